This design comes from an exercise in tuning for a short achievable clock period and few clock cycles on the open sky130 flow, not from production work.
At most, simulation tests tie the RTL to the original design; equivalence was not proved.
Runs are listed by start time; runs that overlapped did not see each other's results, and the first one shown may already differ from the original design.
Not every run is shown, and edits may drop behaviour that the tests do not exercise.
For runs 2 to 4, 6, 8, 10 and 11, only the layout was checked, not whether the RTL still works.
Power figures rest on the tool's default switching activity, not on a simulated workload.

===== flow/run.sh =====
#!/bin/bash
# synth_recipe.tcl (not shown) runs the flow's synth.tcl, then flattens the netlist and writes it again
# the make line also repeats each setting of config.mk as NAME=value (left out here)
make -C /OpenROAD-flow-scripts/flow DESIGN_CONFIG=/design/flow/config.mk WORK_HOME=/design/flow/orfs CLKGATE_MAP_FILE= SYNTH_SCRIPT=/design/flow/synth_recipe.tcl finish

===== flow/config.mk =====
export PLATFORM = sky130hd
export DESIGN_NAME = cpu
export DESIGN_NICKNAME = cpu
export VERILOG_FILES = /design/flow/design.v
export SDC_FILE = /design/flow/constraint.sdc
export NUM_CORES = 4
export LEC_CHECK = 0
export CAP_MARGIN = 20
export CORE_MARGIN = 2
export CORE_UTILIZATION = 40
export SLEW_MARGIN = 20

===== flow/constraint.sdc =====
create_clock -name core_clock -period 8.0 [get_ports {clock}]
set_input_delay 1.6000 -clock core_clock [delete_from_list [all_inputs] [get_ports {clock}]]
set_output_delay 1.6000 -clock core_clock [all_outputs]
set_load 0.01 [all_outputs]

===== flow/design.v =====
module regfile(clock,raddr1,rout1,raddr2,rout2,wen,waddr,win);
    input clock;    
    input wen; 
    input [15:0] win;
    input [2:0] raddr1,raddr2;
    input [2:0] waddr;
    output [15:0] rout1,rout2;
    reg [15:0] ram[7:0];
    assign rout1 = ram[raddr1];
    assign rout2 = ram[raddr2];
    always @(posedge clock) 
    begin
        ram[0]<=16'b0;
        if (wen) 
        begin
            if(waddr!=0) ram[waddr]<= win;
        end
    end
endmodule
module fetch_module(clock,reset,brbus,inst,imem_addr,imem_data);
    input clock;
    input reset;
    input [17:0]brbus;
    output [11:0]imem_addr;  
    input [15:0]imem_data;   
    output [15:0]inst;  
    reg [15:0]inst;
    reg [15:0] pc;
    wire brbus_valid;  
    wire brbus_taken;  
    wire [15:0]brbus_offset;
    assign brbus_valid=brbus[17];
    assign brbus_taken=brbus[16];
    assign brbus_offset=brbus[15:0];
    wire [15:0]rom_out;
    assign imem_addr=pc[12:1];
    assign rom_out=imem_data;
    reg rom_en;
    always @(posedge clock) begin
        if(reset==1) begin
            rom_en<=0;
        end
        else begin
            rom_en<=1;
        end
    end
    always @(posedge clock) begin
        if(reset==1) begin
            pc<=0;
        end
        else if(brbus_taken==1) begin
            pc<=pc+brbus_offset;
        end
        else if(brbus_valid==1) begin
            pc<=pc+2;
        end
    end
    always @(posedge clock) begin
        if(reset==1) begin
            inst<=0;
        end
        else begin
            inst<=(rom_en==1)? rom_out:16'h0000;
        end
    end
endmodule  
module decode_module(clock,reset,inst,ex_dest,mem_dest,wb_dest,wbbus,brbus,idbus);
    input clock;
    input reset;
    input [15:0]inst;
    input [2:0] ex_dest,mem_dest,wb_dest;
    input [19:0]wbbus;
    output [55:0]idbus;
    reg [55:0] idbus;
    output [17:0]brbus;
    wire wbbus_valid;
    wire [2:0]wbbus_dest;
    wire [15:0]wbbus_value;
    reg idbus_valid;
    wire [3:0]idbus_op;
    wire [2:0]idbus_dest;
    wire [15:0]idbus_value1;
    wire [15:0]idbus_value2;
    wire [15:0]idbus_stvalue;
    reg brbus_valid;
    reg brbus_taken;
    reg [15:0]brbus_offset;
    assign wbbus_valid=wbbus[19];
    assign wbbus_dest=wbbus[18:16];
    assign wbbus_value=wbbus[15:0];
    reg [15:0] inst_save;
    reg inst_save_valid;
    always @(posedge clock) begin
        if(reset==1) begin
            inst_save<=0;
            inst_save_valid<=1'b0;
        end
        else begin
            if(brbus_valid==1) begin
                inst_save<=0;
                inst_save_valid<=1'b0;
            end
            else if(inst_save_valid==1'b0) begin
                inst_save<=inst;
                inst_save_valid<=1'b1;
            end
        end
    end
    reg [15:0] cur_inst;
    always @(*) begin
        if(inst_save_valid==0) begin
            cur_inst<=inst;
        end
        else begin
            cur_inst<=inst_save;
        end
    end
    reg [2:0]reg_rd_addr2;
    always @(*) begin
        if(cur_inst[15:12]==4'b1011) begin  
            reg_rd_addr2<=cur_inst[11:9];
        end
        else begin
            reg_rd_addr2<=cur_inst[5:3];
        end
    end
    regfile registers(.clock(clock),.raddr1(cur_inst[8:6]),.rout1(idbus_value1),.raddr2(reg_rd_addr2),
                .rout2(idbus_value2),.wen(wbbus_valid),.waddr(wbbus_dest),.win(wbbus_value));
    assign idbus_stvalue={{11{cur_inst[5]}},cur_inst[4:0]};
    assign idbus_op=cur_inst[15:12];
    assign idbus_dest=cur_inst[11:9];
    reg reset_over;
    always @(posedge clock) begin
        if(reset==1) begin
            reset_over<=0;
        end
        else begin
            reset_over<=1;
        end
    end
    always @(*) begin
        if(reset_over==1) begin
            brbus_valid<=1'b1;
        end
        else begin
            brbus_valid<=1'b0;
        end
        if((cur_inst[8:6]!=0)&&((cur_inst[8:6]==ex_dest)||(cur_inst[8:6]==mem_dest)||(cur_inst[8:6]==wb_dest))) begin
            brbus_valid<=1'b0;
        end
        if(cur_inst[15:14]!=4'b11) begin
            if((cur_inst[11:9]!=0)&&((cur_inst[11:9]==ex_dest)||(cur_inst[11:9]==mem_dest)||(cur_inst[11:9]==wb_dest))) begin
                brbus_valid<=1'b0;
            end
            if((cur_inst[15]==1'b0)||(cur_inst[15:12]==4'b1000)) begin
                if((cur_inst[5:3]!=0)&&((cur_inst[5:3]==ex_dest)||(cur_inst[5:3]==mem_dest)||(cur_inst[5:3]==wb_dest))) begin
                    brbus_valid<=1'b0;
                end
            end
        end
    end
    always @(*) begin
        brbus_taken<=1'b0;
        brbus_offset<=16'h0000;
        if(cur_inst[15:14]==2'b11) begin  
            if((cur_inst[8:6]==0)||((cur_inst[8:6]!=ex_dest)&&(cur_inst[8:6]!=mem_dest)&&(cur_inst[8:6]!=wb_dest))) begin
                case(cur_inst[10:9])
                    2'b00: begin  
                        if(idbus_value1==0) begin
                            brbus_taken<=1'b1;
                            brbus_offset<={{11{cur_inst[5]}},cur_inst[4:0]};
                        end
                    end
                    2'b01: begin  
                        if((idbus_value1[15]==0)&&(idbus_value1[14:0]!=0)) begin
                            brbus_taken<=1'b1;
                            brbus_offset<={{11{cur_inst[5]}},cur_inst[4:0]};
                        end
                    end
                    2'b10: begin  
                        if((idbus_value1[15]==1)||(idbus_value1==0)) begin
                            brbus_taken<=1'b1;
                            brbus_offset<={{11{cur_inst[5]}},cur_inst[4:0]};
                        end
                    end
                endcase
            end
        end
    end
    always @(posedge clock) begin
        if(reset==1) begin
            idbus_valid<=0;
        end
        else begin
            idbus_valid<=brbus_valid;
        end
    end
    assign brbus[17]=brbus_valid;
    assign brbus[16]=brbus_taken;
    assign brbus[15:0]=brbus_offset;
    always @(posedge clock) begin
        if(reset==1) begin
            idbus<=0;
        end
        else begin
            idbus[55]<=brbus_valid;
            idbus[54:51]<=idbus_op;
            idbus[50:48]<=idbus_dest;
            idbus[47:32]<=idbus_value1;
            idbus[31:16]<=idbus_value2;
            idbus[15:0]<=idbus_stvalue;
        end
    end
endmodule
module alu_module(clock,reset,idbus,exbus,ex_dest);
    input clock;
    input reset;
    input [55:0]idbus;
    output [39:0]exbus;
    reg [39:0]exbus;
    output [2:0]ex_dest;
    reg [2:0]ex_dest;
    wire idbus_valid;
    wire [3:0]idbus_op;
    wire [2:0]idbus_dest;
    wire [15:0]idbus_value1;
    wire [15:0]idbus_value2;
    wire [15:0]idbus_stvalue;
    reg exbus_valid;
    reg [3:0]exbus_op;
    reg [2:0]exbus_dest;
    reg [15:0]exbus_exresult;
    reg [15:0]exbus_stvalue;
    assign idbus_valid=idbus[55];
    assign idbus_op=idbus[54:51];
    assign idbus_dest=idbus[50:48];
    assign idbus_value1=idbus[47:32];
    assign idbus_value2=idbus[31:16];
    assign idbus_stvalue=idbus[15:0];
    always @(*) begin
        if(idbus_valid==1) begin
            ex_dest<=idbus_dest;
        end
        else begin
            ex_dest<=0;
        end
    end
    always @(*) begin
        exbus_valid<=0;
        exbus_op<=0;
        exbus_dest<=0;
        exbus_exresult<=16'h0000;
        exbus_stvalue<=16'h0000;
        if(idbus_valid==1'b1) begin
            exbus_valid<=1;
            exbus_op<=idbus_op;
            exbus_dest<=idbus_dest;
            case(idbus_op)
                4'b0001: begin  
                    exbus_exresult<=idbus_value1+idbus_value2;
                end
                4'b0010: begin  
                    exbus_exresult<=idbus_value1-idbus_value2;
                end
                4'b0011: begin  
                    exbus_exresult<=idbus_value1&idbus_value2;
                end
                4'b0100: begin  
                    exbus_exresult<=idbus_value1|idbus_value2;
                end
                4'b0101: begin  
                    exbus_exresult<=~idbus_value1;
                end
                4'b0110: begin  
                    exbus_exresult<=idbus_value1<<idbus_value2[3:0];
                end
                4'b0111: begin  
                    exbus_exresult<=(~(16'hffff>>idbus_value2[3:0]))|(idbus_value1>>idbus_value2[3:0]);
                end
                4'b1000: begin  
                    exbus_exresult<=idbus_value1>>idbus_value2[3:0];
                end
                4'b1001: begin  
                    exbus_exresult<=idbus_value1+idbus_stvalue;
                end
                4'b1010: begin  
                    exbus_exresult<=idbus_value1+idbus_stvalue;
                end
                4'b1011: begin  
                    exbus_exresult<=idbus_value1+idbus_stvalue;
                    exbus_stvalue<=idbus_value2;
                end
            endcase
        end
    end
    always @(posedge clock) begin
        if(reset==1) begin
            exbus<=0;
        end
        else begin
            exbus[39]<=exbus_valid;
            exbus[38:35]<=exbus_op;
            exbus[34:32]<=exbus_dest;
            exbus[31:16]<=exbus_exresult;
            exbus[15:0]<=exbus_stvalue;
        end
    end
endmodule 
module mem_module(clock,reset,exbus,membus,mem_dest,dmem_addr,dmem_we,dmem_wdata,dmem_rdata);
    input clock;
    input reset;
    output [11:0]dmem_addr;   
    output dmem_we;           
    output [15:0]dmem_wdata;  
    input [15:0]dmem_rdata;   
    input [39:0]exbus;
    output [39:0]membus;
    reg [39:0] membus;
    output [2:0]mem_dest;
    reg [2:0]mem_dest;
    wire exbus_valid;
    wire [3:0]exbus_op;
    wire [2:0]exbus_dest;
    wire [15:0]exbus_exresult;
    wire [15:0]exbus_stvalue;
    wire membus_valid;
    wire [3:0]membus_op;
    wire [2:0]membus_dest;
    wire [15:0]membus_exresult;
    wire [15:0]membus_memresult;
    assign exbus_valid=exbus[39];
    assign exbus_op=exbus[38:35];
    assign exbus_dest=exbus[34:32];
    assign exbus_exresult=exbus[31:16];
    assign exbus_stvalue=exbus[15:0];
    always @(*) begin
        if(exbus_valid==1) begin
            mem_dest<=exbus_dest;
        end
        else begin
            mem_dest<=0;
        end
end
    reg rd_wr;  
    always @(*) begin
        rd_wr<=0;
        if(exbus_op==4'b1011) begin  
            rd_wr<=1;
        end
    end
    assign membus_valid=exbus_valid;
    assign membus_op=exbus_op;
    assign membus_dest=exbus_dest;
    assign membus_exresult=exbus_exresult;
    assign dmem_addr=exbus_exresult[11:0];
    assign dmem_we=rd_wr;
    assign dmem_wdata=exbus_stvalue;
    assign membus_memresult=dmem_rdata;
    always @(posedge clock) begin
        if(reset==1) begin
            membus<=0;
        end
        else begin
            membus[39]<=membus_valid;
            membus[38:35]<=membus_op;
            membus[34:32]<=membus_dest;
            membus[31:16]<=membus_exresult;
            membus[15:0]<=membus_memresult;
        end
    end
endmodule 
module wb_module(clock,reset,membus,wbbus,wb_dest);
    input clock;
    input reset;
    input [39:0]membus;
    output [19:0]wbbus;
    reg [19:0]wbbus;
    output [2:0]wb_dest;
    reg [2:0]wb_dest;
    wire membus_valid;
    wire [3:0]membus_op;
    wire [2:0]membus_dest;
    wire [15:0]membus_exresult;
    wire [15:0]membus_memresult;
    reg wbbus_valid;
    reg [2:0]wbbus_dest;
    reg [15:0]wbbus_value;
    assign membus_valid=membus[39];
    assign membus_op=membus[38:35];
    assign membus_dest=membus[34:32];
    assign membus_exresult=membus[31:16];
    assign membus_memresult=membus[15:0];
    always @(*) begin
        if(membus_valid==1) begin
            wb_dest<=membus_dest;
        end
        else begin
            wb_dest<=0;
        end
    end
    always @(*) begin
        wbbus_valid<=0;
        wbbus_dest<=0;
        wbbus_value<=0;
        if(membus_valid==1) begin
            if((membus_op[3]==1'b0)||((membus_op[3:2]==2'b10)&&(membus_op[1:0]!=2'b11))) begin
                wbbus_valid<=1;
                wbbus_dest<=membus_dest;
                wbbus_value<=(membus_op[3:1]==3'b101)? membus_memresult:membus_exresult;
            end
        end
    end
    always @(*) begin
        wbbus[19]<=wbbus_valid;
        wbbus[18:16]<=wbbus_dest;
        wbbus[15:0]<=wbbus_value;
    end
endmodule
module cpu(clock,reset,imem_addr,imem_data,dmem_addr,dmem_we,dmem_wdata,dmem_rdata);
    input clock;
    input reset;
    output [11:0]imem_addr;
    input [15:0]imem_data;
    output [11:0]dmem_addr;
    output dmem_we;
    output [15:0]dmem_wdata;
    input [15:0]dmem_rdata;
    wire [17:0]brbus;
    wire [15:0]inst;
    wire [2:0] ex_dest,mem_dest,wb_dest;
    wire [19:0]wbbus;
    wire [55:0]idbus;
    wire [39:0]exbus;
    wire [39:0]membus;
    fetch_module fetch(.clock(clock),.reset(reset),.brbus(brbus),.inst(inst),.imem_addr(imem_addr),.imem_data(imem_data));
    decode_module decode(.clock(clock),.reset(reset),.inst(inst),.ex_dest(ex_dest),.mem_dest(mem_dest),
                        .wb_dest(wb_dest),.wbbus(wbbus),.brbus(brbus),.idbus(idbus));
    alu_module alu(.clock(clock),.reset(reset),.idbus(idbus),.exbus(exbus),.ex_dest(ex_dest));
    mem_module mem(.clock(clock),.reset(reset),.exbus(exbus),.membus(membus),.mem_dest(mem_dest),
                   .dmem_addr(dmem_addr),.dmem_we(dmem_we),.dmem_wdata(dmem_wdata),.dmem_rdata(dmem_rdata));
    wb_module wb(.clock(clock),.reset(reset),.membus(membus),.wbbus(wbbus),.wb_dest(wb_dest));
endmodule

==> flow_metrics.py, run 1 <==
metrics = {
    "timing": {
        "rsz0062_at_grt": "false",
        "setup_violations": 0,
        "timing.hold.ws_ns": 0.451,
        "worstMarginPinSlew_ns": 1.09,
        "fin_skew_ns": 0.0219,
        "min_period_ns": 7.03,
        "hold_viol": 0,
        "fin_ws_ns": 0.973,
        "maxSlewViolCount": 0,
        "fin_tns_setup_ns": 0,
        "fin_crit_sh_pct": 87.8,
        "max_slew_margin_pct": 25.3,
        "fmax_mhz": 142,
    },
    "synth": {
        "synth_edf_count": 112,
        "synthCells": 1587,
        "seq_area_frac_synth_pct": 45.4,
        "ys.flop_type": "dfxtp_1",
        "synth_area_um2": 15700,
        "synth.avg_cell_area_um2": 9.92,
        "synth.distinct_cells": 76,
        "yosys_warnings": 6,
        "async_flop_share_pct": 0,
        "synth_seq_cells": 301,
    },
    "place": {
        "place_ws_ns": 0.979,
        "gp_congestion": 0.936,
        "io_buffers": 74,
        "place_area_um2": 16700,
        "hpwl_um": 32100,
    },
    "routing": {
        "route.vias.total": 12257,
        "wire_per_inst_um": 21.2,
        "first_pass_iters": 5,
        "wirelength_um": 45500,
        "drc_errors": 0,
        "drt_iter0_drc": 993,
        "drt.antenna.violating_nets": 0,
        "vias_per_cell": 5.72,
    },
    "clocking": {
        "insertion_delay_ns": 0.52,
        "cts_tree": "done",
        "cts-root-buf": "clkbuf_16",
        "clockBufferDepth": 3,
        "ctsResizeCount": 0,
        "post_cts_buffers": 0,
        "h-tree-depth": 2,
        "numCtsBuffers": 34,
        "holdBufCountCts": 0,
        "clk_pin_slew_ns": 0.06,
        "clock_sinks": 301,
    },
    "critical_path": {
        "crit_path_end_kind": "flip-flop",
        "cp.required_ns": 8.38,
        "critPathKind": "flip-flop to flip-flop",
        "arrival_ns": 7.40,
        "cp_max_fo": 49,
        "start_kind": "flip-flop",
    },
    "grt": {
        "grt-ovfl-total": 0,
        "grt_pass1_vias": 12190,
        "antenna_found_initial": 0,
        "grt_first_pass_wirelength_um": 70400,
        "grt_max_degree": 87,
        "grt_usage_pct": 22.0,
    },
    "finish": {
        "design_area_um2": 17900,
        "postLayoutCoreUtil_pct": 46.3,
        "seq_area_um2": 7150,
        "area_growth_pct": 13.9,
        "layout_commonest_cell": "nor2_1",
        "fill_cells": 3659,
        "multiInputGateArea_um2": 7950,
        "diodes": 0,
        "layout-drive-gt1-share_pct": 10.4,
        "nets": 1669,
        "final_cell_mix": "nor2_1, dfxtp_1, edfxtp_1",
    },
    "pwr": {
        "p_int_mw": 2.80,
        "combPwrFrac_pct": 12.8,
        "switching_share_pct": 25.8,
        "p_leak_nw": 6.63,
        "p_per_area_nw_per_um2": 211,
        "p_sw_mw": 0.974,
        "seq_power_share_pct": 44.3,
        "ir_drop_mv": 0.108,
        "clockPowerShare_pct": 42.9,
    },
    "run": {
        "drv_cap": 0,
    },
    "die": {
        "num_rows": 72,
        "top_level_ports": 75,
        "initial_core_util_pct": 40.6,
        "die_area_um2": 41000,
        "die_w_um": 202,
        "die_h_um": 202,
        "core_area_um2": 38700,
    },
    "status": {
        "outcome": "no timing/DRC/antenna violations",
    },
    "hold_path": {
        "hp-class": "flip-flop to flip-flop",
    },
}
==> logic make-up (layout without fill, tap and decap cells) <==
logic type                 count (synthesis)  count (layout)  share of synthesized area (%)
and+or+nand+nor                          525             525                           16.1
AOI/OAI and AO/OA                        379             379                           15.5
DFF                                      301             301                           45.4
buffers and inverters                    160             184                           5.16
muxes                                    135             135                           12.2
xor gates and xnor gates                  52              52                           2.89
adders and majority gates                 34              34                           2.80
other                                      1              16                         0.0238
==> final timing paths <==
| path | startpoint | end | slack (ns) | cells after the start |
|---|---|---|---|---|
| setup reg to reg | decode.inst_save[6] | fetch.pc[12] | 0.97 | 20 |
| hold / removal | alu.exbus[29] | mem.membus[29] | 0.45 | 1 |
| hold reg to reg | alu.exbus[29] | mem.membus[29] | 0.45 | 1 |
| setup / recovery | decode.inst_save[6] | fetch.pc[12] | 0.97 | 20 |
==> metal layers <==
metal,GRT usage (%),up-vias,part of all wire (%)
li1,-,5762,-
met1,29.2,5911,43
met2,35.2,466,46
met3,4.19,118,6.6
met4,9.20,0,4.0
met5,0,-,0
==> critical path: stages (launching register included) <==
cell and delay (ns):
dfxtp_1 0.69, mux2_4 0.82, mux4_2 0.58, mux2i_1 0.27, nand4_1 0.21, nor4_2 0.49, mux2i_1 0.26, buf_4 0.23
and2_1 0.64, nor2_1 0.12, ha_1 0.25, fa_1 0.41, a21oi_1 0.21, o21ai_0 0.09, and2_1 0.15, o41ai_1 0.40
o21ai_0 0.20, o41ai_1 0.35, xor2_1 0.24, a211o_1 0.15, o211ai_2 0.08
==> state kept, by name, summed over array words and instances (netlist names) <==
signal                  cells
decode.reset_over           1
decode.inst_save_valid      1
mem.membus                 40
decode.inst_save           16
fetch.inst                 16
decode.idbus               46
decode.registers.ram      128
fetch.pc                   13
alu.exbus                  40
==> synth_stat cells (all sizes together), types with 43 or more instances <==
cell    instances  area [um2]
nor2b          52         325
dfxtp         189        3780
o21ai          96         480
a21oi         107         536
edfxtp        112        3360
mux2i          82         828
and2           46         288
buf            72         482
nor2          196         736
clkbuf         64         240
nand2         106         398
mux4           43         968
==> power groups by stage <==
stage                     registers (mW)  logic [mW]  clock network (mW)
final                               1.67       0.485                1.62
after global routing                1.68       0.531                1.71
after CTS                           1.67       0.479                1.65
after detailed placement            1.70       0.476                   0
after global placement              1.70       0.472                   0
after floorplan                     1.67       0.360                   0
==> final cells by class <==
| cell class | count | share of cell area (%) |
|---|---|---|
| multi-input combinational | 1141 | 44.3 |
| sequential | 301 | 39.9 |
| clock buffer | 46 | 5.46 |
| timing repair buffer | 99 | 5.16 |
| tap | 518 | 3.62 |
| clock inverter | 15 | 1.08 |
| inverter | 24 | 0.502 |
==> metrics by stage <==
step           power, mW  instances
5_1_grt             3.92       2144
3_3_place_gp        2.18       2083
3_5_place_dp        2.18       2083
6_report            3.78       2144
2_1_floorplan       2.03       1602
4_1_cts             3.80       2144
Testbench counts, summed over its fixed seeds: cycles 65,131.
==> run 2, diff against run 1 <==
==> flow/design.v (replaced) <==
module cpu(clock,reset,imem_addr,imem_data,dmem_addr,dmem_we,dmem_wdata,dmem_rdata);
    input clock;
    input reset;
    output [11:0]imem_addr;
    input [15:0]imem_data;
    output [11:0]dmem_addr;
    output dmem_we;
    output [15:0]dmem_wdata;
    input [15:0]dmem_rdata;
    reg [15:0] pc;
    reg [15:0] ir;
    reg        ir_v;
    assign imem_addr = pc[12:1];
    reg [15:0] held;         
    reg        held_v;
    reg        hold;
    reg        e_v;          
    reg [2:0]  e_rd;
    reg        e_ld;         
    reg        e_st;         
    reg [15:0] e_a, e_b, e_sd;
    reg [8:0]  e_sel;        
    reg        m_v;
    reg [2:0]  m_rd;
    reg        m_ld;
    reg        m_st;
    reg [15:0] m_res;
    reg [11:0] m_addr;
    reg [15:0] m_sd;
    reg        w_v;
    reg [2:0]  w_rd;
    reg [15:0] w_val;
    reg [15:0] r1, r2, r3, r4, r5, r6, r7;
    function [15:0] rfread(input [2:0] a, input [15:0] x1, input [15:0] x2, input [15:0] x3,
                           input [15:0] x4, input [15:0] x5, input [15:0] x6, input [15:0] x7);
        case (a)
            3'd1: rfread = x1;
            3'd2: rfread = x2;
            3'd3: rfread = x3;
            3'd4: rfread = x4;
            3'd5: rfread = x5;
            3'd6: rfread = x6;
            3'd7: rfread = x7;
            default: rfread = 16'd0;
        endcase
    endfunction
    assign dmem_addr  = m_addr;
    assign dmem_we    = m_st;
    assign dmem_wdata = m_sd;
    wire [15:0] di = hold ? held : ir;
    wire        dv = hold ? held_v : ir_v;
    wire [3:0]  op  = di[15:12];
    wire [2:0]  rd  = di[11:9];
    wire [2:0]  rs1 = di[8:6];
    wire [2:0]  rs2 = di[5:3];
    wire [15:0] imm = {{10{di[5]}}, di[5:0]};
    wire        is_br  = op[3] & op[2];
    wire        is_st  = (op == 4'b1011);
    wire        is_ld  = (op == 4'b1010);
    wire        use1   = (op != 4'b0000);
    wire        use2   = (op == 4'd1) | (op == 4'd2) | (op == 4'd3) | (op == 4'd4) |
                         (op == 4'd6) | (op == 4'd7) | (op == 4'd8);
    wire        wen    = ~op[3] | (op == 4'd8) | (op == 4'd9) | (op == 4'd10);
    wire [2:0]  rb     = is_st ? rd : rs2;    
    wire [15:0] rf1 = rfread(rs1, r1, r2, r3, r4, r5, r6, r7);
    wire [15:0] rfb = rfread(rb,  r1, r2, r3, r4, r5, r6, r7);
    wire e1 = e_v & (e_rd == rs1) & (rs1 != 3'd0);
    wire m1 = m_v & (m_rd == rs1) & (rs1 != 3'd0);
    wire w1 = w_v & (w_rd == rs1) & (rs1 != 3'd0);
    wire eb = e_v & (e_rd == rb) & (rb != 3'd0);
    wire mb = m_v & (m_rd == rb) & (rb != 3'd0);
    wire wb = w_v & (w_rd == rb) & (rb != 3'd0);
    wire [15:0] mval = m_ld ? dmem_rdata : m_res;
    wire [15:0] v1_noe = m1 ? mval : w1 ? w_val : rf1;
    wire [15:0] vb_noe = mb ? mval : wb ? w_val : rfb;
    wire ld_use = e_v & e_ld & ((use1 & e1) | (use2 & eb));
    wire br_ld  = is_br & ((e1 & e_ld) | (m1 & m_ld));
    wire stall  = dv & (ld_use | br_ld);
    wire [15:0] sum  = e_a + e_b;
    wire [15:0] diff = e_a - e_b;
    wire [15:0] shl  = e_a << e_b[3:0];
    wire [15:0] shr  = e_a >> e_b[3:0];
    wire [15:0] sra1 = ~(16'hffff >> e_b[3:0]) | shr;
    wire [15:0] res =
        ({16{e_sel[0]}} & sum)  | ({16{e_sel[1]}} & diff) |
        ({16{e_sel[2]}} & (e_a & e_b)) | ({16{e_sel[3]}} & (e_a | e_b)) |
        ({16{e_sel[4]}} & ~e_a) | ({16{e_sel[5]}} & shl) |
        ({16{e_sel[6]}} & sra1) | ({16{e_sel[7]}} & shr);
    wire e_zero =
        (e_sel[0] & ((e_a ^ e_b) == {e_a[14:0] | e_b[14:0], 1'b0})) |
        (e_sel[1] & (e_a == e_b)) |
        (e_sel[2] & ((e_a & e_b) == 16'd0)) |
        (e_sel[3] & ((e_a | e_b) == 16'd0)) |
        (e_sel[4] & (e_a == 16'hffff)) |
        (e_sel[5] & (shl == 16'd0)) |
        (e_sel[6] & (sra1 == 16'd0)) |
        (e_sel[7] & (shr == 16'd0)) |
        e_sel[8];
    wire e_sign =
        (e_sel[0] & sum[15]) | (e_sel[1] & diff[15]) |
        (e_sel[2] & e_a[15] & e_b[15]) | (e_sel[3] & (e_a[15] | e_b[15])) |
        (e_sel[4] & ~e_a[15]) | (e_sel[5] & shl[15]) |
        (e_sel[6] & sra1[15]) | (e_sel[7] & shr[15]);
    wire zero1 = e1 ? e_zero : (v1_noe == 16'd0);
    wire sign1 = e1 ? e_sign : v1_noe[15];
    reg  cond;
    always @(*) begin
        case (di[10:9])
            2'b00: cond = zero1;
            2'b01: cond = ~sign1 & ~zero1;
            2'b10: cond = sign1 | zero1;
            default: cond = 1'b0;
        endcase
    end
    wire taken = dv & is_br & cond & ~stall;
    wire [15:0] pc_seq = pc + 16'd2;
    wire [15:0] pc_br  = pc + imm;
    always @(posedge clock) begin
        if (reset) begin
            pc   <= 16'd0;
            ir_v <= 1'b0;
            hold <= 1'b0;
        end else begin
            if (!stall) pc <= taken ? pc_br : pc_seq;
            ir_v <= 1'b1;
            hold <= stall;
        end
        ir     <= imem_data;
        held   <= di;
        held_v <= dv;
    end
    wire [8:0] sel;
    assign sel[0] = (op == 4'd1) | (op == 4'd9) | (op == 4'd10) | (op == 4'd11);
    assign sel[1] = (op == 4'd2);
    assign sel[2] = (op == 4'd3);
    assign sel[3] = (op == 4'd4);
    assign sel[4] = (op == 4'd5);
    assign sel[5] = (op == 4'd6);
    assign sel[6] = (op == 4'd7);
    assign sel[7] = (op == 4'd8);
    assign sel[8] = (op == 4'd0);
    wire use_imm = op[3] & (op[1] | op[0]);    
    always @(posedge clock) begin
        if (reset) begin
            e_v  <= 1'b0;
            e_ld <= 1'b0;
            e_st <= 1'b0;
        end else begin
            e_v  <= dv & ~stall & wen & (rd != 3'd0);
            e_ld <= dv & ~stall & is_ld;
            e_st <= dv & ~stall & is_st;
        end
        e_rd  <= rd;
        e_sel <= sel;
        e_a   <= e1 ? res : v1_noe;
        e_b   <= use_imm ? imm : (eb ? res : vb_noe);
        e_sd  <= eb ? res : vb_noe;
    end
    reg [2:0] e_sdr;
    always @(posedge clock) e_sdr <= rb;
    wire sd_m = m_v & m_ld & (m_rd == e_sdr) & (e_sdr != 3'd0);
    always @(posedge clock) begin
        if (reset) begin
            m_v  <= 1'b0;
            m_ld <= 1'b0;
            m_st <= 1'b0;
        end else begin
            m_v  <= e_v;
            m_ld <= e_ld;
            m_st <= e_st;
        end
        m_rd   <= e_rd;
        m_res  <= res;
        m_addr <= sum[11:0];
        m_sd   <= sd_m ? dmem_rdata : e_sd;
    end
    always @(posedge clock) begin
        if (reset) begin
            w_v <= 1'b0;
        end else begin
            w_v <= m_v;
        end
        w_rd  <= m_rd;
        w_val <= mval;
    end
    always @(posedge clock) begin
        if (w_v & (w_rd == 3'd1)) r1 <= w_val;
        if (w_v & (w_rd == 3'd2)) r2 <= w_val;
        if (w_v & (w_rd == 3'd3)) r3 <= w_val;
        if (w_v & (w_rd == 3'd4)) r4 <= w_val;
        if (w_v & (w_rd == 3'd5)) r5 <= w_val;
        if (w_v & (w_rd == 3'd6)) r6 <= w_val;
        if (w_v & (w_rd == 3'd7)) r7 <= w_val;
    end
endmodule
--- a/flow/config.mk
+++ b/flow/config.mk
@@ -8,4 +8,5 @@
 export CAP_MARGIN = 20
 export CORE_MARGIN = 2
 export CORE_UTILIZATION = 40
+export SETUP_SLACK_MARGIN = 5
 export SLEW_MARGIN = 20
==> run 2 against run 1 <==
Still clean. Sequential power up 14%. Sequential share of layout area fell by 7.8 points. Cell count is 15% higher. Setup slack improved by 2.9 ns. Count of clock-buffer cells in the layout down 1. Core utilization increased by 7.2 points. Non-clock buffer count up 155. Via count rose by 23%. Fmax increased by 72%. Wire length rose by 38%. Synthesized cell count up 8.9%. Critical path type is now primary input to flip-flop. Largest power group unchanged.
==> flow_metrics.py, run 2 <==
metrics = {
    "timing": {
        "fin_crit_sh_pct": 51.0,
        "worstMarginPinSlew_ns": 1.02,
        "rsz0062_at_grt": "true",
        "fin_tns_setup_ns": 0,
        "hold_viol": 0,
        "min_period_ns": 4.08,
        "fin_skew_ns": 0.0244,
        "fmax_mhz": 245,
        "maxSlewViolCount": 0,
        "max_slew_margin_pct": 32.1,
        "fin_ws_ns": 3.92,
        "setup_violations": 0,
    },
    "clocking": {
        "clk_pin_slew_ns": 0.06,
        "clock_sinks": 293,
        "h-tree-depth": 2,
        "cts_tree": "done",
        "insertion_delay_ns": 0.56,
        "clockBufferDepth": 3,
        "cts-root-buf": "clkbuf_16",
        "numCtsBuffers": 34,
    },
    "place": {
        "place_area_um2": 18100,
        "io_buffers": 74,
        "gp_congestion": 0.962,
        "placed_cells": 2238,
        "hpwl_um": 39700,
        "place_ws_ns": 2.84,
    },
    "die": {
        "initial_core_util_pct": 40.7,
        "num_rows": 74,
        "die_w_um": 209,
        "die_h_um": 209,
        "top_level_ports": 75,
        "die_area_um2": 43500,
        "core_area_um2": 41100,
    },
    "hold_path": {
        "min_path_cells": 0,
        "hp-class": "flip-flop to flip-flop",
    },
    "finish": {
        "fill_cells": 3587,
        "area_growth_pct": 31.4,
        "layoutNonFillerInstCount": 2460,
        "design_area_um2": 22000,
        "layout-drive-gt1-share_pct": 27.7,
        "nets": 2003,
        "final_cell_mix": "nand2_1, dfxtp_1, buf_4",
        "diodes": 0,
        "layout_commonest_cell": "nand2_1",
    },
    "synth": {
        "async_flop_share_pct": 0,
        "seq_area_frac_synth_pct": 41.7,
        "synth_area_um2": 16700,
        "yosys_warnings": 1,
        "synth.area.top_cells": "dfxtp_1, edfxtp_1, mux2i_1, ha_1, nand2_1",
        "synthCells": 1729,
        "synth_commonest_cells": "dfxtp_1, nand2_1, edfxtp_1",
        "synth.avg_cell_area_um2": 9.69,
        "yosysTopAreaCell": "dfxtp_1",
        "synth.distinct_cells": 87,
        "ys.flop_type": "dfxtp_1",
        "synth_edf_count": 112,
        "synth_seq_cells": 293,
        "netlist.area_leader.share_pct": 21.6,
    },
    "critical_path": {
        "arrival_ns": 4.55,
        "critPathKind": "primary input to flip-flop",
        "cp.required_ns": 8.46,
        "start_kind": "primary input",
        "cp_max_fo": 5,
        "rrSetupSlack_ns": 3.94,
        "startpoint": "dmem_rdata[6]",
        "crit_path_end": "pc[3]",
        "timing.rr.end": "pc[3]",
        "crit_path_end_kind": "flip-flop",
        "timing.rr.start": "hold",
        "ff2ff_path_depth": 16,
    },
    "grt": {
        "grt-ovfl-total": 0,
        "grt_first_pass_wirelength_um": 91100,
        "grt_max_degree": 47,
        "grt_usage_pct": 27.4,
        "antenna_found_initial": 0,
        "grt_pass1_vias": 14828,
    },
    "pwr": {
        "ir_drop_mv": 0.155,
        "p_per_area_nw_per_um2": 223,
        "total_power_mw": 4.91,
        "p_leak_nw": 8.81,
    },
    "routing": {
        "wire_per_inst_um": 25.5,
        "drt.antenna.violating_nets": 0,
        "route.vias.total": 15113,
        "first_pass_iters": 6,
        "drt_iter0_drc": 1678,
        "drc_errors": 0,
        "wirelength_um": 62700,
        "vias_per_cell": 6.14,
    },
    "run": {
        "drv_cap": 0,
    },
    "status": {
        "outcome": "no timing/DRC/antenna violations",
    },
}
## run 2: cell count changes in the layout (fill, tap and decap cells not counted), moves of 24 or more
cell | before | now
nor2_1 | 195 | 86
buf_4 | 26 | 122
nand2_1 | 106 | 178
inv_1 | 21 | 86
o21ai_0 | 94 | 54
and2_1 | 46 | 7
mux2_2 | 9 | 46
dfxtp_1 | 189 | 154
clkdlybuf4s50_1 | 73 | 39
dlygate4sd2_1 | 0 | 30
nor2b_1 | 52 | 23
buf_12 | 0 | 24
## run 2: kinds of logic after synthesis
logic type | synth area share [%]
simple gates | 12.6
compound gates | 18.7
flops | 41.7
buf+inv | 5.60
mux | 13.5
fa+ha+maj | 5.14
xor+xnor | 2.82
## run 2: stage by stage
stage | hold slack, ns | util [%]
2_1_floorplan | 0.329 | -
3_3_place_gp | 0.427 | 43.9
3_5_place_dp | 0.434 | 43.9
4_1_cts | 0.441 | 51.3
5_1_grt | 0.451 | 53.5
6_report | 0.437 | 53.5
## run 2: layout make-up
cell class              instances  area (um2)  area share, %
multi-input cells            1218        9990           45.4
repair buffers                254        2690           12.2
clock inverters                17         196          0.893
repair inverters                3        30.0          0.136
inverters                      98         429           1.95
flip-flops and latches        293        7060           32.1
well taps                     532         666           3.03
clock buffers                  45         942           4.28
## run 2: worst min-delay path by stage
stage | end | slack [ns] | startpoint
4_1_cts | m_rd[2] | 0.44 | held[11]
3_5_place_dp | m_rd[2] | 0.43 | held[11]
2_1_floorplan | w_rd[1] | 0.33 | m_rd[1]
3_3_place_gp | m_rd[2] | 0.43 | held[11]
6_report | m_rd[2] | 0.44 | held[11]
5_1_grt | m_rd[2] | 0.45 | held[11]
## run 2: routing by layer
| metal | global-route usage, % | part of all wire [%] | vias to the layer above |
|---|---|---|---|
| li1 | - | - | 6739 |
| met1 | 33.7 | 39 | 7353 |
| met2 | 46.7 | 48 | 810 |
| met3 | 4.64 | 7.9 | 211 |
| met4 | 13.3 | 5.0 | 0 |
| met5 | 0 | 0 | - |
## run 2: worst max-delay path: stages
cell,delay [ns]
clkdlybuf4s50_1,0.44
mux2i_1,0.60
nand4_1,0.21
o21ai_0,0.19
nand4_1,0.21
o21ai_2,0.22
nor4_2,0.05
o31a_1,0.38
buf_6,0.17
clkbuf_16,0.17
o31ai_2,0.17
o2bb2ai_1,0.13
## run 2: repair_timing
item,CTS,global route
pin swaps,52,61
setup endpoints to repair,115,72
gates cloned,11,7
gates resized for setup,230,99
hold buffers,0,0
endpoints found under the hold margin,0,0
buffers inserted,102,40
## run 2: where the power goes
| group | total, mW | internal (mW) | switching (mW) |
|---|---|---|---|
| clock | 1.59 | 0.937 | 0.648 |
| combinational | 1.42 | 0.620 | 0.802 |
| sequential | 1.90 | 1.73 | 0.169 |
| total | 4.91 | 3.29 | 1.62 |
==> run 3, diff against run 2 <==
==> flow/design.v (replaced) <==
module cpu(clock,reset,imem_addr,imem_data,dmem_addr,dmem_we,dmem_wdata,dmem_rdata);
    input clock;
    input reset;
    output [11:0]imem_addr;
    input [15:0]imem_data;
    output [11:0]dmem_addr;
    output dmem_we;
    output [15:0]dmem_wdata;
    input [15:0]dmem_rdata;
    reg [15:0] pc;
    reg [15:0] ir;
    reg        ir_v;
    assign imem_addr = pc[12:1];
    reg        e_v;          
    reg [2:0]  e_rd;
    reg        e_ld;         
    reg        e_st;         
    reg [15:0] e_a, e_b;
    reg [11:0] e_addr;
    reg [15:0] e_sd;
    reg [8:0]  e_sel;        
    reg        e_shift;      
    reg [15:0] e_sa;         
    reg [3:0]  e_sh;         
    reg        w_v;
    reg [2:0]  w_rd;
    reg [15:0] w_val;
    reg [15:0] r1, r2, r3, r4, r5, r6, r7;
    reg [7:1]  rz;           
    function [15:0] rfread(input [2:0] a, input [15:0] x1, input [15:0] x2, input [15:0] x3,
                           input [15:0] x4, input [15:0] x5, input [15:0] x6, input [15:0] x7);
        case (a)
            3'd1: rfread = x1;
            3'd2: rfread = x2;
            3'd3: rfread = x3;
            3'd4: rfread = x4;
            3'd5: rfread = x5;
            3'd6: rfread = x6;
            3'd7: rfread = x7;
            default: rfread = 16'd0;
        endcase
    endfunction
    assign dmem_addr  = e_addr;
    assign dmem_we    = e_st;
    assign dmem_wdata = e_sd;
    wire [15:0] di = ir;
    wire        dv = ir_v;
    wire [3:0]  op  = di[15:12];
    wire [2:0]  rd  = di[11:9];
    wire [2:0]  rs1 = di[8:6];
    wire [2:0]  rs2 = di[5:3];
    wire [15:0] imm = {{10{di[5]}}, di[5:0]};
    wire        is_br  = op[3] & op[2];
    wire        is_st  = (op == 4'b1011);
    wire        is_ld  = (op == 4'b1010);
    wire        is_mem = is_st | is_ld;
    wire        wen    = ~op[3] | (op == 4'd8) | (op == 4'd9) | (op == 4'd10);
    wire [15:0] rf1 = rfread(rs1, r1, r2, r3, r4, r5, r6, r7);
    wire [15:0] rf2 = rfread(rs2, r1, r2, r3, r4, r5, r6, r7);
    wire [15:0] rfd = rfread(rd,  r1, r2, r3, r4, r5, r6, r7);
    wire e1 = e_v & (e_rd == rs1) & (rs1 != 3'd0);
    wire w1 = w_v & (w_rd == rs1) & (rs1 != 3'd0);
    wire e2 = e_v & (e_rd == rs2) & (rs2 != 3'd0);
    wire w2 = w_v & (w_rd == rs2) & (rs2 != 3'd0);
    wire ed = e_v & (e_rd == rd)  & (rd  != 3'd0);
    wire wd = w_v & (w_rd == rd)  & (rd  != 3'd0);
    wire [15:0] v1_noe = w1 ? w_val : rf1;
    wire [15:0] v2_noe = w2 ? w_val : rf2;
    wire [15:0] vd_noe = wd ? w_val : rfd;
    wire stall = dv & ((is_mem & e1) | (is_br & e1 & (e_ld | e_shift)));
    wire [15:0] sum  = e_a + e_b;
    wire [15:0] diff = e_a - e_b;
    wire [15:0] shl  = e_sa << e_sh;
    wire [15:0] shr  = e_sa >> e_sh;
    wire [15:0] sra1 = ~(16'hffff >> e_sh) | shr;
    wire [15:0] res =
        ({16{e_sel[0]}} & sum)  | ({16{e_sel[1]}} & diff) |
        ({16{e_sel[2]}} & (e_a & e_b)) | ({16{e_sel[3]}} & (e_a | e_b)) |
        ({16{e_sel[4]}} & ~e_a) | ({16{e_sel[5]}} & shl) |
        ({16{e_sel[6]}} & sra1) | ({16{e_sel[7]}} & shr);
    wire [15:0] eval = e_ld ? dmem_rdata : res;
    wire e_zero =
        (e_sel[0] & ((e_a ^ e_b) == {e_a[14:0] | e_b[14:0], 1'b0})) |
        (e_sel[1] & (e_a == e_b)) |
        (e_sel[2] & ((e_a & e_b) == 16'd0)) |
        (e_sel[3] & ((e_a | e_b) == 16'd0)) |
        (e_sel[4] & (e_a == 16'hffff)) |
        e_sel[8];
    wire e_sign =
        (e_sel[0] & sum[15]) | (e_sel[1] & diff[15]) |
        (e_sel[2] & e_a[15] & e_b[15]) | (e_sel[3] & (e_a[15] | e_b[15])) |
        (e_sel[4] & ~e_a[15]);
    wire rz1   = (rs1 == 3'd0) | rz[rs1];
    wire zero1 = e1 ? e_zero : w1 ? (w_val == 16'd0) : rz1;
    wire sign1 = e1 ? e_sign : v1_noe[15];
    reg  cond;
    always @(*) begin
        case (di[10:9])
            2'b00: cond = zero1;
            2'b01: cond = ~sign1 & ~zero1;
            2'b10: cond = sign1 | zero1;
            default: cond = 1'b0;
        endcase
    end
    wire taken = dv & is_br & cond & ~stall;
    wire [15:0] pc_seq = pc + 16'd2;
    wire [15:0] pc_br  = pc + imm;
    always @(posedge clock) begin
        if (reset) begin
            pc   <= 16'd0;
            ir_v <= 1'b0;
        end else if (!stall) begin
            pc   <= taken ? pc_br : pc_seq;
            ir_v <= 1'b1;
        end
        if (!stall) ir <= imem_data;
    end
    wire [8:0] sel;
    assign sel[0] = (op == 4'd1) | (op == 4'd9);
    assign sel[1] = (op == 4'd2);
    assign sel[2] = (op == 4'd3);
    assign sel[3] = (op == 4'd4);
    assign sel[4] = (op == 4'd5);
    assign sel[5] = (op == 4'd6);
    assign sel[6] = (op == 4'd7);
    assign sel[7] = (op == 4'd8);
    assign sel[8] = (op == 4'd0);
    wire use_imm = (op == 4'd9);
    wire [15:0] addr = v1_noe + imm;
    always @(posedge clock) begin
        if (reset) begin
            e_v  <= 1'b0;
            e_ld <= 1'b0;
            e_st <= 1'b0;
        end else begin
            e_v  <= dv & ~stall & wen & (rd != 3'd0);
            e_ld <= dv & ~stall & is_ld;
            e_st <= dv & ~stall & is_st;
        end
        e_shift <= dv & ~stall & (sel[5] | sel[6] | sel[7]);
        e_sa   <= (sel[5] | sel[6] | sel[7]) ? (e1 ? eval : v1_noe) : 16'd0;
        e_sh   <= (sel[5] | sel[6] | sel[7]) ? (e2 ? eval[3:0] : v2_noe[3:0]) : 4'd0;
        e_rd   <= rd;
        e_sel  <= sel;
        e_a    <= e1 ? eval : v1_noe;
        e_b    <= use_imm ? imm : (e2 ? eval : v2_noe);
        e_sd   <= ed ? eval : vd_noe;
        e_addr <= addr[11:0];
    end
    always @(posedge clock) begin
        if (reset) begin
            w_v <= 1'b0;
        end else begin
            w_v <= e_v;
        end
        w_rd  <= e_rd;
        w_val <= eval;
    end
    always @(posedge clock) begin
        if (w_v) rz[w_rd] <= (w_val == 16'd0);
        if (w_v & (w_rd == 3'd1)) r1 <= w_val;
        if (w_v & (w_rd == 3'd2)) r2 <= w_val;
        if (w_v & (w_rd == 3'd3)) r3 <= w_val;
        if (w_v & (w_rd == 3'd4)) r4 <= w_val;
        if (w_v & (w_rd == 3'd5)) r5 <= w_val;
        if (w_v & (w_rd == 3'd6)) r6 <= w_val;
        if (w_v & (w_rd == 3'd7)) r7 <= w_val;
    end
endmodule
==> run 3 against run 2 <==
Critical path depth grew 8. Register-to-register slack improved by 0.58 ns. Power fell by 16%. Cell count is 1.4% higher. Sequential share of layout area down 0.38 points. Synthesized cell count up 4.6%. Combinational power decreased by 23%. Cell area is 3.3% lower. Count of clock-buffer cells in the layout shrank 6. Core utilization decreased by 2.8 points. Critical endpoint is now e_addr[10]. Largest cell class unchanged.
==> flow_metrics.py, run 3 <==
metrics = {
    "routing": {
        "vias_per_cell": 6.20,
        "drc_errors": 0,
        "wire_per_inst_um": 24.9,
        "drt_iter0_drc": 1992,
        "first_pass_iters": 7,
        "route.vias.total": 15472,
        "wirelength_um": 62200,
        "drt.antenna.violating_nets": 0,
    },
    "pwr": {
        "ir_drop_mv": 0.178,
        "p_leak_nw": 8.17,
        "p_per_area_nw_per_um2": 193,
    },
    "run": {
        "drv_cap": 0,
    },
    "clocking": {
        "cts_tree": "done",
        "clockBufferDepth": 3,
        "h-tree-depth": 1,
        "numCtsBuffers": 29,
        "insertion_delay_ns": 0.57,
        "holdBufCountCts": 0,
        "clock_sinks": 265,
        "clk_pin_slew_ns": 0.07,
        "cts-root-buf": "clkbuf_16",
    },
    "synth": {
        "ys.flop_type": "edfxtp_1",
        "synth.distinct_cells": 78,
        "synth.most_common_cell": "o21ai_0",
        "synth_area_um2": 17000,
        "yosysTopAreaCell": "edfxtp_1",
        "synth.area.top_cells": "edfxtp_1, dfxtp_1, ha_1, o21ai_0, mux4_2",
        "yosys_warnings": 1,
        "synth_seq_cells": 265,
        "synthCells": 1809,
        "synth_commonest_cells": "o21ai_0, nand2_1, edfxtp_1",
        "async_flop_share_pct": 0,
        "netlist.area_leader.share_pct": 23.8,
        "synth_edf_count": 135,
        "synth.avg_cell_area_um2": 9.40,
        "seq_area_frac_synth_pct": 39.1,
    },
    "grt": {
        "grt_max_degree": 57,
        "antenna_found_initial": 4,
        "grt_pass1_vias": 14647,
        "grt-ovfl-total": 0,
        "grt_first_pass_wirelength_um": 92900,
        "grt_usage_pct": 27.5,
    },
    "critical_path": {
        "critPathKind": "flip-flop to flip-flop",
        "arrival_ns": 3.98,
        "cp_max_fo": 8,
        "cp.required_ns": 8.50,
        "crit_path_top_delay_cell": "edfxtp_1",
        "crit_path_end_kind": "flip-flop",
        "start_kind": "flip-flop",
        "max_stage_delay_ns": 0.39,
        "crit_chain": "buf_6 > buf_6 > inv_8 > ha_4 > buf_12 > buf_4 > buf_4 > a22o_1 > o21ai_0 > o21ai_0 > a22o_1 > ha_1 > a21boi_2 > o21ai_2 > a21boi_2 > o21ai_1 > nand2b_1 > a21o_1 > a21oi_2 > xnor2_1",
    },
    "die": {
        "die_area_um2": 44200,
        "initial_core_util_pct": 40.6,
        "die_w_um": 210,
        "core_area_um2": 41900,
        "num_rows": 75,
        "die_h_um": 210,
        "top_level_ports": 75,
    },
    "timing": {
        "setup_violations": 0,
        "fin_tns_setup_ns": 0,
        "fin_crit_sh_pct": 43.5,
        "rsz0062_at_grt": "true",
        "maxSlewViolCount": 0,
        "fin_skew_ns": 0.0139,
        "hold_viol": 0,
        "worstMarginPinSlew_ns": 1.15,
        "min_period_ns": 3.48,
        "max_slew_margin_pct": 23.7,
        "fmax_mhz": 287,
    },
    "finish": {
        "area_growth_pct": 25.0,
        "layout_commonest_cell": "nand2_1",
        "nets": 2058,
        "fill_cells": 3810,
        "layout-drive-gt1-share_pct": 24.1,
        "final_cell_mix": "nand2_1, edfxtp_1, o21ai_0",
        "layoutNonFillerInstCount": 2495,
    },
    "place": {
        "hpwl_um": 42500,
        "io_buffers": 74,
        "placed_cells": 2308,
        "gp_congestion": 0.992,
    },
    "hold_path": {
        "hp-class": "flip-flop to flip-flop",
    },
    "status": {
        "outcome": "no timing/DRC/antenna violations",
    },
}
run 3: cell type report:
type	instances	area [um2]	area share, %
multi-input cells	1312	10400	48.8
flip-flops and latches	265	6750	31.7
clock buffers	39	867	4.08
repair inverters	1	5.00	0.0235
diodes	1	2.50	0.0118
well taps	539	674	3.17
clock inverters	14	116	0.547
inverters	97	410	1.93
repair buffers	227	2060	9.68
run 3: where the power goes:
group | leakage, nW | internal [mW] | total, mW | switching, mW
logic | 5.34 | 0.486 | 1.09 | 0.601
registers | 2.35 | 1.52 | 1.64 | 0.116
clock network | 0.476 | 0.795 | 1.38 | 0.581
run 3: logic make-up (layout without fill, tap and decap cells):
kind of cell	Yosys count	after routing	share of synthesized area, %
XOR/XNOR	64	64	3.30
other	0	1	0
buffers and inverters	232	378	5.58
AO/OA/AOI/OAI	538	538	21.5
multiplexers	129	129	9.89
flip-flops	265	265	39.1
adder cells (fa/ha/maj)	91	91	6.87
AND/OR/NAND/NOR	490	490	13.7
run 3: metrics by stage:
step | hold slack (ns) | worst slack, ns | power, mW | area (um2) | utilization (%)
floorplan | 0.346 | 4.62 | 2.19 | 17300 | -
global placement | 0.441 | 4.03 | 2.50 | 18200 | 43.3
detailed placement | 0.431 | 3.92 | 2.50 | 18200 | 43.4
CTS | 0.432 | 4.59 | 3.99 | 20500 | 48.8
global route | 0.448 | 4.37 | 4.25 | 21300 | 50.7
finish | 0.433 | 4.52 | 4.10 | 21300 | 50.7
run 3: path summary, 6_finish.rpt:
check / cells after the start / from / slack [ns] / end
setup / recovery: 20 / ir[6] / 4.52 / e_addr[10]
hold / removal: 0 / e_rd[0] / 0.43 / w_rd[0]
setup reg to reg: 20 / ir[6] / 4.52 / e_addr[10]
hold reg to reg: 0 / e_rd[0] / 0.43 / w_rd[0]
run 3: what timing repair did:
| item | in CTS | in global routing |
|---|---|---|
| gates resized for setup | 207 | 106 |
| cloned | 2 | 1 |
| endpoints found under the setup margin | 163 | 71 |
| buffers inserted | 82 | 48 |
| pin swaps | 60 | 49 |
run 3: routing by layer:
metal  wire (um)  vias to the layer above  GRT usage [%]
met5          26                        -              0
met4        2990                        4           11.3
met2       28700                      812           44.6
met3        5400                      179           3.67
met1       25100                     7471           37.1
li1            -                     7006              -
run 3: worst max-delay path: cells and delay by family, from the launching register on:
family,cells,cell delay [ns]
AO/OA/AOI/OAI,10,1.64
buffers and inverters,6,0.67
adder cells (fa/ha/maj),2,0.51
flip-flops,1,0.39
XOR/XNOR,1,0.13
AND/OR/NAND/NOR,1,0.08
==> run 4, diff against run 3 <==
==> flow/design.v (replaced) <==
module cpu(clock,reset,imem_addr,imem_data,dmem_addr,dmem_we,dmem_wdata,dmem_rdata);
    input clock;
    input reset;
    output [11:0]imem_addr;
    input [15:0]imem_data;
    output [11:0]dmem_addr;
    output dmem_we;
    output [15:0]dmem_wdata;
    input [15:0]dmem_rdata;
    function [15:0] ksadd(input [15:0] a, input [15:0] b, input ci);
        reg [15:0] g, p, g1, p1, g2, p2, g3, p3, g4;
        integer i;
        begin
            g = a & b;
            p = a ^ b;
            g[0] = g[0] | (p[0] & ci);
            for (i = 0; i < 16; i = i + 1) begin
                g1[i] = (i >= 1) ? (g[i]  | (p[i]  & g[i-1]))  : g[i];
                p1[i] = (i >= 1) ? (p[i]  & p[i-1])            : p[i];
            end
            for (i = 0; i < 16; i = i + 1) begin
                g2[i] = (i >= 2) ? (g1[i] | (p1[i] & g1[i-2])) : g1[i];
                p2[i] = (i >= 2) ? (p1[i] & p1[i-2])           : p1[i];
            end
            for (i = 0; i < 16; i = i + 1) begin
                g3[i] = (i >= 4) ? (g2[i] | (p2[i] & g2[i-4])) : g2[i];
                p3[i] = (i >= 4) ? (p2[i] & p2[i-4])           : p2[i];
            end
            for (i = 0; i < 16; i = i + 1)
                g4[i] = (i >= 8) ? (g3[i] | (p3[i] & g3[i-8])) : g3[i];
            ksadd = (a ^ b) ^ {g4[14:0], ci};
        end
    endfunction
    function [7:0] onehot(input [2:0] a);
        onehot = 8'd1 << a;
    endfunction
    function [15:0] rfsel(input [7:0] s, input [15:0] x1, input [15:0] x2, input [15:0] x3,
                          input [15:0] x4, input [15:0] x5, input [15:0] x6, input [15:0] x7);
        rfsel = ({16{s[1]}} & x1) | ({16{s[2]}} & x2) | ({16{s[3]}} & x3) |
                ({16{s[4]}} & x4) | ({16{s[5]}} & x5) | ({16{s[6]}} & x6) |
                ({16{s[7]}} & x7);
    endfunction
    reg [15:0] pc;
    reg [15:0] ir;
    reg        ir_v;
    reg [7:0]  ir_s1, ir_s2, ir_sd;    
    reg        e_v;          
    reg [7:0]  e_rd;         
    reg        e_ld;
    reg        e_st;
    reg        e_shift;
    reg [15:0] e_a, e_b;
    reg [15:0] e_sa;         
    reg [3:0]  e_sh;         
    reg [11:0] e_addr;
    reg [15:0] e_sd;
    reg [8:0]  e_sel;        
    reg        w_v;
    reg [7:0]  w_rd;         
    reg [15:0] w_val;
    reg [15:0] r1, r2, r3, r4, r5, r6, r7;
    reg [7:1]  rz;           
    assign imem_addr  = pc[12:1];
    assign dmem_addr  = e_addr;
    assign dmem_we    = e_st;
    assign dmem_wdata = e_sd;
    wire [3:0]  op  = ir[15:12];
    wire [15:0] imm = {{10{ir[5]}}, ir[5:0]};
    wire        dv  = ir_v;
    wire        is_br  = op[3] & op[2];
    wire        is_st  = (op == 4'd11);
    wire        is_ld  = (op == 4'd10);
    wire        is_mem = is_st | is_ld;
    wire        wen    = ~op[3] | (op == 4'd8) | (op == 4'd9) | (op == 4'd10);
    wire        rd_nz  = ir[11:9] != 3'd0;
    wire [15:0] rf1 = rfsel(ir_s1, r1, r2, r3, r4, r5, r6, r7);
    wire [15:0] rf2 = rfsel(ir_s2, r1, r2, r3, r4, r5, r6, r7);
    wire [15:0] rfd = rfsel(ir_sd, r1, r2, r3, r4, r5, r6, r7);
    wire        rz1 = ir_s1[0] | (|(ir_s1[7:1] & rz));
    wire e1 = e_v & (|(e_rd & ir_s1));
    wire e2 = e_v & (|(e_rd & ir_s2));
    wire ed = e_v & (|(e_rd & ir_sd));
    wire w1 = w_v & (|(w_rd & ir_s1));
    wire w2 = w_v & (|(w_rd & ir_s2));
    wire wd = w_v & (|(w_rd & ir_sd));
    wire [15:0] v1_noe = w1 ? w_val : rf1;
    wire [15:0] v2_noe = w2 ? w_val : rf2;
    wire [15:0] vd_noe = wd ? w_val : rfd;
    wire stall = dv & e1 & (is_mem | (is_br & (e_ld | e_shift)));
    wire [15:0] sum  = ksadd(e_a, e_b, 1'b0);
    wire [15:0] diff = ksadd(e_a, ~e_b, 1'b1);
    wire [15:0] shl  = e_sa << e_sh;
    wire [15:0] shr  = e_sa >> e_sh;
    wire [15:0] sra1 = ~(16'hffff >> e_sh) | shr;
    wire [15:0] res_fast =
        ({16{e_sel[2]}} & (e_a & e_b)) | ({16{e_sel[3]}} & (e_a | e_b)) |
        ({16{e_sel[4]}} & ~e_a) | ({16{e_sel[5]}} & shl) |
        ({16{e_sel[6]}} & sra1) | ({16{e_sel[7]}} & shr);
    wire [15:0] res = ({16{e_sel[0]}} & sum) | ({16{e_sel[1]}} & diff) | res_fast;
    wire [15:0] eval = e_ld ? dmem_rdata : res;
    wire e_zero =
        (e_sel[0] & ((e_a ^ e_b) == {e_a[14:0] | e_b[14:0], 1'b0})) |
        (e_sel[1] & (e_a == e_b)) |
        (e_sel[2] & ((e_a & e_b) == 16'd0)) |
        (e_sel[3] & ((e_a | e_b) == 16'd0)) |
        (e_sel[4] & (e_a == 16'hffff)) |
        e_sel[8];
    wire e_sign =
        (e_sel[0] & sum[15]) | (e_sel[1] & diff[15]) |
        (e_sel[2] & e_a[15] & e_b[15]) | (e_sel[3] & (e_a[15] | e_b[15])) |
        (e_sel[4] & ~e_a[15]);
    wire zero1 = e1 ? e_zero : w1 ? (w_val == 16'd0) : rz1;
    wire sign1 = e1 ? e_sign : v1_noe[15];
    reg  cond;
    always @(*) begin
        case (ir[10:9])
            2'b00: cond = zero1;
            2'b01: cond = ~sign1 & ~zero1;
            2'b10: cond = sign1 | zero1;
            default: cond = 1'b0;
        endcase
    end
    wire taken = dv & is_br & cond & ~stall;
    wire [15:0] pc_seq = pc + 16'd2;
    wire [15:0] pc_br  = pc + imm;
    always @(posedge clock) begin
        if (reset) begin
            pc   <= 16'd0;
            ir_v <= 1'b0;
        end else if (!stall) begin
            pc   <= taken ? pc_br : pc_seq;
            ir_v <= 1'b1;
        end
        if (!stall) begin
            ir    <= imem_data;
            ir_s1 <= onehot(imem_data[8:6]);
            ir_s2 <= onehot(imem_data[5:3]);
            ir_sd <= onehot(imem_data[11:9]);
        end
    end
    wire [8:0] sel;
    assign sel[0] = (op == 4'd1) | (op == 4'd9);
    assign sel[1] = (op == 4'd2);
    assign sel[2] = (op == 4'd3);
    assign sel[3] = (op == 4'd4);
    assign sel[4] = (op == 4'd5);
    assign sel[5] = (op == 4'd6);
    assign sel[6] = (op == 4'd7);
    assign sel[7] = (op == 4'd8);
    assign sel[8] = (op == 4'd0);
    wire is_shift = sel[5] | sel[6] | sel[7];
    wire use_imm  = (op == 4'd9);
    wire [15:0] addr = ksadd(v1_noe, imm, 1'b0);
    always @(posedge clock) begin
        if (reset) begin
            e_v     <= 1'b0;
            e_ld    <= 1'b0;
            e_st    <= 1'b0;
            e_shift <= 1'b0;
        end else begin
            e_v     <= dv & ~stall & wen & rd_nz;
            e_ld    <= dv & ~stall & is_ld;
            e_st    <= dv & ~stall & is_st;
            e_shift <= dv & ~stall & is_shift;
        end
        e_rd   <= ir_sd & {7'h7f, 1'b0};
        e_sel  <= sel;
        e_a    <= e1 ? eval : v1_noe;
        e_b    <= use_imm ? imm : (e2 ? eval : v2_noe);
        e_sa   <= is_shift ? (e1 ? eval : v1_noe) : 16'd0;
        e_sh   <= is_shift ? (e2 ? eval[3:0] : v2_noe[3:0]) : 4'd0;
        e_sd   <= ed ? eval : vd_noe;
        e_addr <= addr[11:0];
    end
    always @(posedge clock) begin
        if (reset) begin
            w_v <= 1'b0;
        end else begin
            w_v <= e_v;
        end
        w_rd  <= e_rd;
        w_val <= eval;
    end
    wire w_zero = (w_val == 16'd0);
    always @(posedge clock) begin
        if (w_v & w_rd[1]) begin r1 <= w_val; rz[1] <= w_zero; end
        if (w_v & w_rd[2]) begin r2 <= w_val; rz[2] <= w_zero; end
        if (w_v & w_rd[3]) begin r3 <= w_val; rz[3] <= w_zero; end
        if (w_v & w_rd[4]) begin r4 <= w_val; rz[4] <= w_zero; end
        if (w_v & w_rd[5]) begin r5 <= w_val; rz[5] <= w_zero; end
        if (w_v & w_rd[6]) begin r6 <= w_val; rz[6] <= w_zero; end
        if (w_v & w_rd[7]) begin r7 <= w_val; rz[7] <= w_zero; end
    end
endmodule
==> run 4 against run 3 <==
Wire length down 1.7%. Cell count down 5.8%. Synthesized area down 2.4%. Clock skew up 0.0061 ns. Worst hold slack worse by 0.051 ns. Combinational power up 6%.
==> flow_metrics.py, run 4 <==
metrics = {
    "critical_path": {
        "ff2ff_path_depth": 18,
        "timing.rr.end": "e_addr[10]",
        "cpMostUsedCell": "a21oi_2",
        "crit_path_end": "e_addr[10]",
        "cp.required_ns": 8.46,
        "max_stage_delay_ns": 0.41,
        "crit_chain": "buf_12 > a222oi_1 > a31oi_2 > buf_8 > mux2i_2 > inv_2 > ha_4 > fa_2 > a21o_1 > a21oi_2 > o21bai_1 > a21oi_2 > nor2b_1 > o21a_1 > o21ai_2 > nand2b_1 > a21oi_2 > xnor2_2",
        "start_kind": "flip-flop",
        "critPathKind": "flip-flop to flip-flop",
        "cp_max_fo": 4,
        "rrSetupSlack_ns": 4.44,
        "timing.rr.start": "ir_s1[5]",
        "crit_path_top_delay_cell": "edfxtp_1",
        "arrival_ns": 4.02,
        "crit_path_end_kind": "flip-flop",
        "startpoint": "ir_s1[5]",
    },
    "place": {
        "io_buffers": 74,
        "hpwl_um": 40400,
        "gp_congestion": 0.936,
    },
    "pwr": {
        "p_per_area_nw_per_um2": 224,
        "ir_drop_mv": 0.130,
        "p_leak_nw": 7.87,
    },
    "routing": {
        "route.vias.total": 15030,
        "drt_iter0_drc": 2059,
        "wirelength_um": 61100,
        "first_pass_iters": 13,
        "wire_per_inst_um": 26.0,
        "drt.antenna.violating_nets": 0,
        "drc_errors": 0,
        "vias_per_cell": 6.39,
    },
    "run": {
        "drv_cap": 0,
    },
    "timing": {
        "rsz0062_at_grt": "true",
        "max_slew_margin_pct": 23.7,
        "fin_tns_setup_ns": 0,
        "timing.hold.ws_ns": 0.382,
        "worstMarginPinSlew_ns": 1.14,
        "hold_viol": 0,
        "setup_violations": 0,
        "min_period_ns": 3.56,
        "fmax_mhz": 281,
        "fin_crit_sh_pct": 44.5,
        "maxSlewViolCount": 0,
        "fin_skew_ns": 0.0200,
    },
    "die": {
        "top_level_ports": 75,
        "die_w_um": 208,
        "num_rows": 74,
        "die_h_um": 208,
        "die_area_um2": 43100,
        "core_area_um2": 40900,
        "initial_core_util_pct": 40.6,
    },
    "synth": {
        "seq_area_frac_synth_pct": 44.5,
        "yosys_warnings": 1,
        "synth.avg_cell_area_um2": 9.88,
        "synth.distinct_cells": 78,
        "synth_area_um2": 16600,
        "async_flop_share_pct": 0,
        "ys.flop_type": "edfxtp_1",
        "synth_commonest_cells": "edfxtp_1, dfxtp_1, a22oi_1",
        "synth.most_common_cell": "edfxtp_1",
        "synth_seq_cells": 292,
        "yosysTopAreaCell": "edfxtp_1",
        "synth_edf_count": 154,
        "synthCells": 1680,
        "synth.area.top_cells": "edfxtp_1, dfxtp_1, ha_1, a22oi_1, mux2i_1",
        "netlist.area_leader.share_pct": 27.9,
    },
    "grt": {
        "grt_usage_pct": 27.5,
        "antenna_found_initial": 0,
        "grt_first_pass_wirelength_um": 91000,
        "grt-ovfl-total": 0,
        "grt_pass1_vias": 14566,
        "grt_max_degree": 50,
    },
    "clocking": {
        "cts_tree": "done",
        "h-tree-depth": 2,
        "clockBufferDepth": 3,
        "clk_pin_slew_ns": 0.06,
        "holdBufCountCts": 0,
        "clock_sinks": 292,
        "numCtsBuffers": 34,
        "insertion_delay_ns": 0.55,
        "cts-root-buf": "clkbuf_16",
    },
    "finish": {
        "diodes": 0,
        "nets": 1905,
        "layout_commonest_cell": "edfxtp_1",
        "final_cell_mix": "edfxtp_1, a22oi_1, buf_4",
        "area_growth_pct": 26.0,
        "layout-drive-gt1-share_pct": 22.2,
    },
    "hold_path": {
        "hp-class": "flip-flop to flip-flop",
    },
    "status": {
        "outcome": "no timing/DRC/antenna violations",
    },
}
==> run 4: changes by cell type in the layout (fill, tap and decap cells not counted), moves of 32 or more <==
cell / previous run / this run
nand3_1: 35 / 67
a222oi_1: 15 / 54
a22oi_1: 30 / 113
o21ai_0: 120 / 55
nand2_1: 143 / 98
a22o_1: 47 / 3
==> run 4: metrics by stage <==
| stage | instances | worst slack, ns | power (mW) | instance area [um2] | util (%) |
|---|---|---|---|---|---|
| floorplan | 1680 | 4.65 | 2.38 | 16800 | - |
| global placement | 2187 | 3.73 | 2.73 | 17800 | 43.5 |
| detailed placement | 2187 | 3.69 | 2.73 | 17800 | 43.5 |
| CTS | 2327 | 4.38 | 4.58 | 20300 | 49.6 |
| global route | 2351 | 4.24 | 4.86 | 20900 | 51.1 |
| finish | 2351 | 4.44 | 4.69 | 20900 | 51.1 |
==> run 4: kinds of logic after synthesis <==
kind of cell / share of synthesized area, %
AND/OR/NAND/NOR: 12.8
flip-flops: 44.5
multiplexers: 6.75
adder cells (fa/ha/maj): 5.99
XOR/XNOR: 2.59
AO/OA/AOI/OAI: 22.1
buffers and inverters: 5.32
==> run 4: timing repair <==
action / in CTS / in global routing
cloned: 2 / 0
setup buffers: 77 / 24
pin swaps: 60 / 57
gates resized for setup: 187 / 101
endpoints found under the setup margin: 155 / 101
endpoints found under the hold margin: 0 / 0
==> run 4: layout make-up <==
cell class              count  area (um2)
well taps                 532         666
fillers                  3672       20000
flip-flops and latches    292        7460
multi-input cells        1170        9360
clock inverters            11         170
clock buffers              50        1060
repair buffers            202        1830
inverters                  94         368
==> run 4: where the power goes <==
| group | total (mW) | leakage (nW) | internal (mW) | switching, mW |
|---|---|---|---|---|
| combinational | 1.15 | 4.64 | 0.523 | 0.625 |
| clock | 1.69 | 0.591 | 1.05 | 0.638 |
| sequential | 1.86 | 2.64 | 1.71 | 0.150 |
==> run 4: routing by layer <==
metal / vias up / global-route usage (%) / wire (um)
met4: 0 / 13.7 / 3010
met3: 195 / 4.92 / 6090
met2: 949 / 42.7 / 27300
li1: 6657 / - / -
met1: 7229 / 36.8 / 24700
met5: - / 0 / 0
==> run 4: how the worst min path moves through the flow <==
stage                     startpoint      end  slack (ns)  cells after the start
final                        e_rd[7]  w_rd[7]        0.38                      0
after floorplan             ir_sd[1]  e_rd[1]        0.35                      0
after global placement       e_rd[7]  w_rd[7]        0.37                      0
after global routing         e_rd[7]  w_rd[7]        0.39                      0
after CTS                    e_rd[7]  w_rd[7]        0.38                      0
after detailed placement     e_rd[2]  w_rd[2]        0.38                      0
==> run 4: critical path: cells and delay by family, from the launching register on <==
kind | cells | cell delay (ns)
AOI/OAI and AO/OA | 9 | 1.65
and+or+nand+nor | 2 | 0.15
adders and majority gates | 2 | 0.54
xor gates and xnor gates | 1 | 0.14
buffers and inverters | 3 | 0.41
DFF | 1 | 0.41
muxes | 1 | 0.17
==> run 5, diff against run 4 <==
--- a/flow/design.v
+++ b/flow/design.v
@@ -43,7 +43,13 @@
     reg [15:0] pc;
     reg [15:0] ir;
     reg        ir_v;
-    reg [7:0]  ir_s1, ir_s2, ir_sd;    
+    reg [7:0]  d_s1, d_s2, d_sd;     
+    reg [7:0]  d_rd;                 
+    reg        d_br, d_ld, d_st, d_shift, d_imm;
+    reg [8:0]  d_sel;                
+    reg        d_e1, d_e2, d_ed;     
+    reg        d_w1, d_w2, d_wd;     
+    reg        stall;
     reg        e_v;          
     reg [7:0]  e_rd;         
     reg        e_ld;
@@ -54,9 +60,9 @@
     reg [3:0]  e_sh;         
     reg [11:0] e_addr;
     reg [15:0] e_sd;
-    reg [8:0]  e_sel;        
+    reg [8:0]  e_sel;
     reg        w_v;
-    reg [7:0]  w_rd;         
+    reg [7:0]  w_rd;
     reg [15:0] w_val;
     reg [15:0] r1, r2, r3, r4, r5, r6, r7;
     reg [7:1]  rz;           
@@ -64,29 +70,15 @@
     assign dmem_addr  = e_addr;
     assign dmem_we    = e_st;
     assign dmem_wdata = e_sd;
-    wire [3:0]  op  = ir[15:12];
     wire [15:0] imm = {{10{ir[5]}}, ir[5:0]};
-    wire        dv  = ir_v;
-    wire        is_br  = op[3] & op[2];
-    wire        is_st  = (op == 4'd11);
-    wire        is_ld  = (op == 4'd10);
-    wire        is_mem = is_st | is_ld;
-    wire        wen    = ~op[3] | (op == 4'd8) | (op == 4'd9) | (op == 4'd10);
-    wire        rd_nz  = ir[11:9] != 3'd0;
-    wire [15:0] rf1 = rfsel(ir_s1, r1, r2, r3, r4, r5, r6, r7);
-    wire [15:0] rf2 = rfsel(ir_s2, r1, r2, r3, r4, r5, r6, r7);
-    wire [15:0] rfd = rfsel(ir_sd, r1, r2, r3, r4, r5, r6, r7);
-    wire        rz1 = ir_s1[0] | (|(ir_s1[7:1] & rz));
-    wire e1 = e_v & (|(e_rd & ir_s1));
-    wire e2 = e_v & (|(e_rd & ir_s2));
-    wire ed = e_v & (|(e_rd & ir_sd));
-    wire w1 = w_v & (|(w_rd & ir_s1));
-    wire w2 = w_v & (|(w_rd & ir_s2));
-    wire wd = w_v & (|(w_rd & ir_sd));
-    wire [15:0] v1_noe = w1 ? w_val : rf1;
-    wire [15:0] v2_noe = w2 ? w_val : rf2;
-    wire [15:0] vd_noe = wd ? w_val : rfd;
-    wire stall = dv & e1 & (is_mem | (is_br & (e_ld | e_shift)));
+    wire        dgo = ir_v & ~stall;        
+    wire [15:0] rf1 = rfsel(d_s1, r1, r2, r3, r4, r5, r6, r7);
+    wire [15:0] rf2 = rfsel(d_s2, r1, r2, r3, r4, r5, r6, r7);
+    wire [15:0] rfd = rfsel(d_sd, r1, r2, r3, r4, r5, r6, r7);
+    wire        rz1 = d_s1[0] | (|(d_s1[7:1] & rz));
+    wire [15:0] v1_noe = d_w1 ? w_val : rf1;
+    wire [15:0] v2_noe = d_w2 ? w_val : rf2;
+    wire [15:0] vd_noe = d_wd ? w_val : rfd;
     wire [15:0] sum  = ksadd(e_a, e_b, 1'b0);
     wire [15:0] diff = ksadd(e_a, ~e_b, 1'b1);
     wire [15:0] shl  = e_sa << e_sh;
@@ -109,8 +101,8 @@
         (e_sel[0] & sum[15]) | (e_sel[1] & diff[15]) |
         (e_sel[2] & e_a[15] & e_b[15]) | (e_sel[3] & (e_a[15] | e_b[15])) |
         (e_sel[4] & ~e_a[15]);
-    wire zero1 = e1 ? e_zero : w1 ? (w_val == 16'd0) : rz1;
-    wire sign1 = e1 ? e_sign : v1_noe[15];
+    wire zero1 = d_e1 ? e_zero : d_w1 ? (w_val == 16'd0) : rz1;
+    wire sign1 = d_e1 ? e_sign : v1_noe[15];
     reg  cond;
     always @(*) begin
         case (ir[10:9])
@@ -120,36 +112,67 @@
             default: cond = 1'b0;
         endcase
     end
-    wire taken = dv & is_br & cond & ~stall;
+    wire taken = dgo & d_br & cond;
     wire [15:0] pc_seq = pc + 16'd2;
     wire [15:0] pc_br  = pc + imm;
+    wire [3:0] n_op  = imem_data[15:12];
+    wire [7:0] n_s1  = onehot(imem_data[8:6]);
+    wire [7:0] n_s2  = onehot(imem_data[5:3]);
+    wire [7:0] n_sd  = onehot(imem_data[11:9]);
+    wire       n_wen = ~n_op[3] | (n_op == 4'd8) | (n_op == 4'd9) | (n_op == 4'd10);
+    wire       n_mem = (n_op == 4'd10) | (n_op == 4'd11);
+    wire       n_br  = n_op[3] & n_op[2];
+    wire [8:0] n_sel;
+    assign n_sel[0] = (n_op == 4'd1) | (n_op == 4'd9);
+    assign n_sel[1] = (n_op == 4'd2);
+    assign n_sel[2] = (n_op == 4'd3);
+    assign n_sel[3] = (n_op == 4'd4);
+    assign n_sel[4] = (n_op == 4'd5);
+    assign n_sel[5] = (n_op == 4'd6);
+    assign n_sel[6] = (n_op == 4'd7);
+    assign n_sel[7] = (n_op == 4'd8);
+    assign n_sel[8] = (n_op == 4'd0);
+    wire [7:0] d_rdgo = d_rd & {8{ir_v}};
+    wire       n_e1   = |(n_s1 & d_rdgo);
     always @(posedge clock) begin
         if (reset) begin
-            pc   <= 16'd0;
-            ir_v <= 1'b0;
+            pc    <= 16'd0;
+            ir_v  <= 1'b0;
+            stall <= 1'b0;
         end else if (!stall) begin
-            pc   <= taken ? pc_br : pc_seq;
-            ir_v <= 1'b1;
+            pc    <= taken ? pc_br : pc_seq;
+            ir_v  <= 1'b1;
+            stall <= n_e1 & (n_mem | (n_br & (d_ld | d_shift)));
+        end else begin
+            stall <= 1'b0;
         end
         if (!stall) begin
-            ir    <= imem_data;
-            ir_s1 <= onehot(imem_data[8:6]);
-            ir_s2 <= onehot(imem_data[5:3]);
-            ir_sd <= onehot(imem_data[11:9]);
-        end
-    end
-    wire [8:0] sel;
-    assign sel[0] = (op == 4'd1) | (op == 4'd9);
-    assign sel[1] = (op == 4'd2);
-    assign sel[2] = (op == 4'd3);
-    assign sel[3] = (op == 4'd4);
-    assign sel[4] = (op == 4'd5);
-    assign sel[5] = (op == 4'd6);
-    assign sel[6] = (op == 4'd7);
-    assign sel[7] = (op == 4'd8);
-    assign sel[8] = (op == 4'd0);
-    wire is_shift = sel[5] | sel[6] | sel[7];
-    wire use_imm  = (op == 4'd9);
+            ir      <= imem_data;
+            d_s1    <= n_s1;
+            d_s2    <= n_s2;
+            d_sd    <= n_sd;
+            d_rd    <= n_sd & {{7{n_wen}}, 1'b0};
+            d_br    <= n_br;
+            d_ld    <= (n_op == 4'd10);
+            d_st    <= (n_op == 4'd11);
+            d_shift <= n_sel[5] | n_sel[6] | n_sel[7];
+            d_imm   <= (n_op == 4'd9);
+            d_sel   <= n_sel;
+            d_e1    <= n_e1;
+            d_e2    <= |(n_s2 & d_rdgo);
+            d_ed    <= |(n_sd & d_rdgo);
+            d_w1    <= e_v & (|(n_s1 & e_rd));
+            d_w2    <= e_v & (|(n_s2 & e_rd));
+            d_wd    <= e_v & (|(n_sd & e_rd));
+        end else begin
+            d_e1    <= 1'b0;
+            d_e2    <= 1'b0;
+            d_ed    <= 1'b0;
+            d_w1    <= e_v & (|(d_s1 & e_rd));
+            d_w2    <= e_v & (|(d_s2 & e_rd));
+            d_wd    <= e_v & (|(d_sd & e_rd));
+        end
+    end
     wire [15:0] addr = ksadd(v1_noe, imm, 1'b0);
     always @(posedge clock) begin
         if (reset) begin
@@ -158,18 +181,18 @@
             e_st    <= 1'b0;
             e_shift <= 1'b0;
         end else begin
-            e_v     <= dv & ~stall & wen & rd_nz;
-            e_ld    <= dv & ~stall & is_ld;
-            e_st    <= dv & ~stall & is_st;
-            e_shift <= dv & ~stall & is_shift;
-        end
-        e_rd   <= ir_sd & {7'h7f, 1'b0};
-        e_sel  <= sel;
-        e_a    <= e1 ? eval : v1_noe;
-        e_b    <= use_imm ? imm : (e2 ? eval : v2_noe);
-        e_sa   <= is_shift ? (e1 ? eval : v1_noe) : 16'd0;
-        e_sh   <= is_shift ? (e2 ? eval[3:0] : v2_noe[3:0]) : 4'd0;
-        e_sd   <= ed ? eval : vd_noe;
+            e_v     <= dgo & (|d_rd);
+            e_ld    <= dgo & d_ld;
+            e_st    <= dgo & d_st;
+            e_shift <= dgo & d_shift;
+        end
+        e_rd   <= d_rd;
+        e_sel  <= d_sel;
+        e_a    <= d_e1 ? eval : v1_noe;
+        e_b    <= d_imm ? imm : (d_e2 ? eval : v2_noe);
+        e_sa   <= d_shift ? (d_e1 ? eval : v1_noe) : 16'd0;
+        e_sh   <= d_shift ? (d_e2 ? eval[3:0] : v2_noe[3:0]) : 4'd0;
+        e_sd   <= d_ed ? eval : vd_noe;
         e_addr <= addr[11:0];
     end
     always @(posedge clock) begin
==> run 5 against run 4 <==
Still clean on timing, DRC and antenna. Fmax up 7.9%. Register-to-register slack better by 0.26 ns. Global-route usage increased by 0.47 points. Sequential power grew 9%. Synthesized area is 5.6% higher. Synthesized cell count up 3.8%. Worst hold slack worse by 0.043 ns. Cell area increased by 3.2%. Via count increased by 5.0%. Sequential share of layout area increased by 1.6 points. Combinational power rose by about 20%.
==> flow_metrics.py, run 5 <==
metrics = {
    "status": {
        "outcome": "no timing/DRC/antenna violations",
    },
    "pwr": {
        "ir_drop_mv": 0.130,
        "p_leak_nw": 7.97,
        "p_per_area_nw_per_um2": 235,
    },
    "routing": {
        "first_pass_iters": 14,
        "route.vias.total": 15779,
        "wire_per_inst_um": 26.2,
        "drc_errors": 0,
        "drt.antenna.violating_nets": 0,
        "drt_iter0_drc": 2426,
        "vias_per_cell": 6.42,
        "wirelength_um": 64300,
    },
    "clocking": {
        "clock_sinks": 314,
        "clockBufferDepth": 3,
        "holdBufCountCts": 0,
        "h-tree-depth": 2,
        "insertion_delay_ns": 0.57,
        "clk_pin_slew_ns": 0.06,
        "cts-root-buf": "clkbuf_16",
        "cts_tree": "done",
        "numCtsBuffers": 37,
    },
    "die": {
        "core_area_um2": 43200,
        "die_area_um2": 45500,
        "die_w_um": 213,
        "top_level_ports": 75,
        "initial_core_util_pct": 40.6,
        "num_rows": 76,
        "die_h_um": 213,
    },
    "synth": {
        "synth_edf_count": 170,
        "synth.distinct_cells": 85,
        "synth.avg_cell_area_um2": 10.1,
        "synth_area_um2": 17500,
        "yosys_warnings": 1,
        "netlist.area_leader.share_pct": 29.1,
        "synth_commonest_cells": "edfxtp_1, dfxtp_1, a22oi_1",
        "async_flop_share_pct": 0,
        "synth.area.top_cells": "edfxtp_1, dfxtp_1, ha_1, a22oi_1, a21oi_1",
        "synthCells": 1743,
        "synth.most_common_cell": "edfxtp_1",
        "ys.flop_type": "edfxtp_1",
        "yosysTopAreaCell": "edfxtp_1",
        "seq_area_frac_synth_pct": 45.6,
        "synth_seq_cells": 314,
    },
    "critical_path": {
        "cp_max_fo": 6,
        "arrival_ns": 3.70,
        "start_kind": "flip-flop",
        "crit_path_top_delay_cell": "dfxtp_4",
        "cp.required_ns": 8.40,
        "critPathKind": "flip-flop to flip-flop",
        "max_stage_delay_ns": 0.39,
        "crit_path_end_kind": "flip-flop",
        "crit_chain": "inv_4 > ha_4 > o21ba_4 > nor4_4 > or3_4 > a31o_4 > mux2i_2 > a211oi_4 > mux2_4 > a21oi_4 > buf_6 > mux2i_1 > a211oi_1",
    },
    "timing": {
        "fin_crit_sh_pct": 41.2,
        "rsz0062_at_grt": "true",
        "worstMarginPinSlew_ns": 1.14,
        "fin_skew_ns": 0.0253,
        "hold_viol": 0,
        "fmax_mhz": 303,
        "max_slew_margin_pct": 23.8,
        "min_period_ns": 3.30,
        "setup_violations": 0,
        "fin_tns_setup_ns": 0,
        "timing.hold.ws_ns": 0.339,
        "maxSlewViolCount": 0,
    },
    "run": {
        "drv_cap": 0,
    },
    "hold_path": {
        "hp-class": "flip-flop to flip-flop",
    },
    "grt": {
        "antenna_found_initial": 1,
        "grt_usage_pct": 27.9,
        "grt_max_degree": 65,
        "grt_first_pass_wirelength_um": 94500,
        "grt_pass1_vias": 15116,
        "grt-ovfl-total": 0,
    },
    "finish": {
        "nets": 1954,
        "layout_commonest_cell": "edfxtp_1",
        "area_growth_pct": 23.2,
        "layout-drive-gt1-share_pct": 21.9,
        "diodes": 0,
        "final_cell_mix": "edfxtp_1, dfxtp_1, buf_4",
    },
    "place": {
        "hpwl_um": 42300,
        "io_buffers": 74,
        "gp_congestion": 0.962,
    },
}
[run 5: layout make-up]
type                       count  area [um2]
inverter                      91         364
timing repair buffer         195        1690
clock inverter                15         128
multi-input combinational   1204        9560
clock buffer                  53        1070
fill                        3929       21600
tap                          585         732
sequential                   314        8040
[run 5: path summary, 6_finish.rpt]
path                  from        to  slack [ns]  depth (start not counted)
setup / recovery    e_a[1]     pc[2]        4.70                         13
hold / removal    d_sel[2]  e_sel[2]        0.34                          0
setup reg to reg    e_a[1]     pc[2]        4.70                         13
hold reg to reg   d_sel[2]  e_sel[2]        0.34                          0
[run 5: layer usage]
| metal | up-vias | global-route usage, % | part of all wire (%) |
|---|---|---|---|
| li1 | 6876 | - | - |
| met2 | 1048 | 42.0 | 44 |
| met1 | 7646 | 39.0 | 41 |
| met5 | - | 0 | 0.020 |
| met3 | 207 | 6.18 | 11 |
| met4 | 2 | 11.4 | 4.4 |
[run 5: power breakdown]
group	switching, mW	internal, mW	leakage (nW)
combinational	0.759	0.621	4.47
clock	0.692	0.970	0.595
sequential	0.167	1.85	2.90
total	1.62	3.44	7.97
[run 5: worst max-delay path, delay by kind of cell (launching register included)]
family / cells / cell delay (ns)
compound gates: 5 / 1.08
mux: 3 / 0.72
flops: 1 / 0.39
simple gates: 2 / 0.39
fa+ha+maj: 1 / 0.32
buf+inv: 2 / 0.23
[run 5: kinds of logic after synthesis]
family / share of synthesized area (%)
adders and majority gates: 5.67
xor gates and xnor gates: 2.20
muxes: 5.24
DFF: 45.6
buffers and inverters: 5.45
AOI/OAI and AO/OA: 22.3
and+or+nand+nor: 13.5
[run 5: repair_timing]
item | in CTS | in global routing
gates resized for setup | 226 | 67
setup buffers | 60 | 34
setup endpoints to repair | 130 | 56
pin swaps | 53 | 34
gates cloned | 2 | 1
[run 5: per-stage QoR]
step	utilization, %	instances	total power [mW]	cell area (um2)	setup WS (ns)
3_3_place_gp	43.2	2292	3.07	18600	3.99
6_report	50.0	2457	5.06	21600	4.70
2_1_floorplan	-	1743	2.67	17600	4.75
4_1_cts	48.7	2422	4.95	21000	4.78
3_5_place_dp	43.2	2292	3.07	18600	3.86
5_1_grt	50.0	2457	5.24	21600	4.55
Testbench counts for the RTL of run 5, summed over its fixed seeds: cycles 32,938.
==> run 6, diff against run 5 <==
==> flow/design.v (replaced) <==
module cpu(clock,reset,imem_addr,imem_data,dmem_addr,dmem_we,dmem_wdata,dmem_rdata);
    input clock;
    input reset;
    output [11:0]imem_addr;
    input [15:0]imem_data;
    output [11:0]dmem_addr;
    output dmem_we;
    output [15:0]dmem_wdata;
    input [15:0]dmem_rdata;
    function [7:0] onehot(input [2:0] a);
        onehot = 8'd1 << a;
    endfunction
    reg [15:0] pc;
    reg [15:0] ir;
    reg        ir_v;
    reg [7:0]  d_s1, d_s2, d_sd;     
    reg [7:0]  d_rd;                 
    reg        d_br, d_ld, d_st, d_shift, d_imm;
    reg [8:0]  d_sel;                
    reg        d_e1, d_e2, d_ed;     
    reg        d_w1, d_w2, d_wd;     
    reg        stall;
    reg        e_v;          
    reg [7:0]  e_rd;         
    reg        e_ld;
    reg        e_st;
    reg [15:0] e_a, e_b;
    reg [15:0] e_sa;         
    reg [3:0]  e_sh;         
    reg [11:0] e_addr;
    reg [15:0] e_sd;
    reg [8:0]  e_sel;
    reg        e_br;         
    reg        e_cz, e_cg, e_cl, e_pred;
    reg [15:0] e_alt;        
    reg        w_v;
    reg [7:0]  w_rd;
    reg [15:0] w_val;
    reg [15:0] r1, r2, r3, r4, r5, r6, r7;
    reg [7:1]  rz;           
    assign imem_addr  = pc[12:1];
    assign dmem_addr  = e_addr;
    assign dmem_we    = e_st;
    assign dmem_wdata = e_sd;
    wire [15:0] imm = {{10{ir[5]}}, ir[5:0]};
    wire        dgo = ir_v & ~stall;        
    wire [15:0] v1_noe, v2_noe, vd_noe;
    wire [11:0] addr;
    rdu rdu (.s1(d_s1), .s2(d_s2), .sd(d_sd), .w1(d_w1), .w2(d_w2), .wd(d_wd), .w_val(w_val),
             .r1(r1), .r2(r2), .r3(r3), .r4(r4), .r5(r5), .r6(r6), .r7(r7), .imm(imm),
             .v1(v1_noe), .v2(v2_noe), .vd(vd_noe), .addr(addr));
    wire        rz1 = d_s1[0] | (|(d_s1[7:1] & rz));
    wire [15:0] eval;
    wire [15:0] n_ea, n_eb, n_esa, n_esd;
    wire [3:0]  n_esh;
    exu exu (.e_a(e_a), .e_b(e_b), .e_sa(e_sa), .e_sh(e_sh), .e_sel(e_sel), .e_ld(e_ld),
             .rdata(dmem_rdata), .v1(v1_noe), .v2(v2_noe), .vd(vd_noe), .imm(imm),
             .f1(d_e1), .f2(d_e2), .fd(d_ed), .use_imm(d_imm), .shift(d_shift),
             .eval(eval), .n_a(n_ea), .n_b(n_eb), .n_sa(n_esa), .n_sh(n_esh), .n_sd(n_esd));
    wire ez   = (e_a == 16'd0);
    wire es   = e_a[15];
    wire eact = (e_cz & ez) | (e_cg & ~es & ~ez) | (e_cl & (es | ez));
    wire miss = e_br & (eact ^ e_pred);
    wire zero1 = d_w1 ? (w_val == 16'd0) : rz1;
    wire sign1 = v1_noe[15];
    reg  cond;
    always @(*) begin
        case (ir[10:9])
            2'b00: cond = zero1;
            2'b01: cond = ~sign1 & ~zero1;
            2'b10: cond = sign1 | zero1;
            default: cond = 1'b0;
        endcase
    end
    wire pred  = imm[15];                           
    wire go_br = dgo & d_br & (d_e1 ? pred : cond);
    wire [15:0] pc_seq, pc_br;
    ks16 add_seq (.a(pc), .b(16'd2), .ci(1'b0), .s(pc_seq));
    ks16 add_br  (.a(pc), .b(imm),   .ci(1'b0), .s(pc_br));
    wire [3:0] n_op  = imem_data[15:12];
    wire [7:0] n_s1  = onehot(imem_data[8:6]);
    wire [7:0] n_s2  = onehot(imem_data[5:3]);
    wire [7:0] n_sd  = onehot(imem_data[11:9]);
    wire       n_wen = ~n_op[3] | (n_op == 4'd8) | (n_op == 4'd9) | (n_op == 4'd10);
    wire       n_mem = (n_op == 4'd10) | (n_op == 4'd11);
    wire [8:0] n_sel;
    assign n_sel[0] = (n_op == 4'd1) | (n_op == 4'd9);
    assign n_sel[1] = (n_op == 4'd2);
    assign n_sel[2] = (n_op == 4'd3);
    assign n_sel[3] = (n_op == 4'd4);
    assign n_sel[4] = (n_op == 4'd5);
    assign n_sel[5] = (n_op == 4'd6);
    assign n_sel[6] = (n_op == 4'd7);
    assign n_sel[7] = (n_op == 4'd8);
    assign n_sel[8] = (n_op == 4'd0);
    wire [7:0] d_rdgo = d_rd & {8{ir_v}};
    wire       n_e1   = |(n_s1 & d_rdgo);
    always @(posedge clock) begin
        if (reset) begin
            pc    <= 16'd0;
            ir_v  <= 1'b0;
            stall <= 1'b0;
        end else if (miss) begin
            pc    <= e_alt;
            ir_v  <= 1'b0;
            stall <= 1'b0;
        end else if (!stall) begin
            pc    <= go_br ? pc_br : pc_seq;
            ir_v  <= 1'b1;
            stall <= n_e1 & n_mem;
        end else begin
            stall <= 1'b0;
        end
        if (!stall) begin
            ir      <= imem_data;
            d_s1    <= n_s1;
            d_s2    <= n_s2;
            d_sd    <= n_sd;
            d_rd    <= n_sd & {{7{n_wen}}, 1'b0};
            d_br    <= n_op[3] & n_op[2];
            d_ld    <= (n_op == 4'd10);
            d_st    <= (n_op == 4'd11);
            d_shift <= n_sel[5] | n_sel[6] | n_sel[7];
            d_imm   <= (n_op == 4'd9);
            d_sel   <= n_sel;
            d_e1    <= n_e1;
            d_e2    <= |(n_s2 & d_rdgo);
            d_ed    <= |(n_sd & d_rdgo);
            d_w1    <= e_v & (|(n_s1 & e_rd));
            d_w2    <= e_v & (|(n_s2 & e_rd));
            d_wd    <= e_v & (|(n_sd & e_rd));
        end else begin
            d_e1    <= 1'b0;
            d_e2    <= 1'b0;
            d_ed    <= 1'b0;
            d_w1    <= e_v & (|(d_s1 & e_rd));
            d_w2    <= e_v & (|(d_s2 & e_rd));
            d_wd    <= e_v & (|(d_sd & e_rd));
        end
    end
    always @(posedge clock) begin
        if (reset) begin
            e_v  <= 1'b0;
            e_ld <= 1'b0;
            e_st <= 1'b0;
            e_br <= 1'b0;
        end else begin
            e_v  <= dgo & (|d_rd);
            e_ld <= dgo & d_ld;
            e_st <= dgo & d_st;
            e_br <= dgo & d_br & d_e1;
        end
        e_rd   <= d_rd;
        e_sel  <= d_sel;
        e_a    <= n_ea;
        e_b    <= n_eb;
        e_sa   <= n_esa;
        e_sh   <= n_esh;
        e_sd   <= n_esd;
        e_addr <= addr;
        e_cz   <= (ir[10:9] == 2'b00);
        e_cg   <= (ir[10:9] == 2'b01);
        e_cl   <= (ir[10:9] == 2'b10);
        e_pred <= pred;
        e_alt  <= pred ? pc_seq : pc_br;
    end
    always @(posedge clock) begin
        if (reset) begin
            w_v <= 1'b0;
        end else begin
            w_v <= e_v;
        end
        w_rd  <= e_rd;
        w_val <= eval;
    end
    wire w_zero = (w_val == 16'd0);
    always @(posedge clock) begin
        if (w_v & w_rd[1]) begin r1 <= w_val; rz[1] <= w_zero; end
        if (w_v & w_rd[2]) begin r2 <= w_val; rz[2] <= w_zero; end
        if (w_v & w_rd[3]) begin r3 <= w_val; rz[3] <= w_zero; end
        if (w_v & w_rd[4]) begin r4 <= w_val; rz[4] <= w_zero; end
        if (w_v & w_rd[5]) begin r5 <= w_val; rz[5] <= w_zero; end
        if (w_v & w_rd[6]) begin r6 <= w_val; rz[6] <= w_zero; end
        if (w_v & w_rd[7]) begin r7 <= w_val; rz[7] <= w_zero; end
    end
endmodule
module exu(e_a, e_b, e_sa, e_sh, e_sel, e_ld, rdata, v1, v2, vd, imm, f1, f2, fd, use_imm,
           shift, eval, n_a, n_b, n_sa, n_sh, n_sd);
    input [15:0] e_a, e_b, e_sa;
    input [3:0]  e_sh;
    input [8:0]  e_sel;
    input        e_ld;
    input [15:0] rdata, v1, v2, vd, imm;
    input        f1, f2, fd, use_imm, shift;
    output [15:0] eval, n_a, n_b, n_sa, n_sd;
    output [3:0]  n_sh;
    function [15:0] ksadd(input [15:0] a, input [15:0] b, input ci);
        reg [15:0] g, p, g1, p1, g2, p2, g3, p3, g4;
        integer i;
        begin
            g = a & b;
            p = a ^ b;
            g[0] = g[0] | (p[0] & ci);
            for (i = 0; i < 16; i = i + 1) begin
                g1[i] = (i >= 1) ? (g[i]  | (p[i]  & g[i-1]))  : g[i];
                p1[i] = (i >= 1) ? (p[i]  & p[i-1])            : p[i];
            end
            for (i = 0; i < 16; i = i + 1) begin
                g2[i] = (i >= 2) ? (g1[i] | (p1[i] & g1[i-2])) : g1[i];
                p2[i] = (i >= 2) ? (p1[i] & p1[i-2])           : p1[i];
            end
            for (i = 0; i < 16; i = i + 1) begin
                g3[i] = (i >= 4) ? (g2[i] | (p2[i] & g2[i-4])) : g2[i];
                p3[i] = (i >= 4) ? (p2[i] & p2[i-4])           : p2[i];
            end
            for (i = 0; i < 16; i = i + 1)
                g4[i] = (i >= 8) ? (g3[i] | (p3[i] & g3[i-8])) : g3[i];
            ksadd = (a ^ b) ^ {g4[14:0], ci};
        end
    endfunction
    wire [15:0] sum  = ksadd(e_a, e_b, 1'b0);
    wire [15:0] diff = ksadd(e_a, ~e_b, 1'b1);
    wire [15:0] shl  = e_sa << e_sh;
    wire [15:0] shr  = e_sa >> e_sh;
    wire [15:0] sra1 = ~(16'hffff >> e_sh) | shr;
    wire [15:0] res =
        ({16{e_sel[0]}} & sum)  | ({16{e_sel[1]}} & diff) |
        ({16{e_sel[2]}} & (e_a & e_b)) | ({16{e_sel[3]}} & (e_a | e_b)) |
        ({16{e_sel[4]}} & ~e_a) | ({16{e_sel[5]}} & shl) |
        ({16{e_sel[6]}} & sra1) | ({16{e_sel[7]}} & shr);
    assign eval = e_ld ? rdata : res;
    assign n_a  = f1 ? eval : v1;
    assign n_b  = use_imm ? imm : (f2 ? eval : v2);
    assign n_sa = shift ? (f1 ? eval : v1) : 16'd0;
    assign n_sh = shift ? (f2 ? eval[3:0] : v2[3:0]) : 4'd0;
    assign n_sd = fd ? eval : vd;
endmodule
module rdu(s1, s2, sd, w1, w2, wd, w_val, r1, r2, r3, r4, r5, r6, r7, imm, v1, v2, vd, addr);
    input [7:0]  s1, s2, sd;
    input        w1, w2, wd;
    input [15:0] w_val, r1, r2, r3, r4, r5, r6, r7, imm;
    output [15:0] v1, v2, vd;
    output [11:0] addr;
    function [15:0] rfsel(input [7:0] s, input [15:0] x1, input [15:0] x2, input [15:0] x3,
                          input [15:0] x4, input [15:0] x5, input [15:0] x6, input [15:0] x7);
        rfsel = ({16{s[1]}} & x1) | ({16{s[2]}} & x2) | ({16{s[3]}} & x3) |
                ({16{s[4]}} & x4) | ({16{s[5]}} & x5) | ({16{s[6]}} & x6) |
                ({16{s[7]}} & x7);
    endfunction
    function [15:0] ksadd(input [15:0] a, input [15:0] b, input ci);
        reg [15:0] g, p, g1, p1, g2, p2, g3, p3, g4;
        integer i;
        begin
            g = a & b;
            p = a ^ b;
            g[0] = g[0] | (p[0] & ci);
            for (i = 0; i < 16; i = i + 1) begin
                g1[i] = (i >= 1) ? (g[i]  | (p[i]  & g[i-1]))  : g[i];
                p1[i] = (i >= 1) ? (p[i]  & p[i-1])            : p[i];
            end
            for (i = 0; i < 16; i = i + 1) begin
                g2[i] = (i >= 2) ? (g1[i] | (p1[i] & g1[i-2])) : g1[i];
                p2[i] = (i >= 2) ? (p1[i] & p1[i-2])           : p1[i];
            end
            for (i = 0; i < 16; i = i + 1) begin
                g3[i] = (i >= 4) ? (g2[i] | (p2[i] & g2[i-4])) : g2[i];
                p3[i] = (i >= 4) ? (p2[i] & p2[i-4])           : p2[i];
            end
            for (i = 0; i < 16; i = i + 1)
                g4[i] = (i >= 8) ? (g3[i] | (p3[i] & g3[i-8])) : g3[i];
            ksadd = (a ^ b) ^ {g4[14:0], ci};
        end
    endfunction
    assign v1 = w1 ? w_val : rfsel(s1, r1, r2, r3, r4, r5, r6, r7);
    assign v2 = w2 ? w_val : rfsel(s2, r1, r2, r3, r4, r5, r6, r7);
    assign vd = wd ? w_val : rfsel(sd, r1, r2, r3, r4, r5, r6, r7);
    wire [15:0] a = ksadd(v1, imm, 1'b0);
    assign addr = a[11:0];
endmodule
module ks16(a, b, ci, s);
    input [15:0] a, b;
    input ci;
    output [15:0] s;
    function [15:0] ksadd(input [15:0] a, input [15:0] b, input ci);
        reg [15:0] g, p, g1, p1, g2, p2, g3, p3, g4;
        integer i;
        begin
            g = a & b;
            p = a ^ b;
            g[0] = g[0] | (p[0] & ci);
            for (i = 0; i < 16; i = i + 1) begin
                g1[i] = (i >= 1) ? (g[i]  | (p[i]  & g[i-1]))  : g[i];
                p1[i] = (i >= 1) ? (p[i]  & p[i-1])            : p[i];
            end
            for (i = 0; i < 16; i = i + 1) begin
                g2[i] = (i >= 2) ? (g1[i] | (p1[i] & g1[i-2])) : g1[i];
                p2[i] = (i >= 2) ? (p1[i] & p1[i-2])           : p1[i];
            end
            for (i = 0; i < 16; i = i + 1) begin
                g3[i] = (i >= 4) ? (g2[i] | (p2[i] & g2[i-4])) : g2[i];
                p3[i] = (i >= 4) ? (p2[i] & p2[i-4])           : p2[i];
            end
            for (i = 0; i < 16; i = i + 1)
                g4[i] = (i >= 8) ? (g3[i] | (p3[i] & g3[i-8])) : g3[i];
            ksadd = (a ^ b) ^ {g4[14:0], ci};
        end
    endfunction
    assign s = ksadd(a, b, ci);
endmodule
==> flow/flow/run.sh (new file) <==
#!/bin/bash
set -o pipefail
bash standard.sh ADDER_MAP_FILE= SETUP_SLACK_MARGIN=6 finish > standard.log 2>&1
==> flow/standard.sh (new file) <==
#!/bin/bash
# synth_recipe.tcl (not shown) runs the flow's synth.tcl, then flattens the netlist and writes it again
# the make line also repeats each setting of config.mk as NAME=value (left out here)
make -C /OpenROAD-flow-scripts/flow DESIGN_CONFIG=/design/flow/config.mk WORK_HOME=/design/flow/orfs CLKGATE_MAP_FILE= SYNTH_SCRIPT=/design/flow/synth_recipe.tcl "${@:-finish}"
--- a/flow/config.mk
+++ b/flow/config.mk
@@ -10,3 +10,4 @@
 export CORE_UTILIZATION = 40
 export SETUP_SLACK_MARGIN = 5
 export SLEW_MARGIN = 20
+export SYNTH_HIERARCHICAL = 1
removed: flow/run.sh
==> run 6 against run 5 <==
Worst hold slack better by 0.00083 ns. Critical path type unchanged. Wire length is 7.0% higher. Synthesized area is 10% higher. Via count is 8.5% higher. Sequential power is 12% higher. Critical path depth is 3 lower. Sequential share of layout area is 4.3 points lower. Non-clock buffer count is 71 higher. Still clean on timing, DRC and antenna. Core utilization is 3.8 points higher. Combinational power is 56% higher. Critical endpoint is now e_addr[8]. Power is 24% higher. Largest cell class unchanged.
==> flow_metrics.py, run 6 <==
metrics = {
    "status": {
        "outcome": "no timing/DRC/antenna violations",
    },
    "finish": {
        "fill_cells": 4056,
        "diodes": 0,
        "layoutNonFillerInstCount": 2716,
        "multiInputGateArea_um2": 12200,
        "final_cell_mix": "edfxtp_1, buf_4, a22oi_1",
        "seq_area_um2": 8440,
        "layout_commonest_cell": "edfxtp_1",
        "layout-drive-gt1-share_pct": 38.2,
        "nets": 2106,
        "area_growth_pct": 32.9,
    },
    "critical_path": {
        "cp.required_ns": 8.41,
        "cp_max_fo": 5,
        "crit_chain": "buf_4 > a222oi_1 > nand3_1 > o21ai_2 > maj3_2 > o21ai_4 > o31ai_4 > a31oi_4 > maj3_2 > xnor2_1",
        "critPathBufInv": 1,
        "critical_path.top_delay_family": "compound AO/OA/AOI/OAI gates",
        "critPathKind": "flip-flop to flip-flop",
        "crit_path_end_kind": "flip-flop",
        "arrival_ns": 3.25,
        "max_stage_delay_ns": 0.51,
        "cpMostUsedCell": "maj3_2",
        "start_kind": "flip-flop",
        "crit_path_top_delay_cell": "edfxtp_1",
    },
    "timing": {
        "rsz0062_at_grt": "true",
        "min_period_ns": 2.84,
        "fmax_mhz": 352,
        "setup_violations": 0,
        "worstMarginPinSlew_ns": 1.16,
        "fin_skew_ns": 0.0211,
        "maxSlewViolCount": 0,
        "hold_viol": 0,
        "max_slew_margin_pct": 22.8,
        "fin_crit_sh_pct": 35.5,
        "fin_tns_setup_ns": 0,
    },
    "pwr": {
        "combPwrFrac_pct": 34.3,
        "seq_power_share_pct": 36.2,
        "clockPowerShare_pct": 29.6,
        "p_leak_nw": 9.46,
        "p_int_mw": 4.18,
        "ir_drop_mv": 0.239,
        "p_sw_mw": 2.08,
        "p_per_area_nw_per_um2": 244,
        "switching_share_pct": 33.2,
    },
    "die": {
        "die_area_um2": 50000,
        "initial_core_util_pct": 40.5,
        "top_level_ports": 75,
        "die_h_um": 224,
        "die_w_um": 224,
        "num_rows": 80,
        "core_area_um2": 47600,
    },
    "place": {
        "placed_cells": 2478,
        "gp_congestion": 0.951,
        "io_buffers": 74,
        "hpwl_um": 43700,
    },
    "clocking": {
        "insertion_delay_ns": 0.54,
        "holdBufCountCts": 0,
        "clockBufferDepth": 3,
        "cts-root-buf": "clkbuf_16",
        "clock_sinks": 330,
        "h-tree-depth": 2,
        "numCtsBuffers": 37,
        "clk_pin_slew_ns": 0.06,
        "cts_tree": "done",
    },
    "hold_path": {
        "hp-class": "flip-flop to flip-flop",
    },
    "routing": {
        "drt.antenna.violating_nets": 0,
        "drc_errors": 0,
        "vias_per_cell": 6.30,
        "first_pass_iters": 9,
        "route.vias.total": 17113,
        "wirelength_um": 68800,
        "drt_iter0_drc": 2375,
        "wire_per_inst_um": 25.3,
    },
    "grt": {
        "grt_max_degree": 53,
        "antenna_found_initial": 0,
        "grt-ovfl-total": 0,
        "grt_pass1_vias": 16596,
        "grt_first_pass_wirelength_um": 102000,
        "grt_usage_pct": 26.6,
    },
    "synth": {
        "synthCells": 1860,
        "yosys_warnings": 10,
        "synth.avg_cell_area_um2": 10.4,
        "synth_area_um2": 19300,
    },
    "run": {
        "drv_cap": 0,
    },
}
run 6: changes by cell type in the layout (fill, tap and decap cells not counted), moves of 35 or more:
cell,delta
buf_6,+64
inv_1,-35
conb_1,+54
ha_1,-50
nand4_1,-39
dlygate4sd2_1,-39
o21ai_0,-43
run 6: final cells by class:
class / count / share of cell area [%]
Multi-Input combinational cell: 1390 / 47.8
Sequential cell: 330 / 32.9
Clock inverter: 15 / 0.747
Tap cell: 615 / 3.00
Inverter: 47 / 0.747
Clock buffer: 53 / 4.50
Timing Repair Buffer: 266 / 10.3
run 6: worst paths after layout:
check,to,depth (start not counted),slack [ns],from
worst min-delay path,e_sel[4],0,0.34,d_sel[4]
worst max-delay path,e_addr[8],10,5.16,d_s1[6]
worst min register to register,e_sel[4],0,0.34,d_sel[4]
worst max register to register,e_addr[8],10,5.16,d_s1[6]
run 6: power groups by stage:
stage	Sequential, mW	Combinational, mW	Clock [mW]
floorplan	2.18	1.28	0
global placement	2.35	1.50	0
detailed placement	2.35	1.52	0
CTS	2.25	1.91	1.87
global route	2.28	2.29	1.94
finish	2.26	2.15	1.85
run 6: worst reg2reg max path: cells and delay by family (launching register included):
kind                       cells  cell delay (ns)
DFF                            1             0.51
AOI/OAI and AO/OA              5             1.04
xor gates and xnor gates       1             0.13
and+or+nand+nor                1             0.20
adders and majority gates      2             0.64
buffers and inverters          1             0.20
run 6: through the flow:
step	utilization [%]	cell area (um2)	power, mW	setup WS [ns]	hold WS (ns)
6_report	53.8	25600	6.26	5.16	0.339
5_1_grt	53.8	25600	6.51	5.09	0.344
4_1_cts	51.1	24400	6.03	5.23	0.340
3_5_place_dp	44.1	21000	3.87	4.47	0.327
3_3_place_gp	44.0	21000	3.85	4.52	0.325
2_1_floorplan	-	20400	3.46	4.81	0.323
run 6: metal layers:
metal / up-vias / share of wire (%) / global-route usage [%] / routed length, um
li1: 7556 / - / - / -
met1: 8437 / 40 / 36.0 / 27700
met2: 954 / 46 / 41.9 / 31600
met3: 166 / 9.8 / 5.19 / 6760
met4: 0 / 4.0 / 10.5 / 2760
met5: - / 0 / 0 / 0
run 6: what timing repair did:
item,in CTS,in global routing
gates resized for setup,530,165
pin swaps,89,77
gates cloned,5,2
buffers inserted,111,51
setup endpoints to repair,220,175
==> run 7, diff against run 6 <==
--- a/flow/design.v
+++ b/flow/design.v
@@ -11,11 +11,16 @@
         onehot = 8'd1 << a;
     endfunction
     reg [15:0] pc;
-    reg [15:0] ir;
+    reg [15:0] ir;           
     reg        ir_v;
+    reg [15:0] di;           
     reg [7:0]  d_s1, d_s2, d_sd;     
     reg [7:0]  d_rd;                 
     reg        d_br, d_ld, d_st, d_shift, d_imm;
+    reg        d_bz, d_bg, d_bl;     
+    reg        d_bp;                 
+    reg        d_dec;                
+    reg        d_fdec;               
     reg [8:0]  d_sel;                
     reg        d_e1, d_e2, d_ed;     
     reg        d_w1, d_w2, d_wd;     
@@ -31,6 +36,7 @@
     reg [15:0] e_sd;
     reg [8:0]  e_sel;
     reg        e_br;         
+    reg        e_dec;        
     reg        e_cz, e_cg, e_cl, e_pred;
     reg [15:0] e_alt;        
     reg        w_v;
@@ -42,7 +48,7 @@
     assign dmem_addr  = e_addr;
     assign dmem_we    = e_st;
     assign dmem_wdata = e_sd;
-    wire [15:0] imm = {{10{ir[5]}}, ir[5:0]};
+    wire [15:0] imm = {{10{di[5]}}, di[5:0]};
     wire        dgo = ir_v & ~stall;        
     wire [15:0] v1_noe, v2_noe, vd_noe;
     wire [11:0] addr;
@@ -61,26 +67,21 @@
     wire es   = e_a[15];
     wire eact = (e_cz & ez) | (e_cg & ~es & ~ez) | (e_cl & (es | ez));
     wire miss = e_br & (eact ^ e_pred);
-    wire zero1 = d_w1 ? (w_val == 16'd0) : rz1;
-    wire sign1 = v1_noe[15];
-    reg  cond;
-    always @(*) begin
-        case (ir[10:9])
-            2'b00: cond = zero1;
-            2'b01: cond = ~sign1 & ~zero1;
-            2'b10: cond = sign1 | zero1;
-            default: cond = 1'b0;
-        endcase
-    end
+    wire zdec  = (e_a == 16'd1);
+    wire sdec  = (e_a == 16'd0) | (e_a[15] & (e_a[14:0] != 15'd0));
+    wire zero1 = d_fdec ? zdec : d_w1 ? (w_val == 16'd0) : rz1;
+    wire sign1 = d_fdec ? sdec : v1_noe[15];
     wire pred  = imm[15];                           
-    wire go_br = dgo & d_br & (d_e1 ? pred : cond);
+    wire go_br = ir_v & ((d_bz & zero1) | (d_bg & ~sign1 & ~zero1) |
+                         (d_bl & (sign1 | zero1)) | d_bp);
     wire [15:0] pc_seq, pc_br;
     ks16 add_seq (.a(pc), .b(16'd2), .ci(1'b0), .s(pc_seq));
     ks16 add_br  (.a(pc), .b(imm),   .ci(1'b0), .s(pc_br));
-    wire [3:0] n_op  = imem_data[15:12];
-    wire [7:0] n_s1  = onehot(imem_data[8:6]);
-    wire [7:0] n_s2  = onehot(imem_data[5:3]);
-    wire [7:0] n_sd  = onehot(imem_data[11:9]);
+    wire [15:0] nx   = stall ? ir : imem_data;
+    wire [3:0] n_op  = nx[15:12];
+    wire [7:0] n_s1  = onehot(nx[8:6]);
+    wire [7:0] n_s2  = onehot(nx[5:3]);
+    wire [7:0] n_sd  = onehot(nx[11:9]);
     wire       n_wen = ~n_op[3] | (n_op == 4'd8) | (n_op == 4'd9) | (n_op == 4'd10);
     wire       n_mem = (n_op == 4'd10) | (n_op == 4'd11);
     wire [8:0] n_sel;
@@ -95,6 +96,7 @@
     assign n_sel[8] = (n_op == 4'd0);
     wire [7:0] d_rdgo = d_rd & {8{ir_v}};
     wire       n_e1   = |(n_s1 & d_rdgo);
+    wire       n_res  = ~n_e1 | (~stall & d_dec);
     always @(posedge clock) begin
         if (reset) begin
             pc    <= 16'd0;
@@ -111,18 +113,25 @@
         end else begin
             stall <= 1'b0;
         end
+        if (!stall) ir <= imem_data;
+        di      <= nx;
+        d_s1    <= n_s1;
+        d_s2    <= n_s2;
+        d_sd    <= n_sd;
+        d_rd    <= n_sd & {{7{n_wen}}, 1'b0};
+        d_br    <= n_op[3] & n_op[2];
+        d_bz    <= n_op[3] & n_op[2] & n_res & (nx[10:9] == 2'b00);
+        d_bg    <= n_op[3] & n_op[2] & n_res & (nx[10:9] == 2'b01);
+        d_bl    <= n_op[3] & n_op[2] & n_res & (nx[10:9] == 2'b10);
+        d_bp    <= n_op[3] & n_op[2] & ~n_res & nx[5];
+        d_dec   <= (n_op == 4'd9) & (nx[5:0] == 6'h3f);
+        d_fdec  <= ~stall & n_e1 & d_dec;
+        d_ld    <= (n_op == 4'd10);
+        d_st    <= (n_op == 4'd11);
+        d_shift <= n_sel[5] | n_sel[6] | n_sel[7];
+        d_imm   <= (n_op == 4'd9);
+        d_sel   <= n_sel;
         if (!stall) begin
-            ir      <= imem_data;
-            d_s1    <= n_s1;
-            d_s2    <= n_s2;
-            d_sd    <= n_sd;
-            d_rd    <= n_sd & {{7{n_wen}}, 1'b0};
-            d_br    <= n_op[3] & n_op[2];
-            d_ld    <= (n_op == 4'd10);
-            d_st    <= (n_op == 4'd11);
-            d_shift <= n_sel[5] | n_sel[6] | n_sel[7];
-            d_imm   <= (n_op == 4'd9);
-            d_sel   <= n_sel;
             d_e1    <= n_e1;
             d_e2    <= |(n_s2 & d_rdgo);
             d_ed    <= |(n_sd & d_rdgo);
@@ -133,9 +142,9 @@
             d_e1    <= 1'b0;
             d_e2    <= 1'b0;
             d_ed    <= 1'b0;
-            d_w1    <= e_v & (|(d_s1 & e_rd));
-            d_w2    <= e_v & (|(d_s2 & e_rd));
-            d_wd    <= e_v & (|(d_sd & e_rd));
+            d_w1    <= e_v & (|(n_s1 & e_rd));
+            d_w2    <= e_v & (|(n_s2 & e_rd));
+            d_wd    <= e_v & (|(n_sd & e_rd));
         end
     end
     always @(posedge clock) begin
@@ -148,7 +157,7 @@
             e_v  <= dgo & (|d_rd);
             e_ld <= dgo & d_ld;
             e_st <= dgo & d_st;
-            e_br <= dgo & d_br & d_e1;
+            e_br <= dgo & d_br & d_e1 & ~d_fdec;
         end
         e_rd   <= d_rd;
         e_sel  <= d_sel;
@@ -158,9 +167,9 @@
         e_sh   <= n_esh;
         e_sd   <= n_esd;
         e_addr <= addr;
-        e_cz   <= (ir[10:9] == 2'b00);
-        e_cg   <= (ir[10:9] == 2'b01);
-        e_cl   <= (ir[10:9] == 2'b10);
+        e_cz   <= (di[10:9] == 2'b00);
+        e_cg   <= (di[10:9] == 2'b01);
+        e_cl   <= (di[10:9] == 2'b10);
         e_pred <= pred;
         e_alt  <= pred ? pc_seq : pc_br;
     end
@@ -247,35 +256,13 @@
                 ({16{s[4]}} & x4) | ({16{s[5]}} & x5) | ({16{s[6]}} & x6) |
                 ({16{s[7]}} & x7);
     endfunction
-    function [15:0] ksadd(input [15:0] a, input [15:0] b, input ci);
-        reg [15:0] g, p, g1, p1, g2, p2, g3, p3, g4;
-        integer i;
-        begin
-            g = a & b;
-            p = a ^ b;
-            g[0] = g[0] | (p[0] & ci);
-            for (i = 0; i < 16; i = i + 1) begin
-                g1[i] = (i >= 1) ? (g[i]  | (p[i]  & g[i-1]))  : g[i];
-                p1[i] = (i >= 1) ? (p[i]  & p[i-1])            : p[i];
-            end
-            for (i = 0; i < 16; i = i + 1) begin
-                g2[i] = (i >= 2) ? (g1[i] | (p1[i] & g1[i-2])) : g1[i];
-                p2[i] = (i >= 2) ? (p1[i] & p1[i-2])           : p1[i];
-            end
-            for (i = 0; i < 16; i = i + 1) begin
-                g3[i] = (i >= 4) ? (g2[i] | (p2[i] & g2[i-4])) : g2[i];
-                p3[i] = (i >= 4) ? (p2[i] & p2[i-4])           : p2[i];
-            end
-            for (i = 0; i < 16; i = i + 1)
-                g4[i] = (i >= 8) ? (g3[i] | (p3[i] & g3[i-8])) : g3[i];
-            ksadd = (a ^ b) ^ {g4[14:0], ci};
-        end
-    endfunction
     assign v1 = w1 ? w_val : rfsel(s1, r1, r2, r3, r4, r5, r6, r7);
     assign v2 = w2 ? w_val : rfsel(s2, r1, r2, r3, r4, r5, r6, r7);
     assign vd = wd ? w_val : rfsel(sd, r1, r2, r3, r4, r5, r6, r7);
-    wire [15:0] a = ksadd(v1, imm, 1'b0);
-    assign addr = a[11:0];
+    wire [15:0] a_rf, a_w;
+    ks16 add_rf (.a(rfsel(s1, r1, r2, r3, r4, r5, r6, r7)), .b(imm), .ci(1'b0), .s(a_rf));
+    ks16 add_w  (.a(w_val), .b(imm), .ci(1'b0), .s(a_w));
+    assign addr = w1 ? a_w[11:0] : a_rf[11:0];
 endmodule
 module ks16(a, b, ci, s);
     input [15:0] a, b;
==> flow/flow/run.sh (replaced) <==
#!/bin/bash
# The standard layout (standard.sh), with these changes to how it is made:
#  - ORFS's full/half-adder extraction is off, so ABC maps the adders itself;
#  - ABC does not use a few weak cells (flow/my_synth.tcl);
set -o pipefail
export FLOW_SYNTH_TCL=$PWD/synth_recipe.tcl
bash standard.sh ADDER_MAP_FILE= SETUP_SLACK_MARGIN=6 SYNTH_SCRIPT=$PWD/flow/my_synth.tcl finish > standard.log 2>&1
==> flow/flow/my_synth.tcl (new file) <==
# The standard flow's synthesis script (synth_recipe.tcl), with ABC told not to use a few
# weak cells: a222oi_1 (made in one size only) and the _0 drive-strength cells.
# Flip-flops are mapped before ABC runs, so the registers are the same.
proc abc {args} {
  foreach c {sky130_fd_sc_hd__a222oi_1 sky130_fd_sc_hd__*_0} { lappend args -dont_use $c }
  yosys abc {*}$args
}
source $::env(FLOW_SYNTH_TCL)
==> run 7 against run 6 <==
Critical path depth fell by 1. Count of clock-buffer cells in the layout up 2. Clock skew shrank 0.0038 ns. Sequential share of layout area shrank 3.0 points. Fmax grew 6.1%. Sequential cell count is 14 higher. Still clean. Register-to-register slack better by 0.16 ns. Non-clock buffer count increased by 72. Power up 2.7%. Synthesized cell count up 13%. Critical path type unchanged.
==> flow_metrics.py, run 7 <==
metrics = {
    "critical_path": {
        "timing.rr.start": "e_sh[0]",
        "cp.required_ns": 8.44,
        "crit_path_end_kind": "flip-flop",
        "timing.rr.end": "e_sd[8]",
        "cp_max_fo": 8,
        "ff2ff_path_depth": 9,
        "start_kind": "flip-flop",
        "arrival_ns": 3.11,
        "rrSetupSlack_ns": 5.32,
        "critPathKind": "flip-flop to flip-flop",
    },
    "synth": {
        "synth.avg_cell_area_um2": 9.69,
        "synthCells": 2097,
        "synth_area_um2": 20300,
        "yosys_warnings": 10,
    },
    "clocking": {
        "clock_sinks": 344,
        "h-tree-depth": 2,
        "holdBufCountCts": 0,
        "cts_tree": "done",
        "cts-root-buf": "clkbuf_16",
        "insertion_delay_ns": 0.57,
        "clockBufferDepth": 3,
        "numCtsBuffers": 39,
        "clk_pin_slew_ns": 0.06,
    },
    "routing": {
        "first_pass_iters": 8,
        "highest_layer": "met4",
        "wirelength_met1_um": 30900,
        "drc_errors": 0,
        "route.vias.total": 18812,
        "drt_iter0_drc": 1889,
        "wire_per_inst_um": 24.4,
        "wl_met3_um": 6100,
        "vias_per_cell": 6.15,
        "wl_met2_um": 34000,
        "drt.antenna.violating_nets": 0,
        "wirelength_um": 74600,
    },
    "hold_path": {
        "hp-start": "d_sel[1]",
        "hold_path_end": "e_sel[1]",
        "min_path_cells": 0,
        "hp-class": "flip-flop to flip-flop",
    },
    "finish": {
        "diodes": 0,
        "layout_commonest_cell": "buf_4",
        "nets": 2391,
        "layout-drive-gt1-share_pct": 39.8,
        "area_growth_pct": 36.0,
        "fill_cells": 4217,
        "final_cell_mix": "buf_4, dfxtp_1, edfxtp_1",
    },
    "pwr": {
        "ir_drop_mv": 0.169,
        "seq_power_share_pct": 35.9,
        "p_int_mw": 4.22,
        "p_leak_nw": 10.2,
        "clockPowerShare_pct": 28.7,
        "p_per_area_nw_per_um2": 233,
        "p_sw_mw": 2.21,
        "combPwrFrac_pct": 35.4,
        "switching_share_pct": 34.3,
    },
    "grt": {
        "grt-ovfl-total": 0,
        "antenna_found_initial": 1,
        "grt_max_degree": 39,
        "grt_usage_pct": 27.0,
        "grt_pass1_vias": 18060,
        "grt_first_pass_wirelength_um": 110000,
    },
    "timing": {
        "setup_violations": 0,
        "fmax_mhz": 374,
        "max_slew_margin_pct": 21.1,
        "fin_crit_sh_pct": 33.4,
        "rsz0062_at_grt": "true",
        "maxSlewViolCount": 0,
        "fin_tns_setup_ns": 0,
        "min_period_ns": 2.68,
        "hold_viol": 0,
        "fin_skew_ns": 0.0172,
        "worstMarginPinSlew_ns": 1.18,
        "timing.hold.ws_ns": 0.320,
    },
    "die": {
        "num_rows": 82,
        "initial_core_util_pct": 40.5,
        "die_area_um2": 52600,
        "die_h_um": 229,
        "die_w_um": 229,
        "core_area_um2": 50200,
        "top_level_ports": 75,
    },
    "run": {
        "drv_cap": 0,
    },
    "place": {
        "gp_congestion": 0.954,
        "hpwl_um": 45600,
        "io_buffers": 74,
    },
    "status": {
        "outcome": "no timing/DRC/antenna violations",
    },
}
-- run 7: cell count changes in the layout (fill, tap and decap cells not counted), sizes merged, moves of 23 or more --
| cell | previous run | this run |
|---|---|---|
| dfxtp | 161 | 225 |
| a222oi | 48 | 0 |
| a221oi | 21 | 44 |
| a22o | 16 | 42 |
| inv | 47 | 74 |
| a32oi | 0 | 34 |
| nor2 | 107 | 143 |
| a21oi | 72 | 127 |
| nand2 | 101 | 147 |
| buf | 243 | 308 |
| nand3 | 52 | 23 |
| edfxtp | 169 | 119 |
-- run 7: worst max-delay path by stage --
stage	slack, ns	depth (start not counted)	endpoint	startpoint
3_3_place_gp	4.33	9	d_bg	imem_data[6]
6_report	5.32	9	e_sd[8]	e_sh[0]
5_1_grt	5.24	11	e_addr[9]	d_s1[4]
3_5_place_dp	4.29	9	d_bg	imem_data[6]
4_1_cts	5.33	1	imem_addr[8]	pc[9]
2_1_floorplan	4.97	8	d_bg	imem_data[6]
-- run 7: power by group through the flow --
stage	sequential, mW	clock [mW]	combinational [mW]
3_5_place_dp	2.40	0	1.59
3_3_place_gp	2.39	0	1.56
2_1_floorplan	2.22	0	1.35
5_1_grt	2.33	1.94	2.42
6_report	2.31	1.85	2.28
4_1_cts	2.29	1.86	2.04
-- run 7: layout make-up --
| cell class | count | area, um2 | area share [%] |
|---|---|---|---|
| repair inverters | 2 | 12.5 | 0.0453 |
| repair buffers | 338 | 3510 | 12.7 |
| clock inverters | 16 | 184 | 0.666 |
| inverters | 79 | 347 | 1.25 |
| multi-input cells | 1553 | 13300 | 48.3 |
| flip-flops and latches | 344 | 8270 | 29.9 |
| clock buffers | 55 | 1130 | 4.08 |
| well taps | 672 | 841 | 3.04 |
-- run 7: stage by stage --
step                total power [mW]  setup WS (ns)  cells  area, um2  util, %
floorplan                       3.56           4.97   2146      21300        -
global placement                3.95           4.33   2747      22000     43.8
detailed placement              3.99           4.29   2747      22000     43.8
CTS                             6.20           5.33   2993      26300     52.5
global route                    6.69           5.24   3059      27600     55.1
finish                          6.43           5.32   3059      27600     55.1
-- run 7: repair_timing --
| item | in CTS | in global routing |
|---|---|---|
| gates cloned | 13 | 1 |
| pin swaps | 117 | 111 |
| endpoints found under the setup margin | 232 | 186 |
| gates resized for setup | 583 | 185 |
| buffers inserted | 162 | 64 |
-- run 7: layer usage --
layer / vias to the layer above / global-route usage, %
li1: 8371 / -
met1: 9215 / 36.2
met2: 1011 / 42.4
met3: 215 / 4.62
met4: 0 / 12.6
met5: - / 0
-- run 7: worst max-delay path: stages (launching register included) --
cell and delay (ns):
dfxtp_4 0.37, buf_12 0.14, mux4_2 0.54, mux2i_1 0.18, o21ai_1 0.14, a221o_1 0.40, a211oi_2 0.19, o31ai_2 0.13
and2_4 0.19, mux2_4 0.25
Testbench counts for the RTL of run 7, summed over its fixed seeds: cycles 32,923.
==> run 8, diff against run 7 <==
--- a/flow/design.v
+++ b/flow/design.v
@@ -21,6 +21,8 @@
     reg        d_bp;                 
     reg        d_dec;                
     reg        d_fdec;               
+    reg        d_ae;                 
+    reg        d_aw, d_arf;          
     reg [8:0]  d_sel;                
     reg        d_e1, d_e2, d_ed;     
     reg        d_w1, d_w2, d_wd;     
@@ -51,10 +53,12 @@
     wire [15:0] imm = {{10{di[5]}}, di[5:0]};
     wire        dgo = ir_v & ~stall;        
     wire [15:0] v1_noe, v2_noe, vd_noe;
-    wire [11:0] addr;
+    wire [11:0] addr, addr_rf, addr_w, addr_e;
     rdu rdu (.s1(d_s1), .s2(d_s2), .sd(d_sd), .w1(d_w1), .w2(d_w2), .wd(d_wd), .w_val(w_val),
              .r1(r1), .r2(r2), .r3(r3), .r4(r4), .r5(r5), .r6(r6), .r7(r7), .imm(imm),
-             .v1(v1_noe), .v2(v2_noe), .vd(vd_noe), .addr(addr));
+             .v1(v1_noe), .v2(v2_noe), .vd(vd_noe), .addr_rf(addr_rf), .addr_w(addr_w));
+    aeu aeu (.a(e_a), .b(e_b), .sub(e_sel[1]), .imm(di[5:0]), .addr(addr_e));
+    assign addr = ({12{d_arf}} & addr_rf) | ({12{d_aw}} & addr_w) | ({12{d_ae}} & addr_e);
     wire        rz1 = d_s1[0] | (|(d_s1[7:1] & rz));
     wire [15:0] eval;
     wire [15:0] n_ea, n_eb, n_esa, n_esd;
@@ -109,7 +113,7 @@
         end else if (!stall) begin
             pc    <= go_br ? pc_br : pc_seq;
             ir_v  <= 1'b1;
-            stall <= n_e1 & n_mem;
+            stall <= n_e1 & n_mem & ~d_sel[0] & ~d_sel[1];
         end else begin
             stall <= 1'b0;
         end
@@ -126,6 +130,9 @@
         d_bp    <= n_op[3] & n_op[2] & ~n_res & nx[5];
         d_dec   <= (n_op == 4'd9) & (nx[5:0] == 6'h3f);
         d_fdec  <= ~stall & n_e1 & d_dec;
+        d_ae    <= ~stall & n_e1;
+        d_aw    <= ~(~stall & n_e1) & e_v & (|(n_s1 & e_rd));
+        d_arf   <= ~(~stall & n_e1) & ~(e_v & (|(n_s1 & e_rd)));
         d_ld    <= (n_op == 4'd10);
         d_st    <= (n_op == 4'd11);
         d_shift <= n_sel[5] | n_sel[6] | n_sel[7];
@@ -244,12 +251,13 @@
     assign n_sh = shift ? (f2 ? eval[3:0] : v2[3:0]) : 4'd0;
     assign n_sd = fd ? eval : vd;
 endmodule
-module rdu(s1, s2, sd, w1, w2, wd, w_val, r1, r2, r3, r4, r5, r6, r7, imm, v1, v2, vd, addr);
+module rdu(s1, s2, sd, w1, w2, wd, w_val, r1, r2, r3, r4, r5, r6, r7, imm, v1, v2, vd,
+           addr_rf, addr_w);
     input [7:0]  s1, s2, sd;
     input        w1, w2, wd;
     input [15:0] w_val, r1, r2, r3, r4, r5, r6, r7, imm;
     output [15:0] v1, v2, vd;
-    output [11:0] addr;
+    output [11:0] addr_rf, addr_w;
     function [15:0] rfsel(input [7:0] s, input [15:0] x1, input [15:0] x2, input [15:0] x3,
                           input [15:0] x4, input [15:0] x5, input [15:0] x6, input [15:0] x7);
         rfsel = ({16{s[1]}} & x1) | ({16{s[2]}} & x2) | ({16{s[3]}} & x3) |
@@ -262,7 +270,41 @@
     wire [15:0] a_rf, a_w;
     ks16 add_rf (.a(rfsel(s1, r1, r2, r3, r4, r5, r6, r7)), .b(imm), .ci(1'b0), .s(a_rf));
     ks16 add_w  (.a(w_val), .b(imm), .ci(1'b0), .s(a_w));
-    assign addr = w1 ? a_w[11:0] : a_rf[11:0];
+    assign addr_rf = a_rf[11:0];
+    assign addr_w  = a_w[11:0];
+endmodule
+module aeu(a, b, sub, imm, addr);
+    input [15:0] a, b;
+    input        sub;
+    input [5:0]  imm;
+    output [11:0] addr;
+    wire [11:0] x = a[11:0];
+    wire [11:0] y = b[11:0] ^ {12{sub}};
+    wire [11:0] z = {{6{imm[5]}}, imm};
+    wire [11:0] s = x ^ y ^ z;
+    wire [11:0] c = (x & y) | (x & z) | (y & z);
+    wire [11:0] p = {s[11:1] ^ c[10:0], s[0]};
+    reg  [11:0] g0, p0, g1, p1, g2, p2, g3, g4;
+    integer i;
+    always @(*) begin
+        for (i = 0; i < 12; i = i + 1) begin
+            g0[i] = (i == 0) ? (s[0] & sub) : (s[i] & c[i-1]);
+            p0[i] = p[i];
+        end
+        for (i = 0; i < 12; i = i + 1) begin
+            g1[i] = (i >= 1) ? (g0[i] | (p0[i] & g0[i-1])) : g0[i];
+            p1[i] = (i >= 1) ? (p0[i] & p0[i-1]) : p0[i];
+        end
+        for (i = 0; i < 12; i = i + 1) begin
+            g2[i] = (i >= 2) ? (g1[i] | (p1[i] & g1[i-2])) : g1[i];
+            p2[i] = (i >= 2) ? (p1[i] & p1[i-2]) : p1[i];
+        end
+        for (i = 0; i < 12; i = i + 1)
+            g3[i] = (i >= 4) ? (g2[i] | (p2[i] & g2[i-4])) : g2[i];
+        for (i = 0; i < 12; i = i + 1)
+            g4[i] = (i >= 8) ? (g3[i] | ((p2[i] & p2[i-4]) & g3[i-8])) : g3[i];
+    end
+    assign addr = (p ^ {g4[10:0], 1'b0}) ^ {11'd0, sub};
 endmodule
 module ks16(a, b, ci, s);
     input [15:0] a, b;
==> flow/flow/my_synth.tcl (replaced) <==
# The standard flow's synthesis script (synth_recipe.tcl), with ABC told not to use some
# slow or weak cells: a222oi_1 (made in one size only), the _0 drive-strength
# cells, mux4, or4, a221o and a211o. Flip-flops are mapped before ABC runs, so
# the registers are the same.
proc abc {args} {
  foreach c {sky130_fd_sc_hd__a222oi_1 sky130_fd_sc_hd__*_0 sky130_fd_sc_hd__mux4*
             sky130_fd_sc_hd__or4* sky130_fd_sc_hd__a221o* sky130_fd_sc_hd__a211o_*} {
    lappend args -dont_use $c
  }
  yosys abc {*}$args
}
source $::env(FLOW_SYNTH_TCL)
--- a/flow/config.mk
+++ b/flow/config.mk
@@ -7,7 +7,8 @@
 export LEC_CHECK = 0
 export CAP_MARGIN = 20
 export CORE_MARGIN = 2
-export CORE_UTILIZATION = 40
+export CORE_UTILIZATION = 50
+export PLACE_DENSITY = 0.7
 export SETUP_SLACK_MARGIN = 5
 export SLEW_MARGIN = 20
 export SYNTH_HIERARCHICAL = 1
==> run 8 against run 7 <==
Still clean. Setup slack got worse by 0.18 ns. Count of clock-buffer cells in the layout decreased by 2. Clock skew increased by 0.00074 ns. Synthesized area increased by 9.4%.
==> flow_metrics.py, run 8 <==
metrics = {
    "status": {
        "outcome": "no timing/DRC/antenna violations",
    },
    "timing": {
        "worstMarginPinSlew_ns": 1.16,
        "fmax_mhz": 351,
        "hold_viol": 0,
        "fin_skew_ns": 0.0180,
        "setup_violations": 0,
        "min_period_ns": 2.85,
        "timing.hold.ws_ns": 0.326,
        "fin_ws_ns": 5.15,
        "fin_tns_setup_ns": 0,
        "maxSlewViolCount": 0,
        "rsz0062_at_grt": "true",
        "fin_crit_sh_pct": 35.6,
        "max_slew_margin_pct": 23.0,
    },
    "synth": {
        "synthCells": 2417,
        "synth_area_um2": 22200,
        "yosys_warnings": 11,
        "synth.avg_cell_area_um2": 9.20,
    },
    "place": {
        "io_buffers": 74,
        "gp_congestion": 0.984,
        "place_area_um2": 23700,
        "hpwl_um": 50100,
        "place_ws_ns": 4.34,
    },
    "finish": {
        "layout-drive-gt1-share_pct": 41.3,
        "layout_commonest_cell": "buf_4",
        "fill_cells": 3098,
        "area_growth_pct": 38.5,
        "design_area_um2": 30800,
        "diodes": 0,
        "final_cell_mix": "buf_4, nand2_1, dfxtp_1",
        "nets": 2750,
    },
    "clocking": {
        "numCtsBuffers": 38,
        "clockBufferDepth": 3,
        "clock_sinks": 347,
        "clk_pin_slew_ns": 0.06,
        "cts_tree": "done",
        "cts-root-buf": "clkbuf_16",
        "h-tree-depth": 2,
        "insertion_delay_ns": 0.57,
    },
    "grt": {
        "grt_usage_pct": 35.1,
        "grt_pass1_vias": 20980,
        "grt-ovfl-total": 0,
        "grt_max_degree": 39,
        "grt_first_pass_wirelength_um": 126000,
        "antenna_found_initial": 1,
    },
    "critical_path": {
        "cp.required_ns": 8.43,
        "critPathKind": "flip-flop to flip-flop",
        "crit_path_end_kind": "flip-flop",
        "cp_max_fo": 17,
        "arrival_ns": 3.28,
        "start_kind": "flip-flop",
    },
    "pwr": {
        "switching_share_pct": 36.6,
        "p_int_mw": 4.32,
        "ir_drop_mv": 0.224,
        "p_sw_mw": 2.49,
        "p_leak_nw": 11.3,
        "combPwrFrac_pct": 39.9,
        "total_power_mw": 6.81,
        "p_per_area_nw_per_um2": 221,
        "seq_power_share_pct": 34.4,
        "clockPowerShare_pct": 25.7,
    },
    "routing": {
        "route.vias.total": 21956,
        "drt_iter0_drc": 2854,
        "wire_per_inst_um": 26.0,
        "vias_per_cell": 6.58,
        "wirelength_um": 86800,
        "drt.antenna.violating_nets": 0,
        "first_pass_iters": 6,
        "drc_errors": 0,
    },
    "run": {
        "drv_cap": 0,
    },
    "die": {
        "die_w_um": 215,
        "core_area_um2": 44000,
        "initial_core_util_pct": 50.5,
        "die_h_um": 215,
        "num_rows": 77,
        "die_area_um2": 46200,
        "top_level_ports": 75,
    },
    "hold_path": {
        "hp-class": "flip-flop to flip-flop",
    },
}
[run 8: cell type report]
class                      instances  area, um2  area share, %
clock buffer                      53       1100           3.57
multi-input combinational       1842      15800           51.3
timing repair inverter             1       7.51         0.0244
tap                              592        741           2.41
timing repair buffer             407       4270           13.9
clock inverter                    17        136          0.443
inverter                          79        372           1.21
sequential                       347       8360           27.2
[run 8: final timing paths]
check / cells past startpoint / endpoint / slack, ns / from
worst max-delay path: 11 / e_addr[5] / 5.15 / d_s1[1]
worst max register to register: 11 / e_addr[5] / 5.15 / d_s1[1]
worst min register to register: 0 / e_sel[4] / 0.33 / d_sel[4]
worst min-delay path: 0 / e_sel[4] / 0.33 / d_sel[4]
[run 8: per-stage QoR]
step / cells / utilization, %
6_report: 3338 / 69.9
5_1_grt: 3338 / 69.9
4_1_cts: 3279 / 66.6
3_5_place_dp: 2954 / 53.8
3_3_place_gp: 2954 / 53.8
2_1_floorplan: 2467 / -
[run 8: routing by layer]
layer,GRT usage (%),routed length [um]
met5,0,0
met4,17.7,4930
met1,45.9,32700
met3,6.82,9790
met2,55.6,39400
[run 8: worst max-delay path, stage by stage, from the launching register on]
cell,delay [ns]
dfxtp_4,0.45
a22oi_1,0.21
nand4_1,0.13
buf_6,0.16
maj3_2,0.33
maj3_2,0.34
nand2_1,0.09
o21ai_2,0.07
maj3_2,0.32
xnor2_1,0.18
a22oi_2,0.26
nand2_1,0.15
[run 8: power by group through the flow]
stage	Sequential (mW)	Combinational (mW)	Clock (mW)
final	2.34	2.72	1.75
after global routing	2.35	2.86	1.82
after CTS	2.32	2.41	1.74
after detailed placement	2.46	1.83	0
after global placement	2.44	1.80	0
after floorplan	2.23	1.58	0
[run 8: repair_timing]
| item | 4_1_cts | 5_1_grt |
|---|---|---|
| setup endpoints to repair | 233 | 199 |
| resized for setup | 676 | 210 |
| endpoints found under the hold margin | 0 | 0 |
| hold buffers | 0 | 0 |
| pin swaps | 144 | 129 |
| buffers inserted | 238 | 58 |
| cloned | 17 | 1 |
==> run 9, diff against run 8 <==
==> flow/design.v: back to that of run 7 <==
==> run 9 against run 8 <==
Global-route usage is 2.4 points lower. Sequential power barely moved. Count of clock-buffer cells in the layout down 1. Register-to-register slack better by 0.22 ns. Critical path type is now flip-flop to output port. Still clean.
==> flow_metrics.py, run 9 <==
metrics = {
    "status": {
        "outcome": "no timing/DRC/antenna violations",
    },
    "die": {
        "die_w_um": 207,
        "die_area_um2": 43000,
        "num_rows": 74,
        "core_area_um2": 40800,
        "die_h_um": 207,
        "initial_core_util_pct": 50.6,
        "top_level_ports": 75,
    },
    "routing": {
        "wirelength_met1_um": 29600,
        "drt_iter0_drc": 2226,
        "wl_met2_um": 34900,
        "drc_errors": 0,
        "first_pass_iters": 7,
        "highest_layer": "met4",
        "vias_per_cell": 6.48,
        "wl_met3_um": 7580,
        "drt.antenna.violating_nets": 0,
        "wire_per_inst_um": 25.2,
        "route.vias.total": 19546,
        "wirelength_um": 76000,
    },
    "clocking": {
        "insertion_delay_ns": 0.56,
        "clock_sinks": 344,
        "numCtsBuffers": 38,
        "cts_tree": "done",
        "clockBufferDepth": 3,
        "h-tree-depth": 2,
        "clk_pin_slew_ns": 0.06,
        "cts-root-buf": "clkbuf_16",
    },
    "place": {
        "hpwl_um": 44600,
        "placed_cells": 2671,
        "place_ws_ns": 4.40,
        "gp_congestion": 0.930,
        "io_buffers": 74,
    },
    "pwr": {
        "seq_power_share_pct": 35.8,
        "p_per_area_nw_per_um2": 230,
        "clockPowerShare_pct": 28.5,
        "switching_share_pct": 34.5,
        "ir_drop_mv": 0.183,
        "combPwrFrac_pct": 35.7,
        "p_leak_nw": 10.4,
        "p_int_mw": 4.28,
        "p_sw_mw": 2.25,
    },
    "finish": {
        "layout-drive-gt1-share_pct": 41.9,
        "layout_commonest_cell": "buf_4",
        "final_cell_mix": "buf_4, nand2_1, dfxtp_1",
        "diodes": 0,
        "nets": 2489,
        "layoutNonFillerInstCount": 3016,
        "area_growth_pct": 37.5,
    },
    "critical_path": {
        "startpoint": "pc[8]",
        "arrival_ns": 1.05,
        "critPathBufInv": 1,
        "cp_max_fo": 2,
        "critPathKind": "flip-flop to output port",
        "start_kind": "flip-flop",
        "ff2ff_path_depth": 10,
        "crit_path_end_kind": "output port",
        "max_stage_delay_ns": 0.39,
        "timing.rr.start": "d_s1[4]",
        "path_depth": 1,
        "cp.required_ns": 6.40,
        "critical_path.top_delay_family": "flip-flops",
        "crit_chain": "buf_6",
        "crit_path_top_delay_cell": "dfxtp_4",
    },
    "timing": {
        "max_slew_margin_pct": 19.5,
        "maxSlewViolCount": 0,
        "fin_tns_setup_ns": 0,
        "fin_ws_ns": 5.35,
        "hold_viol": 0,
        "setup_violations": 0,
        "min_period_ns": 2.65,
        "worstMarginPinSlew_ns": 1.21,
        "fin_skew_ns": 0.0168,
        "fin_crit_sh_pct": 33.1,
        "fmax_mhz": 378,
        "rsz0062_at_grt": "true",
    },
    "grt": {
        "grt_pass1_vias": 18945,
        "antenna_found_initial": 0,
        "grt_usage_pct": 32.7,
        "grt-ovfl-total": 0,
        "grt_max_degree": 78,
        "grt_first_pass_wirelength_um": 110000,
    },
    "synth": {
        "synth_area_um2": 20700,
        "synth.avg_cell_area_um2": 9.48,
        "synthCells": 2178,
        "yosys_warnings": 10,
    },
    "hold_path": {
        "min_path_cells": 0,
        "hp-class": "flip-flop to flip-flop",
        "hp-start": "d_sel[4]",
    },
    "run": {
        "drv_cap": 0,
    },
}
-- run 9: path summary, 6_finish.rpt --
| check | end | slack, ns |
|---|---|---|
| max | imem_addr[7] | 5.35 |
| min | e_sel[4] | 0.33 |
| max reg2reg | e_addr[5] | 5.37 |
| min reg2reg | e_sel[4] | 0.33 |
-- run 9: area by class of cell --
class / count / area, um2
sequential: 344 / 8280
clock buffer: 52 / 1100
clock inverter: 17 / 243
timing repair inverter: 1 / 7.51
multi-input combinational: 1630 / 14100
timing repair buffer: 369 / 3700
tap: 532 / 666
inverter: 71 / 327
fill: 2835 / 12400
-- run 9: repair_timing --
action	CTS	global route
cloned	7	1
resized for setup	653	162
endpoints found under the setup margin	226	184
setup buffers	213	54
hold buffers	0	0
pin swaps	148	94
-- run 9: per-layer routing --
metal / global-route usage, % / vias up
li1: - / 8553
met1: 43.5 / 9513
met2: 51.5 / 1214
met3: 6.49 / 266
met4: 15.0 / 0
met5: 0 / -
-- run 9: stage by stage --
stage	cell area, um2	total power [mW]	hold WS, ns	util, %
after global placement	22200	4.00	0.315	54.3
final	28400	6.53	0.327	69.5
after CTS	27200	6.28	0.326	66.5
after detailed placement	22200	4.04	0.313	54.3
after floorplan	21900	3.64	0.310	-
after global routing	28400	6.76	0.334	69.5
-- run 9: power by group through the flow --
stage / clock network [mW] / registers, mW / logic (mW)
floorplan: 0 / 2.22 / 1.42
global placement: 0 / 2.42 / 1.58
detailed placement: 0 / 2.43 / 1.62
CTS: 1.86 / 2.32 / 2.10
global route: 1.94 / 2.35 / 2.47
finish: 1.86 / 2.34 / 2.33
Testbench counts for the RTL of run 9, summed over its fixed seeds: cycles 32,923.
==> run 10, diff against run 9 <==
--- a/flow/design.v
+++ b/flow/design.v
@@ -259,11 +259,37 @@
     assign v1 = w1 ? w_val : rfsel(s1, r1, r2, r3, r4, r5, r6, r7);
     assign v2 = w2 ? w_val : rfsel(s2, r1, r2, r3, r4, r5, r6, r7);
     assign vd = wd ? w_val : rfsel(sd, r1, r2, r3, r4, r5, r6, r7);
-    wire [15:0] a_rf, a_w;
-    ks16 add_rf (.a(rfsel(s1, r1, r2, r3, r4, r5, r6, r7)), .b(imm), .ci(1'b0), .s(a_rf));
-    ks16 add_w  (.a(w_val), .b(imm), .ci(1'b0), .s(a_w));
+    wire [11:0] a_rf, a_w;
+    wire [15:0] rf1 = rfsel(s1, r1, r2, r3, r4, r5, r6, r7);
+    ks12 add_rf (.a(rf1[11:0]), .b(imm[11:0]), .s(a_rf));
+    ks12 add_w  (.a(w_val[11:0]), .b(imm[11:0]), .s(a_w));
     assign addr = w1 ? a_w[11:0] : a_rf[11:0];
 endmodule
+module ks12(a, b, s);
+    input [11:0] a, b;
+    output [11:0] s;
+    reg [11:0] g, p, g1, p1, g2, p2, g3, p3, g4;
+    integer i;
+    always @(*) begin
+        g = a & b;
+        p = a ^ b;
+        for (i = 0; i < 12; i = i + 1) begin
+            g1[i] = (i >= 1) ? (g[i]  | (p[i]  & g[i-1]))  : g[i];
+            p1[i] = (i >= 1) ? (p[i]  & p[i-1])            : p[i];
+        end
+        for (i = 0; i < 12; i = i + 1) begin
+            g2[i] = (i >= 2) ? (g1[i] | (p1[i] & g1[i-2])) : g1[i];
+            p2[i] = (i >= 2) ? (p1[i] & p1[i-2])           : p1[i];
+        end
+        for (i = 0; i < 12; i = i + 1) begin
+            g3[i] = (i >= 4) ? (g2[i] | (p2[i] & g2[i-4])) : g2[i];
+            p3[i] = (i >= 4) ? (p2[i] & p2[i-4])           : p2[i];
+        end
+        for (i = 0; i < 12; i = i + 1)
+            g4[i] = (i >= 8) ? (g3[i] | (p3[i] & g3[i-8])) : g3[i];
+    end
+    assign s = (a ^ b) ^ {g4[10:0], 1'b0};
+endmodule
 module ks16(a, b, ci, s);
     input [15:0] a, b;
     input ci;
==> run 10 against run 9 <==
Critical path type unchanged. Core utilization is 1.1 points higher. Highest routed layer unchanged. Fmax is 0.19% higher. Worst hold slack worse by 0.0011 ns.
==> flow_metrics.py, run 10 <==
metrics = {
    "critical_path": {
        "critical_path.top_delay_family": "flip-flops",
        "crit_path_end_kind": "output port",
        "path_depth": 1,
        "max_stage_delay_ns": 0.37,
        "cp_max_fo": 2,
        "crit_path_top_delay_cell": "dfxtp_4",
        "critPathBufInv": 1,
        "crit_chain": "buf_6",
        "arrival_ns": 1.04,
        "critPathKind": "flip-flop to output port",
        "ff2ff_path_depth": 10,
        "cp.required_ns": 6.40,
        "start_kind": "flip-flop",
    },
    "die": {
        "top_level_ports": 75,
        "die_w_um": 207,
        "core_area_um2": 40800,
        "num_rows": 74,
        "initial_core_util_pct": 50.6,
        "die_h_um": 207,
        "die_area_um2": 43000,
    },
    "clocking": {
        "cts-root-buf": "clkbuf_16",
        "h-tree-depth": 2,
        "clock_sinks": 344,
        "insertion_delay_ns": 0.56,
        "cts_tree": "done",
        "clockBufferDepth": 3,
        "clk_pin_slew_ns": 0.06,
        "numCtsBuffers": 37,
    },
    "grt": {
        "grt_pass1_vias": 19464,
        "grt_max_degree": 81,
        "grt_first_pass_wirelength_um": 116000,
        "grt_usage_pct": 34.5,
        "antenna_found_initial": 0,
        "grt-ovfl-total": 0,
    },
    "hold_path": {
        "hp-class": "flip-flop to flip-flop",
        "min_path_cells": 0,
    },
    "synth": {
        "synthCells": 2187,
        "yosys_warnings": 11,
        "synth.avg_cell_area_um2": 9.45,
        "synth_area_um2": 20700,
    },
    "place": {
        "hpwl_um": 45400,
        "gp_congestion": 0.953,
        "place_ws_ns": 4.44,
        "place_area_um2": 22100,
        "io_buffers": 74,
    },
    "timing": {
        "rsz0062_at_grt": "true",
        "max_slew_margin_pct": 18.2,
        "hold_viol": 0,
        "worstMarginPinSlew_ns": 1.22,
        "fmax_mhz": 379,
        "fin_ws_ns": 5.36,
        "fin_skew_ns": 0.0207,
        "setup_violations": 0,
        "maxSlewViolCount": 0,
        "fin_tns_setup_ns": 0,
        "min_period_ns": 2.64,
        "fin_crit_sh_pct": 33.0,
    },
    "routing": {
        "first_pass_iters": 6,
        "drt_iter0_drc": 2511,
        "drt.antenna.violating_nets": 0,
        "route.vias.total": 20591,
        "wire_per_inst_um": 26.8,
        "wirelength_um": 81700,
        "drc_errors": 0,
        "vias_per_cell": 6.76,
    },
    "finish": {
        "postLayoutCoreUtil_pct": 70.7,
        "layout_commonest_cell": "buf_4",
        "area_growth_pct": 39.6,
        "nets": 2519,
        "final_cell_mix": "buf_4, nand2_1, a22oi_1",
        "layout-drive-gt1-share_pct": 43.7,
        "diodes": 0,
        "design_area_um2": 28800,
    },
    "run": {
        "drv_cap": 0,
    },
    "pwr": {
        "p_per_area_nw_per_um2": 227,
        "p_leak_nw": 10.6,
        "ir_drop_mv": 0.220,
    },
    "status": {
        "outcome": "no timing/DRC/antenna violations",
    },
}
[run 10: through the flow]
step	hold slack [ns]	power (mW)	std cells
global route	0.325	6.77	3044
finish	0.325	6.55	3044
detailed placement	0.312	4.05	2676
global placement	0.312	4.00	2676
CTS	0.324	6.21	2977
floorplan	0.310	3.62	2234
[run 10: cell type report]
class | count | area, um2
clock buffer | 55 | 1110
clock inverter | 11 | 92.6
fill | 2677 | 12000
inverter | 65 | 314
multi-input combinational | 1642 | 14300
sequential | 344 | 8300
tap | 532 | 666
timing repair buffer | 393 | 4010
timing repair inverter | 2 | 13.8
[run 10: per-layer routing]
metal,share of wire [%],vias up,GRT usage [%]
met3,11,376,7.62
met5,0,-,0
li1,-,8702,-
met1,38,9992,45.4
met2,46,1521,54.5
met4,5.6,0,15.4
[run 10: path summary, 6_finish.rpt]
check,endpoint,slack (ns),startpoint
setup / recovery,imem_addr[8],5.36,pc[9]
hold / removal,e_sel[0],0.33,d_sel[0]
setup reg to reg,e_addr[11],5.36,d_s1[4]
hold reg to reg,e_sel[0],0.33,d_sel[0]
[run 10: timing repair]
item	in CTS	in global routing
cloned	11	1
resized for setup	685	226
setup buffers	224	66
pin swaps	134	120
hold buffers	0	0
setup endpoints to repair	231	186
[run 10: power breakdown]
group          leakage [nW]  total, mW  internal (mW)  switching [mW]
clock                 0.597       1.75          0.998           0.748
sequential             2.97       2.35           2.04           0.310
combinational          7.03       2.46           1.18            1.28
total                  10.6       6.55           4.22            2.34
==> run 11, diff against run 10 <==
--- a/flow/design.v
+++ b/flow/design.v
@@ -21,6 +21,8 @@
     reg        d_bp;                 
     reg        d_dec;                
     reg        d_fdec;               
+    reg        d_ae;                 
+    reg        d_aw, d_arf;          
     reg [8:0]  d_sel;                
     reg        d_e1, d_e2, d_ed;     
     reg        d_w1, d_w2, d_wd;     
@@ -51,10 +53,12 @@
     wire [15:0] imm = {{10{di[5]}}, di[5:0]};
     wire        dgo = ir_v & ~stall;        
     wire [15:0] v1_noe, v2_noe, vd_noe;
-    wire [11:0] addr;
+    wire [11:0] addr, addr_e;
     rdu rdu (.s1(d_s1), .s2(d_s2), .sd(d_sd), .w1(d_w1), .w2(d_w2), .wd(d_wd), .w_val(w_val),
              .r1(r1), .r2(r2), .r3(r3), .r4(r4), .r5(r5), .r6(r6), .r7(r7), .imm(imm),
-             .v1(v1_noe), .v2(v2_noe), .vd(vd_noe), .addr(addr));
+             .v1(v1_noe), .v2(v2_noe), .vd(vd_noe), .addr_e(addr_e), .sel_rf(d_arf),
+             .sel_w(d_aw), .addr(addr));
+    aeu aeu (.a(e_a), .b(e_b), .sub(e_sel[1]), .imm(di[5:0]), .addr(addr_e));
     wire        rz1 = d_s1[0] | (|(d_s1[7:1] & rz));
     wire [15:0] eval;
     wire [15:0] n_ea, n_eb, n_esa, n_esd;
@@ -109,7 +113,7 @@
         end else if (!stall) begin
             pc    <= go_br ? pc_br : pc_seq;
             ir_v  <= 1'b1;
-            stall <= n_e1 & n_mem;
+            stall <= n_e1 & n_mem & ~d_sel[0] & ~d_sel[1];
         end else begin
             stall <= 1'b0;
         end
@@ -126,6 +130,9 @@
         d_bp    <= n_op[3] & n_op[2] & ~n_res & nx[5];
         d_dec   <= (n_op == 4'd9) & (nx[5:0] == 6'h3f);
         d_fdec  <= ~stall & n_e1 & d_dec;
+        d_ae    <= ~stall & n_e1;
+        d_aw    <= ~(~stall & n_e1) & e_v & (|(n_s1 & e_rd));
+        d_arf   <= ~(~stall & n_e1) & ~(e_v & (|(n_s1 & e_rd)));
         d_ld    <= (n_op == 4'd10);
         d_st    <= (n_op == 4'd11);
         d_shift <= n_sel[5] | n_sel[6] | n_sel[7];
@@ -244,11 +251,14 @@
     assign n_sh = shift ? (f2 ? eval[3:0] : v2[3:0]) : 4'd0;
     assign n_sd = fd ? eval : vd;
 endmodule
-module rdu(s1, s2, sd, w1, w2, wd, w_val, r1, r2, r3, r4, r5, r6, r7, imm, v1, v2, vd, addr);
+module rdu(s1, s2, sd, w1, w2, wd, w_val, r1, r2, r3, r4, r5, r6, r7, imm, v1, v2, vd,
+           addr_e, sel_rf, sel_w, addr);
     input [7:0]  s1, s2, sd;
     input        w1, w2, wd;
     input [15:0] w_val, r1, r2, r3, r4, r5, r6, r7, imm;
     output [15:0] v1, v2, vd;
+    input [11:0] addr_e;         
+    input        sel_rf, sel_w;   
     output [11:0] addr;
     function [15:0] rfsel(input [7:0] s, input [15:0] x1, input [15:0] x2, input [15:0] x3,
                           input [15:0] x4, input [15:0] x5, input [15:0] x6, input [15:0] x7);
@@ -263,7 +273,40 @@
     wire [15:0] rf1 = rfsel(s1, r1, r2, r3, r4, r5, r6, r7);
     ks12 add_rf (.a(rf1[11:0]), .b(imm[11:0]), .s(a_rf));
     ks12 add_w  (.a(w_val[11:0]), .b(imm[11:0]), .s(a_w));
-    assign addr = w1 ? a_w[11:0] : a_rf[11:0];
+    assign addr = sel_rf ? a_rf : (sel_w ? a_w : addr_e);
+endmodule
+module aeu(a, b, sub, imm, addr);
+    input [15:0] a, b;
+    input        sub;
+    input [5:0]  imm;
+    output [11:0] addr;
+    wire [11:0] x = a[11:0];
+    wire [11:0] y = b[11:0] ^ {12{sub}};
+    wire [11:0] z = {{6{imm[5]}}, imm};
+    wire [11:0] s = x ^ y ^ z;
+    wire [11:0] c = (x & y) | (x & z) | (y & z);
+    wire [11:0] p = {s[11:1] ^ c[10:0], s[0]};
+    reg  [11:0] g0, p0, g1, p1, g2, p2, g3, g4;
+    integer i;
+    always @(*) begin
+        for (i = 0; i < 12; i = i + 1) begin
+            g0[i] = (i == 0) ? (s[0] & sub) : (s[i] & c[i-1]);
+            p0[i] = p[i];
+        end
+        for (i = 0; i < 12; i = i + 1) begin
+            g1[i] = (i >= 1) ? (g0[i] | (p0[i] & g0[i-1])) : g0[i];
+            p1[i] = (i >= 1) ? (p0[i] & p0[i-1]) : p0[i];
+        end
+        for (i = 0; i < 12; i = i + 1) begin
+            g2[i] = (i >= 2) ? (g1[i] | (p1[i] & g1[i-2])) : g1[i];
+            p2[i] = (i >= 2) ? (p1[i] & p1[i-2]) : p1[i];
+        end
+        for (i = 0; i < 12; i = i + 1)
+            g3[i] = (i >= 4) ? (g2[i] | (p2[i] & g2[i-4])) : g2[i];
+        for (i = 0; i < 12; i = i + 1)
+            g4[i] = (i >= 8) ? (g3[i] | ((p2[i] & p2[i-4]) & g3[i-8])) : g3[i];
+    end
+    assign addr = (p ^ {g4[10:0], 1'b0}) ^ {11'd0, sub};
 endmodule
 module ks12(a, b, s);
     input [11:0] a, b;
==> run 11 against run 10 <==
Wire length rose by 12%. Cell count is 11% higher. Sequential power is essentially flat. Register-to-register slack worse by 0.09 ns. Die area is 8.0% higher. Critical path depth increased by 8. Sequential cell count is 2 higher. Worst hold slack is essentially flat. Critical path type is now flip-flop to flip-flop. Still clean on timing, DRC and antenna.
==> flow_metrics.py, run 11 <==
metrics = {
    "routing": {
        "wirelength_um": 91400,
        "vias_per_cell": 6.84,
        "route.vias.total": 23196,
        "drt.antenna.violating_nets": 0,
        "drt_iter0_drc": 3307,
        "wire_per_inst_um": 26.9,
        "drc_errors": 0,
        "first_pass_iters": 8,
    },
    "clocking": {
        "clockBufferDepth": 3,
        "cts-root-buf": "clkbuf_16",
        "clk_pin_slew_ns": 0.07,
        "insertion_delay_ns": 0.59,
        "cts_tree": "done",
        "numCtsBuffers": 39,
        "h-tree-depth": 2,
        "clock_sinks": 346,
    },
    "pwr": {
        "p_leak_nw": 11.5,
        "ir_drop_mv": 0.224,
        "p_per_area_nw_per_um2": 225,
    },
    "die": {
        "top_level_ports": 75,
        "num_rows": 77,
        "die_w_um": 215,
        "core_area_um2": 44100,
        "die_area_um2": 46400,
        "initial_core_util_pct": 50.6,
        "die_h_um": 215,
    },
    "grt": {
        "grt_first_pass_wirelength_um": 127000,
        "grt-ovfl-total": 0,
        "grt_usage_pct": 35.3,
        "grt_max_degree": 45,
        "antenna_found_initial": 1,
        "grt_pass1_vias": 21528,
    },
    "timing": {
        "rsz0062_at_grt": "true",
        "fin_tns_setup_ns": 0,
        "fin_ws_ns": 5.27,
        "setup_violations": 0,
        "maxSlewViolCount": 0,
        "fin_skew_ns": 0.0300,
        "worstMarginPinSlew_ns": 1.24,
        "hold_viol": 0,
        "fin_crit_sh_pct": 34.1,
        "fmax_mhz": 367,
        "min_period_ns": 2.73,
        "max_slew_margin_pct": 17.1,
    },
    "finish": {
        "final_cell_mix": "buf_4, nand2_1, a22oi_1",
        "layoutNonFillerInstCount": 3393,
        "nets": 2804,
        "layout-drive-gt1-share_pct": 42.3,
        "area_growth_pct": 40.6,
        "layout_commonest_cell": "buf_4",
        "postLayoutCoreUtil_pct": 71.2,
    },
    "critical_path": {
        "critPathBufInv": 2,
        "start_kind": "flip-flop",
        "crit_path_end_kind": "flip-flop",
        "crit_chain": "nor4_4 > nand4_1 > buf_6 > buf_4 > nor3_1 > a21o_1 > mux2i_4 > o21a_4 > o221ai_1",
        "max_stage_delay_ns": 0.43,
        "cp.required_ns": 8.42,
        "critical_path.top_delay_family": "simple AND/OR/NAND/NOR gates",
        "crit_path_top_delay_cell": "mux2i_4",
        "cp_max_fo": 7,
        "critPathKind": "flip-flop to flip-flop",
        "arrival_ns": 3.15,
    },
    "synth": {
        "synth_area_um2": 22300,
        "synth.avg_cell_area_um2": 9.12,
        "yosys_warnings": 12,
        "synthCells": 2448,
    },
    "place": {
        "gp_congestion": 0.968,
        "place_ws_ns": 3.88,
        "placed_cells": 2970,
        "hpwl_um": 49100,
        "io_buffers": 74,
    },
    "run": {
        "drv_cap": 0,
    },
    "hold_path": {
        "hp-class": "flip-flop to flip-flop",
    },
    "status": {
        "outcome": "no timing/DRC/antenna violations",
    },
}
-- run 11: cell types whose count changed in the layout (fill, tap and decap cells not counted), moves of 10 or more --
cell / delta
o21ai_1: +20
xor2_1: +10
xnor2_1: +34
buf_4: +42
o22ai_1: -11
nor2_1: +17
nand2_1: +46
a21oi_1: +17
o2111ai_2: +13
buf_6: -13
-- run 11: area by class of cell --
cell class	instances	area, um2
Clock inverter	18	184
Multi-Input combinational cell	1872	16200
Sequential cell	346	8360
Timing Repair Buffer	437	4470
Timing Repair inverter	1	7.51
Tap cell	592	741
Antenna cell	1	2.50
Clock buffer	53	1100
Inverter	73	359
Fill cell	2897	12700
-- run 11: worst paths after layout --
path,startpoint,endpoint,slack (ns),cells past startpoint
max,e_a[6],pc[7],5.27,9
min,d_sel[5],e_sel[5],0.33,0
max reg2reg,e_a[6],pc[7],5.27,9
min reg2reg,d_sel[5],e_sel[5],0.33,0
-- run 11: per-layer routing --
| layer | global-route usage, % | part of all wire (%) | vias to the layer above |
|---|---|---|---|
| met4 | 18.6 | 6.7 | 0 |
| met5 | 0 | 0 | - |
| met3 | 8.25 | 12 | 481 |
| met2 | 55.3 | 45 | 1909 |
| met1 | 45.2 | 36 | 11097 |
| li1 | - | - | 9709 |
-- run 11: per-stage QoR --
| step | power [mW] | area (um2) | hold slack [ns] |
|---|---|---|---|
| final | 7.08 | 31400 | 0.326 |
| after global routing | 7.28 | 31400 | 0.337 |
| after CTS | 6.61 | 29500 | 0.323 |
| after detailed placement | 4.29 | 23600 | 0.314 |
| after global placement | 4.23 | 23600 | 0.315 |
| after floorplan | 3.83 | 23300 | 0.310 |
-- run 11: timing repair --
action                                  4_1_cts  5_1_grt
hold buffers                                  0        0
endpoints found under the setup margin      230      194
pin swaps                                   184      115
setup buffers                               249       86
gates cloned                                 15        1
resized for setup                           753      228
-- run 11: power breakdown --
part	total [mW]	switching, mW	leakage, nW	internal (mW)
Sequential	2.34	0.304	3.01	2.03
Combinational	2.91	1.56	7.81	1.35
Clock	1.83	0.787	0.640	1.05
==> run 12, diff against run 11 <==
--- a/flow/design.v
+++ b/flow/design.v
@@ -21,8 +21,6 @@
     reg        d_bp;                 
     reg        d_dec;                
     reg        d_fdec;               
-    reg        d_ae;                 
-    reg        d_aw, d_arf;          
     reg [8:0]  d_sel;                
     reg        d_e1, d_e2, d_ed;     
     reg        d_w1, d_w2, d_wd;     
@@ -53,12 +51,10 @@
     wire [15:0] imm = {{10{di[5]}}, di[5:0]};
     wire        dgo = ir_v & ~stall;        
     wire [15:0] v1_noe, v2_noe, vd_noe;
-    wire [11:0] addr, addr_e;
+    wire [11:0] addr;
     rdu rdu (.s1(d_s1), .s2(d_s2), .sd(d_sd), .w1(d_w1), .w2(d_w2), .wd(d_wd), .w_val(w_val),
              .r1(r1), .r2(r2), .r3(r3), .r4(r4), .r5(r5), .r6(r6), .r7(r7), .imm(imm),
-             .v1(v1_noe), .v2(v2_noe), .vd(vd_noe), .addr_e(addr_e), .sel_rf(d_arf),
-             .sel_w(d_aw), .addr(addr));
-    aeu aeu (.a(e_a), .b(e_b), .sub(e_sel[1]), .imm(di[5:0]), .addr(addr_e));
+             .v1(v1_noe), .v2(v2_noe), .vd(vd_noe), .addr(addr));
     wire        rz1 = d_s1[0] | (|(d_s1[7:1] & rz));
     wire [15:0] eval;
     wire [15:0] n_ea, n_eb, n_esa, n_esd;
@@ -101,10 +97,16 @@
     wire [7:0] d_rdgo = d_rd & {8{ir_v}};
     wire       n_e1   = |(n_s1 & d_rdgo);
     wire       n_res  = ~n_e1 | (~stall & d_dec);
+    wire       pre0   = (pc == 16'd0) & ~stall & ~ir_v & ~e_v & ~w_v;
     always @(posedge clock) begin
         if (reset) begin
-            pc    <= 16'd0;
-            ir_v  <= 1'b0;
+            if (pre0) begin
+                pc   <= 16'd2;
+                ir_v <= 1'b1;
+            end else begin
+                pc   <= 16'd0;
+                ir_v <= 1'b0;
+            end
             stall <= 1'b0;
         end else if (miss) begin
             pc    <= e_alt;
@@ -113,7 +115,7 @@
         end else if (!stall) begin
             pc    <= go_br ? pc_br : pc_seq;
             ir_v  <= 1'b1;
-            stall <= n_e1 & n_mem & ~d_sel[0] & ~d_sel[1];
+            stall <= n_e1 & n_mem;
         end else begin
             stall <= 1'b0;
         end
@@ -130,9 +132,6 @@
         d_bp    <= n_op[3] & n_op[2] & ~n_res & nx[5];
         d_dec   <= (n_op == 4'd9) & (nx[5:0] == 6'h3f);
         d_fdec  <= ~stall & n_e1 & d_dec;
-        d_ae    <= ~stall & n_e1;
-        d_aw    <= ~(~stall & n_e1) & e_v & (|(n_s1 & e_rd));
-        d_arf   <= ~(~stall & n_e1) & ~(e_v & (|(n_s1 & e_rd)));
         d_ld    <= (n_op == 4'd10);
         d_st    <= (n_op == 4'd11);
         d_shift <= n_sel[5] | n_sel[6] | n_sel[7];
@@ -251,14 +250,11 @@
     assign n_sh = shift ? (f2 ? eval[3:0] : v2[3:0]) : 4'd0;
     assign n_sd = fd ? eval : vd;
 endmodule
-module rdu(s1, s2, sd, w1, w2, wd, w_val, r1, r2, r3, r4, r5, r6, r7, imm, v1, v2, vd,
-           addr_e, sel_rf, sel_w, addr);
+module rdu(s1, s2, sd, w1, w2, wd, w_val, r1, r2, r3, r4, r5, r6, r7, imm, v1, v2, vd, addr);
     input [7:0]  s1, s2, sd;
     input        w1, w2, wd;
     input [15:0] w_val, r1, r2, r3, r4, r5, r6, r7, imm;
     output [15:0] v1, v2, vd;
-    input [11:0] addr_e;         
-    input        sel_rf, sel_w;   
     output [11:0] addr;
     function [15:0] rfsel(input [7:0] s, input [15:0] x1, input [15:0] x2, input [15:0] x3,
                           input [15:0] x4, input [15:0] x5, input [15:0] x6, input [15:0] x7);
@@ -273,40 +269,7 @@
     wire [15:0] rf1 = rfsel(s1, r1, r2, r3, r4, r5, r6, r7);
     ks12 add_rf (.a(rf1[11:0]), .b(imm[11:0]), .s(a_rf));
     ks12 add_w  (.a(w_val[11:0]), .b(imm[11:0]), .s(a_w));
-    assign addr = sel_rf ? a_rf : (sel_w ? a_w : addr_e);
-endmodule
-module aeu(a, b, sub, imm, addr);
-    input [15:0] a, b;
-    input        sub;
-    input [5:0]  imm;
-    output [11:0] addr;
-    wire [11:0] x = a[11:0];
-    wire [11:0] y = b[11:0] ^ {12{sub}};
-    wire [11:0] z = {{6{imm[5]}}, imm};
-    wire [11:0] s = x ^ y ^ z;
-    wire [11:0] c = (x & y) | (x & z) | (y & z);
-    wire [11:0] p = {s[11:1] ^ c[10:0], s[0]};
-    reg  [11:0] g0, p0, g1, p1, g2, p2, g3, g4;
-    integer i;
-    always @(*) begin
-        for (i = 0; i < 12; i = i + 1) begin
-            g0[i] = (i == 0) ? (s[0] & sub) : (s[i] & c[i-1]);
-            p0[i] = p[i];
-        end
-        for (i = 0; i < 12; i = i + 1) begin
-            g1[i] = (i >= 1) ? (g0[i] | (p0[i] & g0[i-1])) : g0[i];
-            p1[i] = (i >= 1) ? (p0[i] & p0[i-1]) : p0[i];
-        end
-        for (i = 0; i < 12; i = i + 1) begin
-            g2[i] = (i >= 2) ? (g1[i] | (p1[i] & g1[i-2])) : g1[i];
-            p2[i] = (i >= 2) ? (p1[i] & p1[i-2]) : p1[i];
-        end
-        for (i = 0; i < 12; i = i + 1)
-            g3[i] = (i >= 4) ? (g2[i] | (p2[i] & g2[i-4])) : g2[i];
-        for (i = 0; i < 12; i = i + 1)
-            g4[i] = (i >= 8) ? (g3[i] | ((p2[i] & p2[i-4]) & g3[i-8])) : g3[i];
-    end
-    assign addr = (p ^ {g4[10:0], 1'b0}) ^ {11'd0, sub};
+    assign addr = w1 ? a_w[11:0] : a_rf[11:0];
 endmodule
 module ks12(a, b, s);
     input [11:0] a, b;
==> run 12 against run 11 <==
Register-to-register slack improved by 0.03 ns. Clock skew increased by 0.0040 ns. Setup slack got worse by 0.11 ns. Critical path type is now flip-flop to output port. Largest cell class unchanged. Largest power group unchanged.
==> flow_metrics.py, run 12 <==
metrics = {
    "clocking": {
        "insertion_delay_ns": 0.56,
        "clk_pin_slew_ns": 0.06,
        "holdBufCountCts": 0,
        "numCtsBuffers": 38,
        "clockBufferDepth": 3,
        "cts_tree": "done",
        "h-tree-depth": 2,
        "clock_sinks": 350,
        "cts-root-buf": "clkbuf_16",
    },
    "grt": {
        "grt-ovfl-total": 0,
        "grt_max_degree": 50,
        "grt_pass1_vias": 19963,
        "grt_first_pass_wirelength_um": 117000,
        "grt_usage_pct": 34.1,
        "antenna_found_initial": 0,
    },
    "finish": {
        "nets": 2654,
        "layout_commonest_cell": "buf_4",
        "layoutNonFillerInstCount": 3188,
        "design_area_um2": 30200,
        "layout-drive-gt1-share_pct": 42.5,
        "diodes": 0,
        "area_growth_pct": 40.2,
        "final_cell_mix": "buf_4, nand2_1, dfxtp_1",
    },
    "die": {
        "die_h_um": 211,
        "num_rows": 75,
        "initial_core_util_pct": 50.9,
        "top_level_ports": 75,
        "die_area_um2": 44700,
        "core_area_um2": 42200,
        "die_w_um": 211,
    },
    "critical_path": {
        "cp.required_ns": 6.40,
        "crit_path_end_kind": "output port",
        "critical_path.top_delay_family": "flip-flops",
        "ff2ff_path_depth": 12,
        "max_stage_delay_ns": 0.49,
        "timing.rr.start": "d_s1[7]",
        "critPathKind": "flip-flop to output port",
        "cp_max_fo": 2,
        "timing.rr.end": "e_addr[11]",
        "critPathBufInv": 1,
        "crit_path_top_delay_cell": "edfxtp_1",
        "crit_chain": "buf_2",
        "rrSetupSlack_ns": 5.30,
        "start_kind": "flip-flop",
        "arrival_ns": 1.24,
    },
    "routing": {
        "drt.antenna.violating_nets": 0,
        "wire_per_inst_um": 25.5,
        "wirelength_um": 81400,
        "route.vias.total": 21264,
        "drc_errors": 0,
        "vias_per_cell": 6.67,
        "first_pass_iters": 8,
        "drt_iter0_drc": 2566,
    },
    "run": {
        "drv_cap": 0,
    },
    "timing": {
        "min_period_ns": 2.84,
        "timing.hold.ws_ns": 0.327,
        "maxSlewViolCount": 0,
        "fmax_mhz": 353,
        "max_slew_margin_pct": 22.9,
        "rsz0062_at_grt": "true",
        "fin_skew_ns": 0.0339,
        "fin_crit_sh_pct": 35.4,
        "setup_violations": 0,
        "hold_viol": 0,
        "fin_tns_setup_ns": 0,
        "worstMarginPinSlew_ns": 1.16,
    },
    "hold_path": {
        "hold_path_end": "e_sel[5]",
        "hp-class": "flip-flop to flip-flop",
        "hp-start": "d_sel[5]",
        "min_path_cells": 0,
    },
    "synth": {
        "synth_area_um2": 21500,
        "synthCells": 2285,
        "yosys_warnings": 11,
        "synth.avg_cell_area_um2": 9.41,
    },
    "place": {
        "placed_cells": 2799,
        "io_buffers": 74,
        "place_area_um2": 23200,
        "gp_congestion": 0.969,
        "hpwl_um": 46900,
    },
    "pwr": {
        "total_power_mw": 7.05,
        "ir_drop_mv": 0.199,
        "p_per_area_nw_per_um2": 234,
        "p_leak_nw": 10.9,
    },
    "status": {
        "outcome": "no timing/DRC/antenna violations",
    },
}
[run 12: final cells by class]
class / instances / area (um2)
multi-input cells: 1749 / 15200
fillers: 2776 / 12100
flip-flops and latches: 350 / 8520
repair buffers: 416 / 4120
clock buffers: 62 / 1170
well taps: 539 / 674
inverters: 64 / 335
clock inverters: 7 / 95.1
repair inverters: 1 / 7.51
[run 12: how the worst max path moves through the flow]
stage / startpoint / slack, ns / cells past startpoint / endpoint
finish: pc[10] / 5.16 / 1 / imem_addr[9]
CTS: pc[10] / 5.19 / 1 / imem_addr[9]
global placement: w_val[10] / 4.15 / 7 / pc[15]
detailed placement: w_val[10] / 4.01 / 7 / pc[15]
global route: pc[11] / 5.17 / 1 / imem_addr[10]
floorplan: imem_data[6] / 5.03 / 8 / d_bg
[run 12: report_power, final]
part / switching [mW] / internal, mW
Combinational: 1.50 / 1.36
Sequential: 0.315 / 2.09
Clock: 0.724 / 1.07
[run 12: per-stage QoR]
step,setup WS [ns],util (%)
floorplan,5.03,-
global placement,4.15,54.8
detailed placement,4.01,54.8
CTS,5.19,67.5
global route,5.17,71.4
finish,5.16,71.4
[run 12: what timing repair did]
item,4_1_cts,5_1_grt
setup endpoints to repair,256,219
pin swaps,157,136
gates cloned,16,2
buffers inserted,229,72
gates resized for setup,683,213
[run 12: routing by layer]
layer	part of all wire [%]	GRT usage (%)	up-vias
li1	-	-	9205
met4	5.8	18.0	0
met1	38	44.5	10274
met5	0	0	-
met3	10	6.47	339
met2	46	53.9	1446
Testbench counts for the RTL of run 12, summed over its fixed seeds: cycles 32,739.
==> run 13, diff against run 12 <==
--- a/flow/design.v
+++ b/flow/design.v
@@ -100,13 +100,8 @@
     wire       pre0   = (pc == 16'd0) & ~stall & ~ir_v & ~e_v & ~w_v;
     always @(posedge clock) begin
         if (reset) begin
-            if (pre0) begin
-                pc   <= 16'd2;
-                ir_v <= 1'b1;
-            end else begin
-                pc   <= 16'd0;
-                ir_v <= 1'b0;
-            end
+            pc    <= 16'd0;
+            ir_v  <= pre0;
             stall <= 1'b0;
         end else if (miss) begin
             pc    <= e_alt;
@@ -119,6 +114,7 @@
         end else begin
             stall <= 1'b0;
         end
+        if (reset & pre0) pc[1] <= 1'b1;
         if (!stall) ir <= imem_data;
         di      <= nx;
         d_s1    <= n_s1;
==> run 13 against run 12 <==
Die area barely moved. Worst hold slack improved by 0.0048 ns. Non-clock buffer count fell by 12. Via count is 0.94% higher. Clock power rose by 11%. Cell count is 1.3% higher. Fmax increased by 2.8%. Register-to-register slack got worse by 0.06 ns. Critical endpoint is now e_sd[15]. Highest routed layer unchanged.
==> flow_metrics.py, run 13 <==
metrics = {
    "status": {
        "outcome": "no timing/DRC/antenna violations",
    },
    "clocking": {
        "clock_sinks": 350,
        "holdBufCountCts": 0,
        "h-tree-depth": 2,
        "clockBufferDepth": 3,
        "clk_pin_slew_ns": 0.06,
        "numCtsBuffers": 39,
        "insertion_delay_ns": 0.56,
        "cts_tree": "done",
        "cts-root-buf": "clkbuf_16",
    },
    "timing": {
        "max_slew_margin_pct": 21.1,
        "setup_violations": 0,
        "rsz0062_at_grt": "true",
        "hold_viol": 0,
        "fmax_mhz": 362,
        "fin_crit_sh_pct": 34.5,
        "worstMarginPinSlew_ns": 1.18,
        "timing.hold.ws_ns": 0.332,
        "maxSlewViolCount": 0,
        "fin_skew_ns": 0.0199,
        "fin_tns_setup_ns": 0,
        "min_period_ns": 2.76,
    },
    "critical_path": {
        "ff2ff_path_depth": 11,
        "cp.required_ns": 8.42,
        "cp_max_fo": 6,
        "crit_path_end_kind": "flip-flop",
        "start_kind": "flip-flop",
        "rrSetupSlack_ns": 5.24,
        "critPathKind": "flip-flop to flip-flop",
        "arrival_ns": 3.18,
        "timing.rr.start": "e_sh[1]",
        "timing.rr.end": "e_sd[15]",
    },
    "place": {
        "place_area_um2": 23100,
        "placed_cells": 2848,
        "io_buffers": 74,
        "gp_congestion": 0.949,
        "hpwl_um": 47900,
    },
    "grt": {
        "grt_usage_pct": 35.0,
        "grt_max_degree": 93,
        "top_usage_layer": "met2",
        "grt_pass1_vias": 20398,
        "grt_first_pass_wirelength_um": 120000,
        "met2_usage_pct": 55.1,
        "antenna_found_initial": 0,
        "grt-ovfl-total": 0,
        "grt_use_met3_pct": 6.50,
        "grtUsageMet1_pct": 45.7,
    },
    "die": {
        "top_level_ports": 75,
        "num_rows": 75,
        "die_area_um2": 44700,
        "die_h_um": 211,
        "core_area_um2": 42200,
        "initial_core_util_pct": 50.9,
        "die_w_um": 211,
    },
    "finish": {
        "nets": 2695,
        "layout-drive-gt1-share_pct": 42.4,
        "area_growth_pct": 41.8,
        "layoutNonFillerInstCount": 3231,
        "design_area_um2": 30500,
        "fill_cells": 2769,
        "diodes": 0,
        "layout_commonest_cell": "buf_4",
        "final_cell_mix": "buf_4, nand2_1, a22oi_1",
    },
    "pwr": {
        "p_leak_nw": 11.0,
        "ir_drop_mv": 0.185,
        "p_per_area_nw_per_um2": 238,
    },
    "routing": {
        "drt.antenna.violating_nets": 0,
        "route.vias.total": 21463,
        "first_pass_iters": 6,
        "drt_iter0_drc": 2742,
        "drc_errors": 0,
        "wirelength_um": 83000,
        "wire_per_inst_um": 25.7,
        "vias_per_cell": 6.64,
    },
    "synth": {
        "synthCells": 2341,
        "yosys_warnings": 11,
        "synth_area_um2": 21500,
        "synth.avg_cell_area_um2": 9.19,
    },
    "hold_path": {
        "hp-class": "flip-flop to flip-flop",
        "hold_path_end": "e_sel[6]",
        "hp-start": "d_sel[6]",
        "min_path_cells": 0,
    },
    "run": {
        "drv_cap": 0,
    },
}
==> run 13: cell type report <==
| class | instances | area, um2 | area share, % |
|---|---|---|---|
| multi-input cells | 1773 | 15500 | 50.8 |
| flip-flops and latches | 350 | 8420 | 27.6 |
| repair buffers | 404 | 4020 | 13.2 |
| clock buffers | 56 | 1180 | 3.86 |
| well taps | 539 | 674 | 2.21 |
| inverters | 92 | 450 | 1.48 |
| clock inverters | 16 | 250 | 0.820 |
| repair inverters | 1 | 7.51 | 0.0246 |
==> run 13: layer usage <==
layer | vias to the layer above | wire, um
li1 | 9325 | -
met1 | 10268 | 31300
met2 | 1503 | 37500
met3 | 367 | 9030
met4 | 0 | 5190
met5 | - | 0
==> run 13: metrics by stage <==
| stage | utilization, % | worst slack, ns | power (mW) |
|---|---|---|---|
| after floorplan | - | 5.22 | 3.88 |
| final | 72.2 | 5.24 | 7.27 |
| after detailed placement | 54.6 | 3.87 | 4.36 |
| after global placement | 54.6 | 4.00 | 4.32 |
| after CTS | 68.6 | 5.35 | 6.95 |
| after global routing | 72.2 | 5.12 | 7.53 |
==> run 13: timing repair <==
item,4_1_cts,5_1_grt
cloned,13,1
endpoints found under the setup margin,234,190
pin swaps,163,117
setup buffers,235,62
resized for setup,767,205
==> run 13: how the worst max path moves through the flow <==
stage,startpoint,endpoint,slack [ns]
floorplan,imem_data[6],stall,5.22
global placement,e_a[11],pc[8],4.00
detailed placement,e_a[11],pc[11],3.87
CTS,pc[11],imem_addr[10],5.35
global route,di[5],pc[15],5.12
finish,e_sh[1],e_sd[15],5.24
==> run 13: critical path, cell delays in order, from the launching register on <==
cell and delay [ns]:
dfxtp_4 0.39, buf_12 0.14, buf_4 0.11, mux2i_2 0.27
mux2i_1 0.15, mux2i_1 0.28, mux2i_1 0.16, a2111oi_2 0.37
o211ai_1 0.20, nor4_4 0.27, buf_6 0.19, o22ai_1 0.09
==> run 13: where the power goes <==
group	leakage [nW]	switching (mW)	internal [mW]
clock network	0.707	0.785	1.21
registers	3.05	0.324	2.08
logic	7.26	1.54	1.33
Testbench counts for the RTL of run 13, summed over its fixed seeds: cycles 32,739.
==> run 14, diff against run 13 <==
--- a/flow/design.v
+++ b/flow/design.v
@@ -31,7 +31,7 @@
     reg        e_st;
     reg [15:0] e_a, e_b;
     reg [15:0] e_sa;         
-    reg [3:0]  e_sh;         
+    reg [7:0]  e_sh;         
     reg [11:0] e_addr;
     reg [15:0] e_sd;
     reg [8:0]  e_sel;
@@ -58,7 +58,7 @@
     wire        rz1 = d_s1[0] | (|(d_s1[7:1] & rz));
     wire [15:0] eval;
     wire [15:0] n_ea, n_eb, n_esa, n_esd;
-    wire [3:0]  n_esh;
+    wire [7:0]  n_esh;
     exu exu (.e_a(e_a), .e_b(e_b), .e_sa(e_sa), .e_sh(e_sh), .e_sel(e_sel), .e_ld(e_ld),
              .rdata(dmem_rdata), .v1(v1_noe), .v2(v2_noe), .vd(vd_noe), .imm(imm),
              .f1(d_e1), .f2(d_e2), .fd(d_ed), .use_imm(d_imm), .shift(d_shift),
@@ -198,13 +198,13 @@
 module exu(e_a, e_b, e_sa, e_sh, e_sel, e_ld, rdata, v1, v2, vd, imm, f1, f2, fd, use_imm,
            shift, eval, n_a, n_b, n_sa, n_sh, n_sd);
     input [15:0] e_a, e_b, e_sa;
-    input [3:0]  e_sh;
+    input [7:0]  e_sh;           
     input [8:0]  e_sel;
     input        e_ld;
     input [15:0] rdata, v1, v2, vd, imm;
     input        f1, f2, fd, use_imm, shift;
     output [15:0] eval, n_a, n_b, n_sa, n_sd;
-    output [3:0]  n_sh;
+    output [7:0]  n_sh;
     function [15:0] ksadd(input [15:0] a, input [15:0] b, input ci);
         reg [15:0] g, p, g1, p1, g2, p2, g3, p3, g4;
         integer i;
@@ -231,19 +231,26 @@
     endfunction
     wire [15:0] sum  = ksadd(e_a, e_b, 1'b0);
     wire [15:0] diff = ksadd(e_a, ~e_b, 1'b1);
-    wire [15:0] shl  = e_sa << e_sh;
-    wire [15:0] shr  = e_sa >> e_sh;
-    wire [15:0] sra1 = ~(16'hffff >> e_sh) | shr;
+    wire        f   = e_sel[6];
+    wire [15:0] l1  = ({16{e_sh[0]}} & e_sa) | ({16{e_sh[1]}} & {e_sa[14:0], 1'b0}) |
+                      ({16{e_sh[2]}} & {e_sa[13:0], 2'b0}) | ({16{e_sh[3]}} & {e_sa[12:0], 3'b0});
+    wire [15:0] shl = ({16{e_sh[4]}} & l1) | ({16{e_sh[5]}} & {l1[11:0], 4'b0}) |
+                      ({16{e_sh[6]}} & {l1[7:0], 8'b0}) | ({16{e_sh[7]}} & {l1[3:0], 12'b0});
+    wire [15:0] r1  = ({16{e_sh[0]}} & e_sa) | ({16{e_sh[1]}} & {f, e_sa[15:1]}) |
+                      ({16{e_sh[2]}} & {{2{f}}, e_sa[15:2]}) | ({16{e_sh[3]}} & {{3{f}}, e_sa[15:3]});
+    wire [15:0] shr = ({16{e_sh[4]}} & r1) | ({16{e_sh[5]}} & {{4{f}}, r1[15:4]}) |
+                      ({16{e_sh[6]}} & {{8{f}}, r1[15:8]}) | ({16{e_sh[7]}} & {{12{f}}, r1[15:12]});
     wire [15:0] res =
         ({16{e_sel[0]}} & sum)  | ({16{e_sel[1]}} & diff) |
         ({16{e_sel[2]}} & (e_a & e_b)) | ({16{e_sel[3]}} & (e_a | e_b)) |
         ({16{e_sel[4]}} & ~e_a) | ({16{e_sel[5]}} & shl) |
-        ({16{e_sel[6]}} & sra1) | ({16{e_sel[7]}} & shr);
+        ({16{e_sel[6] | e_sel[7]}} & shr);
     assign eval = e_ld ? rdata : res;
     assign n_a  = f1 ? eval : v1;
     assign n_b  = use_imm ? imm : (f2 ? eval : v2);
     assign n_sa = shift ? (f1 ? eval : v1) : 16'd0;
-    assign n_sh = shift ? (f2 ? eval[3:0] : v2[3:0]) : 4'd0;
+    wire [3:0]  amt = f2 ? eval[3:0] : v2[3:0];
+    assign n_sh = shift ? {4'd1 << amt[3:2], 4'd1 << amt[1:0]} : 8'd0;
     assign n_sd = fd ? eval : vd;
 endmodule
 module rdu(s1, s2, sd, w1, w2, wd, w_val, r1, r2, r3, r4, r5, r6, r7, imm, v1, v2, vd, addr);
==> run 14 against run 13 <==
Largest cell class unchanged. Fmax decreased by 3.7%. Wire length increased by 3.2%. Critical path depth decreased by 2. Critical endpoint is now stall. Via count increased by 2.3%. Still clean. Non-clock buffer count decreased by 3. Combinational power about the same. Cell area decreased by 2.9%. Worst hold slack got worse by 0.0057 ns.
==> flow_metrics.py, run 14 <==
metrics = {
    "grt": {
        "grt-ovfl-total": 0,
        "grt_max_degree": 75,
        "grt_pass1_vias": 21158,
        "grt_usage_pct": 35.8,
        "antenna_found_initial": 0,
        "grt_first_pass_wirelength_um": 123000,
    },
    "synth": {
        "synthCells": 2370,
        "synth_area_um2": 21500,
        "synth.avg_cell_area_um2": 9.07,
        "yosys_warnings": 11,
    },
    "pwr": {
        "p_leak_nw": 10.7,
        "p_int_mw": 4.47,
        "seq_power_share_pct": 34.1,
        "switching_share_pct": 37.2,
        "total_power_mw": 7.12,
        "p_sw_mw": 2.65,
        "combPwrFrac_pct": 40.6,
        "ir_drop_mv": 0.206,
        "clockPowerShare_pct": 25.3,
        "p_per_area_nw_per_um2": 240,
    },
    "run": {
        "drv_cap": 0,
    },
    "critical_path": {
        "critPathKind": "primary input to flip-flop",
        "timing.rr.end": "stall",
        "crit_path_end": "stall",
        "start_kind": "primary input",
        "crit_chain": "buf_6 > mux2i_4 > nand2_1 > and3_1 > a31oi_1 > o211ai_1 > buf_4 > nor2_4 > nor4b_2",
        "startpoint": "imem_data[6]",
        "rrSetupSlack_ns": 5.18,
        "crit_path_top_delay_cell": "nor4b_2",
        "arrival_ns": 3.25,
        "ff2ff_path_depth": 9,
        "crit_path_end_kind": "flip-flop",
        "cp.required_ns": 8.38,
        "max_stage_delay_ns": 0.45,
        "cp_max_fo": 4,
        "timing.rr.start": "stall",
    },
    "routing": {
        "wire_per_inst_um": 26.3,
        "drt_iter0_drc": 2930,
        "drc_errors": 0,
        "first_pass_iters": 8,
        "drt.antenna.violating_nets": 0,
        "wirelength_um": 85600,
        "route.vias.total": 21964,
        "vias_per_cell": 6.75,
    },
    "place": {
        "gp_congestion": 0.965,
        "hpwl_um": 48400,
        "io_buffers": 74,
        "place_area_um2": 23100,
    },
    "timing": {
        "fin_tns_setup_ns": 0,
        "fin_skew_ns": 0.0114,
        "setup_violations": 0,
        "rsz0062_at_grt": "true",
        "fmax_mhz": 349,
        "max_slew_margin_pct": 19.5,
        "maxSlewViolCount": 0,
        "min_period_ns": 2.87,
        "worstMarginPinSlew_ns": 1.21,
        "hold_viol": 0,
        "fin_crit_sh_pct": 35.8,
    },
    "die": {
        "die_h_um": 211,
        "die_w_um": 211,
        "die_area_um2": 44600,
        "top_level_ports": 75,
        "core_area_um2": 42100,
        "num_rows": 75,
        "initial_core_util_pct": 51.0,
    },
    "finish": {
        "fill_cells": 2917,
        "layout_commonest_cell": "nand2_1",
        "nets": 2722,
        "design_area_um2": 29600,
        "final_cell_mix": "nand2_1, buf_4, a22oi_1",
        "multiInputGateArea_um2": 14900,
        "seq_area_um2": 8520,
        "area_growth_pct": 37.9,
        "layout-drive-gt1-share_pct": 40.5,
    },
    "clocking": {
        "clockBufferDepth": 3,
        "numCtsBuffers": 37,
        "cts_tree": "done",
        "cts-root-buf": "clkbuf_16",
        "insertion_delay_ns": 0.55,
        "clock_sinks": 354,
        "holdBufCountCts": 0,
        "clk_pin_slew_ns": 0.07,
        "h-tree-depth": 2,
    },
    "hold_path": {
        "hp-class": "flip-flop to flip-flop",
        "hp-start": "d_sel[4]",
    },
    "status": {
        "outcome": "no timing/DRC/antenna violations",
    },
}
## run 14: worst min path at each step
stage,endpoint,cells after the start,slack [ns]
after floorplan,e_sel[0],0,0.31
after global placement,e_sel[7],0,0.31
after detailed placement,e_sel[4],0,0.31
after CTS,e_sel[4],0,0.33
after global routing,e_sel[4],0,0.33
final,e_sel[4],0,0.33
## run 14: cell type report
type | instances | share of cell area, %
timing repair buffer | 401 | 13.2
clock inverter | 18 | 0.642
inverter | 83 | 1.25
clock buffer | 49 | 3.56
antenna | 1 | 0.00845
multi-input combinational | 1811 | 50.3
tap | 539 | 2.28
sequential | 354 | 28.7
## run 14: timing repair
action	4_1_cts	5_1_grt
cloned	9	1
setup endpoints to repair	241	196
pin swaps	188	98
gates resized for setup	710	187
buffers inserted	246	50
endpoints found under the hold margin	0	0
## run 14: per-layer routing
layer | wire length (um) | global-route usage, % | share of wire [%]
met5 | 0 | 0 | 0
met4 | 5430 | 20.3 | 6.3
met3 | 10200 | 7.08 | 12
met2 | 38500 | 56.3 | 45
met1 | 31500 | 46.2 | 37
## run 14: power groups by stage
stage                     Clock [mW]  Combinational [mW]  Sequential, mW
after floorplan                    0                1.62            2.30
after global placement             0                1.84            2.51
after detailed placement           0                1.88            2.52
after CTS                       1.78                2.56            2.39
after global routing            1.87                3.05            2.44
final                           1.80                2.89            2.42
## run 14: stage by stage
step	setup slack [ns]	hold WS, ns	cells	util, %
final	5.13	0.326	3256	70.3
after global routing	5.11	0.334	3255	70.3
after CTS	5.36	0.326	3204	67.4
after detailed placement	3.91	0.312	2882	54.7
after global placement	4.08	0.313	2882	54.7
after floorplan	5.22	0.310	2430	-
## run 14: worst max-delay path: cells and delay by family
family	cells	cell delay, ns
simple gates	4	0.84
buf+inv	2	0.30
compound gates	2	0.28
mux	1	0.23
Testbench counts for the RTL of run 14, summed over its fixed seeds: cycles 32,739.
==> run 15, diff against run 14 <==
--- a/flow/design.v
+++ b/flow/design.v
@@ -83,7 +83,6 @@
     wire [7:0] n_s2  = onehot(nx[5:3]);
     wire [7:0] n_sd  = onehot(nx[11:9]);
     wire       n_wen = ~n_op[3] | (n_op == 4'd8) | (n_op == 4'd9) | (n_op == 4'd10);
-    wire       n_mem = (n_op == 4'd10) | (n_op == 4'd11);
     wire [8:0] n_sel;
     assign n_sel[0] = (n_op == 4'd1) | (n_op == 4'd9);
     assign n_sel[1] = (n_op == 4'd2);
@@ -95,25 +94,27 @@
     assign n_sel[7] = (n_op == 4'd8);
     assign n_sel[8] = (n_op == 4'd0);
     wire [7:0] d_rdgo = d_rd & {8{ir_v}};
-    wire       n_e1   = |(n_s1 & d_rdgo);
-    wire       n_res  = ~n_e1 | (~stall & d_dec);
+    wire [3:0] i_op  = imem_data[15:12];
+    wire [7:0] i_s1  = onehot(imem_data[8:6]);
+    wire [7:0] i_s2  = onehot(imem_data[5:3]);
+    wire [7:0] i_sd  = onehot(imem_data[11:9]);
+    wire       i_mem = (i_op == 4'd10) | (i_op == 4'd11);
+    wire       i_br  = i_op[3] & i_op[2];
+    wire       i_e1  = |(i_s1 & d_rdgo);
+    wire       i_res = ~i_e1 | d_dec;
     wire       pre0   = (pc == 16'd0) & ~stall & ~ir_v & ~e_v & ~w_v;
     always @(posedge clock) begin
         if (reset) begin
             pc    <= 16'd0;
             ir_v  <= pre0;
-            stall <= 1'b0;
         end else if (miss) begin
             pc    <= e_alt;
             ir_v  <= 1'b0;
-            stall <= 1'b0;
         end else if (!stall) begin
             pc    <= go_br ? pc_br : pc_seq;
             ir_v  <= 1'b1;
-            stall <= n_e1 & n_mem;
-        end else begin
-            stall <= 1'b0;
         end
+        stall <= ~reset & ~stall & i_e1 & i_mem;
         if (reset & pre0) pc[1] <= 1'b1;
         if (!stall) ir <= imem_data;
         di      <= nx;
@@ -122,31 +123,31 @@
         d_sd    <= n_sd;
         d_rd    <= n_sd & {{7{n_wen}}, 1'b0};
         d_br    <= n_op[3] & n_op[2];
-        d_bz    <= n_op[3] & n_op[2] & n_res & (nx[10:9] == 2'b00);
-        d_bg    <= n_op[3] & n_op[2] & n_res & (nx[10:9] == 2'b01);
-        d_bl    <= n_op[3] & n_op[2] & n_res & (nx[10:9] == 2'b10);
-        d_bp    <= n_op[3] & n_op[2] & ~n_res & nx[5];
+        d_bz    <= ~stall & i_br & i_res & (imem_data[10:9] == 2'b00);
+        d_bg    <= ~stall & i_br & i_res & (imem_data[10:9] == 2'b01);
+        d_bl    <= ~stall & i_br & i_res & (imem_data[10:9] == 2'b10);
+        d_bp    <= ~stall & i_br & ~i_res & imem_data[5];
         d_dec   <= (n_op == 4'd9) & (nx[5:0] == 6'h3f);
-        d_fdec  <= ~stall & n_e1 & d_dec;
+        d_fdec  <= ~stall & i_e1 & d_dec;
         d_ld    <= (n_op == 4'd10);
         d_st    <= (n_op == 4'd11);
         d_shift <= n_sel[5] | n_sel[6] | n_sel[7];
         d_imm   <= (n_op == 4'd9);
         d_sel   <= n_sel;
         if (!stall) begin
-            d_e1    <= n_e1;
-            d_e2    <= |(n_s2 & d_rdgo);
-            d_ed    <= |(n_sd & d_rdgo);
-            d_w1    <= e_v & (|(n_s1 & e_rd));
-            d_w2    <= e_v & (|(n_s2 & e_rd));
-            d_wd    <= e_v & (|(n_sd & e_rd));
+            d_e1    <= i_e1;
+            d_e2    <= |(i_s2 & d_rdgo);
+            d_ed    <= |(i_sd & d_rdgo);
+            d_w1    <= e_v & (|(i_s1 & e_rd));
+            d_w2    <= e_v & (|(i_s2 & e_rd));
+            d_wd    <= e_v & (|(i_sd & e_rd));
         end else begin
             d_e1    <= 1'b0;
             d_e2    <= 1'b0;
             d_ed    <= 1'b0;
-            d_w1    <= e_v & (|(n_s1 & e_rd));
-            d_w2    <= e_v & (|(n_s2 & e_rd));
-            d_wd    <= e_v & (|(n_sd & e_rd));
+            d_w1    <= e_v & (|(d_s1 & e_rd));
+            d_w2    <= e_v & (|(d_s2 & e_rd));
+            d_wd    <= e_v & (|(d_sd & e_rd));
         end
     end
     always @(posedge clock) begin
==> run 15 against run 14 <==
First-iteration DRC count is 1.1% higher. Still clean on timing, DRC and antenna. Critical path type is now flip-flop to flip-flop. Via count is 0.56% lower. Worst hold slack worse by 0.0015 ns. Largest power group unchanged. Highest routed layer unchanged. Fmax is 6.8% higher.
==> flow_metrics.py, run 15 <==
metrics = {
    "grt": {
        "grt_max_degree": 48,
        "grt_usage_pct": 35.5,
        "grt-ovfl-total": 0,
        "antenna_found_initial": 4,
        "grt_first_pass_wirelength_um": 123000,
        "grt_pass1_vias": 20625,
    },
    "pwr": {
        "switching_share_pct": 37.5,
        "clockPowerShare_pct": 23.2,
        "p_per_area_nw_per_um2": 247,
        "p_leak_nw": 10.7,
        "seq_power_share_pct": 33.7,
        "p_int_mw": 4.58,
        "combPwrFrac_pct": 43.1,
        "ir_drop_mv": 0.232,
        "p_sw_mw": 2.75,
    },
    "critical_path": {
        "crit_path_top_delay_cell": "dfxtp_4",
        "start_kind": "flip-flop",
        "crit_path_end_kind": "flip-flop",
        "arrival_ns": 3.13,
        "cp.required_ns": 8.45,
        "timing.rr.start": "d_s1[6]",
        "crit_chain": "buf_12 > buf_8 > a22oi_2 > nand4_1 > mux2_4 > nor2_1 > nand2_1 > nand2_2 > nor3_4 > a31oi_4 > buf_12 > mux2i_2 > o221ai_2",
        "cpMostUsedCell": "buf_12",
        "startpoint": "d_s1[6]",
        "max_stage_delay_ns": 0.36,
        "critPathKind": "flip-flop to flip-flop",
        "cp_max_fo": 8,
    },
    "status": {
        "outcome": "no timing/DRC/antenna violations",
    },
    "routing": {
        "drt.antenna.violating_nets": 0,
        "vias_per_cell": 6.70,
        "first_pass_iters": 5,
        "wirelength_um": 85600,
        "route.vias.total": 21840,
        "drc_errors": 0,
        "wire_per_inst_um": 26.3,
        "drt_iter0_drc": 2961,
    },
    "finish": {
        "diodes": 0,
        "design_area_um2": 29700,
        "multiInputGateArea_um2": 15100,
        "final_cell_mix": "nand2_1, buf_4, a22oi_1",
        "layoutNonFillerInstCount": 3259,
        "area_growth_pct": 36.4,
        "nets": 2681,
        "layout-drive-gt1-share_pct": 39.9,
        "seq_area_um2": 8550,
        "layout_commonest_cell": "nand2_1",
        "fill_cells": 3040,
    },
    "clocking": {
        "cts_tree": "done",
        "holdBufCountCts": 0,
        "insertion_delay_ns": 0.56,
        "clk_pin_slew_ns": 0.07,
        "clockBufferDepth": 3,
        "h-tree-depth": 2,
        "numCtsBuffers": 37,
        "clock_sinks": 354,
        "cts-root-buf": "clkbuf_16",
    },
    "die": {
        "top_level_ports": 75,
        "num_rows": 76,
        "core_area_um2": 43000,
        "die_h_um": 213,
        "die_w_um": 213,
        "initial_core_util_pct": 50.6,
        "die_area_um2": 45200,
    },
    "timing": {
        "maxSlewViolCount": 0,
        "setup_violations": 0,
        "fin_tns_setup_ns": 0,
        "rsz0062_at_grt": "true",
        "timing.hold.ws_ns": 0.325,
        "fmax_mhz": 373,
        "min_period_ns": 2.68,
        "hold_viol": 0,
        "fin_skew_ns": 0.0268,
        "worstMarginPinSlew_ns": 1.21,
        "max_slew_margin_pct": 19.1,
        "fin_crit_sh_pct": 33.5,
    },
    "synth": {
        "synthCells": 2344,
        "yosys_warnings": 11,
        "synth.avg_cell_area_um2": 9.28,
        "synth_area_um2": 21800,
    },
    "place": {
        "gp_congestion": 0.929,
        "hpwl_um": 48700,
        "placed_cells": 2900,
        "io_buffers": 74,
        "place_area_um2": 23300,
    },
    "run": {
        "drv_cap": 0,
    },
    "hold_path": {
        "hp-start": "d_sel[0]",
        "hp-class": "flip-flop to flip-flop",
    },
}
## run 15: cell count changes in the layout (fill, tap and decap cells not counted), sizes merged, moves of 7 or more
cell	delta
mux2i	+33
inv	-28
o21ai	-25
nor3	-21
mux2	+17
nand2	-15
and2	+14
o21a	-14
buf	-12
o221ai	-11
o22ai	+10
clkbuf	+9
a211oi	+7
## run 15: per-layer routing
layer,vias up,global-route usage (%),share of wire (%)
met5,-,0,0
met4,0,18.8,6.3
met3,400,6.79,11
met2,1604,56.5,45
met1,10481,45.8,37
li1,9355,-,-
## run 15: repair_timing
item | 4_1_cts | 5_1_grt
setup endpoints to repair | 244 | 204
gates cloned | 9 | 2
setup buffers | 224 | 58
pin swaps | 158 | 111
resized for setup | 691 | 174
## run 15: cell type report
cell class | instances | share of cell area [%]
Multi-Input combinational cell | 1810 | 50.9
Sequential cell | 354 | 28.8
Timing Repair Buffer | 389 | 13.1
Clock buffer | 56 | 3.65
Tap cell | 585 | 2.47
Inverter | 55 | 0.788
Clock inverter | 10 | 0.291
## run 15: metrics by stage
step / total power [mW] / util (%) / setup slack (ns)
6_report: 7.33 / 69.1 / 5.32
2_1_floorplan: 4.02 / - / 5.27
3_3_place_gp: 4.46 / 54.2 / 4.45
4_1_cts: 6.85 / 66.1 / 5.35
3_5_place_dp: 4.52 / 54.2 / 4.39
5_1_grt: 7.56 / 69.1 / 5.26
## run 15: worst paths after layout
kind               to  slack (ns)  cells past startpoint
min          e_sel[0]        0.32                      0
max reg2reg    pc[13]        5.32                     13
max            pc[13]        5.32                     13
min reg2reg  e_sel[0]        0.32                      0
## run 15: worst max-delay path: cells and delay by family, from the launching register on
kind | cells | cell delay (ns)
AO/OA/AOI/OAI | 3 | 0.57
buffers and inverters | 3 | 0.49
flip-flops | 1 | 0.36
multiplexers | 2 | 0.63
AND/OR/NAND/NOR | 5 | 0.52
## run 15: power groups by stage
stage	Sequential [mW]	Combinational [mW]	Clock [mW]
final	2.47	3.16	1.70
after detailed placement	2.59	1.93	0
after floorplan	2.32	1.70	0
after global routing	2.48	3.31	1.77
after CTS	2.44	2.72	1.69
after global placement	2.58	1.89	0
Testbench counts for the RTL of run 15, summed over its fixed seeds: cycles 32,740.
==> run 16, diff against run 15 <==
--- a/flow/design.v
+++ b/flow/design.v
@@ -70,13 +70,16 @@
     wire zdec  = (e_a == 16'd1);
     wire sdec  = (e_a == 16'd0) | (e_a[15] & (e_a[14:0] != 15'd0));
     wire zero1 = d_fdec ? zdec : d_w1 ? (w_val == 16'd0) : rz1;
-    wire sign1 = d_fdec ? sdec : v1_noe[15];
+    wire srf   = |(d_s1[7:1] & {r7[15], r6[15], r5[15], r4[15], r3[15], r2[15], r1[15]});
+    wire sign1 = d_fdec ? sdec : d_w1 ? w_val[15] : srf;
     wire pred  = imm[15];                           
-    wire go_br = ir_v & ((d_bz & zero1) | (d_bg & ~sign1 & ~zero1) |
-                         (d_bl & (sign1 | zero1)) | d_bp);
+    wire go_br = ir_v & (zero1 ? (d_bz | d_bl | d_bp) :
+                         sign1 ? (d_bl | d_bp) : (d_bg | d_bp));
     wire [15:0] pc_seq, pc_br;
     ks16 add_seq (.a(pc), .b(16'd2), .ci(1'b0), .s(pc_seq));
     ks16 add_br  (.a(pc), .b(imm),   .ci(1'b0), .s(pc_br));
+    wire [15:0] pc_base = miss ? e_alt : (stall ? pc : pc_seq);
+    wire [15:0] pc_next = (go_br & ~miss) ? pc_br : pc_base;
     wire [15:0] nx   = stall ? ir : imem_data;
     wire [3:0] n_op  = nx[15:12];
     wire [7:0] n_s1  = onehot(nx[8:6]);
@@ -104,14 +107,12 @@
     wire       i_res = ~i_e1 | d_dec;
     wire       pre0   = (pc == 16'd0) & ~stall & ~ir_v & ~e_v & ~w_v;
     always @(posedge clock) begin
+        pc <= reset ? 16'd0 : pc_next;
         if (reset) begin
-            pc    <= 16'd0;
             ir_v  <= pre0;
         end else if (miss) begin
-            pc    <= e_alt;
             ir_v  <= 1'b0;
         end else if (!stall) begin
-            pc    <= go_br ? pc_br : pc_seq;
             ir_v  <= 1'b1;
         end
         stall <= ~reset & ~stall & i_e1 & i_mem;
==> run 16 against run 15 <==
First-iteration DRC count grew 5.2%. Core utilization grew 1.1 points. Die area grew 0.11%. Critical path depth shrank 12. Non-clock buffer count grew 27. Combinational power grew 3%. Sequential cell count is the same. Power grew 2.4%. Global-route usage grew 0.15 points. Synthesized area grew 0.11%. Sequential share of layout area shrank 0.52 points. Count of clock-buffer cells in the layout grew 1. Critical path type is now flip-flop to output port. Critical endpoint is now imem_addr[5]. Highest routed layer unchanged.
==> flow_metrics.py, run 16 <==
metrics = {
    "critical_path": {
        "rrSetupSlack_ns": 5.38,
        "critPathBufInv": 1,
        "start_kind": "flip-flop",
        "path_depth": 1,
        "crit_path_top_delay_cell": "dfxtp_4",
        "timing.rr.start": "d_s1[7]",
        "cp.required_ns": 6.40,
        "ff2ff_path_depth": 10,
        "arrival_ns": 1.04,
        "timing.rr.end": "e_addr[10]",
        "crit_path_end": "imem_addr[5]",
        "critPathKind": "flip-flop to output port",
        "crit_chain": "buf_6",
        "startpoint": "pc[6]",
        "cp_max_fo": 2,
        "critical_path.top_delay_family": "flip-flops",
        "max_stage_delay_ns": 0.36,
        "crit_path_end_kind": "output port",
    },
    "timing": {
        "hold_viol": 0,
        "worstMarginPinSlew_ns": 1.24,
        "fin_skew_ns": 0.0216,
        "fin_tns_setup_ns": 0,
        "fmax_mhz": 379,
        "min_period_ns": 2.64,
        "setup_violations": 0,
        "timing.hold.ws_ns": 0.328,
        "rsz0062_at_grt": "true",
        "max_slew_margin_pct": 17.0,
        "fin_crit_sh_pct": 32.9,
        "maxSlewViolCount": 0,
        "fin_ws_ns": 5.36,
    },
    "synth": {
        "synthCells": 2394,
        "synth_area_um2": 21800,
        "yosys_warnings": 11,
        "synth.avg_cell_area_um2": 9.10,
    },
    "place": {
        "placed_cells": 2953,
        "place_area_um2": 23500,
        "place_ws_ns": 4.12,
        "hpwl_um": 48100,
        "gp_congestion": 0.966,
        "io_buffers": 74,
    },
    "grt": {
        "grt_usage_pct": 35.6,
        "grt_max_degree": 86,
        "grt_first_pass_wirelength_um": 123000,
        "grt_pass1_vias": 20898,
        "grt-ovfl-total": 0,
        "antenna_found_initial": 0,
    },
    "pwr": {
        "switching_share_pct": 37.6,
        "total_power_mw": 7.51,
        "p_int_mw": 4.69,
        "ir_drop_mv": 0.234,
        "seq_power_share_pct": 32.8,
        "p_leak_nw": 11.1,
        "combPwrFrac_pct": 43.2,
        "p_sw_mw": 2.82,
        "clockPowerShare_pct": 24.0,
        "p_per_area_nw_per_um2": 248,
    },
    "finish": {
        "final_cell_mix": "nand2_1, buf_4, a22oi_1",
        "layout-drive-gt1-share_pct": 39.8,
        "area_growth_pct": 38.8,
        "nets": 2759,
        "layoutNonFillerInstCount": 3339,
        "design_area_um2": 30200,
        "postLayoutCoreUtil_pct": 70.2,
        "diodes": 0,
        "layout_commonest_cell": "nand2_1",
    },
    "routing": {
        "wire_per_inst_um": 25.7,
        "route.vias.total": 22172,
        "wirelength_um": 85800,
        "first_pass_iters": 8,
        "vias_per_cell": 6.64,
        "drt.antenna.violating_nets": 0,
        "drt_iter0_drc": 3115,
        "drc_errors": 0,
    },
    "die": {
        "num_rows": 76,
        "core_area_um2": 43100,
        "die_w_um": 213,
        "die_h_um": 213,
        "die_area_um2": 45200,
        "top_level_ports": 75,
        "initial_core_util_pct": 50.6,
    },
    "clocking": {
        "holdBufCountCts": 0,
        "numCtsBuffers": 39,
        "clock_sinks": 354,
        "h-tree-depth": 2,
        "clk_pin_slew_ns": 0.07,
        "insertion_delay_ns": 0.55,
        "clockBufferDepth": 3,
        "cts-root-buf": "clkbuf_16",
        "cts_tree": "done",
    },
    "run": {
        "drv_cap": 0,
    },
    "status": {
        "outcome": "no timing/DRC/antenna violations",
    },
    "hold_path": {
        "hp-class": "flip-flop to flip-flop",
    },
}
## run 16: layout make-up
cell class                      count  area [um2]
Multi-Input combinational cell   1826       15100
Fill cell                        2980       12800
Sequential cell                   354        8550
Timing Repair Buffer              416        4240
Clock buffer                       57        1170
Tap cell                          585         732
Inverter                           88         353
Clock inverter                     13         114
## run 16: power groups by stage
stage / clock (mW) / combinational, mW / sequential (mW)
floorplan: 0 / 1.81 / 2.34
global placement: 0 / 1.99 / 2.60
detailed placement: 0 / 2.04 / 2.61
CTS: 1.80 / 2.75 / 2.44
global route: 1.88 / 3.44 / 2.48
finish: 1.80 / 3.24 / 2.46
## run 16: layer usage
layer  vias up  track usage (%)  part of all wire (%)
li1       9561                -                     -
met1     10703             46.4                    37
met2      1526             56.8                    46
met3       382             6.94                    11
met4         0             17.5                   6.0
met5         -                0                     0
## run 16: what timing repair did
action,4_1_cts,5_1_grt
pin swaps,138,123
setup buffers,229,75
setup endpoints to repair,239,187
cloned,7,5
resized for setup,654,226
## run 16: worst min-delay path by stage
stage	startpoint	to	slack [ns]	cells after the start
finish	d_sel[5]	e_sel[5]	0.33	0
global route	d_sel[3]	e_sel[3]	0.33	0
CTS	d_sel[5]	e_sel[5]	0.33	0
detailed placement	d_sel[7]	e_sel[7]	0.31	0
global placement	d_sel[1]	e_sel[1]	0.31	0
floorplan	d_sel[0]	e_sel[0]	0.31	0
## run 16: worst reg2reg max path: stages (launching register included)
cell and delay (ns):
dfxtp_4 0.36, buf_12 0.14, a22oi_2 0.14, nand4_1 0.24
a22oi_2 0.31, o311ai_4 0.23, o31ai_2 0.35, nand2_1 0.15
a32oi_2 0.24, xnor2_1 0.10, mux2_4 0.27
Testbench counts for the RTL of run 16, summed over its fixed seeds: cycles 32,740.
==> run 17, diff against run 16 <==
--- a/flow/design.v
+++ b/flow/design.v
@@ -270,11 +270,22 @@
     assign v1 = w1 ? w_val : rfsel(s1, r1, r2, r3, r4, r5, r6, r7);
     assign v2 = w2 ? w_val : rfsel(s2, r1, r2, r3, r4, r5, r6, r7);
     assign vd = wd ? w_val : rfsel(sd, r1, r2, r3, r4, r5, r6, r7);
+    agu agu (.s1(s1), .w1(w1), .w_val(w_val[11:0]), .r1(r1[11:0]), .r2(r2[11:0]),
+             .r3(r3[11:0]), .r4(r4[11:0]), .r5(r5[11:0]), .r6(r6[11:0]), .r7(r7[11:0]),
+             .imm(imm[11:0]), .addr(addr));
+endmodule
+module agu(s1, w1, w_val, r1, r2, r3, r4, r5, r6, r7, imm, addr);
+    input [7:0]  s1;
+    input        w1;
+    input [11:0] w_val, r1, r2, r3, r4, r5, r6, r7, imm;
+    output [11:0] addr;
+    wire [11:0] rf1 = ({12{s1[1]}} & r1) | ({12{s1[2]}} & r2) | ({12{s1[3]}} & r3) |
+                      ({12{s1[4]}} & r4) | ({12{s1[5]}} & r5) | ({12{s1[6]}} & r6) |
+                      ({12{s1[7]}} & r7);
     wire [11:0] a_rf, a_w;
-    wire [15:0] rf1 = rfsel(s1, r1, r2, r3, r4, r5, r6, r7);
-    ks12 add_rf (.a(rf1[11:0]), .b(imm[11:0]), .s(a_rf));
-    ks12 add_w  (.a(w_val[11:0]), .b(imm[11:0]), .s(a_w));
-    assign addr = w1 ? a_w[11:0] : a_rf[11:0];
+    ks12 add_rf (.a(rf1), .b(imm), .s(a_rf));
+    ks12 add_w  (.a(w_val), .b(imm), .s(a_w));
+    assign addr = w1 ? a_w : a_rf;
 endmodule
 module ks12(a, b, s);
     input [11:0] a, b;
==> run 17 against run 16 <==
Sequential power up 2%. Fmax down 0.41%. Register-to-register slack worse by 0.02 ns. Die area up 2.5%. Clock skew up 0.0019 ns. Critical endpoint is now imem_addr[11]. Worst hold slack worse by 0.0016 ns. Synthesized area up 2.6%. Combinational power up 2%. Clock power about the same. Still clean on timing, DRC and antenna. Cell count about the same. Largest cell class unchanged. Global-route usage down 1.3 points. Largest power group unchanged.
==> flow_metrics.py, run 17 <==
metrics = {
    "status": {
        "outcome": "no timing/DRC/antenna violations",
    },
    "finish": {
        "final_cell_mix": "nand2_1, a22oi_1, buf_4",
        "nets": 2754,
        "layout-drive-gt1-share_pct": 37.4,
        "area_growth_pct": 34.5,
        "layoutNonFillerInstCount": 3341,
        "diodes": 0,
        "postLayoutCoreUtil_pct": 68.1,
        "layout_commonest_cell": "nand2_1",
        "design_area_um2": 30000,
    },
    "die": {
        "die_h_um": 215,
        "top_level_ports": 75,
        "core_area_um2": 44100,
        "initial_core_util_pct": 50.6,
        "num_rows": 77,
        "die_w_um": 215,
        "die_area_um2": 46400,
    },
    "critical_path": {
        "critical_path.top_delay_family": "flip-flops",
        "start_kind": "flip-flop",
        "path_depth": 1,
        "startpoint": "pc[12]",
        "critPathBufInv": 1,
        "critPathKind": "flip-flop to output port",
        "cp.required_ns": 6.40,
        "crit_path_end_kind": "output port",
        "max_stage_delay_ns": 0.38,
        "timing.rr.end": "pc[15]",
        "cp_max_fo": 2,
        "timing.rr.start": "di[5]",
        "crit_path_end": "imem_addr[11]",
        "crit_path_top_delay_cell": "dfxtp_4",
        "ff2ff_path_depth": 12,
        "rrSetupSlack_ns": 5.36,
        "crit_chain": "buf_6",
        "arrival_ns": 1.05,
    },
    "synth": {
        "synth.avg_cell_area_um2": 9.08,
        "yosys_warnings": 11,
        "synth_area_um2": 22300,
        "synthCells": 2461,
    },
    "pwr": {
        "switching_share_pct": 37.8,
        "p_int_mw": 4.72,
        "p_per_area_nw_per_um2": 253,
        "p_sw_mw": 2.88,
        "seq_power_share_pct": 32.9,
        "ir_drop_mv": 0.261,
        "p_leak_nw": 10.9,
        "combPwrFrac_pct": 43.5,
        "clockPowerShare_pct": 23.7,
    },
    "timing": {
        "worstMarginPinSlew_ns": 1.26,
        "fin_tns_setup_ns": 0,
        "max_slew_margin_pct": 16.0,
        "hold_viol": 0,
        "fin_crit_sh_pct": 33.1,
        "maxSlewViolCount": 0,
        "rsz0062_at_grt": "true",
        "fin_skew_ns": 0.0235,
        "min_period_ns": 2.65,
        "setup_violations": 0,
        "fmax_mhz": 378,
    },
    "routing": {
        "wire_per_inst_um": 26.0,
        "drt.antenna.violating_nets": 0,
        "wirelength_um": 86700,
        "drt_iter0_drc": 2973,
        "vias_per_cell": 6.75,
        "drc_errors": 0,
        "first_pass_iters": 7,
        "route.vias.total": 22552,
    },
    "clocking": {
        "h-tree-depth": 2,
        "clockBufferDepth": 3,
        "clk_pin_slew_ns": 0.06,
        "clock_sinks": 354,
        "insertion_delay_ns": 0.55,
        "holdBufCountCts": 0,
        "numCtsBuffers": 38,
        "cts-root-buf": "clkbuf_16",
        "cts_tree": "done",
    },
    "grt": {
        "grt_max_degree": 76,
        "antenna_found_initial": 1,
        "grt_pass1_vias": 21236,
        "grt_usage_pct": 34.3,
        "grt-ovfl-total": 0,
        "grt_first_pass_wirelength_um": 124000,
    },
    "hold_path": {
        "hp-class": "flip-flop to flip-flop",
    },
    "place": {
        "placed_cells": 3011,
        "place_area_um2": 23900,
        "gp_congestion": 0.949,
        "hpwl_um": 49300,
        "io_buffers": 74,
    },
    "run": {
        "drv_cap": 0,
    },
}
[run 17: area by class of cell]
cell class / instances / area (um2)
timing repair buffer: 352 / 3630
clock inverter: 17 / 195
clock buffer: 52 / 1070
fill: 3244 / 14100
multi-input combinational: 1886 / 15500
tap: 592 / 741
sequential: 354 / 8550
inverter: 88 / 355
[run 17: per-stage QoR]
stage | hold slack (ns) | total power [mW] | worst slack (ns)
6_report | 0.326 | 7.60 | 5.35
3_3_place_gp | 0.311 | 4.62 | 4.20
3_5_place_dp | 0.312 | 4.68 | 4.14
5_1_grt | 0.328 | 7.89 | 5.30
2_1_floorplan | 0.310 | 4.19 | 5.21
4_1_cts | 0.326 | 6.98 | 5.36
[run 17: worst min path at each step]
stage | startpoint | to | slack [ns] | cells after the start
2_1_floorplan | d_sel[0] | e_sel[0] | 0.31 | 0
3_3_place_gp | d_sel[1] | e_sel[1] | 0.31 | 0
3_5_place_dp | d_sel[4] | e_sel[4] | 0.31 | 0
4_1_cts | d_sel[5] | e_sel[5] | 0.33 | 0
5_1_grt | d_sel[5] | e_sel[5] | 0.33 | 0
6_report | d_sel[5] | e_sel[5] | 0.33 | 0
[run 17: timing repair]
action | 4_1_cts | 5_1_grt
setup buffers | 176 | 71
pin swaps | 149 | 139
gates cloned | 10 | 4
resized for setup | 611 | 222
endpoints found under the setup margin | 242 | 185
[run 17: power by group through the flow]
stage / logic (mW) / registers [mW] / clock network [mW]
final: 3.30 / 2.50 / 1.80
after global routing: 3.49 / 2.51 / 1.89
after CTS: 2.71 / 2.46 / 1.80
after detailed placement: 2.05 / 2.63 / 0
after global placement: 2.01 / 2.61 / 0
after floorplan: 1.85 / 2.34 / 0
[run 17: metal layers]
layer,up-vias,share of wire (%),track usage [%]
met5,-,0,0
met4,0,6.1,15.4
met3,419,12,7.97
met2,1647,45,53.5
met1,10785,37,45.3
li1,9701,-,-
Testbench counts for the RTL of run 17, summed over its fixed seeds: cycles 32,740.
==> run 18, diff against run 17 <==
--- a/flow/design.v
+++ b/flow/design.v
@@ -105,7 +105,12 @@
     wire       i_br  = i_op[3] & i_op[2];
     wire       i_e1  = |(i_s1 & d_rdgo);
     wire       i_res = ~i_e1 | d_dec;
-    wire       pre0   = (pc == 16'd0) & ~stall & ~ir_v & ~e_v & ~w_v;
+    reg        rst1, rst2;   
+    always @(posedge clock) begin
+        rst1 <= reset;
+        rst2 <= rst1;
+    end
+    wire       pre0   = rst1 & ~rst2 & (pc == 16'd0) & ~stall & ~ir_v & ~e_v & ~w_v;
     always @(posedge clock) begin
         pc <= reset ? 16'd0 : pc_next;
         if (reset) begin
@@ -270,22 +275,11 @@
     assign v1 = w1 ? w_val : rfsel(s1, r1, r2, r3, r4, r5, r6, r7);
     assign v2 = w2 ? w_val : rfsel(s2, r1, r2, r3, r4, r5, r6, r7);
     assign vd = wd ? w_val : rfsel(sd, r1, r2, r3, r4, r5, r6, r7);
-    agu agu (.s1(s1), .w1(w1), .w_val(w_val[11:0]), .r1(r1[11:0]), .r2(r2[11:0]),
-             .r3(r3[11:0]), .r4(r4[11:0]), .r5(r5[11:0]), .r6(r6[11:0]), .r7(r7[11:0]),
-             .imm(imm[11:0]), .addr(addr));
-endmodule
-module agu(s1, w1, w_val, r1, r2, r3, r4, r5, r6, r7, imm, addr);
-    input [7:0]  s1;
-    input        w1;
-    input [11:0] w_val, r1, r2, r3, r4, r5, r6, r7, imm;
-    output [11:0] addr;
-    wire [11:0] rf1 = ({12{s1[1]}} & r1) | ({12{s1[2]}} & r2) | ({12{s1[3]}} & r3) |
-                      ({12{s1[4]}} & r4) | ({12{s1[5]}} & r5) | ({12{s1[6]}} & r6) |
-                      ({12{s1[7]}} & r7);
     wire [11:0] a_rf, a_w;
-    ks12 add_rf (.a(rf1), .b(imm), .s(a_rf));
-    ks12 add_w  (.a(w_val), .b(imm), .s(a_w));
-    assign addr = w1 ? a_w : a_rf;
+    wire [15:0] rf1 = rfsel(s1, r1, r2, r3, r4, r5, r6, r7);
+    ks12 add_rf (.a(rf1[11:0]), .b(imm[11:0]), .s(a_rf));
+    ks12 add_w  (.a(w_val[11:0]), .b(imm[11:0]), .s(a_w));
+    assign addr = w1 ? a_w[11:0] : a_rf[11:0];
 endmodule
 module ks12(a, b, s);
     input [11:0] a, b;
==> run 18 against run 17 <==
Wire length is 1.6% lower. Count of clock-buffer cells in the layout up 9. Clock power shrank 3%. Global-route usage rose by 0.92 points. Fmax down 1.4%. Via count shrank 3.0%. Sequential power about the same. Critical path type unchanged.
==> flow_metrics.py, run 18 <==
metrics = {
    "status": {
        "outcome": "no timing/DRC/antenna violations",
    },
    "grt": {
        "grt_first_pass_wirelength_um": 123000,
        "grt-ovfl-total": 0,
        "grt_pass1_vias": 20680,
        "grt_max_degree": 87,
        "grt_usage_pct": 35.2,
        "antenna_found_initial": 0,
    },
    "critical_path": {
        "timing.rr.end": "e_addr[5]",
        "crit_path_end": "imem_addr[0]",
        "max_stage_delay_ns": 0.39,
        "start_kind": "flip-flop",
        "cp.required_ns": 6.40,
        "cp_max_fo": 2,
        "path_depth": 1,
        "arrival_ns": 1.08,
        "crit_path_top_delay_cell": "dfxtp_4",
        "crit_path_end_kind": "output port",
        "rrSetupSlack_ns": 5.33,
        "critPathKind": "flip-flop to output port",
        "timing.rr.start": "r2[0]",
        "critical_path.top_delay_family": "flip-flops",
        "crit_chain": "buf_6",
        "ff2ff_path_depth": 10,
        "critPathBufInv": 1,
        "startpoint": "pc[1]",
    },
    "clocking": {
        "clockBufferDepth": 3,
        "cts_tree": "done",
        "insertion_delay_ns": 0.58,
        "numCtsBuffers": 40,
        "cts-root-buf": "clkbuf_16",
        "clk_pin_slew_ns": 0.06,
        "h-tree-depth": 2,
        "holdBufCountCts": 0,
        "clock_sinks": 356,
    },
    "routing": {
        "drc_errors": 0,
        "drt_iter0_drc": 2786,
        "wirelength_um": 85300,
        "drt.antenna.violating_nets": 0,
        "vias_per_cell": 6.63,
        "wire_per_inst_um": 25.9,
        "first_pass_iters": 6,
        "route.vias.total": 21881,
    },
    "place": {
        "place_area_um2": 23600,
        "place_ws_ns": 4.37,
        "hpwl_um": 48700,
        "placed_cells": 2924,
        "gp_congestion": 0.959,
        "io_buffers": 74,
    },
    "pwr": {
        "seq_power_share_pct": 32.2,
        "p_int_mw": 4.80,
        "p_leak_nw": 10.9,
        "total_power_mw": 7.71,
        "clockPowerShare_pct": 22.6,
        "ir_drop_mv": 0.216,
        "p_sw_mw": 2.91,
        "p_per_area_nw_per_um2": 256,
        "switching_share_pct": 37.7,
        "combPwrFrac_pct": 45.2,
    },
    "synth": {
        "synth_area_um2": 21900,
        "synthCells": 2371,
        "synth.avg_cell_area_um2": 9.25,
        "yosys_warnings": 11,
    },
    "timing": {
        "fin_tns_setup_ns": 0,
        "fmax_mhz": 373,
        "timing.hold.ws_ns": 0.329,
        "setup_violations": 0,
        "max_slew_margin_pct": 21.3,
        "min_period_ns": 2.68,
        "maxSlewViolCount": 0,
        "hold_viol": 0,
        "rsz0062_at_grt": "true",
        "worstMarginPinSlew_ns": 1.18,
        "fin_ws_ns": 5.32,
        "fin_skew_ns": 0.0391,
        "fin_crit_sh_pct": 33.5,
    },
    "finish": {
        "layoutNonFillerInstCount": 3298,
        "layout-drive-gt1-share_pct": 40.8,
        "postLayoutCoreUtil_pct": 69.8,
        "nets": 2719,
        "area_growth_pct": 37.6,
        "final_cell_mix": "nand2_1, buf_4, a22oi_1",
        "layout_commonest_cell": "nand2_1",
        "design_area_um2": 30200,
        "diodes": 0,
    },
    "hold_path": {
        "hp-class": "flip-flop to flip-flop",
    },
    "die": {
        "core_area_um2": 43200,
        "die_w_um": 213,
        "die_area_um2": 45500,
        "top_level_ports": 75,
        "die_h_um": 213,
        "num_rows": 76,
        "initial_core_util_pct": 50.8,
    },
    "run": {
        "drv_cap": 0,
    },
}
-- run 18: final cells by class --
type                       count  area, um2
sequential                   356       8620
fill                        3045      13000
timing repair buffer         400       4030
multi-input combinational   1829      15300
clock inverter                 9       75.1
inverter                      58        243
clock buffer                  61       1130
tap                          585        732
-- run 18: repair_timing --
action,in CTS,in global routing
buffers inserted,217,78
pin swaps,163,129
setup endpoints to repair,240,195
gates cloned,8,0
gates resized for setup,686,185
-- run 18: how the worst min path moves through the flow --
stage,from,endpoint,cells past startpoint
CTS,d_sel[7],e_sel[7],0
finish,d_sel[4],e_sel[4],0
global route,d_sel[4],e_sel[4],0
floorplan,d_sel[0],e_sel[0],0
global placement,d_sel[1],e_sel[1],0
detailed placement,d_sel[7],e_sel[7],0
-- run 18: power by group through the flow --
stage	clock network [mW]	logic (mW)	registers, mW
3_5_place_dp	0	2.08	2.66
4_1_cts	1.73	2.92	2.46
5_1_grt	1.83	3.66	2.50
2_1_floorplan	0	1.84	2.38
3_3_place_gp	0	2.03	2.65
6_report	1.74	3.49	2.48
-- run 18: per-layer routing --
metal	up-vias	track usage, %	wire length [um]
li1	9484	-	-
met1	10570	46.0	32000
met2	1471	56.7	39700
met3	356	6.66	8910
met4	0	16.3	4630
met5	-	0	0
Testbench counts for the RTL of run 18, summed over its fixed seeds: cycles 32,740.

[static timing again, ports no longer ideal]
The results above use ideal ports. As a check the final layouts listed here were re-extracted and re-timed, cells and wires unchanged.
Step 1 sets driving cells, clkbuf_16 on the clock port and buf_2 on the other inputs (assumed; they add their load-dependent delay and slew).
Step 2, shift: input delay + t, output delay - t, t = (earliest + latest rising clock arrival at the registers) / 2. This alone moves slack from input paths to output paths.
Three values: ideal ports, drivers, drivers and shift; two values: the first two.
run | t, ns | slack for setup (ns) | worst setup path at the end | worst register clock-pin slew, ns
run 1 | 0.566 | 0.973 / 0.973 / 0.973 | register to register | 0.06 / 0.06
run 2 | 0.599 | 3.919 / 3.937 / 3.354 | input to register | 0.06 / 0.06
run 3 | 0.613 | 4.518 / 4.518 / 4.465 | input to register | 0.07 / 0.07
run 4 | 0.590 | 4.443 / 4.443 / 4.443 | register to register | 0.06 / 0.06
run 5 | 0.617 | 4.703 / 4.703 / 4.309 | input to register | 0.06 / 0.06
run 6 | 0.590 | 5.162 / 5.162 / 4.914 | input to register | 0.07 / 0.07
run 7 | 0.619 | 5.325 / 5.299 / 4.763 | input to register | 0.07 / 0.07
run 8 | 0.616 | 5.149 / 5.149 / 4.825 | input to register | 0.06 / 0.06
run 9 | 0.610 | 5.353 / 5.294 / 4.810 | input to register | 0.07 / 0.07
run 10 | 0.603 | 5.358 / 5.301 / 4.921 | input to register | 0.07 / 0.07
run 11 | 0.635 | 5.272 / 5.254 / 4.727 | input to register | 0.07 / 0.07
run 12 | 0.602 | 5.165 / 5.101 / 4.810 | input to register | 0.07 / 0.07
run 13 | 0.617 | 5.241 / 5.241 / 4.865 | input to register | 0.07 / 0.07
run 14 | 0.603 | 5.134 / 5.163 / 4.560 | input to register | 0.07 / 0.07
run 15 | 0.613 | 5.316 / 5.285 / 4.977 | input to register | 0.07 / 0.07
run 16 | 0.604 | 5.365 / 5.302 / 4.810 | input to register | 0.07 / 0.07
run 17 | 0.598 | 5.354 / 5.298 / 4.924 | input to register | 0.07 / 0.07
run 18 | 0.613 | 5.317 / 5.266 / 4.815 | input to register | 0.06 / 0.06
After both steps setup and hold are still met in every run listed. For run 14, which loses most, drivers alone change the setup slack by +0.029 ns; drivers and shift together by -0.574 ns.
